Context: an optimization exercise on an open-source flow, tuned for small area and a short achievable clock period. The choices shown serve that exercise and are no tape-out recipe. In this exercise RTL edits were held to simulation tests only and were not proved equivalent to the original. Order is by start time. A run may have started before the one above it ended, and the first run may already hold edits. Some runs may be left out. An edit can pass the tests and still lose a function that they never use. The clock port is modelled as an ideal driver; clocking choices that lean on that would not hold on a real chip.

## config.mk

```make
export PLATFORM = sky130hd
export DESIGN_NAME = sincos
export DESIGN_NICKNAME = sincos
export VERILOG_FILES = /design/flow/design.v
export SDC_FILE = /design/flow/constraint.sdc
export NUM_CORES = 4
export LEC_CHECK = 0
export CAP_MARGIN = 20
export CORE_MARGIN = 2
export CORE_UTILIZATION = 40
export SLEW_MARGIN = 20
```

## constraint.sdc

```tcl
create_clock -name core_clock -period 4.0 [get_ports {clk}]
set_input_delay 0.8000 -clock core_clock [delete_from_list [all_inputs] [get_ports {clk}]]
set_output_delay 0.8000 -clock core_clock [all_outputs]
set_load 0.01 [all_outputs]
```

## design.v

```verilog
module sincos (
    input wire clk,
    input wire rst,
    input wire [7:0] theta,          
    output reg [7:0] sine,           
    output reg [7:0] cosine,         
    output reg done                  
);
    localparam stage = 8;
    reg signed [7:0] x [0:stage];
    reg signed [7:0] y [0:stage];
    reg signed [7:0] z [0:stage];
    reg signed [7:0] theta_q;        
    reg signed [7:0] atan [0:stage-1];
    reg [3:0] count;  
    reg [stage-1:0] valid;  
    integer i;
    always @(posedge clk or posedge rst) begin
        if (rst) begin
            atan[0] <= 8'd50;   
            atan[1] <= 8'd29;   
            atan[2] <= 8'd15;
            atan[3] <= 8'd8;
            atan[4] <= 8'd4;
            atan[5] <= 8'd2;
            atan[6] <= 8'd1;
            atan[7] <= 8'd1;
            x[0] <= 8'd49;   
            y[0] <= 0;
            valid <= 0;
            done <= 0;
            count <= 0;
        end else begin
            if (theta_q >= 0) begin
                x[1] <= x[0] - y[0];
                y[1] <= y[0] + x[0];
                z[1] <= theta_q - atan[0];
            end else begin
                x[1] <= x[0] + y[0];
                y[1] <= y[0] - x[0];
                z[1] <= theta_q + atan[0];
            end
            for (i = 1; i < stage; i = i + 1) begin
                if (z[i] >= 0) begin
                    x[i+1] <= x[i] - (y[i] >>> i);
                    y[i+1] <= y[i] + (x[i] >>> i);
                    z[i+1] <= z[i] - atan[i];
                end else begin
                    x[i+1] <= x[i] + (y[i] >>> i);
                    y[i+1] <= y[i] - (x[i] >>> i);
                    z[i+1] <= z[i] + atan[i];
                end
            end
            x[0] <= 8'd49;    
            y[0] <= 0;
            valid <= {valid[stage-2:0], 1'b1};
            done <= valid[stage-1];
            sine   <= y[stage];
            cosine <= x[stage];
        end
    end
    always @(posedge clk) begin
        theta_q <= theta;
    end
endmodule
```

## run.sh

```bash
#!/bin/bash
# synth_recipe.tcl (not shown) runs the flow's synth.tcl, then flattens the netlist and writes it again
# the make line also repeats each setting of config.mk as NAME=value (left out here)
make -C /OpenROAD-flow-scripts/flow DESIGN_CONFIG=/design/flow/config.mk WORK_HOME=/design/flow/orfs CLKGATE_MAP_FILE= SYNTH_SCRIPT=/design/flow/synth_recipe.tcl finish
```

==> flow_summary_export.csv, run 1 <==
group,metric,value,unit
detailed_routing,drt-total-wl,17.3,mm
setup_path,rr_startpoint,"z[6][7]",
clocking,cts_tree,"yes",
floorplanning,ios,27,
detailed_routing,ant_nets,0,
floorplanning,die_x,172,um
setup_path,crit_type,"flop to flop",
final_layout,area_delta_synth_final,12.6,%
flow_run,maxCapViolCount,0,
detailed_routing,vias,6706,
setup_path,start_kind,"flop",
final_layout,post-route-util,0.458,
detailed_routing,viasPerCell,4.80,
setup_path,crit_top_cell,"ha_1",
floorplanning,start_util,0.407,
clocking,hold_buffers,0,
timing,worst_pin_slew,0.704,ns
detailed_routing,drc,0,
yosys,synth_flop_cell,"edfxtp_1",
clocking,insertion_delay,0.45,ns
placement,dpl.cell_count,1364,
setup_path,worstSetupStartpoint,"z[6][7]",
setup_path,r2r_cells,13,
yosys,syn_area_per_cell,11.9,um^2
clocking,cts_setup_buffers,0,
final_layout,drive_above_1_share,0.0560,
placement,dp_hpwl,13.3,mm
final_layout,nFillCells,2534,
timing,max_freq,272,MHz
clocking,clock_path_buffers,2,
clocking,clk_pin_slew_worst_paths,0.08,ns
global_route,antenna_found_initial,0,
clocking,ctsResizeCount,0,
clocking,cts_max_level,4,
yosys,synth_seq_cells,190,
yosys,ys_seq_area_frac,0.492,
outcome,status,"no timing/DRC/antenna violations",
clocking,numCtsBuffers,17,
setup_path,arrival,3.86,ns
yosys,yosys-top-cells-area,"edfxtp_1, ha_1, xnor2_1, inv_1, a21oi_1",
setup_path,critPathSlowestCell,"or4b_4",
yosys,syn_inst,956,
yosys,synth_edf_count,173,
placement,gp_congestion,0.759,
timing,hold_viol_final,0,
floorplanning,core_area,0.0279,mm^2
clocking,root_buffer,"clkbuf_16",
setup_path,reg2reg_slack,0.32,ns
timing,drv_slew,0,
final_layout,antennaDiodeCount,0,
setup_path,cpPeakStageDelay,0.48,ns
setup_path,cp-end-kind,"flop",
final_layout,fin_cells,1396,
yosys,async_flop_share,0.0474,
final_layout,multiInputGateArea,0.00533,mm^2
yosys,netlist.area_leader.share,0.458,
yosys,yosysWarningCount,5,
placement,port_buffers,26,
floorplanning,dieArea,0.0297,mm^2
final_layout,nNetsFinal,1168,
timing,skew,0.0155,ns
floorplanning,fp.dieH,172,um
final_layout,final-seq-area,0.00558,mm^2
global_route,grt_pass1_vias,6879,
setup_path,crit_end,"y[7][7]",
detailed_routing,detail_route.wl_per_cell,12.4,um
global_route,grt_max_degree,74,
timing,rsz0062_at_grt,"false",
global_route,grt_pass1_wl,30.2,mm
setup_path,worstPathCellList,"inv_1 > ha_1 > or4b_4 > o41ai_4 > nand2_1 > o21ai_0 > ha_1 > a21o_1 > a21oi_1 > nor2b_1 > o21a_1 > o41a_1 > xnor3_1",
timing,post-route-period-util,0.920,
yosys,syn_nets,1119,
min_path,hold_path.class,"flop to flop",
detailed_routing,first_iter_violations,270,
yosys,synth_area,0.0113,mm^2
setup_path,critPathMaxFanout,4,
detailed_routing,firstDrtPassIters,4,
setup_path,rr_endpoint,"y[7][7]",
timing,layout_min_cycle_time,3.68,ns
timing,setup_tns,0,ns
yosys,synth_cell_types,57,
timing,final-setup-viol-count,0,
global_route,overflow,0,
yosys,synth_top_area_cell,"edfxtp_1",
floorplanning,row_count,61,
setup_path,critPathRequiredTime,4.18,ns
clocking,clock-sinks,190,
timing,relSlewSlack,0.518,
global_route,grt_usage,0.127,
==> cell usage in the layout, fill, tap and decap left out, types with 25 or more instances in the layout <==
| cell type | n |
|---|---|
| xor2_1 | 33 |
| clkdlybuf4s50_1 | 26 |
| o21ai_0 | 28 |
| edfxtp_1 | 173 |
| a21oi_1 | 72 |
| nor2_1 | 62 |
| inv_1 | 105 |
| xnor2_1 | 88 |
| nand2_1 | 38 |
| ha_1 | 135 |
| a21o_1 | 25 |
==> layer usage <==
metal	vias up	routed length (um)	GRT usage
met1	3118	6880	0.127
met5	-	0	0
met3	25	369	0.0247
met4	0	347	0.0420
li1	3501	-	-
met2	62	9680	0.258
==> area by class of cell <==
type,count,area share
Clock buffer,18,0.0336
Sequential cell,190,0.437
Inverter,107,0.0318
Timing Repair Buffer,37,0.0298
Tap cell,378,0.0370
Multi-Input combinational cell,652,0.418
Clock inverter,14,0.0129
==> per-stage QoR <==
stage	area (um^2)	hold WS [ns]	setup slack, ns
finish	12800	0.342	0.319
global route	12800	0.361	0.0701
CTS	12800	0.346	0.249
detailed placement	12200	0.335	0.262
global placement	12200	0.332	0.397
floorplan	11300	0.331	0.145
==> cells by family after synthesis <==
logic type | after synthesis | synth area share
flops | 190 | 0.492
compound gates | 184 | 0.106
simple gates | 184 | 0.0793
fa+ha+maj | 154 | 0.182
xor+xnor | 123 | 0.0974
buf+inv | 114 | 0.0385
mux | 6 | 0.00540
other cells | 1 | 0.000331
==> flip-flops by register name, indices dropped and copies added, names as in the netlist <==
name	flops
sine	8
valid	8
cosine	8
y	54
done	1
x	54
z	49
theta_q	8
==> synthesized netlist by cell type (5+ instances only) <==
cell type,count
edfxtp_1,173
ha_1,135
inv_1,106
xnor2_1,88
a21oi_1,72
nor2_1,62
nand2_1,38
xor2_1,33
o21ai_0,28
a21o_1,25
nor2b_1,21
nor3_1,21
fa_1,18
o21bai_1,16
o21a_1,10
dfrtp_1,9
dfxtp_1,8
o41ai_1,8
nand3_1,7
nand2b_1,6
mux2i_1,5
nor4_1,5
==> critical path: cells and delay by family (launching register included) <==
kind                       cells  cell delay [ns]
adders and majority gates      2             0.46
DFF                            1             0.44
buffers and inverters          1             0.11
and+or+nand+nor                3             0.66
xor gates and xnor gates       1             0.34
AOI/OAI and AO/OA              6             1.41
==> how the worst min path moves through the flow <==
stage | from | end | slack [ns] | cells after the start
after floorplan | valid[7] | done | 0.33 | 0
after global placement | valid[0] | valid[1] | 0.33 | 0
after detailed placement | valid[2] | valid[3] | 0.33 | 0
after CTS | valid[5] | valid[6] | 0.35 | 0
after global routing | valid[5] | valid[6] | 0.36 | 0
final | valid[5] | valid[6] | 0.34 | 0
Power of run 1 is not shown: the default activity estimate is doubtful for this run.
==> run 2, diff against run 1 <==
==> design.v (replaced) <==
module sincos (
    input wire clk,
    input wire rst,
    input wire [7:0] theta,
    output reg [7:0] sine,
    output reg [7:0] cosine,
    output reg done
);
    reg [7:0] t [0:8];
    integer i;
    always @(posedge clk) begin
        t[0] <= theta;
        for (i = 1; i < 9; i = i + 1) t[i] <= t[i-1];
    end
    reg [7:0] s_n, c_n;
    always @* begin
        case (t[8])
            8'd0: begin s_n = 8'd1; c_n = 8'd80; end
            8'd1: begin s_n = 8'd1; c_n = 8'd80; end
            8'd2: begin s_n = 8'd3; c_n = 8'd80; end
            8'd3: begin s_n = 8'd3; c_n = 8'd80; end
            8'd4: begin s_n = 8'd5; c_n = 8'd80; end
            8'd5: begin s_n = 8'd5; c_n = 8'd80; end
            8'd6: begin s_n = 8'd9; c_n = 8'd80; end
            8'd7: begin s_n = 8'd9; c_n = 8'd80; end
            8'd8: begin s_n = 8'd11; c_n = 8'd80; end
            8'd9: begin s_n = 8'd11; c_n = 8'd80; end
            8'd10: begin s_n = 8'd13; c_n = 8'd80; end
            8'd11: begin s_n = 8'd13; c_n = 8'd80; end
            8'd12: begin s_n = 8'd15; c_n = 8'd80; end
            8'd13: begin s_n = 8'd15; c_n = 8'd80; end
            8'd14: begin s_n = 8'd17; c_n = 8'd78; end
            8'd15: begin s_n = 8'd17; c_n = 8'd78; end
            8'd16: begin s_n = 8'd19; c_n = 8'd78; end
            8'd17: begin s_n = 8'd19; c_n = 8'd78; end
            8'd18: begin s_n = 8'd21; c_n = 8'd78; end
            8'd19: begin s_n = 8'd21; c_n = 8'd78; end
            8'd20: begin s_n = 8'd23; c_n = 8'd78; end
            8'd21: begin s_n = 8'd28; c_n = 8'd74; end
            8'd22: begin s_n = 8'd30; c_n = 8'd74; end
            8'd23: begin s_n = 8'd30; c_n = 8'd74; end
            8'd24: begin s_n = 8'd32; c_n = 8'd74; end
            8'd25: begin s_n = 8'd32; c_n = 8'd74; end
            8'd26: begin s_n = 8'd34; c_n = 8'd74; end
            8'd27: begin s_n = 8'd34; c_n = 8'd74; end
            8'd28: begin s_n = 8'd36; c_n = 8'd71; end
            8'd29: begin s_n = 8'd36; c_n = 8'd71; end
            8'd30: begin s_n = 8'd38; c_n = 8'd71; end
            8'd31: begin s_n = 8'd38; c_n = 8'd71; end
            8'd32: begin s_n = 8'd40; c_n = 8'd69; end
            8'd33: begin s_n = 8'd40; c_n = 8'd69; end
            8'd34: begin s_n = 8'd42; c_n = 8'd69; end
            8'd35: begin s_n = 8'd42; c_n = 8'd69; end
            8'd36: begin s_n = 8'd45; c_n = 8'd66; end
            8'd37: begin s_n = 8'd45; c_n = 8'd66; end
            8'd38: begin s_n = 8'd47; c_n = 8'd66; end
            8'd39: begin s_n = 8'd47; c_n = 8'd66; end
            8'd40: begin s_n = 8'd49; c_n = 8'd64; end
            8'd41: begin s_n = 8'd49; c_n = 8'd64; end
            8'd42: begin s_n = 8'd51; c_n = 8'd64; end
            8'd43: begin s_n = 8'd51; c_n = 8'd64; end
            8'd44: begin s_n = 8'd53; c_n = 8'd60; end
            8'd45: begin s_n = 8'd53; c_n = 8'd60; end
            8'd46: begin s_n = 8'd53; c_n = 8'd60; end
            8'd47: begin s_n = 8'd53; c_n = 8'd60; end
            8'd48: begin s_n = 8'd55; c_n = 8'd58; end
            8'd49: begin s_n = 8'd55; c_n = 8'd58; end
            8'd50: begin s_n = 8'd58; c_n = 8'd55; end
            8'd51: begin s_n = 8'd58; c_n = 8'd55; end
            8'd52: begin s_n = 8'd60; c_n = 8'd53; end
            8'd53: begin s_n = 8'd60; c_n = 8'd53; end
            8'd54: begin s_n = 8'd60; c_n = 8'd53; end
            8'd55: begin s_n = 8'd60; c_n = 8'd53; end
            8'd56: begin s_n = 8'd64; c_n = 8'd51; end
            8'd57: begin s_n = 8'd64; c_n = 8'd51; end
            8'd58: begin s_n = 8'd64; c_n = 8'd49; end
            8'd59: begin s_n = 8'd64; c_n = 8'd49; end
            8'd60: begin s_n = 8'd66; c_n = 8'd47; end
            8'd61: begin s_n = 8'd66; c_n = 8'd47; end
            8'd62: begin s_n = 8'd66; c_n = 8'd45; end
            8'd63: begin s_n = 8'd66; c_n = 8'd45; end
            8'd64: begin s_n = 8'd69; c_n = 8'd42; end
            8'd65: begin s_n = 8'd69; c_n = 8'd42; end
            8'd66: begin s_n = 8'd69; c_n = 8'd40; end
            8'd67: begin s_n = 8'd69; c_n = 8'd40; end
            8'd68: begin s_n = 8'd71; c_n = 8'd38; end
            8'd69: begin s_n = 8'd71; c_n = 8'd38; end
            8'd70: begin s_n = 8'd71; c_n = 8'd36; end
            8'd71: begin s_n = 8'd71; c_n = 8'd36; end
            8'd72: begin s_n = 8'd74; c_n = 8'd34; end
            8'd73: begin s_n = 8'd74; c_n = 8'd34; end
            8'd74: begin s_n = 8'd74; c_n = 8'd32; end
            8'd75: begin s_n = 8'd74; c_n = 8'd32; end
            8'd76: begin s_n = 8'd74; c_n = 8'd30; end
            8'd77: begin s_n = 8'd74; c_n = 8'd30; end
            8'd78: begin s_n = 8'd74; c_n = 8'd28; end
            8'd79: begin s_n = 8'd78; c_n = 8'd23; end
            8'd80: begin s_n = 8'd78; c_n = 8'd21; end
            8'd81: begin s_n = 8'd78; c_n = 8'd21; end
            8'd82: begin s_n = 8'd78; c_n = 8'd19; end
            8'd83: begin s_n = 8'd78; c_n = 8'd19; end
            8'd84: begin s_n = 8'd78; c_n = 8'd17; end
            8'd85: begin s_n = 8'd78; c_n = 8'd17; end
            8'd86: begin s_n = 8'd80; c_n = 8'd15; end
            8'd87: begin s_n = 8'd80; c_n = 8'd15; end
            8'd88: begin s_n = 8'd80; c_n = 8'd13; end
            8'd89: begin s_n = 8'd80; c_n = 8'd13; end
            8'd90: begin s_n = 8'd80; c_n = 8'd11; end
            8'd91: begin s_n = 8'd80; c_n = 8'd11; end
            8'd92: begin s_n = 8'd80; c_n = 8'd9; end
            8'd93: begin s_n = 8'd80; c_n = 8'd9; end
            8'd94: begin s_n = 8'd80; c_n = 8'd5; end
            8'd95: begin s_n = 8'd80; c_n = 8'd5; end
            8'd96: begin s_n = 8'd80; c_n = 8'd3; end
            8'd97: begin s_n = 8'd80; c_n = 8'd3; end
            8'd98: begin s_n = 8'd80; c_n = 8'd1; end
            8'd99: begin s_n = 8'd80; c_n = 8'd1; end
            8'd100: begin s_n = 8'd81; c_n = 8'd255; end
            8'd101: begin s_n = 8'd79; c_n = 8'd255; end
            8'd102: begin s_n = 8'd81; c_n = 8'd253; end
            8'd103: begin s_n = 8'd79; c_n = 8'd253; end
            8'd104: begin s_n = 8'd79; c_n = 8'd251; end
            8'd105: begin s_n = 8'd77; c_n = 8'd251; end
            8'd106: begin s_n = 8'd79; c_n = 8'd249; end
            8'd107: begin s_n = 8'd77; c_n = 8'd249; end
            8'd108: begin s_n = 8'd77; c_n = 8'd247; end
            8'd109: begin s_n = 8'd75; c_n = 8'd247; end
            8'd110: begin s_n = 8'd75; c_n = 8'd247; end
            8'd111: begin s_n = 8'd75; c_n = 8'd247; end
            8'd112: begin s_n = 8'd75; c_n = 8'd247; end
            8'd113: begin s_n = 8'd75; c_n = 8'd247; end
            8'd114: begin s_n = 8'd75; c_n = 8'd247; end
            8'd115: begin s_n = 8'd75; c_n = 8'd247; end
            8'd116: begin s_n = 8'd75; c_n = 8'd247; end
            8'd117: begin s_n = 8'd75; c_n = 8'd247; end
            8'd118: begin s_n = 8'd75; c_n = 8'd247; end
            8'd119: begin s_n = 8'd75; c_n = 8'd247; end
            8'd120: begin s_n = 8'd75; c_n = 8'd247; end
            8'd121: begin s_n = 8'd75; c_n = 8'd247; end
            8'd122: begin s_n = 8'd75; c_n = 8'd247; end
            8'd123: begin s_n = 8'd75; c_n = 8'd247; end
            8'd124: begin s_n = 8'd75; c_n = 8'd247; end
            8'd125: begin s_n = 8'd75; c_n = 8'd247; end
            8'd126: begin s_n = 8'd75; c_n = 8'd247; end
            8'd127: begin s_n = 8'd75; c_n = 8'd247; end
            8'd128: begin s_n = 8'd181; c_n = 8'd240; end
            8'd129: begin s_n = 8'd181; c_n = 8'd240; end
            8'd130: begin s_n = 8'd181; c_n = 8'd240; end
            8'd131: begin s_n = 8'd181; c_n = 8'd240; end
            8'd132: begin s_n = 8'd181; c_n = 8'd240; end
            8'd133: begin s_n = 8'd181; c_n = 8'd240; end
            8'd134: begin s_n = 8'd181; c_n = 8'd240; end
            8'd135: begin s_n = 8'd181; c_n = 8'd240; end
            8'd136: begin s_n = 8'd181; c_n = 8'd240; end
            8'd137: begin s_n = 8'd181; c_n = 8'd240; end
            8'd138: begin s_n = 8'd181; c_n = 8'd240; end
            8'd139: begin s_n = 8'd181; c_n = 8'd240; end
            8'd140: begin s_n = 8'd181; c_n = 8'd240; end
            8'd141: begin s_n = 8'd181; c_n = 8'd240; end
            8'd142: begin s_n = 8'd181; c_n = 8'd240; end
            8'd143: begin s_n = 8'd181; c_n = 8'd240; end
            8'd144: begin s_n = 8'd181; c_n = 8'd240; end
            8'd145: begin s_n = 8'd181; c_n = 8'd240; end
            8'd146: begin s_n = 8'd181; c_n = 8'd240; end
            8'd147: begin s_n = 8'd179; c_n = 8'd242; end
            8'd148: begin s_n = 8'd179; c_n = 8'd244; end
            8'd149: begin s_n = 8'd177; c_n = 8'd246; end
            8'd150: begin s_n = 8'd179; c_n = 8'd246; end
            8'd151: begin s_n = 8'd177; c_n = 8'd248; end
            8'd152: begin s_n = 8'd177; c_n = 8'd250; end
            8'd153: begin s_n = 8'd175; c_n = 8'd252; end
            8'd154: begin s_n = 8'd178; c_n = 8'd250; end
            8'd155: begin s_n = 8'd176; c_n = 8'd252; end
            8'd156: begin s_n = 8'd176; c_n = 8'd254; end
            8'd157: begin s_n = 8'd174; c_n = 8'd0; end
            8'd158: begin s_n = 8'd176; c_n = 8'd0; end
            8'd159: begin s_n = 8'd176; c_n = 8'd2; end
            8'd160: begin s_n = 8'd176; c_n = 8'd4; end
            8'd161: begin s_n = 8'd176; c_n = 8'd6; end
            8'd162: begin s_n = 8'd177; c_n = 8'd4; end
            8'd163: begin s_n = 8'd177; c_n = 8'd6; end
            8'd164: begin s_n = 8'd177; c_n = 8'd8; end
            8'd165: begin s_n = 8'd177; c_n = 8'd10; end
            8'd166: begin s_n = 8'd177; c_n = 8'd10; end
            8'd167: begin s_n = 8'd177; c_n = 8'd12; end
            8'd168: begin s_n = 8'd177; c_n = 8'd14; end
            8'd169: begin s_n = 8'd177; c_n = 8'd16; end
            8'd170: begin s_n = 8'd177; c_n = 8'd14; end
            8'd171: begin s_n = 8'd177; c_n = 8'd16; end
            8'd172: begin s_n = 8'd177; c_n = 8'd18; end
            8'd173: begin s_n = 8'd177; c_n = 8'd20; end
            8'd174: begin s_n = 8'd177; c_n = 8'd20; end
            8'd175: begin s_n = 8'd177; c_n = 8'd22; end
            8'd176: begin s_n = 8'd177; c_n = 8'd24; end
            8'd177: begin s_n = 8'd182; c_n = 8'd25; end
            8'd178: begin s_n = 8'd182; c_n = 8'd27; end
            8'd179: begin s_n = 8'd182; c_n = 8'd29; end
            8'd180: begin s_n = 8'd182; c_n = 8'd29; end
            8'd181: begin s_n = 8'd182; c_n = 8'd31; end
            8'd182: begin s_n = 8'd182; c_n = 8'd33; end
            8'd183: begin s_n = 8'd182; c_n = 8'd35; end
            8'd184: begin s_n = 8'd185; c_n = 8'd33; end
            8'd185: begin s_n = 8'd185; c_n = 8'd35; end
            8'd186: begin s_n = 8'd185; c_n = 8'd37; end
            8'd187: begin s_n = 8'd185; c_n = 8'd39; end
            8'd188: begin s_n = 8'd187; c_n = 8'd39; end
            8'd189: begin s_n = 8'd187; c_n = 8'd41; end
            8'd190: begin s_n = 8'd187; c_n = 8'd43; end
            8'd191: begin s_n = 8'd187; c_n = 8'd45; end
            8'd192: begin s_n = 8'd190; c_n = 8'd42; end
            8'd193: begin s_n = 8'd190; c_n = 8'd44; end
            8'd194: begin s_n = 8'd190; c_n = 8'd46; end
            8'd195: begin s_n = 8'd190; c_n = 8'd48; end
            8'd196: begin s_n = 8'd192; c_n = 8'd49; end
            8'd197: begin s_n = 8'd192; c_n = 8'd51; end
            8'd198: begin s_n = 8'd192; c_n = 8'd51; end
            8'd199: begin s_n = 8'd192; c_n = 8'd53; end
            8'd200: begin s_n = 8'd196; c_n = 8'd52; end
            8'd201: begin s_n = 8'd196; c_n = 8'd54; end
            8'd202: begin s_n = 8'd196; c_n = 8'd54; end
            8'd203: begin s_n = 8'd196; c_n = 8'd56; end
            8'd204: begin s_n = 8'd198; c_n = 8'd56; end
            8'd205: begin s_n = 8'd198; c_n = 8'd58; end
            8'd206: begin s_n = 8'd201; c_n = 8'd55; end
            8'd207: begin s_n = 8'd201; c_n = 8'd57; end
            8'd208: begin s_n = 8'd203; c_n = 8'd57; end
            8'd209: begin s_n = 8'd203; c_n = 8'd59; end
            8'd210: begin s_n = 8'd203; c_n = 8'd59; end
            8'd211: begin s_n = 8'd203; c_n = 8'd61; end
            8'd212: begin s_n = 8'd206; c_n = 8'd61; end
            8'd213: begin s_n = 8'd206; c_n = 8'd63; end
            8'd214: begin s_n = 8'd206; c_n = 8'd63; end
            8'd215: begin s_n = 8'd206; c_n = 8'd65; end
            8'd216: begin s_n = 8'd209; c_n = 8'd65; end
            8'd217: begin s_n = 8'd209; c_n = 8'd67; end
            8'd218: begin s_n = 8'd211; c_n = 8'd67; end
            8'd219: begin s_n = 8'd211; c_n = 8'd69; end
            8'd220: begin s_n = 8'd214; c_n = 8'd66; end
            8'd221: begin s_n = 8'd214; c_n = 8'd68; end
            8'd222: begin s_n = 8'd216; c_n = 8'd68; end
            8'd223: begin s_n = 8'd216; c_n = 8'd70; end
            8'd224: begin s_n = 8'd218; c_n = 8'd70; end
            8'd225: begin s_n = 8'd218; c_n = 8'd72; end
            8'd226: begin s_n = 8'd220; c_n = 8'd72; end
            8'd227: begin s_n = 8'd220; c_n = 8'd74; end
            8'd228: begin s_n = 8'd222; c_n = 8'd73; end
            8'd229: begin s_n = 8'd222; c_n = 8'd75; end
            8'd230: begin s_n = 8'd224; c_n = 8'd75; end
            8'd231: begin s_n = 8'd224; c_n = 8'd77; end
            8'd232: begin s_n = 8'd226; c_n = 8'd75; end
            8'd233: begin s_n = 8'd226; c_n = 8'd77; end
            8'd234: begin s_n = 8'd228; c_n = 8'd77; end
            8'd235: begin s_n = 8'd231; c_n = 8'd77; end
            8'd236: begin s_n = 8'd233; c_n = 8'd77; end
            8'd237: begin s_n = 8'd233; c_n = 8'd79; end
            8'd238: begin s_n = 8'd235; c_n = 8'd77; end
            8'd239: begin s_n = 8'd235; c_n = 8'd79; end
            8'd240: begin s_n = 8'd237; c_n = 8'd79; end
            8'd241: begin s_n = 8'd237; c_n = 8'd81; end
            8'd242: begin s_n = 8'd241; c_n = 8'd79; end
            8'd243: begin s_n = 8'd241; c_n = 8'd81; end
            8'd244: begin s_n = 8'd243; c_n = 8'd81; end
            8'd245: begin s_n = 8'd243; c_n = 8'd83; end
            8'd246: begin s_n = 8'd245; c_n = 8'd81; end
            8'd247: begin s_n = 8'd245; c_n = 8'd83; end
            8'd248: begin s_n = 8'd247; c_n = 8'd83; end
            8'd249: begin s_n = 8'd247; c_n = 8'd85; end
            8'd250: begin s_n = 8'd251; c_n = 8'd79; end
            8'd251: begin s_n = 8'd251; c_n = 8'd81; end
            8'd252: begin s_n = 8'd253; c_n = 8'd81; end
            8'd253: begin s_n = 8'd253; c_n = 8'd83; end
            8'd254: begin s_n = 8'd255; c_n = 8'd82; end
            8'd255: begin s_n = 8'd255; c_n = 8'd84; end
        endcase
    end
    always @(posedge clk) begin
        sine <= s_n;
        cosine <= c_n;
    end
    reg [2:0] cnt;
    reg full;
    always @(posedge clk or posedge rst) begin
        if (rst) begin
            cnt <= 3'd0;
            full <= 1'b0;
            done <= 1'b0;
        end else begin
            cnt <= cnt + 3'd1;
            full <= full | (&cnt);
            done <= full;
        end
    end
endmodule
==> flow_summary_export.csv, run 2 <==
group,metric,value,unit
outcome,status,"no timing/DRC/antenna violations",
floorplanning,fp.dieH,109,um
yosys,synth_area,0.00445,mm^2
final_layout,top_regs,"t: 72 flops, cosine: 8 flops, sine: 8 flops",
yosys,syn_nets,506,
min_path,hold_path.class,"flop to flop",
floorplanning,core_area,0.0108,mm^2
detailed_routing,vias,3585,
clocking,clock-sinks,93,
final_layout,multiInputGateArea,0.00228,mm^2
clocking,cts_max_level,3,
clocking,clock_path_buffers,2,
global_route,grt_usage,0.186,
detailed_routing,viasPerCell,5.86,
yosys,synth_top_cells_by_count,"dfxtp_1, ha_1, a21oi_1, o21ai_0, nand2_1",
floorplanning,dieArea,0.0120,mm^2
setup_path,cpPeakStageDelay,0.77,ns
detailed_routing,ant_nets,0,
final_layout,antennaDiodeCount,0,
timing,final-setup-viol-count,0,
yosys,synth_seq_cells,93,
detailed_routing,drt-total-wl,10.7,mm
detailed_routing,first_iter_violations,412,
timing,rsz0062_at_grt,"false",
final_layout,nFillCells,1044,
clocking,cts_setup_buffers,0,
yosys,synth_cell_types,72,
global_route,grt_pass1_wl,17.0,mm
timing,layout_min_cycle_time,3.07,ns
timing,hold_viol_final,0,
global_route,grt_pass1_vias,3284,
detailed_routing,detail_route.wl_per_cell,17.5,um
yosys,syn_area_per_cell,9.64,um^2
setup_path,critPathRequiredTime,4.28,ns
yosys,yosysWarningCount,2,
yosys,netlist.area_leader.share,0.396,
final_layout,area_delta_synth_final,11.4,%
final_layout,fin_cells,612,
timing,setup_tns,0,ns
timing,post-route-period-util,0.768,
yosys,synth_most_common_cell,"dfxtp_1",
min_path,hold_start,"t[6][2]",
final_layout,largest_register_ff_count,72,
floorplanning,die_x,109,um
clocking,root_buffer,"clkbuf_8",
floorplanning,start_util,0.411,
placement,gp_congestion,0.917,
final_layout,final-seq-area,0.00189,mm^2
timing,worst_pin_slew,0.776,ns
timing,drv_slew,0,
yosys,syn_inst,462,
clocking,ctsResizeCount,0,
detailed_routing,firstDrtPassIters,5,
yosys,yosys-top-cells-area,"dfxtp_1, ha_1, a21oi_1, o21ai_0, dfrtp_1",
detailed_routing,drc,0,
timing,fin_ws,0.929,ns
yosys,synth_edf_count,0,
setup_path,critPathMaxFanout,20,
setup_path,start_kind,"flop",
timing,relSlewSlack,0.482,
placement,port_buffers,26,
flow_run,maxCapViolCount,0,
floorplanning,row_count,38,
placement,dp_hpwl,7.04,mm
global_route,grt_max_degree,80,
global_route,antenna_found_initial,0,
setup_path,arrival,3.35,ns
clocking,cts_tree,"yes",
timing,max_freq,326,MHz
floorplanning,ios,27,
setup_path,cp-end-kind,"flop",
final_layout,final_common_cell,"dfxtp_1",
clocking,numCtsBuffers,9,
setup_path,worstSetupStartpoint,"t[8][1]",
clocking,hold_buffers,0,
setup_path,critPathSlowestCell,"dfxtp_1",
setup_path,worstPathCellList,"inv_1 > ha_1 > or2b_1 > a21boi_1 > a2111oi_2 > nor3_1 > a221oi_2",
final_layout,post-route-util,0.458,
yosys,async_flop_share,0.0538,
setup_path,reg2reg_slack,0.93,ns
placement,dpl.cell_count,596,
final_layout,nNetsFinal,511,
placement,post-place-ws,0.963,ns
yosys,synth_top_area_cell,"dfxtp_1",
setup_path,crit_type,"flop to flop",
global_route,overflow,0,
final_layout,most-common-layout-cells,"dfxtp_1, ha_1, o21ai_0, a21oi_1",
clocking,clk_pin_slew_worst_paths,0.11,ns
clocking,insertion_delay,0.37,ns
timing,skew,0.0197,ns
final_layout,drive_above_1_share,0.0996,
yosys,synth_flop_cell,"dfxtp_1",
final_layout,top_register,"t",
yosys,ys_seq_area_frac,0.424,
setup_path,rr_startpoint,"t[8][1]",
[run 2: cell count changes after synthesis, sizes merged, moves of 41 or more]
| cell | before | now |
|---|---|---|
| a21oi | 72 | 31 |
| edfxtp | 173 | 0 |
| dfxtp | 8 | 88 |
| ha | 135 | 34 |
| inv | 107 | 11 |
| xnor2 | 88 | 1 |
[run 2: cell type report]
class                      instances  area share
clock buffer                      10      0.0257
clock inverter                     6      0.0240
sequential                        93       0.381
tap                              140      0.0353
inverter                          13      0.0101
multi-input combinational        316       0.459
timing repair buffer              34      0.0646
[run 2: metal layers]
| metal | up-vias | GRT usage | part of all wire |
|---|---|---|---|
| li1 | 1694 | - | - |
| met1 | 1673 | 0.250 | 0.43 |
| met2 | 190 | 0.285 | 0.46 |
| met3 | 28 | 0.0462 | 0.081 |
| met4 | 0 | 0.0750 | 0.028 |
| met5 | - | 0 | 0 |
[run 2: worst paths after layout]
kind,end,cells after the start
max in group asynchronous,full,2
min in group asynchronous,done,2
hold reg to reg,t[7][2],0
hold / removal,t[7][2],0
setup / recovery,cosine[1],7
setup reg to reg,cosine[1],7
[run 2: worst max-delay path, delay by kind of cell, from the launching register on]
| kind | cells | cell delay [ns] |
|---|---|---|
| and+or+nand+nor | 2 | 0.40 |
| AOI/OAI and AO/OA | 3 | 0.91 |
| adders and majority gates | 1 | 0.58 |
| buffers and inverters | 1 | 0.34 |
| DFF | 1 | 0.77 |
[run 2: through the flow]
step	cell area, um^2	hold WS (ns)
floorplan	4450	0.310
finish	4960	0.320
CTS	4960	0.327
global placement	4710	0.310
global route	4960	0.332
detailed placement	4710	0.312
[run 2: logic make-up after synthesis]
group,synth area share
compound gates,0.244
xor+xnor,0.00197
fa+ha+maj,0.0956
buf+inv,0.0644
flops,0.424
mux,0.0332
simple gates,0.137
Power of run 2 is not shown: the default activity estimate is doubtful for this run.
==> run 3, diff against run 2 <==
--- a/config.mk
+++ b/config.mk
@@ -7,2 +7,3 @@
 export LEC_CHECK = 0
+export ABC_CLOCK_PERIOD_IN_PS = 1500
 export CAP_MARGIN = 20
@@ -10,2 +11,3 @@
 export CORE_UTILIZATION = 40
+export SETUP_SLACK_MARGIN = 2.2
 export SLEW_MARGIN = 20
==> flow_summary_export.csv, run 3 <==
group,metric,value,unit
outcome,status,"no timing/DRC/antenna violations",
final_layout,largest_register_ff_count,72,
setup_path,reg2reg_slack,1.94,ns
yosys,synth_most_common_cell,"dfxtp_1",
min_path,hold_start,"t[7][2]",
timing,drv_slew,0,
clocking,clock_path_buffers,2,
setup_path,worstPathCellList,"clkinvlp_4 > buf_4 > buf_6 > ha_2 > a21o_1 > mux4_2 > a211oi_2 > a21oi_1",
setup_path,arrival,2.31,ns
clocking,cts_tree,"yes",
final_layout,top_regs,"t: 72 flops, cosine: 8 flops, sine: 8 flops",
timing,hold_slack,0.315,ns
yosys,synth_cell_types,72,
yosys,synth_top_area_cell,"dfxtp_1",
setup_path,cp-end-kind,"flop",
floorplanning,dieArea,0.0120,mm^2
yosys,syn_area_per_cell,9.64,um^2
min_path,hold_path.class,"flop to flop",
setup_path,crit_family,"multiplexers",
timing,relSlewSlack,0.687,
floorplanning,start_util,0.411,
detailed_routing,drc,0,
timing,post-route-period-util,0.515,
global_route,overflow,0,
final_layout,nNetsFinal,544,
placement,port_buffers,26,
setup_path,critPathBufInv,3,
setup_path,critPathRequiredTime,4.25,ns
floorplanning,row_count,38,
timing,layout_min_cycle_time,2.06,ns
setup_path,r2r_cells,8,
global_route,grt_max_degree,51,
floorplanning,ios,27,
detailed_routing,ant_nets,0,
detailed_routing,drt-total-wl,12.6,mm
setup_path,critPathSlowestCell,"mux4_2",
final_layout,post-route-util,0.509,
final_layout,antennaDiodeCount,0,
final_layout,final-seq-area,0.00191,mm^2
timing,hold_viol_final,0,
setup_path,critPathMaxFanout,4,
min_path,whs_endpoint,"t[8][2]",
timing,final-setup-viol-count,0,
floorplanning,core_area,0.0108,mm^2
clocking,numCtsBuffers,9,
yosys,syn_inst,462,
placement,dp_hpwl,7.16,mm
yosys,synth_flop_cell,"dfxtp_1",
placement,gp_congestion,0.915,
final_layout,drive_above_1_share,0.250,
yosys,yosysWarningCount,2,
yosys,synth_area,0.00445,mm^2
timing,max_freq,486,MHz
final_layout,final_common_cell,"dfxtp_1",
clocking,hold_buffers,0,
detailed_routing,firstDrtPassIters,5,
final_layout,top_register,"t",
setup_path,start_kind,"flop",
yosys,async_flop_share,0.0538,
detailed_routing,viasPerCell,6.01,
clocking,insertion_delay,0.38,ns
yosys,synth_edf_count,0,
setup_path,rr_endpoint,"sine[3]",
global_route,grt_pass1_wl,19.7,mm
setup_path,rr_startpoint,"t[8][1]",
timing,rsz0062_at_grt,"true",
clocking,clk_pin_slew_worst_paths,0.11,ns
final_layout,multiInputGateArea,0.00253,mm^2
yosys,netlist.area_leader.share,0.396,
detailed_routing,detail_route.wl_per_cell,19.5,um
floorplanning,fp.dieH,109,um
floorplanning,die_x,109,um
detailed_routing,first_iter_violations,436,
timing,skew,0.0214,ns
clocking,root_buffer,"clkbuf_8",
clocking,cts_max_level,3,
yosys,synth_top_cells_by_count,"dfxtp_1, ha_1, a21oi_1, o21ai_0, nand2_1",
timing,setup_tns,0,ns
min_path,whs_path_depth,0,
yosys,synth_seq_cells,93,
yosys,syn_nets,506,
setup_path,crit_type,"flop to flop",
global_route,grt_pass1_vias,3640,
yosys,ys_seq_area_frac,0.424,
timing,worst_pin_slew,0.467,ns
clocking,clock-sinks,93,
final_layout,nFillCells,1018,
detailed_routing,vias,3879,
setup_path,cpPeakStageDelay,0.49,ns
flow_run,maxCapViolCount,0,
final_layout,most-common-layout-cells,"dfxtp_1, a21oi_1, o21ai_0, buf_4, nand2_1",
yosys,yosys-top-cells-area,"dfxtp_1, ha_1, a21oi_1, o21ai_0, dfrtp_1",
global_route,antenna_found_initial,0,
global_route,grt_usage,0.217,
final_layout,area_delta_synth_final,23.9,%
run 3: logic make-up after synthesis:
logic type | count (synthesis) | share of synthesized area
xor gates and xnor gates | 1 | 0.00197
muxes | 12 | 0.0332
DFF | 93 | 0.424
buffers and inverters | 53 | 0.0644
and+or+nand+nor | 116 | 0.137
adders and majority gates | 34 | 0.0956
AOI/OAI and AO/OA | 153 | 0.244
run 3: through the flow:
| stage | instances | setup WS (ns) | instance area (um^2) |
|---|---|---|---|
| 6_report | 645 | 1.94 | 5520 |
| 5_1_grt | 645 | 1.84 | 5520 |
| 4_1_cts | 635 | 1.95 | 5370 |
| 3_5_place_dp | 595 | 1.27 | 4760 |
| 3_3_place_gp | 595 | 1.28 | 4760 |
| 2_1_floorplan | 462 | 1.90 | 4510 |
run 3: repair_timing:
action,CTS,global route
setup buffers,24,9
gates cloned,0,1
resized for setup,76,27
endpoints found under the hold margin,0,0
setup endpoints to repair,32,17
pin swaps,9,10
run 3: per-layer routing:
| metal | global-route usage | share of wire | vias up |
|---|---|---|---|
| li1 | - | - | 1775 |
| met1 | 0.283 | 0.42 | 1843 |
| met2 | 0.324 | 0.46 | 220 |
| met3 | 0.0569 | 0.084 | 41 |
| met4 | 0.125 | 0.037 | 0 |
| met5 | 0 | 0 | - |
run 3: worst reg2reg max path, cell delays in order (launching register included):
cell and delay [ns]:
dfxtp_4 0.39, clkinvlp_4 0.13, buf_4 0.15, buf_6 0.12, ha_2 0.20, a21o_1 0.17, mux4_2 0.49, a211oi_2 0.22
a21oi_1 0.07
run 3: how the worst max path moves through the flow:
stage               startpoint   endpoint  slack [ns]  depth (start not counted)
detailed placement     t[8][2]    sine[3]        1.27                          6
global route           t[8][0]  cosine[1]        1.84                          7
CTS                    t[8][1]  cosine[1]        1.95                          7
finish                 t[8][1]    sine[3]        1.94                          8
floorplan              t[8][1]  cosine[1]        1.90                          8
global placement       t[8][2]    sine[3]        1.28                          6
run 3: cell type report:
type	instances	area share
Inverter	13	0.0143
Clock buffer	9	0.0225
Timing Repair Buffer	66	0.112
Sequential cell	93	0.346
Tap cell	140	0.0318
Timing Repair inverter	1	0.00136
Multi-Input combinational cell	316	0.459
Clock inverter	7	0.0127
Power of run 3 is not shown: the default activity estimate is doubtful for this run.
==> run 4, diff against run 3 <==
--- a/config.mk
+++ b/config.mk
@@ -7,3 +7,2 @@
 export LEC_CHECK = 0
-export ABC_CLOCK_PERIOD_IN_PS = 1500
 export CAP_MARGIN = 20
==> flow_summary_export.csv, run 4 <==
group,metric,value,unit
yosys,synth_top_cells_by_count,"dfxtp_1, ha_1, a21oi_1, o21ai_0, nand2_1",
yosys,syn_inst,462,
timing,final-setup-viol-count,0,
setup_path,crit_type,"flop to flop",
yosys,synth_cell_types,72,
yosys,async_flop_share,0.0538,
timing,max_freq,486,MHz
global_route,grt_max_degree,51,
timing,rsz0062_at_grt,"true",
detailed_routing,met3WireLength,1.06,mm
min_path,whs_endpoint,"t[8][2]",
detailed_routing,drt-met1-wl,5.30,mm
timing,drv_slew,0,
clocking,clock_path_buffers,2,
setup_path,critPathRequiredTime,4.25,ns
clocking,clk_pin_slew_worst_paths,0.11,ns
final_layout,area_delta_synth_final,23.9,%
final_layout,nFillCells,1018,
setup_path,critPathMaxFanout,4,
global_route,grt_pass1_vias,3640,
setup_path,rr_endpoint,"sine[3]",
yosys,synth_flop_cell,"dfxtp_1",
setup_path,cpPeakStageDelay,0.49,ns
detailed_routing,drt-total-wl,12.6,mm
floorplanning,core_area,0.0108,mm^2
clocking,cts_tree,"yes",
floorplanning,fp.dieH,109,um
final_layout,top_register,"t",
final_layout,drive_above_1_share,0.250,
final_layout,most-common-layout-cells,"dfxtp_1, a21oi_1, o21ai_0, buf_4, nand2_1",
final_layout,top_regs,"t: 72 flops, cosine: 8 flops, sine: 8 flops",
global_route,grt_usage,0.217,
final_layout,fin_area,0.00552,mm^2
setup_path,r2r_cells,8,
final_layout,largest_register_ff_count,72,
yosys,syn_area_per_cell,9.64,um^2
placement,gp_congestion,0.915,
detailed_routing,first_iter_violations,436,
clocking,insertion_delay,0.38,ns
global_route,antenna_found_initial,0,
setup_path,worstPathCellList,"clkinvlp_4 > buf_4 > buf_6 > ha_2 > a21o_1 > mux4_2 > a211oi_2 > a21oi_1",
placement,dp_hpwl,7.16,mm
yosys,synth_top_area_cell,"dfxtp_1",
final_layout,final_common_cell,"dfxtp_1",
timing,hold_viol_final,0,
yosys,yosysWarningCount,2,
floorplanning,row_count,38,
timing,relSlewSlack,0.687,
yosys,synthAdderAreaFrac,0.0956,
floorplanning,die_x,109,um
floorplanning,start_util,0.411,
final_layout,nNetsFinal,544,
setup_path,rr_startpoint,"t[8][1]",
detailed_routing,vias,3879,
min_path,hold_start,"t[7][2]",
yosys,synth_most_common_cell,"dfxtp_1",
setup_path,critPathSlowestCell,"mux4_2",
yosys,synthMuxAreaShare,0.0332,
floorplanning,dieArea,0.0120,mm^2
timing,post-route-period-util,0.515,
min_path,whs_path_depth,0,
min_path,hold_path.class,"flop to flop",
clocking,cts_max_level,3,
yosys,yosys-top-cells-area,"dfxtp_1, ha_1, a21oi_1, o21ai_0, dfrtp_1",
global_route,overflow,0,
yosys,netlist.area_leader.share,0.396,
clocking,root_buffer,"clkbuf_8",
setup_path,start_kind,"flop",
timing,skew,0.0214,ns
clocking,clock-sinks,93,
placement,placed_area,0.00476,mm^2
yosys,yosys.area_share.simple,0.137,
detailed_routing,drc,0,
timing,worst_pin_slew,0.467,ns
setup_path,critPathBufInv,3,
yosys,syn_nets,506,
detailed_routing,viasPerCell,6.01,
clocking,numCtsBuffers,9,
timing,setup_tns,0,ns
detailed_routing,detail_route.wl_per_cell,19.5,um
setup_path,arrival,2.31,ns
yosys,synth_compound_area_frac,0.244,
setup_path,cp-end-kind,"flop",
detailed_routing,routed.top_layer,"met4",
setup_path,crit_family,"multiplexers",
setup_path,cp.depth,8,
outcome,status,"no timing/DRC/antenna violations",
final_layout,antennaDiodeCount,0,
placement,port_buffers,26,
setup_path,reg2reg_slack,1.94,ns
yosys,synth_xor_area_frac,0.00197,
flow_run,maxCapViolCount,0,
detailed_routing,met2_length,5.73,mm
detailed_routing,ant_nets,0,
yosys,ys_seq_area_frac,0.424,
yosys,synth_top_family_by_area,"compound AO/OA/AOI/OAI gates",
floorplanning,ios,27,
yosys,synth_seq_cells,93,
timing,layout_min_cycle_time,2.06,ns
detailed_routing,firstDrtPassIters,5,
yosys,synth_edf_count,0,
global_route,grt_pass1_wl,19.7,mm
yosys,synth_area,0.00445,mm^2
==> run 4: repair_timing <==
item                                    CTS  global route
hold buffers                              0             0
endpoints found under the setup margin   32            17
buffers inserted                         24             9
cloned                                    0             1
pin swaps                                 9            10
resized for setup                        76            27
==> run 4: worst max-delay path by stage <==
stage,slack [ns],endpoint,start
2_1_floorplan,1.90,cosine[1],t[8][1]
6_report,1.94,sine[3],t[8][1]
4_1_cts,1.95,cosine[1],t[8][1]
3_5_place_dp,1.27,sine[3],t[8][2]
5_1_grt,1.84,cosine[1],t[8][0]
3_3_place_gp,1.28,sine[3],t[8][2]
==> run 4: worst register-to-register path: cells and delay by family, from the launching register on <==
kind,cells,cell delay [ns]
flip-flops,1,0.39
AO/OA/AOI/OAI,3,0.46
buffers and inverters,3,0.40
multiplexers,1,0.49
adder cells (fa/ha/maj),1,0.20
==> run 4: metrics by stage <==
| stage | hold slack, ns | setup WS (ns) | instances | util |
|---|---|---|---|---|
| 2_1_floorplan | 0.309 | 1.90 | 462 | - |
| 3_3_place_gp | 0.309 | 1.28 | 595 | 0.439 |
| 3_5_place_dp | 0.312 | 1.27 | 595 | 0.439 |
| 4_1_cts | 0.316 | 1.95 | 635 | 0.495 |
| 5_1_grt | 0.337 | 1.84 | 645 | 0.509 |
| 6_report | 0.315 | 1.94 | 645 | 0.509 |
==> run 4: area by class of cell <==
type                       count  area, um^2  area share
timing repair buffer          66         619       0.112
sequential                    93        1910       0.346
tap                          140         175      0.0318
clock inverter                 7        70.1      0.0127
multi-input combinational    316        2530       0.459
timing repair inverter         1        7.51     0.00136
inverter                      13        78.8      0.0143
clock buffer                   9         124      0.0225
==> run 4: kinds of logic after synthesis <==
group,after synthesis
and+or+nand+nor,116
DFF,93
buffers and inverters,53
xor gates and xnor gates,1
adders and majority gates,34
AOI/OAI and AO/OA,153
muxes,12
==> run 4: per-layer routing <==
| layer | vias up | track usage |
|---|---|---|
| met5 | - | 0 |
| met4 | 0 | 0.125 |
| met3 | 41 | 0.0569 |
| met2 | 220 | 0.324 |
| met1 | 1843 | 0.283 |
| li1 | 1775 | - |
Power of run 4 is not shown: the default activity estimate is doubtful for this run.
==> run 5, diff against run 4 <==
==> design.v (replaced) <==
module sincos (
    input wire clk,
    input wire rst,
    input wire [7:0] theta,
    output reg [7:0] sine,
    output reg [7:0] cosine,
    output reg done
);
    reg [7:0] t [0:6];
    reg [7:0] t8;
    integer i;
    always @(posedge clk) begin
        t[0] <= theta;
        for (i = 1; i < 7; i = i + 1) t[i] <= t[i-1];
        t8 <= t[6];
    end
    wire a_n25, a_n26, a_n27, a_n28, a_n29, a_n30, a_n31, a_n32, a_s6, a_n34;
    wire a_n35, a_n36, a_n37, a_n38, a_n39, a_n40, a_n41, a_n42, a_s5, a_n44;
    wire a_n45, a_n46, a_n47, a_n48, a_n49, a_n50, a_n51, a_n52, a_n53, a_n54;
    wire a_n55, a_n56, a_n57, a_n58, a_n59, a_n60, a_n61, a_n62, a_n63, a_n64;
    wire a_n65, a_n66, a_n67, a_n68, a_n69, a_n70, a_n71, a_n72, a_n73, a_n74;
    wire a_n75, a_n76, a_n77, a_n78, a_n79, a_n80, a_n81, a_n82, a_n83, a_n84;
    wire a_n85, a_n86, a_n87, a_n88, a_n89, a_n90, a_n91, a_n92, a_n93, a_n94;
    wire a_n95, a_n96, a_n97, a_n98, a_n99, a_n100, a_n101, a_n102, a_n103, a_n104;
    wire a_n105, a_n106, a_n107, a_n108, a_n109, a_n110, a_n111, a_n112, a_n113, a_n114;
    wire a_n115, a_n116, a_n117, a_n118, a_n119, a_n120, a_n121, a_n122, a_n123, a_n124;
    wire a_n125, a_n126, a_n127, a_n128, a_n129, a_n130, a_n131, a_n132, a_n133, a_n134;
    wire a_n135, a_n136, a_n137, a_n138, a_n139, a_n140, a_n141, a_n142, a_n143, a_n144;
    wire a_n145, a_n146, a_n147, a_n148, a_n149, a_s1, a_n151, a_n152, a_n153, a_n154;
    wire a_n156, a_n157, a_n158, a_n159, a_n160, a_n161, a_n162, a_n163, a_n164, a_n165;
    wire a_n166, a_n167, a_n168, a_n169, a_n170, a_n171, a_n172, a_n173, a_n177, a_n181;
    wire a_n182, a_n183, a_n184, a_n185, a_n187, a_n189, a_n191, a_n192, a_n193, a_n194;
    wire a_n195, a_n196, a_n197, a_n198, a_n199, a_n200, a_n201, a_n202, a_n203, a_n204;
    wire a_n205, a_n206, a_n207, a_n208, a_n209, a_n210, a_n211, a_n212, a_n213, a_n214;
    wire a_n215, a_n218, a_n219, a_n220, a_n221, a_n222, a_n223, a_n224, a_n225, a_n226;
    wire a_n227, a_n228, a_n229, a_n230, a_n231, a_n232, a_n233, a_n234, a_n235, a_n236;
    wire a_n237, a_n238, a_n239, a_s0, a_n241, a_n242, a_n243, a_n244, a_n245, a_c7;
    wire a_n247, a_n248, a_n249, a_n250, a_n251, a_c6, a_n253, a_n254, a_n255, a_n256;
    wire a_n260, a_n261, a_n262, a_n263, a_n264, a_n265, a_n266, a_n267, a_n269, a_n270;
    wire a_n272, a_n273, a_n274, a_n275, a_n276, a_n277, a_n278, a_n279, a_n280, a_n282;
    wire a_n283, a_n284, a_n285, a_n286, a_n287, a_n288, a_n289, a_n290, a_n291, a_n292;
    wire a_n293, a_n294, a_n295, a_n296, a_n297, a_n298, a_n299, a_n300, a_n301, a_n302;
    wire a_n303, a_n304, a_n305, a_n306, a_n307, a_n308, a_n309, a_n310, a_n311, a_n312;
    wire a_n313, a_n314, a_n315, a_n316, a_n317, a_n318, a_n319, a_n320, a_n321, a_n322;
    wire a_n323, a_c3, a_n325, a_n326, a_n327, a_n328, a_n329, a_n330, a_n331, a_n332;
    wire a_n333, a_n334, a_n335, a_n336, a_n337, a_n338, a_n339, a_n340, a_n341, a_n342;
    wire a_n343, a_n344, a_n345, a_n346, a_n347, a_n348, a_n349, a_n350, a_n351, a_n352;
    wire a_n353, a_n354, a_n355, a_n356, a_n357, a_n358, a_n359, a_n360, a_n361, a_n362;
    wire a_n363, a_n364, a_n365, a_n366, a_n367, a_n368, a_n369, a_n370, a_n371, a_n372;
    wire a_c2, a_n374, a_n375, a_n376, a_n377, a_n378, a_n379, a_n380, a_n381, a_n382;
    wire a_n383, a_n384, a_n385, a_n386, a_n387, a_n388, a_n389, a_n390, a_n391, a_n392;
    wire a_n393, a_n394, a_n395, a_n396, a_n397, a_n398, a_n399, a_n400, a_n401, a_n402;
    wire a_n403, a_n404, a_n405, a_n406, a_n407, a_n408, a_n409, a_n410, a_n411, a_n412;
    wire a_n413, a_c1, a_n417, a_n419;
    assign a_n25 = t8[4] & t8[3];
    assign a_n26 = ~t8[7] & t8[5];
    assign a_n27 = a_n25 & a_n26;
    assign a_n28 = t8[7] & ~t8[5];
    assign a_n29 = ~t8[3] & ~t8[2];
    assign a_n30 = ~t8[4] & a_n29;
    assign a_n31 = a_n28 & a_n30;
    assign a_n32 = t8[6] & ~a_n31;
    assign a_s6 = a_n27 | a_n32;
    assign a_n34 = t8[7] & t8[5];
    assign a_n35 = ~t8[4] & ~t8[3];
    assign a_n36 = t8[2] & t8[1];
    assign a_n37 = a_n35 & ~a_n36;
    assign a_n38 = a_n34 & ~a_n37;
    assign a_n39 = a_n32 & ~a_n38;
    assign a_n40 = ~t8[7] & ~t8[5];
    assign a_n41 = ~a_n25 & a_n40;
    assign a_n42 = ~a_n27 & ~a_n41;
    assign a_s5 = ~a_n39 & a_n42;
    assign a_n44 = t8[5] & t8[4];
    assign a_n45 = ~t8[3] & t8[2];
    assign a_n46 = ~t8[7] & a_n45;
    assign a_n47 = t8[3] & ~t8[2];
    assign a_n48 = ~a_n46 & ~a_n47;
    assign a_n49 = a_n44 & ~a_n48;
    assign a_n50 = ~t8[6] & t8[4];
    assign a_n51 = ~t8[7] & ~t8[6];
    assign a_n52 = ~t8[2] & a_n51;
    assign a_n53 = t8[5] & ~a_n29;
    assign a_n54 = ~a_n52 & a_n53;
    assign a_n55 = ~a_n44 & ~a_n54;
    assign a_n56 = ~t8[6] & a_n35;
    assign a_n57 = ~a_n55 & ~a_n56;
    assign a_n58 = a_n51 & ~a_n57;
    assign a_n59 = ~a_n50 & ~a_n58;
    assign a_n60 = ~a_n49 & ~a_n59;
    assign a_n61 = ~t8[3] & ~a_n36;
    assign a_n62 = t8[4] & ~a_n61;
    assign a_n63 = a_n40 & a_n62;
    assign a_n64 = t8[4] & ~t8[1];
    assign a_n65 = a_n47 & a_n64;
    assign a_n66 = ~t8[5] & a_n65;
    assign a_n67 = t8[6] & ~a_n66;
    assign a_n68 = ~a_n63 & a_n67;
    assign a_n69 = ~a_n60 & ~a_n68;
    assign a_n70 = ~t8[1] & ~a_n50;
    assign a_n71 = ~t8[1] & t8[0];
    assign a_n72 = ~a_n44 & ~a_n71;
    assign a_n73 = ~a_n70 & ~a_n72;
    assign a_n74 = t8[7] & t8[3];
    assign a_n75 = ~a_n46 & ~a_n74;
    assign a_n76 = t8[1] & a_n29;
    assign a_n77 = ~t8[7] & a_n76;
    assign a_n78 = a_n75 & ~a_n77;
    assign a_n79 = a_n73 & ~a_n78;
    assign a_n80 = ~t8[7] & ~t8[4];
    assign a_n81 = t8[5] & ~t8[4];
    assign a_n82 = ~a_n36 & ~a_n81;
    assign a_n83 = a_n80 & a_n82;
    assign a_n84 = t8[6] & t8[5];
    assign a_n85 = ~a_n36 & a_n84;
    assign a_n86 = ~a_n83 & ~a_n85;
    assign a_n87 = t8[7] & ~t8[2];
    assign a_n88 = t8[3] & ~a_n87;
    assign a_n89 = ~a_n86 & a_n88;
    assign a_n90 = ~a_n79 & ~a_n89;
    assign a_n91 = t8[3] & ~t8[1];
    assign a_n92 = ~a_n76 & ~a_n91;
    assign a_n93 = t8[7] & t8[0];
    assign a_n94 = t8[4] & a_n93;
    assign a_n95 = ~a_n80 & ~a_n94;
    assign a_n96 = a_n92 & a_n95;
    assign a_n97 = a_n90 & a_n96;
    assign a_n98 = ~t8[6] & ~t8[5];
    assign a_n99 = ~a_n92 & ~a_n95;
    assign a_n100 = a_n98 & ~a_n99;
    assign a_n101 = ~a_n97 & a_n100;
    assign a_n102 = ~t8[7] & t8[3];
    assign a_n103 = t8[5] & a_n45;
    assign a_n104 = ~a_n102 & ~a_n103;
    assign a_n105 = ~a_n36 & ~a_n104;
    assign a_n106 = ~a_n26 & ~a_n105;
    assign a_n107 = t8[3] & t8[2];
    assign a_n108 = t8[0] & a_n107;
    assign a_n109 = a_n81 & ~a_n108;
    assign a_n110 = ~a_n106 & ~a_n109;
    assign a_n111 = t8[6] & ~t8[2];
    assign a_n112 = t8[6] & ~a_n80;
    assign a_n113 = t8[6] & ~t8[4];
    assign a_n114 = t8[3] & a_n113;
    assign a_n115 = ~t8[0] & a_n114;
    assign a_n116 = ~a_n112 & ~a_n115;
    assign a_n117 = a_n111 & a_n116;
    assign a_n118 = ~a_n86 & a_n107;
    assign a_n119 = ~a_n117 & ~a_n118;
    assign a_n120 = ~a_n110 & ~a_n119;
    assign a_n121 = a_n28 & a_n107;
    assign a_n122 = ~t8[3] & a_n84;
    assign a_n123 = ~a_n121 & ~a_n122;
    assign a_n124 = ~a_n25 & ~a_n35;
    assign a_n125 = ~t8[5] & t8[1];
    assign a_n126 = a_n124 & a_n125;
    assign a_n127 = a_n52 & ~a_n126;
    assign a_n128 = t8[4] & a_n111;
    assign a_n129 = t8[7] & a_n128;
    assign a_n130 = ~a_n127 & ~a_n129;
    assign a_n131 = ~t8[0] & a_n80;
    assign a_n132 = t8[7] & t8[1];
    assign a_n133 = ~a_n131 & ~a_n132;
    assign a_n134 = a_n130 & a_n133;
    assign a_n135 = ~a_n123 & ~a_n134;
    assign a_n136 = ~t8[6] & ~t8[1];
    assign a_n137 = ~t8[0] & a_n87;
    assign a_n138 = ~a_n81 & ~a_n137;
    assign a_n139 = a_n136 & ~a_n138;
    assign a_n140 = t8[1] & ~a_n93;
    assign a_n141 = t8[5] & ~a_n140;
    assign a_n142 = ~t8[4] & ~a_n29;
    assign a_n143 = t8[7] & ~a_n107;
    assign a_n144 = a_n142 & a_n143;
    assign a_n145 = ~a_n141 & a_n144;
    assign a_n146 = ~a_n139 & ~a_n145;
    assign a_n147 = ~a_n135 & a_n146;
    assign a_n148 = ~a_n120 & a_n147;
    assign a_n149 = ~a_n101 & a_n148;
    assign a_s1 = ~a_n69 & a_n149;
    assign a_n151 = t8[7] & t8[4];
    assign a_n152 = ~t8[5] & ~t8[4];
    assign a_n153 = ~a_n87 & ~a_n152;
    assign a_n154 = ~a_n151 & a_n153;
    assign a_n156 = ~t8[6] & ~t8[3];
    assign a_n157 = ~t8[7] & a_n156;
    assign a_n158 = ~a_n82 & a_n157;
    assign a_n159 = a_n90 & ~a_n158;
    assign a_n160 = t8[4] & a_n107;
    assign a_n161 = t8[6] & t8[1];
    assign a_n162 = a_n160 & a_n161;
    assign a_n163 = ~a_n30 & ~a_n162;
    assign a_n164 = t8[7] & ~a_n163;
    assign a_n165 = ~t8[4] & t8[1];
    assign a_n166 = a_n107 & a_n165;
    assign a_n167 = a_n29 & a_n64;
    assign a_n168 = ~t8[5] & ~t8[3];
    assign a_n169 = a_n151 & a_n168;
    assign a_n170 = ~a_n167 & ~a_n169;
    assign a_n171 = ~a_n166 & a_n170;
    assign a_n172 = ~a_n164 & a_n171;
    assign a_n173 = a_n159 & a_n172;
    assign a_n177 = ~t8[4] & ~a_n26;
    assign a_n181 = ~t8[5] & t8[3];
    assign a_n182 = a_n73 & a_n181;
    assign a_n183 = a_n51 & ~a_n124;
    assign a_n184 = ~a_n83 & ~a_n183;
    assign a_n185 = ~a_n182 & a_n184;
    assign a_n187 = ~t8[6] & a_n159;
    assign a_n189 = t8[5] & a_n35;
    assign a_n191 = ~t8[6] & t8[5];
    assign a_n192 = a_n25 & a_n191;
    assign a_n193 = ~a_n101 & a_n116;
    assign a_n194 = t8[7] & ~a_n181;
    assign a_n195 = a_n36 & ~a_n194;
    assign a_n196 = ~a_n193 & a_n195;
    assign a_n197 = t8[6] & a_n110;
    assign a_n198 = ~t8[1] & a_n44;
    assign a_n199 = ~a_n130 & ~a_n198;
    assign a_n200 = ~t8[0] & a_n168;
    assign a_n201 = ~a_n161 & ~a_n200;
    assign a_n202 = ~t8[2] & ~a_n201;
    assign a_n203 = ~t8[0] & a_n64;
    assign a_n204 = ~a_n81 & ~a_n203;
    assign a_n205 = ~a_n45 & ~a_n125;
    assign a_n206 = a_n204 & a_n205;
    assign a_n207 = ~t8[4] & ~a_n98;
    assign a_n208 = ~a_n50 & ~a_n207;
    assign a_n209 = t8[7] & ~a_n103;
    assign a_n210 = ~a_n208 & a_n209;
    assign a_n211 = ~a_n206 & a_n210;
    assign a_n212 = ~a_n202 & a_n211;
    assign a_n213 = ~a_n199 & ~a_n212;
    assign a_n214 = ~a_n197 & a_n213;
    assign a_n215 = ~a_n196 & a_n214;
    assign a_n218 = ~a_n165 & ~a_n168;
    assign a_n219 = a_n187 & ~a_n218;
    assign a_n220 = a_n95 & a_n167;
    assign a_n221 = ~a_n142 & ~a_n220;
    assign a_n222 = ~t8[6] & ~a_n221;
    assign a_n223 = ~a_n65 & ~a_n128;
    assign a_n224 = t8[5] & t8[3];
    assign a_n225 = t8[1] & t8[0];
    assign a_n226 = a_n224 & a_n225;
    assign a_n227 = ~a_n166 & ~a_n226;
    assign a_n228 = a_n223 & a_n227;
    assign a_n229 = t8[7] & ~a_n228;
    assign a_n230 = ~a_n35 & a_n84;
    assign a_n231 = ~a_n87 & a_n230;
    assign a_n232 = t8[5] & ~t8[2];
    assign a_n233 = ~t8[3] & a_n80;
    assign a_n234 = ~a_n232 & a_n233;
    assign a_n235 = a_n25 & a_n34;
    assign a_n236 = ~a_n234 & ~a_n235;
    assign a_n237 = ~a_n231 & a_n236;
    assign a_n238 = ~a_n229 & a_n237;
    assign a_n239 = ~a_n222 & a_n238;
    assign a_s0 = a_n219 | ~a_n239;
    assign a_n241 = ~t8[7] & t8[6];
    assign a_n242 = ~a_n55 & a_n241;
    assign a_n243 = a_n160 & ~a_n203;
    assign a_n244 = t8[7] & a_n98;
    assign a_n245 = ~a_n243 & a_n244;
    assign a_c7 = a_n242 | a_n245;
    assign a_n247 = ~t8[5] & ~a_n62;
    assign a_n248 = ~a_n200 & ~a_n247;
    assign a_n249 = t8[7] & t8[6];
    assign a_n250 = a_n248 & a_n249;
    assign a_n251 = ~a_n58 & ~a_c7;
    assign a_c6 = a_n250 | ~a_n251;
    assign a_n253 = ~t8[6] & a_n62;
    assign a_n254 = t8[7] & ~a_n253;
    assign a_n255 = a_n57 & ~a_n254;
    assign a_n256 = ~a_n69 & ~a_n248;
    assign a_n260 = ~t8[7] & a_n113;
    assign a_n261 = t8[4] & a_n51;
    assign a_n262 = ~a_n260 & ~a_n261;
    assign a_n263 = ~a_n107 & ~a_n262;
    assign a_n264 = a_n35 & a_n111;
    assign a_n265 = ~a_n225 & a_n264;
    assign a_n266 = ~a_n263 & ~a_n265;
    assign a_n267 = a_n40 & a_n266;
    assign a_n269 = a_n51 & a_n166;
    assign a_n270 = a_n266 & ~a_n269;
    assign a_n272 = ~t8[0] & a_n47;
    assign a_n273 = ~a_n64 & a_n272;
    assign a_n274 = t8[6] & ~t8[0];
    assign a_n275 = a_n29 & a_n274;
    assign a_n276 = ~a_n113 & ~a_n275;
    assign a_n277 = ~a_n273 & a_n276;
    assign a_n278 = ~a_n253 & a_n277;
    assign a_n279 = a_n270 & ~a_n278;
    assign a_n280 = a_n57 & ~a_n279;
    assign a_n282 = ~a_n51 & a_n103;
    assign a_n283 = ~a_n137 & a_n249;
    assign a_n284 = ~a_n282 & ~a_n283;
    assign a_n285 = ~a_n81 & ~a_n136;
    assign a_n286 = a_n266 & a_n285;
    assign a_n287 = ~a_n284 & ~a_n286;
    assign a_n288 = a_n44 & ~a_n203;
    assign a_n289 = ~t8[5] & ~t8[1];
    assign a_n290 = a_n80 & ~a_n289;
    assign a_n291 = ~t8[6] & ~a_n290;
    assign a_n292 = ~a_n288 & a_n291;
    assign a_n293 = ~a_n84 & a_n107;
    assign a_n294 = ~a_n161 & a_n293;
    assign a_n295 = ~a_n292 & a_n294;
    assign a_n296 = ~a_n51 & ~a_n249;
    assign a_n297 = a_n61 & a_n296;
    assign a_n298 = t8[7] & ~t8[0];
    assign a_n299 = ~t8[6] & a_n36;
    assign a_n300 = a_n298 & a_n299;
    assign a_n301 = a_n107 & ~a_n298;
    assign a_n302 = ~t8[5] & t8[4];
    assign a_n303 = ~a_n301 & a_n302;
    assign a_n304 = ~a_n300 & a_n303;
    assign a_n305 = ~a_n297 & a_n304;
    assign a_n306 = ~a_n295 & ~a_n305;
    assign a_n307 = ~a_n250 & ~a_n306;
    assign a_n308 = a_n50 & a_n141;
    assign a_n309 = t8[6] & ~a_n93;
    assign a_n310 = a_n152 & a_n309;
    assign a_n311 = ~a_n308 & ~a_n310;
    assign a_n312 = t8[2] & ~t8[0];
    assign a_n313 = a_n102 & a_n312;
    assign a_n314 = ~a_n29 & ~a_n313;
    assign a_n315 = ~a_n311 & ~a_n314;
    assign a_n316 = ~a_n124 & ~a_n161;
    assign a_n317 = a_n298 & ~a_n316;
    assign a_n318 = ~a_n114 & ~a_n317;
    assign a_n319 = t8[1] & a_n93;
    assign a_n320 = ~a_n232 & ~a_n319;
    assign a_n321 = ~a_n318 & ~a_n320;
    assign a_n322 = ~a_n315 & ~a_n321;
    assign a_n323 = ~a_n307 & a_n322;
    assign a_c3 = a_n287 | ~a_n323;
    assign a_n325 = t8[3] & t8[0];
    assign a_n326 = ~a_n289 & ~a_n325;
    assign a_n327 = a_n95 & ~a_n326;
    assign a_n328 = t8[6] & ~a_n327;
    assign a_n329 = ~a_n102 & a_n204;
    assign a_n330 = ~a_n70 & ~a_n329;
    assign a_n331 = t8[5] & ~a_n298;
    assign a_n332 = ~a_n169 & ~a_n331;
    assign a_n333 = ~a_n330 & a_n332;
    assign a_n334 = ~a_n328 & a_n333;
    assign a_n335 = a_n35 & ~a_n241;
    assign a_n336 = a_n44 & ~a_n156;
    assign a_n337 = ~a_n93 & ~a_n249;
    assign a_n338 = a_n336 & ~a_n337;
    assign a_n339 = ~a_n335 & ~a_n338;
    assign a_n340 = ~a_n319 & ~a_n339;
    assign a_n341 = t8[1] & a_n94;
    assign a_n342 = t8[2] & ~a_n341;
    assign a_n343 = ~a_n107 & ~a_n342;
    assign a_n344 = ~a_n340 & ~a_n343;
    assign a_n345 = ~a_n334 & a_n344;
    assign a_n346 = ~t8[6] & ~a_n102;
    assign a_n347 = ~a_n198 & a_n346;
    assign a_n348 = ~t8[4] & a_n325;
    assign a_n349 = t8[7] & a_n168;
    assign a_n350 = ~a_n348 & ~a_n349;
    assign a_n351 = a_n347 & a_n350;
    assign a_n352 = ~a_n40 & ~a_n189;
    assign a_n353 = t8[1] & ~a_n352;
    assign a_n354 = a_n44 & a_n319;
    assign a_n355 = ~t8[5] & ~a_n64;
    assign a_n356 = a_n93 & ~a_n224;
    assign a_n357 = ~a_n355 & a_n356;
    assign a_n358 = a_n112 & ~a_n357;
    assign a_n359 = ~a_n354 & a_n358;
    assign a_n360 = ~a_n353 & a_n359;
    assign a_n361 = ~a_n351 & ~a_n360;
    assign a_n362 = t8[4] & ~a_n336;
    assign a_n363 = a_n84 & a_n91;
    assign a_n364 = ~t8[3] & a_n289;
    assign a_n365 = ~a_n363 & ~a_n364;
    assign a_n366 = ~a_n362 & a_n365;
    assign a_n367 = a_n298 & ~a_n366;
    assign a_n368 = t8[6] & ~a_n319;
    assign a_n369 = a_n152 & ~a_n368;
    assign a_n370 = ~t8[2] & ~a_n369;
    assign a_n371 = ~a_n367 & a_n370;
    assign a_n372 = ~a_n361 & a_n371;
    assign a_c2 = a_n345 | a_n372;
    assign a_n374 = t8[4] & a_n168;
    assign a_n375 = a_n34 & ~a_n124;
    assign a_n376 = ~a_n374 & ~a_n375;
    assign a_n377 = t8[2] & ~a_n376;
    assign a_n378 = ~a_n108 & a_n337;
    assign a_n379 = a_n152 & ~a_n378;
    assign a_n380 = a_n29 & a_n44;
    assign a_n381 = ~a_n128 & ~a_n380;
    assign a_n382 = ~a_n379 & a_n381;
    assign a_n383 = ~a_n377 & a_n382;
    assign a_n384 = ~a_n93 & ~a_n383;
    assign a_n385 = ~a_n47 & a_n93;
    assign a_n386 = a_n383 & a_n385;
    assign a_n387 = t8[1] & ~a_n386;
    assign a_n388 = ~a_n384 & a_n387;
    assign a_n389 = ~a_n160 & ~a_n224;
    assign a_n390 = ~a_n84 & ~a_n389;
    assign a_n391 = ~a_n30 & ~a_n232;
    assign a_n392 = ~a_n390 & a_n391;
    assign a_n393 = ~a_n260 & a_n392;
    assign a_n394 = a_n262 & ~a_n298;
    assign a_n395 = ~a_n393 & ~a_n394;
    assign a_n396 = a_n93 & a_n392;
    assign a_n397 = ~t8[1] & ~a_n396;
    assign a_n398 = ~a_n395 & a_n397;
    assign a_n399 = a_n136 & ~a_n153;
    assign a_n400 = ~a_n398 & ~a_n399;
    assign a_n401 = ~a_n388 & a_n400;
    assign a_n402 = ~t8[4] & ~a_n166;
    assign a_n403 = t8[7] & ~a_n272;
    assign a_n404 = ~a_n84 & ~a_n98;
    assign a_n405 = ~a_n403 & ~a_n404;
    assign a_n406 = ~a_n402 & a_n405;
    assign a_n407 = ~t8[4] & ~a_n75;
    assign a_n408 = ~a_n403 & a_n407;
    assign a_n409 = t8[0] & a_n87;
    assign a_n410 = ~a_n124 & a_n409;
    assign a_n411 = ~a_n408 & ~a_n410;
    assign a_n412 = a_n191 & ~a_n411;
    assign a_n413 = ~a_n406 & ~a_n412;
    assign a_c1 = a_n401 | ~a_n413;
    assign a_n417 = ~t8[5] & ~a_n112;
    assign a_n419 = ~a_n164 & ~a_n222;
    reg k_t7, k_t6, k_t3, k_n28, k_s6, k_s5, k_n51, k_n124, k_s1, k_n154, k_n173, k_n177, k_n185, k_n187, k_n189, k_n192, k_n215, k_s0, k_c7, k_c6, k_n255, k_n256, k_n267, k_n270, k_n280, k_c3, k_c2, k_c1, k_n417, k_n419;
    always @(posedge clk) begin
        k_t7 <= t8[7];
        k_t6 <= t8[6];
        k_t3 <= t8[3];
        k_n28 <= a_n28;
        k_s6 <= a_s6;
        k_s5 <= a_s5;
        k_n51 <= a_n51;
        k_n124 <= a_n124;
        k_s1 <= a_s1;
        k_n154 <= a_n154;
        k_n173 <= a_n173;
        k_n177 <= a_n177;
        k_n185 <= a_n185;
        k_n187 <= a_n187;
        k_n189 <= a_n189;
        k_n192 <= a_n192;
        k_n215 <= a_n215;
        k_s0 <= a_s0;
        k_c7 <= a_c7;
        k_c6 <= a_c6;
        k_n255 <= a_n255;
        k_n256 <= a_n256;
        k_n267 <= a_n267;
        k_n270 <= a_n270;
        k_n280 <= a_n280;
        k_c3 <= a_c3;
        k_c2 <= a_c2;
        k_c1 <= a_c1;
        k_n417 <= a_n417;
        k_n419 <= a_n419;
    end
    wire [7:0] s_n, c_n;
    wire b_n155, b_n174, b_n175, b_n176, b_n178, b_n179, b_n180, b_n190, b_n216, b_n257;
    wire b_n258, b_n259, b_n271, b_n415, b_n416, b_n418, b_n420;
    assign b_n155 = k_s1 & k_n154;
    assign b_n174 = ~b_n155 & k_n173;
    assign b_n175 = k_t7 & ~k_n124;
    assign b_n176 = ~b_n174 & b_n175;
    assign b_n178 = b_n174 & ~k_n177;
    assign b_n179 = k_t6 & ~b_n178;
    assign b_n180 = ~b_n176 & b_n179;
    assign s_n[4] = ~b_n180 & k_n185;
    assign s_n[3] = ~b_n174 & ~k_n187;
    assign b_n190 = b_n174 & k_n189;
    assign b_n216 = ~k_n192 & k_n215;
    assign s_n[2] = ~b_n190 & b_n216;
    assign b_n257 = ~k_c7 & ~k_n256;
    assign b_n258 = ~k_n51 & ~b_n257;
    assign b_n259 = ~k_n255 & ~b_n258;
    assign c_n[5] = ~b_n259 & ~k_n267;
    assign b_n271 = ~b_n257 & k_n270;
    assign c_n[4] = b_n271 | k_n280;
    assign b_n415 = k_t3 & k_n215;
    assign b_n416 = k_n28 & b_n415;
    assign b_n418 = ~b_n415 & k_n417;
    assign b_n420 = ~b_n418 & k_n419;
    assign c_n[0] = ~b_n416 & b_n420;
    assign s_n[7] = k_t7;
    assign s_n[6] = k_s6;
    assign s_n[5] = k_s5;
    assign s_n[1] = k_s1;
    assign s_n[0] = k_s0;
    assign c_n[7] = k_c7;
    assign c_n[6] = k_c6;
    assign c_n[3] = k_c3;
    assign c_n[2] = k_c2;
    assign c_n[1] = k_c1;
    always @(posedge clk) begin
        sine <= s_n;
        cosine <= c_n;
    end
    reg [2:0] cnt;
    reg full;
    always @(posedge clk or posedge rst) begin
        if (rst) begin
            cnt <= 3'd0;
            full <= 1'b0;
            done <= 1'b0;
        end else begin
            cnt <= cnt + 3'd1;
            full <= full | (&cnt);
            done <= full;
        end
    end
endmodule
==> flow/run.sh (new file) <==
#!/bin/bash
# Own layout flow: the standard ORFS flow (standard.sh, unchanged synthesis), with the
# port buffers made from sky130_fd_sc_hd__buf_2 instead of the delay-buffer cell that
# buffer_ports picks by default, and repair allowed to change a cell's footprint.
set -euo pipefail
cd "$(dirname "$0")/.."
bash standard.sh \
  BUFFER_PORTS_ARGS="-buffer_cell sky130_fd_sc_hd__buf_2" \
  MATCH_CELL_FOOTPRINT=0 \
  finish > flow_make.log 2>&1
==> standard.sh (new file) <==
#!/bin/bash
# synth_recipe.tcl (not shown) runs the flow's synth.tcl, then flattens the netlist and writes it again
# the make line also repeats each setting of config.mk as NAME=value (left out here)
make -C /OpenROAD-flow-scripts/flow DESIGN_CONFIG=/design/flow/config.mk WORK_HOME=/design/flow/orfs CLKGATE_MAP_FILE= SYNTH_SCRIPT=/design/flow/synth_recipe.tcl "${@:-finish}"
removed: run.sh
==> flow_summary_export.csv, run 5 <==
group,metric,value,unit
outcome,status,"no timing/DRC/antenna violations",
floorplanning,core_area,0.00982,mm^2
yosys,synth_flop_cell,"dfxtp_1",
final_layout,nNetsFinal,489,
placement,port_buffers,26,
setup_path,worstSetupStartpoint,"done",
detailed_routing,drc,0,
timing,rsz0062_at_grt,"true",
timing,drv_slew,0,
setup_path,cp.depth,1,
clocking,numCtsBuffers,17,
setup_path,rr_endpoint,"k_s1",
global_route,grt_pass1_wl,17.4,mm
final_layout,most-common-layout-cells,"dfxtp_1, nor2_1, nand2_1, o21ai_0",
setup_path,rr_startpoint,"t8[4]",
timing,final-setup-viol-count,0,
floorplanning,start_util,0.415,
final_layout,area_delta_synth_final,30.7,%
global_route,overflow,0,
detailed_routing,ant_nets,0,
timing,max_freq,556,MHz
setup_path,cpPeakStageDelay,0.36,ns
clocking,hold_buffers,0,
setup_path,arrival,1.00,ns
yosys,yosysWarningCount,2,
final_layout,final-seq-area,0.00235,mm^2
detailed_routing,viasPerCell,5.63,
yosys,yosys-top-cells-area,"dfxtp_1, nor2_1, o21ai_0, a21oi_1, dfrtp_1",
final_layout,top_register,"t",
yosys,synth_most_common_cell,"dfxtp_1",
timing,hold_viol_final,0,
setup_path,critPathMaxFanout,1,
setup_path,start_kind,"flop",
clocking,cts_tree,"yes",
clocking,root_buffer,"clkbuf_8",
final_layout,final_common_cell,"dfxtp_1",
setup_path,critPathBufInv,1,
yosys,synth_top_cells_by_count,"dfxtp_1, nor2_1, o21ai_0, nand2_1, a21oi_1",
setup_path,crit_type,"flop to output pin",
placement,gp_congestion,0.954,
setup_path,r2r_cells,8,
yosys,synth_seq_cells,115,
yosys,syn_nets,437,
setup_path,crit_family,"flip-flops",
final_layout,antennaDiodeCount,0,
placement,dp_hpwl,6.66,mm
floorplanning,dieArea,0.0110,mm^2
floorplanning,die_x,105,um
detailed_routing,detail_route.wl_per_cell,17.9,um
floorplanning,ios,27,
setup_path,critPathSlowestCell,"dfrtp_1",
final_layout,nFillCells,913,
clocking,clk_pin_slew_worst_paths,0.06,ns
floorplanning,row_count,36,
clocking,cts_max_level,4,
yosys,synth_area,0.00408,mm^2
setup_path,reg2reg_slack,2.21,ns
detailed_routing,vias,3461,
setup_path,critPathRequiredTime,3.20,ns
final_layout,largest_register_ff_count,56,
clocking,clock_path_buffers,2,
timing,layout_min_cycle_time,1.80,ns
global_route,grt_max_degree,37,
yosys,synth_cell_types,58,
flow_run,maxCapViolCount,0,
yosys,syn_area_per_cell,9.78,um^2
min_path,hold_path.class,"primary input to async pin",
yosys,netlist.area_leader.share,0.540,
timing,relSlewSlack,0.688,
yosys,synth_top_area_cell,"dfxtp_1",
timing,setup_tns,0,ns
detailed_routing,drt-total-wl,11.0,mm
setup_path,worstPathCellList,"buf_2",
detailed_routing,firstDrtPassIters,6,
detailed_routing,first_iter_violations,498,
setup_path,cp-end-kind,"output pin",
yosys,syn_inst,417,
yosys,ys_seq_area_frac,0.571,
clocking,clock-sinks,115,
timing,worst_pin_slew,0.464,ns
global_route,antenna_found_initial,0,
yosys,synth_edf_count,0,
timing,post-route-period-util,0.450,
clocking,insertion_delay,0.51,ns
final_layout,multiInputGateArea,0.00167,mm^2
timing,skew,0.00745,ns
global_route,grt_usage,0.206,
floorplanning,fp.dieH,105,um
final_layout,drive_above_1_share,0.268,
yosys,async_flop_share,0.0435,
global_route,grt_pass1_vias,3299,
[run 5: layout make-up]
| cell class | count | area share |
|---|---|---|
| repair buffers | 61 | 0.0909 |
| well taps | 133 | 0.0312 |
| multi-input cells | 262 | 0.313 |
| inverters | 12 | 0.0115 |
| clock inverters | 14 | 0.0331 |
| flip-flops and latches | 115 | 0.442 |
| clock buffers | 18 | 0.0784 |
[run 5: cell families after synthesis]
group           after synthesis  synth area share
fa+ha+maj                    10            0.0307
buf+inv                      40            0.0448
xor+xnor                      1           0.00215
compound gates              117             0.187
mux                           2           0.00491
simple gates                132             0.160
flops                       115             0.571
[run 5: through the flow]
step | area, um^2 | hold WS (ns) | std cells | setup WS (ns) | util
after floorplan | 4100 | 0.310 | 417 | 2.20 | -
after global placement | 4320 | 0.310 | 558 | 1.65 | 0.440
after detailed placement | 4320 | 0.312 | 558 | 1.68 | 0.440
after CTS | 5150 | 0.161 | 601 | 2.17 | 0.524
after global routing | 5330 | 0.182 | 615 | 2.10 | 0.543
final | 5330 | 0.172 | 615 | 2.20 | 0.543
[run 5: worst max path at each step]
stage,endpoint,slack [ns]
2_1_floorplan,k_s1,2.20
5_1_grt,k_s1,2.10
3_3_place_gp,k_c1,1.65
6_report,done,2.20
4_1_cts,done,2.17
3_5_place_dp,k_c1,1.68
[run 5: metal layers]
metal  GRT usage  wire [um]  vias up
met5           0          0        -
met4       0.100        540        0
met3      0.0512        983       55
met2       0.332       5110      206
met1       0.258       4400     1616
li1            -          -     1584
[run 5: what timing repair did]
item / CTS / global route
resized for setup: 38 / 16
buffers inserted: 10 / 13
cloned: 1 / 1
setup endpoints to repair: 17 / 12
pin swaps: 9 / 11
Power of run 5 is not shown: the default activity estimate is doubtful for this run.
==> run 6, diff against run 5 <==
==> flow/run.sh (replaced) <==
#!/bin/bash
# Own layout flow: the standard ORFS flow (standard.sh, with its unchanged synthesis) and
# three changes to how the layout is made:
#  - port buffers are sky130_fd_sc_hd__buf_2 instead of the delay cell buffer_ports picks;
#  - repair may change a cell's footprint (MATCH_CELL_FOOTPRINT=0);
#  - the clock is distributed by flow/clock_tree.tcl (run as the CTS step's pre-hook): the
#    clock port drives 4 clkbuf_16, one per cluster of nearby flip-flops, so every register
#    sees one buffer level; TritonCTS then finds the clock already buffered and leaves it.
# Each tool's full output stays in orfs/logs/ (ORFS writes one log per step); make's own
# output goes to flow_make.log.
set -euo pipefail
cd "$(dirname "$0")/.."
bash standard.sh \
  BUFFER_PORTS_ARGS="-buffer_cell sky130_fd_sc_hd__buf_2" \
  MATCH_CELL_FOOTPRINT=0 \
  PRE_CTS_TCL="$PWD/flow/clock_tree.tcl" \
  finish > flow_make.log 2>&1
==> flow/clock_tree.tcl (new file) <==
# Clock distribution made here instead of TritonCTS's H-tree: the clock port drives
# CLK_TREE_K clock buffers, each placed at the centre of a cluster of nearby flip-flops and
# driving that cluster's clock pins. One level of buffering gives every register the same
# kind of clock path (a balanced tree with a single buffer level).
set k_want [expr {[info exists ::env(CLK_TREE_K)] ? $::env(CLK_TREE_K) : 4}]
set bufname [expr {[info exists ::env(CLK_TREE_BUF)] ? $::env(CLK_TREE_BUF) : "sky130_fd_sc_hd__clkbuf_16"}]
set block [ord::get_db_block]
set db [ord::get_db]
set clk_port [lindex [sta::find_clocks_matching * 0 0] 0]
set clknet ""
foreach bt [$block getBTerms] {
  if {[$bt getName] eq "clk"} { set clknet [$bt getNet] }
}
set master [$db findMaster $bufname]
set sinks {}
foreach it [$clknet getITerms] { lappend sinks $it }
set n [llength $sinks]
puts "clock_tree: $n sinks, $k_want buffers of $bufname"
# coordinates
set xs {}; set ys {}
foreach it $sinks {
  set b [[$it getInst] getBBox]
  lappend xs [expr {([$b xMin] + [$b xMax]) / 2.0}]
  lappend ys [expr {([$b yMin] + [$b yMax]) / 2.0}]
}
# k-means, seeded by sorting along x then y (deterministic)
set order [lsort -integer -indices [lmap x $xs {expr {int($x)}}]]
set cx {}; set cy {}
for {set k 0} {$k < $k_want} {incr k} {
  set i [lindex $order [expr {int(($k + 0.5) * $n / $k_want)}]]
  lappend cx [lindex $xs $i]; lappend cy [lindex $ys $i]
}
set cap [expr {int(ceil(double($n) / $k_want)) + 2}]
for {set iter 0} {$iter < 30} {incr iter} {
  # balanced assignment: greedy by distance with a cap per cluster
  set pairs {}
  for {set i 0} {$i < $n} {incr i} {
    for {set k 0} {$k < $k_want} {incr k} {
      set d [expr {abs([lindex $xs $i] - [lindex $cx $k]) + abs([lindex $ys $i] - [lindex $cy $k])}]
      lappend pairs [list $d $i $k]
    }
  }
  set pairs [lsort -real -index 0 $pairs]
  set asg [lrepeat $n -1]; set cnt [lrepeat $k_want 0]
  foreach p $pairs {
    lassign $p d i k
    if {[lindex $asg $i] >= 0} continue
    if {[lindex $cnt $k] >= $cap} continue
    lset asg $i $k; lset cnt $k [expr {[lindex $cnt $k] + 1}]
  }
  set sx [lrepeat $k_want 0.0]; set sy [lrepeat $k_want 0.0]
  for {set i 0} {$i < $n} {incr i} {
    set k [lindex $asg $i]
    lset sx $k [expr {[lindex $sx $k] + [lindex $xs $i]}]
    lset sy $k [expr {[lindex $sy $k] + [lindex $ys $i]}]
  }
  for {set k 0} {$k < $k_want} {incr k} {
    if {[lindex $cnt $k] > 0} {
      lset cx $k [expr {[lindex $sx $k] / [lindex $cnt $k]}]
      lset cy $k [expr {[lindex $sy $k] / [lindex $cnt $k]}]
    }
  }
}
for {set k 0} {$k < $k_want} {incr k} {
  set inst [odb::dbInst_create $block $master "clkbuf_root_$k"]
  set net [odb::dbNet_create $block "clknet_root_$k"]
  $net setSigType CLOCK
  [$inst findITerm A] connect $clknet
  [$inst findITerm X] connect $net
  set w [[$inst getMaster] getWidth]; set h [[$inst getMaster] getHeight]
  $inst setLocation [expr {int([lindex $cx $k] - $w / 2)}] [expr {int([lindex $cy $k] - $h / 2)}]
  $inst setPlacementStatus PLACED
  $inst setSourceType TIMING
  puts "clock_tree: buffer $k at ([expr {int([lindex $cx $k])}], [expr {int([lindex $cy $k])}]) drives [lindex $cnt $k] sinks"
}
for {set i 0} {$i < $n} {incr i} {
  set it [lindex $sinks $i]
  set k [lindex $asg $i]
  $it disconnect
  $it connect [$block findNet "clknet_root_$k"]
}
$clknet setSigType CLOCK
global_connect
set_propagated_clock [all_clocks]
--- a/config.mk
+++ b/config.mk
@@ -10,3 +10,3 @@
 export CORE_UTILIZATION = 40
-export SETUP_SLACK_MARGIN = 2.2
+export SETUP_SLACK_MARGIN = 2.3
 export SLEW_MARGIN = 20
==> flow_summary_export.csv, run 6 <==
group,metric,value,unit
timing,final-setup-viol-count,0,
min_path,hold_start,"t[4][7]",
clocking,insertion_delay,0.17,ns
placement,post-place-ws,1.74,ns
setup_path,reg2reg_slack,2.25,ns
final_layout,multiInputGateArea,0.00169,mm^2
yosys,async_flop_share,0.0435,
final_layout,final-seq-area,0.00236,mm^2
detailed_routing,drt-total-wl,10.4,mm
setup_path,crit_type,"flop to flop",
timing,layout_min_cycle_time,1.75,ns
detailed_routing,drc,0,
timing,relSlewSlack,0.666,
yosys,yosysWarningCount,2,
floorplanning,dieArea,0.0110,mm^2
global_route,grt_usage,0.184,
timing,worst_pin_slew,0.497,ns
final_layout,nFillCells,941,
detailed_routing,ant_nets,0,
floorplanning,core_area,0.00982,mm^2
min_path,hold_path.class,"flop to flop",
timing,rsz0062_at_grt,"true",
detailed_routing,firstDrtPassIters,5,
placement,placed_area,0.00432,mm^2
final_layout,fin_area,0.00481,mm^2
final_layout,final_common_cell,"dfxtp_1",
timing,fin_ws,2.25,ns
yosys,synth_top_area_cell,"dfxtp_1",
detailed_routing,first_iter_violations,445,
floorplanning,die_x,105,um
yosys,synth_most_common_cell,"dfxtp_1",
detailed_routing,vias,3310,
yosys,netlist.area_leader.share,0.540,
global_route,antenna_found_initial,0,
setup_path,worstPathCellList,"inv_6 > ha_4 > nor2b_1 > o311ai_2 > nand2_1 > a32oi_1 > nor2_1 > nor4_2",
setup_path,critPathSlowestCell,"dfxtp_4",
placement,port_buffers,26,
floorplanning,ios,27,
setup_path,critPathBufInv,1,
placement,gp_congestion,1.03,
floorplanning,row_count,36,
setup_path,cp-end-kind,"flop",
detailed_routing,viasPerCell,5.68,
yosys,syn_inst,417,
clocking,clk_pin_slew_worst_paths,0.11,ns
timing,post-route-period-util,0.437,
floorplanning,fp.dieH,105,um
global_route,grt_pass1_vias,3151,
setup_path,critPathRequiredTime,4.08,ns
final_layout,most-common-layout-cells,"dfxtp_1, nor2_1, o21ai_0, nand2_1, buf_2",
timing,skew,0.0145,ns
placement,dp_hpwl,6.24,mm
global_route,grt_pass1_wl,16.5,mm
setup_path,rr_startpoint,"t8[6]",
setup_path,critPathMaxFanout,9,
final_layout,largest_register_ff_count,56,
final_layout,drive_above_1_share,0.227,
yosys,synth_flop_cell,"dfxtp_1",
timing,drv_slew,0,
setup_path,cpPeakStageDelay,0.40,ns
yosys,synth_seq_cells,115,
setup_path,worstSetupStartpoint,"t8[6]",
yosys,synth_cell_types,58,
global_route,grt_max_degree,37,
detailed_routing,detail_route.wl_per_cell,17.8,um
final_layout,area_delta_synth_final,17.9,%
final_layout,top_register,"t",
yosys,synth_area,0.00408,mm^2
setup_path,arrival,1.83,ns
yosys,synth_top_cells_by_count,"dfxtp_1, nor2_1, o21ai_0, nand2_1, a21oi_1",
yosys,yosys-top-cells-area,"dfxtp_1, nor2_1, o21ai_0, a21oi_1, dfrtp_1",
floorplanning,start_util,0.415,
timing,hold_viol_final,0,
outcome,status,"no timing/DRC/antenna violations",
timing,max_freq,572,MHz
yosys,ys_seq_area_frac,0.571,
setup_path,start_kind,"flop",
setup_path,crit_family,"simple AND/OR/NAND/NOR gates",
flow_run,maxCapViolCount,0,
final_layout,nNetsFinal,472,
yosys,syn_nets,437,
yosys,syn_area_per_cell,9.78,um^2
global_route,overflow,0,
timing,setup_tns,0,ns
yosys,synth_edf_count,0,
final_layout,antennaDiodeCount,0,
## run 6: cell counts after synthesis
No cell type changed its count.
## run 6: cell families after synthesis
kind of cell | Yosys count | synth area share
adders and majority gates | 10 | 0.0307
xor gates and xnor gates | 1 | 0.00215
DFF | 115 | 0.571
muxes | 2 | 0.00491
and+or+nand+nor | 132 | 0.160
buffers and inverters | 40 | 0.0448
AOI/OAI and AO/OA | 117 | 0.187
## run 6: path summary, 6_finish.rpt
check | endpoint | cells after the start
setup / recovery | k_s1 | 8
hold / removal | t[5][7] | 0
setup reg to reg | k_s1 | 8
hold reg to reg | t[5][7] | 0
max in group asynchronous | cnt[0] | 2
min in group asynchronous | cnt[2] | 2
## run 6: per-stage QoR
stage	hold WS [ns]	cells	util
after global placement	0.310	554	0.440
after detailed placement	0.312	554	0.440
after CTS	0.329	576	0.476
after global routing	0.337	583	0.489
after floorplan	0.310	417	-
final	0.324	583	0.489
## run 6: cell type report, without the clock buffers
type,count,share of cell area
Multi-Input combinational cell,262,0.352
Inverter,12,0.0141
Tap cell,133,0.0346
Sequential cell,115,0.490
Timing Repair Buffer,57,0.0880
## run 6: repair_timing
| item | in CTS | in global routing |
|---|---|---|
| setup buffers | 18 | 7 |
| pin swaps | 4 | 9 |
| endpoints found under the setup margin | 19 | 9 |
| resized for setup | 33 | 15 |
| hold buffers | 0 | 0 |
## run 6: per-layer routing
layer	routed length, um	GRT usage
met3	1240	0.0343
met5	0	0
met4	561	0.0905
met2	4480	0.289
met1	4100	0.242
Power of run 6 is not shown: the default activity estimate is doubtful for this run.
==> run 7, diff against run 6 <==
==> flow/run.sh (replaced) <==
#!/bin/bash
# Own layout flow: the standard ORFS flow (standard.sh, with its unchanged synthesis) and
# these changes to how the layout is made:
#  - port buffers are sky130_fd_sc_hd__buf_2 instead of the delay cell buffer_ports picks;
#  - repair may change a cell's footprint (MATCH_CELL_FOOTPRINT=0);
#  - the clock is distributed by flow/clock_tree.tcl (run as the CTS step's pre-hook): the
#    clock port drives 3 clkbuf_16, one per cluster of nearby flip-flops, so those registers
#    see one buffer level; the 4th branch feeds the registers in the middle of the result
#    table (k_*, register-to-register paths only, no port paths) through one delay cell and a
#    clkbuf_16, which moves time from the short stage after them to the long stage before
#    them. TritonCTS then finds the clock already buffered and leaves it.
# Each tool's full output stays in orfs/logs/ (ORFS writes one log per step); make's own
# output goes to flow_make.log.
set -euo pipefail
cd "$(dirname "$0")/.."
bash standard.sh \
  BUFFER_PORTS_ARGS="-buffer_cell sky130_fd_sc_hd__buf_2" \
  MATCH_CELL_FOOTPRINT=0 \
  PRE_CTS_TCL="$PWD/flow/clock_tree.tcl" \
  CLK_SKEW_PATTERN='k_*' \
  CLK_SKEW_CELL=sky130_fd_sc_hd__clkdlybuf4s25_1 \
  finish > flow_make.log 2>&1
--- a/flow/clock_tree.tcl
+++ b/flow/clock_tree.tcl
@@ -14,4 +14,9 @@
 set master [$db findMaster $bufname]
-set sinks {}
-foreach it [$clknet getITerms] { lappend sinks $it }
+set skew_pat [expr {[info exists ::env(CLK_SKEW_PATTERN)] ? $::env(CLK_SKEW_PATTERN) : ""}]
+set skew_cell [expr {[info exists ::env(CLK_SKEW_CELL)] ? $::env(CLK_SKEW_CELL) : ""}]
+set sinks {}; set late {}
+foreach it [$clknet getITerms] {
+  if {$skew_pat ne "" && [string match $skew_pat [[$it getInst] getName]]} { lappend late $it } else { lappend sinks $it }
+}
+if {[llength $late] > 0} { incr k_want -1 }
 set n [llength $sinks]
@@ -81,2 +86,26 @@
 }
+if {[llength $late] > 0} {
+  # the pipeline's middle register: its clock passes one delay cell more, which moves time
+  # from the stage after it to the stage before it (both are register-to-register paths)
+  set lx 0.0; set ly 0.0
+  foreach it $late {
+    set b [[$it getInst] getBBox]
+    set lx [expr {$lx + ([$b xMin] + [$b xMax]) / 2.0}]; set ly [expr {$ly + ([$b yMin] + [$b yMax]) / 2.0}]
+  }
+  set lx [expr {int($lx / [llength $late])}]; set ly [expr {int($ly / [llength $late])}]
+  set dly [odb::dbInst_create $block [$db findMaster $skew_cell] "clkdly_late"]
+  set dnet [odb::dbNet_create $block "clknet_late_d"]
+  $dnet setSigType CLOCK
+  [$dly findITerm A] connect $clknet
+  [$dly findITerm X] connect $dnet
+  $dly setLocation [expr {$lx - 2000}] $ly; $dly setPlacementStatus PLACED; $dly setSourceType TIMING
+  set lb [odb::dbInst_create $block $master "clkbuf_late"]
+  set lnet [odb::dbNet_create $block "clknet_late"]
+  $lnet setSigType CLOCK
+  [$lb findITerm A] connect $dnet
+  [$lb findITerm X] connect $lnet
+  $lb setLocation $lx $ly; $lb setPlacementStatus PLACED; $lb setSourceType TIMING
+  foreach it $late { $it disconnect; $it connect $lnet }
+  puts "clock_tree: [llength $late] sinks matching $skew_pat behind $skew_cell"
+}
 $clknet setSigType CLOCK
--- a/config.mk
+++ b/config.mk
@@ -10,3 +10,3 @@
 export CORE_UTILIZATION = 40
-export SETUP_SLACK_MARGIN = 2.3
+export SETUP_SLACK_MARGIN = 2.45
 export SLEW_MARGIN = 20
==> flow_summary_export.csv, run 7 <==
group,metric,value,unit
detailed_routing,detail_route.wl_per_cell,18.1,um
detailed_routing,firstDrtPassIters,5,
setup_path,worstPathCellList,"inv_2 > ha_1 > a21oi_1 > a31o_1 > a32oi_1 > o2bb2a_1 > o311ai_1",
yosys,synth_most_common_cell,"dfxtp_1",
setup_path,reg2reg_slack,2.51,ns
setup_path,critPathMaxFanout,17,
min_path,hold_start,"t8[6]",
setup_path,crit_type,"flop to flop",
timing,hold_viol_final,0,
min_path,whs_path_depth,1,
detailed_routing,vias,3334,
floorplanning,row_count,36,
yosys,netlist.area_leader.share,0.540,
clocking,clk_pin_slew_worst_paths,0.12,ns
detailed_routing,viasPerCell,5.77,
final_layout,most-common-layout-cells,"dfxtp_1, nor2_1, o21ai_0, nand2_1",
placement,port_buffers,26,
yosys,syn_inst,417,
yosys,yosys-top-cells-area,"dfxtp_1, nor2_1, o21ai_0, a21oi_1, dfrtp_1",
yosys,synth_cell_types,58,
setup_path,cpPeakStageDelay,0.48,ns
final_layout,antennaDiodeCount,0,
setup_path,start_kind,"flop",
setup_path,r2r_cells,7,
timing,final-setup-viol-count,0,
setup_path,rr_endpoint,"k_c1",
yosys,async_flop_share,0.0435,
yosys,yosysWarningCount,2,
timing,relSlewSlack,0.609,
global_route,antenna_found_initial,0,
setup_path,cp-end-kind,"flop",
detailed_routing,drc,0,
yosys,synth_edf_count,0,
final_layout,top_register,"t",
setup_path,rr_startpoint,"t8[5]",
timing,fin_ws,2.51,ns
setup_path,critPathBufInv,1,
outcome,status,"no timing/DRC/antenna violations",
yosys,synth_top_cells_by_count,"dfxtp_1, nor2_1, o21ai_0, nand2_1, a21oi_1",
setup_path,arrival,1.88,ns
floorplanning,start_util,0.415,
yosys,synth_area,0.00408,mm^2
global_route,grt_usage,0.183,
yosys,syn_nets,437,
clocking,hold_buffers,0,
setup_path,critPathRequiredTime,4.40,ns
yosys,syn_area_per_cell,9.78,um^2
final_layout,largest_register_ff_count,56,
global_route,grt_pass1_wl,16.6,mm
placement,post-place-ws,1.69,ns
timing,worst_pin_slew,0.584,ns
final_layout,final_common_cell,"dfxtp_1",
final_layout,post-route-util,0.478,
setup_path,crit_family,"compound AO/OA/AOI/OAI gates",
timing,drv_slew,0,
final_layout,area_delta_synth_final,15.1,%
global_route,grt_max_degree,36,
timing,layout_min_cycle_time,1.49,ns
timing,rsz0062_at_grt,"true",
global_route,grt_pass1_vias,3256,
clocking,insertion_delay,0.48,ns
floorplanning,ios,27,
yosys,ys_seq_area_frac,0.571,
floorplanning,fp.dieH,105,um
yosys,synth_top_area_cell,"dfxtp_1",
timing,post-route-period-util,0.371,
yosys,synth_flop_cell,"dfxtp_1",
yosys,synth_seq_cells,115,
final_layout,drive_above_1_share,0.187,
timing,skew,0.326,ns
min_path,hold_path.class,"flop to flop",
setup_path,critPathSlowestCell,"dfxtp_4",
timing,max_freq,673,MHz
detailed_routing,drt-total-wl,10.4,mm
final_layout,nNetsFinal,467,
placement,dp_hpwl,6.36,mm
placement,gp_congestion,0.959,
floorplanning,die_x,105,um
floorplanning,core_area,0.00982,mm^2
flow_run,maxCapViolCount,0,
timing,setup_tns,0,ns
min_path,whs_endpoint,"k_t6",
detailed_routing,first_iter_violations,395,
global_route,overflow,0,
floorplanning,dieArea,0.0110,mm^2
detailed_routing,ant_nets,0,
-- run 7: cell counts after synthesis --
Identical to the previous run, type by type.
-- run 7: per-layer routing --
| metal | up-vias | GRT usage | routed length [um] |
|---|---|---|---|
| met5 | - | 0 | 0 |
| met4 | 0 | 0.103 | 669 |
| met3 | 61 | 0.0218 | 968 |
| met2 | 231 | 0.296 | 4610 |
| met1 | 1529 | 0.238 | 4200 |
| li1 | 1513 | - | - |
-- run 7: cell type report, without the clock buffers --
class | count | area (um^2)
well taps | 133 | 166
fillers | 971 | 5130
multi-input cells | 262 | 1630
repair buffers | 51 | 370
inverters | 12 | 60.1
flip-flops and latches | 115 | 2350
-- run 7: worst max path at each step --
stage | start | end | cells after the start
after floorplan | t8[6] | k_s1 | 9
after global placement | t8[7] | k_c2 | 6
after detailed placement | t8[7] | k_s1 | 5
after CTS | t8[1] | k_s1 | 6
after global routing | t8[4] | k_s1 | 8
final | t8[5] | k_c1 | 7
-- run 7: what timing repair did --
| action | 4_1_cts | 5_1_grt |
|---|---|---|
| pin swaps | 0 | 4 |
| setup endpoints to repair | 17 | 8 |
| setup buffers | 8 | 10 |
| gates resized for setup | 6 | 11 |
| gates cloned | 0 | 1 |
-- run 7: worst reg2reg max path, cell delays in order, from the launching register on --
cell and delay, ns:
dfxtp_4 0.48, inv_2 0.18, ha_1 0.33, a21oi_1 0.14
a31o_1 0.14, a32oi_1 0.05, o2bb2a_1 0.31, o311ai_1 0.08
-- run 7: stage by stage --
| stage | instances | instance area [um^2] | hold slack (ns) |
|---|---|---|---|
| after global placement | 554 | 4350 | 0.310 |
| after global routing | 578 | 4690 | 0.297 |
| after floorplan | 417 | 4190 | 0.309 |
| after CTS | 567 | 4550 | 0.299 |
| after detailed placement | 554 | 4350 | 0.312 |
| final | 578 | 4690 | 0.293 |
-- run 7: logic make-up after synthesis --
family	after synthesis	synth area share
AOI/OAI and AO/OA	117	0.187
DFF	115	0.571
and+or+nand+nor	132	0.160
xor gates and xnor gates	1	0.00215
adders and majority gates	10	0.0307
muxes	2	0.00491
buffers and inverters	40	0.0448
Power of run 7 is not shown: the default activity estimate is doubtful for this run.
==> run 8, diff against run 7 <==
==> design.v (replaced) <==
module sincos (
    input wire clk,
    input wire rst,
    input wire [7:0] theta,
    output reg [7:0] sine,
    output reg [7:0] cosine,
    output reg done
);
    reg [7:0] t [0:6];
    reg [7:0] t8;
    integer i;
    always @(posedge clk) begin
        t[0] <= theta;
        for (i = 1; i < 7; i = i + 1) t[i] <= t[i-1];
        t8 <= t[6];
    end
    wire a_n25, a_n26, a_n27, a_n28, a_n29, a_n30, a_n31, a_n32, a_s6, a_n34;
    wire a_n35, a_n36, a_n37, a_n38, a_n39, a_n40, a_n41, a_n42, a_s5, a_n44;
    wire a_n45, a_n46, a_n47, a_n48, a_n49, a_n50, a_n51, a_n52, a_n53, a_n54;
    wire a_n55, a_n56, a_n57, a_n58, a_n59, a_n60, a_n61, a_n62, a_n63, a_n64;
    wire a_n65, a_n66, a_n67, a_n68, a_n69, a_n70, a_n71, a_n72, a_n73, a_n74;
    wire a_n75, a_n76, a_n77, a_n78, a_n79, a_n80, a_n81, a_n82, a_n83, a_n84;
    wire a_n85, a_n86, a_n87, a_n88, a_n89, a_n90, a_n91, a_n92, a_n93, a_n94;
    wire a_n95, a_n96, a_n97, a_n98, a_n99, a_n100, a_n101, a_n102, a_n103, a_n104;
    wire a_n105, a_n106, a_n107, a_n108, a_n109, a_n110, a_n111, a_n112, a_n113, a_n114;
    wire a_n115, a_n116, a_n117, a_n118, a_n119, a_n120, a_n121, a_n122, a_n123, a_n124;
    wire a_n125, a_n126, a_n127, a_n128, a_n129, a_n130, a_n131, a_n132, a_n133, a_n134;
    wire a_n135, a_n136, a_n137, a_n138, a_n139, a_n140, a_n141, a_n142, a_n143, a_n144;
    wire a_n145, a_n146, a_n147, a_n148, a_n149, a_n150, a_n151, a_n152, a_n153, a_n154;
    wire a_n155, a_n156, a_n157, a_n158, a_n159, a_n160, a_n161, a_n162, a_n163, a_n164;
    wire a_n165, a_n166, a_n167, a_n168, a_n169, a_n170, a_n171, a_n172, a_n173, a_n174;
    wire a_n175, a_n176, a_n177, a_n178, a_n179, a_n180, a_n181, a_n182, a_n183, a_n184;
    wire a_n186, a_n187, a_n188, a_n189, a_n190, a_n191, a_n192, a_n193, a_n195, a_n196;
    wire a_n198, a_n200, a_n201, a_n202, a_n203, a_n204, a_n205, a_n206, a_n207, a_n208;
    wire a_n209, a_n210, a_n211, a_n212, a_n213, a_n214, a_n215, a_n216, a_n217, a_n218;
    wire a_n219, a_n220, a_n221, a_n222, a_n223, a_n224, a_n225, a_n226, a_n227, a_n228;
    wire a_n229, a_n231, a_s1, a_n233, a_n234, a_n235, a_n236, a_n237, a_n238, a_n239;
    wire a_n240, a_n241, a_n242, a_n243, a_n244, a_n245, a_n246, a_n247, a_n248, a_n249;
    wire a_n250, a_n251, a_n252, a_n253, a_n254, a_s0, a_n256, a_n257, a_n258, a_n259;
    wire a_n260, a_n261, a_n262, a_n263, a_c7, a_n265, a_n266, a_n267, a_n268, a_n269;
    wire a_n270, a_n271, a_n272, a_c6, a_n274, a_n275, a_n276, a_n277, a_n278, a_n279;
    wire a_n280, a_n281, a_n282, a_n283, a_n284, a_n285, a_n286, a_n287, a_n288, a_n290;
    wire a_n291, a_n292, a_n293, a_n294, a_n295, a_n296, a_n297, a_n298, a_n299, a_n300;
    wire a_n301, a_c4, a_n303, a_n304, a_n305, a_n306, a_n307, a_n308, a_n309, a_n310;
    wire a_n311, a_n312, a_n313, a_n314, a_n315, a_n316, a_n317, a_n318, a_n319, a_n320;
    wire a_n321, a_n322, a_n323, a_n324, a_n325, a_n326, a_n327, a_n328, a_n329, a_n330;
    wire a_n331, a_n332, a_n333, a_n334, a_n335, a_n336, a_n337, a_n338, a_n339, a_n340;
    wire a_n341, a_n342, a_n343, a_n344, a_c3, a_n346, a_n347, a_n348, a_n349, a_n350;
    wire a_n351, a_n352, a_n353, a_n354, a_n355, a_n356, a_n357, a_n358, a_n359, a_n360;
    wire a_n361, a_n362, a_n363, a_n364, a_n365, a_n366, a_n367, a_n368, a_n369, a_n370;
    wire a_n371, a_n372, a_n373, a_n374, a_n375, a_n376, a_n377, a_n378, a_n379, a_n380;
    wire a_n381, a_n382, a_n383, a_n384, a_n385, a_n386, a_n387, a_n388, a_n389, a_n390;
    wire a_n391, a_n392, a_n393, a_c2, a_n395, a_n396, a_n397, a_n398, a_n399, a_n400;
    wire a_n401, a_n402, a_n403, a_n404, a_n405, a_n406, a_n407, a_n408, a_n409, a_n410;
    wire a_n411, a_n412, a_n413, a_n414, a_n415, a_n416, a_n417, a_n418, a_n419, a_n420;
    wire a_n421, a_n422, a_n423, a_n424, a_n425, a_n426, a_n427, a_n428, a_n429, a_n430;
    wire a_n431, a_n432, a_n433, a_n434, a_n435, a_n436, a_n438, a_n439, a_n440, a_n441;
    wire a_n443;
    assign a_n25 = t8[4] & t8[3];
    assign a_n26 = ~t8[7] & t8[5];
    assign a_n27 = a_n25 & a_n26;
    assign a_n28 = t8[7] & ~t8[5];
    assign a_n29 = ~t8[3] & ~t8[2];
    assign a_n30 = ~t8[4] & a_n29;
    assign a_n31 = a_n28 & a_n30;
    assign a_n32 = t8[6] & ~a_n31;
    assign a_s6 = a_n27 | a_n32;
    assign a_n34 = t8[7] & t8[5];
    assign a_n35 = ~t8[4] & ~t8[3];
    assign a_n36 = t8[2] & t8[1];
    assign a_n37 = a_n35 & ~a_n36;
    assign a_n38 = a_n34 & ~a_n37;
    assign a_n39 = a_n32 & ~a_n38;
    assign a_n40 = ~t8[7] & ~t8[5];
    assign a_n41 = ~a_n25 & a_n40;
    assign a_n42 = ~a_n27 & ~a_n41;
    assign a_s5 = ~a_n39 & a_n42;
    assign a_n44 = t8[3] & t8[2];
    assign a_n45 = a_n28 & a_n44;
    assign a_n46 = t8[6] & t8[5];
    assign a_n47 = ~t8[3] & a_n46;
    assign a_n48 = ~a_n45 & ~a_n47;
    assign a_n49 = ~t8[7] & ~t8[6];
    assign a_n50 = ~t8[2] & a_n49;
    assign a_n51 = ~a_n25 & ~a_n35;
    assign a_n52 = ~t8[5] & t8[1];
    assign a_n53 = a_n51 & a_n52;
    assign a_n54 = a_n50 & ~a_n53;
    assign a_n55 = t8[6] & ~t8[2];
    assign a_n56 = t8[4] & a_n55;
    assign a_n57 = t8[7] & a_n56;
    assign a_n58 = ~a_n54 & ~a_n57;
    assign a_n59 = ~t8[7] & ~t8[4];
    assign a_n60 = ~t8[0] & a_n59;
    assign a_n61 = t8[7] & t8[1];
    assign a_n62 = ~a_n60 & ~a_n61;
    assign a_n63 = a_n58 & a_n62;
    assign a_n64 = ~a_n48 & ~a_n63;
    assign a_n65 = ~t8[6] & ~t8[1];
    assign a_n66 = t8[5] & ~t8[4];
    assign a_n67 = t8[7] & ~t8[2];
    assign a_n68 = ~t8[0] & a_n67;
    assign a_n69 = ~a_n66 & ~a_n68;
    assign a_n70 = a_n65 & ~a_n69;
    assign a_n71 = t8[7] & t8[0];
    assign a_n72 = t8[1] & ~a_n71;
    assign a_n73 = t8[5] & ~a_n72;
    assign a_n74 = ~t8[4] & ~a_n29;
    assign a_n75 = t8[7] & ~a_n44;
    assign a_n76 = a_n74 & a_n75;
    assign a_n77 = ~a_n73 & a_n76;
    assign a_n78 = ~a_n70 & ~a_n77;
    assign a_n79 = t8[0] & a_n44;
    assign a_n80 = a_n66 & ~a_n79;
    assign a_n81 = ~t8[3] & t8[2];
    assign a_n82 = t8[5] & a_n81;
    assign a_n83 = ~t8[7] & t8[3];
    assign a_n84 = ~a_n26 & ~a_n83;
    assign a_n85 = ~a_n82 & a_n84;
    assign a_n86 = ~a_n80 & ~a_n85;
    assign a_n87 = ~a_n26 & a_n36;
    assign a_n88 = a_n86 & ~a_n87;
    assign a_n89 = t8[6] & ~a_n59;
    assign a_n90 = t8[6] & ~t8[4];
    assign a_n91 = t8[3] & ~t8[0];
    assign a_n92 = a_n90 & a_n91;
    assign a_n93 = ~a_n89 & ~a_n92;
    assign a_n94 = a_n55 & a_n93;
    assign a_n95 = ~t8[5] & t8[4];
    assign a_n96 = ~a_n36 & ~a_n95;
    assign a_n97 = ~t8[6] & t8[5];
    assign a_n98 = ~a_n28 & ~a_n97;
    assign a_n99 = a_n96 & a_n98;
    assign a_n100 = a_n44 & a_n99;
    assign a_n101 = ~a_n94 & ~a_n100;
    assign a_n102 = ~a_n88 & ~a_n101;
    assign a_n103 = a_n78 & ~a_n102;
    assign a_n104 = ~a_n64 & a_n103;
    assign a_n105 = t8[3] & ~a_n67;
    assign a_n106 = a_n99 & a_n105;
    assign a_n107 = ~t8[6] & t8[4];
    assign a_n108 = ~t8[1] & ~a_n107;
    assign a_n109 = t8[5] & t8[4];
    assign a_n110 = ~t8[1] & t8[0];
    assign a_n111 = ~a_n109 & ~a_n110;
    assign a_n112 = ~a_n108 & ~a_n111;
    assign a_n113 = ~t8[7] & ~t8[2];
    assign a_n114 = ~t8[1] & a_n113;
    assign a_n115 = t8[7] & ~t8[3];
    assign a_n116 = ~a_n83 & ~a_n115;
    assign a_n117 = ~a_n114 & a_n116;
    assign a_n118 = a_n112 & a_n117;
    assign a_n119 = ~a_n106 & ~a_n118;
    assign a_n120 = t8[3] & ~t8[1];
    assign a_n121 = t8[1] & a_n29;
    assign a_n122 = ~a_n120 & ~a_n121;
    assign a_n123 = t8[4] & a_n71;
    assign a_n124 = ~a_n59 & ~a_n123;
    assign a_n125 = a_n122 & a_n124;
    assign a_n126 = a_n119 & a_n125;
    assign a_n127 = ~t8[6] & ~t8[5];
    assign a_n128 = ~a_n122 & ~a_n124;
    assign a_n129 = a_n127 & ~a_n128;
    assign a_n130 = ~a_n126 & a_n129;
    assign a_n131 = ~t8[3] & ~a_n36;
    assign a_n132 = t8[4] & ~a_n131;
    assign a_n133 = a_n40 & a_n132;
    assign a_n134 = t8[3] & ~t8[2];
    assign a_n135 = t8[4] & ~t8[1];
    assign a_n136 = a_n134 & a_n135;
    assign a_n137 = ~t8[5] & a_n136;
    assign a_n138 = t8[6] & ~a_n137;
    assign a_n139 = ~a_n133 & a_n138;
    assign a_n140 = ~t8[7] & a_n81;
    assign a_n141 = ~a_n134 & ~a_n140;
    assign a_n142 = a_n109 & ~a_n141;
    assign a_n143 = ~t8[4] & ~t8[2];
    assign a_n144 = a_n49 & a_n143;
    assign a_n145 = ~t8[6] & ~t8[3];
    assign a_n146 = a_n49 & a_n145;
    assign a_n147 = ~a_n144 & ~a_n146;
    assign a_n148 = ~t8[5] & a_n49;
    assign a_n149 = ~a_n107 & ~a_n148;
    assign a_n150 = a_n147 & a_n149;
    assign a_n151 = ~a_n142 & ~a_n150;
    assign a_n152 = ~a_n139 & ~a_n151;
    assign a_n153 = t8[7] & t8[4];
    assign a_n154 = ~t8[5] & ~t8[4];
    assign a_n155 = ~a_n67 & ~a_n154;
    assign a_n156 = ~a_n153 & a_n155;
    assign a_n157 = ~a_n152 & a_n156;
    assign a_n158 = ~a_n130 & a_n157;
    assign a_n159 = a_n104 & a_n158;
    assign a_n160 = ~a_n36 & ~a_n66;
    assign a_n161 = ~t8[7] & a_n145;
    assign a_n162 = ~a_n160 & a_n161;
    assign a_n163 = a_n119 & ~a_n162;
    assign a_n164 = t8[4] & a_n44;
    assign a_n165 = t8[6] & t8[1];
    assign a_n166 = a_n164 & a_n165;
    assign a_n167 = ~a_n30 & ~a_n166;
    assign a_n168 = t8[7] & ~a_n167;
    assign a_n169 = ~t8[5] & ~t8[3];
    assign a_n170 = a_n153 & a_n169;
    assign a_n171 = ~t8[4] & t8[1];
    assign a_n172 = a_n44 & a_n171;
    assign a_n173 = a_n29 & a_n135;
    assign a_n174 = ~a_n172 & ~a_n173;
    assign a_n175 = ~a_n170 & a_n174;
    assign a_n176 = ~a_n168 & a_n175;
    assign a_n177 = a_n163 & a_n176;
    assign a_n178 = ~t8[4] & ~a_n26;
    assign a_n179 = t8[6] & a_n178;
    assign a_n180 = a_n177 & a_n179;
    assign a_n181 = ~a_n159 & a_n180;
    assign a_n182 = t8[7] & ~a_n51;
    assign a_n183 = t8[6] & ~a_n182;
    assign a_n184 = a_n159 & a_n183;
    assign a_n186 = ~t8[5] & t8[3];
    assign a_n187 = a_n112 & a_n186;
    assign a_n188 = a_n49 & ~a_n51;
    assign a_n189 = a_n59 & a_n160;
    assign a_n190 = ~a_n188 & ~a_n189;
    assign a_n191 = ~a_n187 & a_n190;
    assign a_n192 = ~a_n177 & a_n183;
    assign a_n193 = a_n191 & ~a_n192;
    assign a_n195 = ~a_n159 & a_n177;
    assign a_n196 = ~t8[6] & a_n163;
    assign a_n198 = t8[5] & a_n35;
    assign a_n200 = a_n93 & a_n125;
    assign a_n201 = a_n119 & a_n200;
    assign a_n202 = a_n93 & a_n128;
    assign a_n203 = t8[7] & ~a_n186;
    assign a_n204 = a_n36 & ~a_n203;
    assign a_n205 = a_n93 & ~a_n127;
    assign a_n206 = a_n204 & ~a_n205;
    assign a_n207 = ~a_n202 & a_n206;
    assign a_n208 = ~a_n201 & a_n207;
    assign a_n209 = ~t8[0] & a_n169;
    assign a_n210 = ~a_n165 & ~a_n209;
    assign a_n211 = ~t8[2] & ~a_n210;
    assign a_n212 = ~t8[4] & ~a_n127;
    assign a_n213 = ~a_n107 & ~a_n212;
    assign a_n214 = t8[7] & ~a_n82;
    assign a_n215 = ~a_n213 & a_n214;
    assign a_n216 = ~t8[0] & a_n135;
    assign a_n217 = ~a_n66 & ~a_n216;
    assign a_n218 = ~a_n52 & ~a_n81;
    assign a_n219 = a_n217 & a_n218;
    assign a_n220 = a_n215 & ~a_n219;
    assign a_n221 = ~a_n211 & a_n220;
    assign a_n222 = ~t8[1] & a_n109;
    assign a_n223 = ~a_n58 & ~a_n222;
    assign a_n224 = ~a_n221 & ~a_n223;
    assign a_n225 = ~a_n208 & a_n224;
    assign a_n226 = t8[6] & a_n88;
    assign a_n227 = a_n225 & ~a_n226;
    assign a_n228 = a_n25 & a_n97;
    assign a_n229 = a_n227 & ~a_n228;
    assign a_n231 = ~a_n130 & ~a_n152;
    assign a_s1 = a_n104 & a_n231;
    assign a_n233 = ~a_n169 & ~a_n171;
    assign a_n234 = a_n196 & ~a_n233;
    assign a_n235 = a_n124 & a_n173;
    assign a_n236 = ~a_n74 & ~a_n235;
    assign a_n237 = ~t8[6] & ~a_n236;
    assign a_n238 = t8[5] & t8[3];
    assign a_n239 = t8[1] & t8[0];
    assign a_n240 = a_n238 & a_n239;
    assign a_n241 = ~a_n172 & ~a_n240;
    assign a_n242 = ~a_n56 & ~a_n136;
    assign a_n243 = a_n241 & a_n242;
    assign a_n244 = t8[7] & ~a_n243;
    assign a_n245 = t8[5] & ~t8[2];
    assign a_n246 = a_n59 & ~a_n245;
    assign a_n247 = ~t8[3] & a_n246;
    assign a_n248 = a_n25 & a_n34;
    assign a_n249 = ~a_n247 & ~a_n248;
    assign a_n250 = ~a_n35 & a_n46;
    assign a_n251 = ~a_n67 & a_n250;
    assign a_n252 = a_n249 & ~a_n251;
    assign a_n253 = ~a_n244 & a_n252;
    assign a_n254 = ~a_n237 & a_n253;
    assign a_s0 = a_n234 | ~a_n254;
    assign a_n256 = a_n164 & ~a_n216;
    assign a_n257 = t8[7] & a_n127;
    assign a_n258 = ~a_n256 & a_n257;
    assign a_n259 = t8[5] & ~a_n29;
    assign a_n260 = ~a_n50 & a_n259;
    assign a_n261 = ~a_n109 & ~a_n260;
    assign a_n262 = ~t8[7] & t8[6];
    assign a_n263 = ~a_n261 & a_n262;
    assign a_c7 = a_n258 | a_n263;
    assign a_n265 = ~t8[5] & ~a_n132;
    assign a_n266 = ~a_n209 & ~a_n265;
    assign a_n267 = t8[7] & t8[6];
    assign a_n268 = a_n266 & a_n267;
    assign a_n269 = ~t8[6] & a_n35;
    assign a_n270 = ~a_n261 & ~a_n269;
    assign a_n271 = a_n49 & ~a_n270;
    assign a_n272 = ~a_c7 & ~a_n271;
    assign a_c6 = a_n268 | ~a_n272;
    assign a_n274 = ~t8[6] & a_n132;
    assign a_n275 = t8[7] & ~a_n274;
    assign a_n276 = a_n270 & ~a_n275;
    assign a_n277 = ~a_n152 & ~a_n266;
    assign a_n278 = ~a_c7 & ~a_n277;
    assign a_n279 = ~a_n49 & ~a_n278;
    assign a_n280 = ~a_n276 & ~a_n279;
    assign a_n281 = ~t8[7] & a_n90;
    assign a_n282 = t8[4] & a_n49;
    assign a_n283 = ~a_n281 & ~a_n282;
    assign a_n284 = ~a_n44 & ~a_n283;
    assign a_n285 = a_n35 & a_n55;
    assign a_n286 = ~a_n239 & a_n285;
    assign a_n287 = ~a_n284 & ~a_n286;
    assign a_n288 = a_n40 & a_n287;
    assign a_n290 = a_n49 & a_n172;
    assign a_n291 = a_n287 & ~a_n290;
    assign a_n292 = ~t8[0] & a_n134;
    assign a_n293 = ~a_n135 & a_n292;
    assign a_n294 = t8[6] & ~t8[0];
    assign a_n295 = a_n29 & a_n294;
    assign a_n296 = ~a_n90 & ~a_n295;
    assign a_n297 = ~a_n293 & a_n296;
    assign a_n298 = ~a_n274 & a_n297;
    assign a_n299 = a_n291 & ~a_n298;
    assign a_n300 = a_n270 & ~a_n299;
    assign a_n301 = ~a_n278 & a_n291;
    assign a_c4 = a_n300 | a_n301;
    assign a_n303 = ~a_n68 & a_n267;
    assign a_n304 = ~a_n49 & a_n82;
    assign a_n305 = ~a_n303 & ~a_n304;
    assign a_n306 = ~a_n65 & ~a_n66;
    assign a_n307 = a_n287 & a_n306;
    assign a_n308 = ~a_n305 & ~a_n307;
    assign a_n309 = t8[7] & ~t8[0];
    assign a_n310 = ~a_n51 & ~a_n165;
    assign a_n311 = a_n309 & ~a_n310;
    assign a_n312 = t8[3] & a_n90;
    assign a_n313 = ~a_n311 & ~a_n312;
    assign a_n314 = t8[1] & a_n71;
    assign a_n315 = ~a_n245 & ~a_n314;
    assign a_n316 = ~a_n313 & ~a_n315;
    assign a_n317 = ~a_n71 & a_n154;
    assign a_n318 = t8[6] & a_n317;
    assign a_n319 = a_n73 & a_n107;
    assign a_n320 = ~a_n318 & ~a_n319;
    assign a_n321 = t8[2] & ~t8[0];
    assign a_n322 = a_n83 & a_n321;
    assign a_n323 = ~a_n29 & ~a_n322;
    assign a_n324 = ~a_n320 & ~a_n323;
    assign a_n325 = ~a_n316 & ~a_n324;
    assign a_n326 = a_n36 & a_n309;
    assign a_n327 = ~t8[6] & a_n326;
    assign a_n328 = a_n44 & ~a_n309;
    assign a_n329 = a_n95 & ~a_n328;
    assign a_n330 = ~a_n327 & a_n329;
    assign a_n331 = ~a_n49 & ~a_n267;
    assign a_n332 = a_n131 & a_n331;
    assign a_n333 = a_n330 & ~a_n332;
    assign a_n334 = a_n109 & ~a_n216;
    assign a_n335 = ~t8[5] & ~t8[1];
    assign a_n336 = a_n59 & ~a_n335;
    assign a_n337 = ~t8[6] & ~a_n336;
    assign a_n338 = ~a_n334 & a_n337;
    assign a_n339 = a_n44 & ~a_n46;
    assign a_n340 = ~a_n165 & a_n339;
    assign a_n341 = ~a_n338 & a_n340;
    assign a_n342 = ~a_n333 & ~a_n341;
    assign a_n343 = ~a_n268 & ~a_n342;
    assign a_n344 = a_n325 & ~a_n343;
    assign a_c3 = a_n308 | ~a_n344;
    assign a_n346 = ~a_n40 & ~a_n198;
    assign a_n347 = t8[1] & ~a_n346;
    assign a_n348 = ~t8[5] & ~a_n135;
    assign a_n349 = a_n71 & ~a_n238;
    assign a_n350 = ~a_n348 & a_n349;
    assign a_n351 = a_n109 & a_n314;
    assign a_n352 = ~a_n350 & ~a_n351;
    assign a_n353 = a_n89 & a_n352;
    assign a_n354 = ~a_n347 & a_n353;
    assign a_n355 = t8[3] & t8[0];
    assign a_n356 = ~t8[4] & a_n355;
    assign a_n357 = t8[7] & a_n169;
    assign a_n358 = ~a_n356 & ~a_n357;
    assign a_n359 = ~t8[6] & ~a_n83;
    assign a_n360 = ~a_n222 & a_n359;
    assign a_n361 = a_n358 & a_n360;
    assign a_n362 = ~a_n354 & ~a_n361;
    assign a_n363 = a_n109 & ~a_n145;
    assign a_n364 = t8[4] & ~a_n363;
    assign a_n365 = ~t8[3] & a_n335;
    assign a_n366 = a_n46 & a_n120;
    assign a_n367 = ~a_n365 & ~a_n366;
    assign a_n368 = ~a_n364 & a_n367;
    assign a_n369 = a_n309 & ~a_n368;
    assign a_n370 = t8[6] & ~a_n314;
    assign a_n371 = a_n154 & ~a_n370;
    assign a_n372 = ~t8[2] & ~a_n371;
    assign a_n373 = ~a_n369 & a_n372;
    assign a_n374 = ~a_n362 & a_n373;
    assign a_n375 = ~a_n83 & a_n217;
    assign a_n376 = ~a_n108 & ~a_n375;
    assign a_n377 = t8[5] & ~a_n309;
    assign a_n378 = ~a_n170 & ~a_n377;
    assign a_n379 = ~a_n376 & a_n378;
    assign a_n380 = ~a_n335 & ~a_n355;
    assign a_n381 = a_n124 & ~a_n380;
    assign a_n382 = t8[6] & ~a_n381;
    assign a_n383 = a_n379 & ~a_n382;
    assign a_n384 = ~a_n71 & ~a_n267;
    assign a_n385 = a_n363 & ~a_n384;
    assign a_n386 = a_n35 & ~a_n262;
    assign a_n387 = ~a_n385 & ~a_n386;
    assign a_n388 = ~a_n314 & ~a_n387;
    assign a_n389 = ~t8[3] & t8[1];
    assign a_n390 = a_n123 & a_n389;
    assign a_n391 = t8[2] & ~a_n390;
    assign a_n392 = ~a_n388 & a_n391;
    assign a_n393 = ~a_n383 & a_n392;
    assign a_c2 = a_n374 | a_n393;
    assign a_n395 = ~a_n79 & a_n384;
    assign a_n396 = a_n154 & ~a_n395;
    assign a_n397 = a_n29 & a_n109;
    assign a_n398 = ~a_n56 & ~a_n397;
    assign a_n399 = ~a_n396 & a_n398;
    assign a_n400 = t8[4] & a_n169;
    assign a_n401 = a_n34 & ~a_n51;
    assign a_n402 = ~a_n400 & ~a_n401;
    assign a_n403 = t8[2] & ~a_n402;
    assign a_n404 = a_n399 & ~a_n403;
    assign a_n405 = ~a_n71 & ~a_n404;
    assign a_n406 = a_n71 & ~a_n134;
    assign a_n407 = a_n404 & a_n406;
    assign a_n408 = ~a_n405 & ~a_n407;
    assign a_n409 = t8[1] & a_n408;
    assign a_n410 = ~a_n164 & ~a_n238;
    assign a_n411 = ~a_n46 & ~a_n410;
    assign a_n412 = ~a_n30 & ~a_n245;
    assign a_n413 = ~a_n411 & a_n412;
    assign a_n414 = ~a_n281 & a_n413;
    assign a_n415 = a_n283 & ~a_n309;
    assign a_n416 = ~a_n414 & ~a_n415;
    assign a_n417 = a_n71 & a_n413;
    assign a_n418 = ~t8[1] & ~a_n417;
    assign a_n419 = ~a_n416 & a_n418;
    assign a_n420 = a_n65 & ~a_n155;
    assign a_n421 = ~a_n419 & ~a_n420;
    assign a_n422 = ~a_n409 & a_n421;
    assign a_n423 = t8[7] & ~a_n292;
    assign a_n424 = ~t8[4] & ~a_n172;
    assign a_n425 = ~a_n423 & ~a_n424;
    assign a_n426 = ~a_n46 & ~a_n127;
    assign a_n427 = a_n425 & ~a_n426;
    assign a_n428 = t8[7] & t8[3];
    assign a_n429 = ~a_n140 & ~a_n428;
    assign a_n430 = ~a_n423 & ~a_n429;
    assign a_n431 = ~t8[4] & a_n430;
    assign a_n432 = t8[0] & a_n67;
    assign a_n433 = ~a_n51 & a_n432;
    assign a_n434 = ~a_n431 & ~a_n433;
    assign a_n435 = a_n97 & ~a_n434;
    assign a_n436 = ~a_n427 & ~a_n435;
    assign a_n438 = t8[3] & a_n227;
    assign a_n439 = ~t8[5] & ~a_n89;
    assign a_n440 = ~a_n168 & ~a_n237;
    assign a_n441 = ~a_n439 & a_n440;
    assign a_n443 = ~a_n28 & a_n440;
    reg k_t7, k_s6, k_s5, k_n181, k_n184, k_n193, k_n195, k_n196, k_n198, k_n229, k_s1, k_s0, k_c7, k_c6, k_n280, k_n288, k_c4, k_c3, k_c2, k_n422, k_n436, k_n438, k_n441, k_n443;
    always @(posedge clk) begin
        k_t7 <= t8[7];
        k_s6 <= a_s6;
        k_s5 <= a_s5;
        k_n181 <= a_n181;
        k_n184 <= a_n184;
        k_n193 <= a_n193;
        k_n195 <= a_n195;
        k_n196 <= a_n196;
        k_n198 <= a_n198;
        k_n229 <= a_n229;
        k_s1 <= a_s1;
        k_s0 <= a_s0;
        k_c7 <= a_c7;
        k_c6 <= a_c6;
        k_n280 <= a_n280;
        k_n288 <= a_n288;
        k_c4 <= a_c4;
        k_c3 <= a_c3;
        k_c2 <= a_c2;
        k_n422 <= a_n422;
        k_n436 <= a_n436;
        k_n438 <= a_n438;
        k_n441 <= a_n441;
        k_n443 <= a_n443;
    end
    wire [7:0] s_n, c_n;
    wire b_n185, b_n199, b_n442, b_n444;
    assign b_n185 = ~k_n181 & ~k_n184;
    assign s_n[4] = b_n185 & k_n193;
    assign s_n[3] = ~k_n195 & ~k_n196;
    assign b_n199 = k_n195 & k_n198;
    assign s_n[2] = ~b_n199 & k_n229;
    assign c_n[5] = ~k_n280 & ~k_n288;
    assign c_n[1] = k_n422 | ~k_n436;
    assign b_n442 = ~k_n438 & k_n441;
    assign b_n444 = k_n438 & k_n443;
    assign c_n[0] = b_n442 | b_n444;
    assign s_n[7] = k_t7;
    assign s_n[6] = k_s6;
    assign s_n[5] = k_s5;
    assign s_n[1] = k_s1;
    assign s_n[0] = k_s0;
    assign c_n[7] = k_c7;
    assign c_n[6] = k_c6;
    assign c_n[4] = k_c4;
    assign c_n[3] = k_c3;
    assign c_n[2] = k_c2;
    always @(posedge clk) begin
        sine <= s_n;
        cosine <= c_n;
    end
    reg [2:0] cnt;
    reg full;
    always @(posedge clk or posedge rst) begin
        if (rst) begin
            cnt <= 3'd0;
            full <= 1'b0;
            done <= 1'b0;
        end else begin
            cnt <= cnt + 3'd1;
            full <= full | (&cnt);
            done <= full;
        end
    end
endmodule
--- a/flow/run.sh
+++ b/flow/run.sh
@@ -20,3 +20,3 @@
   CLK_SKEW_PATTERN='k_*' \
-  CLK_SKEW_CELL=sky130_fd_sc_hd__clkdlybuf4s25_1 \
+  CLK_SKEW_CELL=sky130_fd_sc_hd__clkdlybuf4s50_1 \
   finish > flow_make.log 2>&1
--- a/config.mk
+++ b/config.mk
@@ -7,2 +7,3 @@
 export LEC_CHECK = 0
+export ABC_AREA = 1
 export CAP_MARGIN = 20
==> flow_summary_export.csv, run 8 <==
group,metric,value,unit
global_route,grt_max_degree,32,
setup_path,start_kind,"flop",
global_route,grt_pass1_vias,3202,
setup_path,critPathMaxFanout,1,
timing,worst_pin_slew,0.500,ns
timing,max_freq,680,MHz
clocking,clk_pin_slew_worst_paths,0.11,ns
yosys,ys_seq_area_frac,0.559,
timing,final-setup-viol-count,0,
timing,relSlewSlack,0.666,
clocking,insertion_delay,0.69,ns
flow_run,maxCapViolCount,0,
setup_path,critPathSlowestCell,"dfrtp_1",
global_route,overflow,0,
floorplanning,fp.dieH,103,um
setup_path,critPathRequiredTime,3.20,ns
yosys,synth_flop_cell,"dfxtp_1",
final_layout,nNetsFinal,525,
final_layout,area_delta_synth_final,12.3,%
final_layout,antennaDiodeCount,0,
yosys,synth_top_area_cell,"dfxtp_1",
yosys,synth_top_cells_by_count,"nand2_1, dfxtp_1, nor2_1, inv_1, nand3_1",
detailed_routing,firstDrtPassIters,5,
yosys,syn_area_per_cell,8.35,um^2
floorplanning,dieArea,0.0107,mm^2
timing,setup_tns,0,ns
placement,dp_hpwl,7.97,mm
yosys,syn_nets,495,
setup_path,crit_family,"flip-flops",
global_route,grt_usage,0.213,
yosys,synth_cell_types,34,
setup_path,rr_startpoint,"t8[2]",
timing,rsz0062_at_grt,"false",
yosys,synth_most_common_cell,"nand2_1",
timing,skew,0.531,ns
setup_path,crit_type,"flop to output pin",
outcome,status,"no timing/DRC/antenna violations",
floorplanning,ios,27,
setup_path,critPathBufInv,1,
min_path,whs_path_depth,3,
setup_path,arrival,0.67,ns
setup_path,r2r_cells,10,
yosys,yosys-top-cells-area,"dfxtp_1, nand2_1, nor2_1, nand3_1, inv_1",
timing,drv_slew,0,
min_path,hold_start,"t8[5]",
placement,placed_area,0.00421,mm^2
detailed_routing,first_iter_violations,314,
floorplanning,die_x,103,um
setup_path,rr_endpoint,"k_n193",
yosys,synth_seq_cells,109,
final_layout,top_register,"t",
setup_path,worstPathCellList,"buf_2",
timing,layout_min_cycle_time,1.47,ns
global_route,grt_pass1_wl,17.1,mm
detailed_routing,detail_route.wl_per_cell,17.5,um
detailed_routing,drt-total-wl,11.1,mm
detailed_routing,drc,0,
timing,hold_viol_final,0,
final_layout,fin_area,0.00444,mm^2
min_path,whs_endpoint,"k_n198",
final_layout,final_common_cell,"nand2_1",
yosys,syn_inst,473,
floorplanning,start_util,0.408,
final_layout,largest_register_ff_count,56,
setup_path,cp-end-kind,"output pin",
setup_path,cpPeakStageDelay,0.37,ns
yosys,synth_edf_count,0,
floorplanning,row_count,36,
floorplanning,core_area,0.00968,mm^2
yosys,synth_area,0.00395,mm^2
min_path,hold_path.class,"flop to flop",
final_layout,drive_above_1_share,0.124,
detailed_routing,ant_nets,0,
detailed_routing,vias,3389,
final_layout,most-common-layout-cells,"nand2_1, dfxtp_1, nor2_1, inv_1, nand3_1",
timing,post-route-period-util,0.368,
yosys,async_flop_share,0.0459,
setup_path,reg2reg_slack,2.62,ns
yosys,netlist.area_leader.share,0.527,
placement,port_buffers,26,
yosys,yosysWarningCount,2,
global_route,antenna_found_initial,0,
placement,gp_congestion,0.996,
detailed_routing,viasPerCell,5.35,
run 8: changes by cell type after synthesis, sizes merged, moves of 9 or more:
cell / delta
a21oi: -12
buf: -9
inv: +37
nand2: +84
nand2b: -11
nand3: +26
nand4: +10
nor2: +15
nor2b: -12
nor3: -9
run 8: worst max path at each step:
stage,startpoint,to,slack [ns],cells after the start
after floorplan,t8[4],k_n181,2.45,11
after global placement,t8[2],k_n193,1.67,9
after detailed placement,t8[2],k_n193,1.79,9
after CTS,done,done,2.52,1
after global routing,t8[6],k_n195,2.47,12
final,done,done,2.53,1
run 8: cell type report, without the clock buffers:
cell class	instances	area, um^2
fillers	955	5250
multi-input cells	300	1510
repair buffers	38	230
flip-flops and latches	109	2220
inverters	49	206
well taps	133	166
run 8: worst register-to-register path: stages (launching register included):
cell and delay (ns):
dfxtp_4 0.42, inv_1 0.26, nand2_1 0.12, nor2_1 0.29
inv_1 0.18, nand2_1 0.10, nand2_1 0.11, nand2_1 0.12
nor2_1 0.07, nor2_1 0.09, nor2_1 0.04
run 8: repair_timing:
item	in CTS	in global routing
setup buffers	7	1
hold buffers	0	1
endpoints found under the hold margin	0	1
endpoints found under the setup margin	8	11
resized for setup	8	15
run 8: layer usage:
layer	track usage	up-vias	wire length, um
li1	-	1587	-
met1	0.272	1548	4420
met2	0.340	205	4980
met3	0.0255	49	901
met4	0.134	0	786
met5	0	-	0
run 8: kinds of logic after synthesis:
| logic type | Yosys count | share of synthesized area |
|---|---|---|
| flip-flops | 109 | 0.559 |
| adder cells (fa/ha/maj) | 12 | 0.0380 |
| AO/OA/AOI/OAI | 67 | 0.0982 |
| buffers and inverters | 64 | 0.0700 |
| multiplexers | 1 | 0.00285 |
| AND/OR/NAND/NOR | 220 | 0.232 |
run 8: stage by stage:
stage | utilization | hold WS (ns) | instances | setup WS (ns)
floorplan | - | 0.310 | 473 | 2.45
global placement | 0.434 | 0.310 | 620 | 1.67
detailed placement | 0.434 | 0.312 | 620 | 1.79
CTS | 0.453 | 0.0183 | 632 | 2.52
global route | 0.458 | 0.165 | 634 | 2.47
finish | 0.458 | 0.152 | 634 | 2.53
Power of run 8 is not shown: the default activity estimate is doubtful for this run.
==> run 9, diff against run 8 <==
==> design.v (replaced) <==
module sincos (
    input wire clk,
    input wire rst,
    input wire [7:0] theta,
    output reg [7:0] sine,
    output reg [7:0] cosine,
    output reg done
);
    reg [7:0] t [0:6];
    reg [7:0] t8;
    integer i;
    always @(posedge clk) begin
        t[0] <= theta;
        for (i = 1; i < 7; i = i + 1) t[i] <= t[i-1];
        t8 <= t[6] ^ {1'b0, t[6][7:1]};
    end
    wire a_n25, a_n26, a_n27, a_n28, a_n29, a_n30, a_n31, a_n32, a_n33, a_n34;
    wire a_n35, a_s6, a_n37, a_n38, a_n39, a_n40, a_n41, a_n42, a_n43, a_n44;
    wire a_n45, a_s5, a_n47, a_n48, a_n49, a_n50, a_n51, a_n52, a_n53, a_n54;
    wire a_n55, a_n56, a_n57, a_n58, a_n59, a_n60, a_n61, a_n62, a_n63, a_n64;
    wire a_n65, a_n66, a_n67, a_n68, a_n69, a_n70, a_n71, a_n72, a_n73, a_n74;
    wire a_n75, a_n76, a_n77, a_n78, a_n79, a_n80, a_n81, a_n82, a_n83, a_n84;
    wire a_n85, a_n86, a_n87, a_n88, a_n89, a_n90, a_n91, a_n92, a_n93, a_n94;
    wire a_n95, a_n96, a_n97, a_n98, a_n99, a_n100, a_n101, a_n102, a_n103, a_n104;
    wire a_n105, a_n106, a_n107, a_n108, a_n109, a_n110, a_n111, a_n112, a_n113, a_n114;
    wire a_n115, a_n116, a_n117, a_n118, a_n119, a_n120, a_n121, a_n122, a_n123, a_n124;
    wire a_n125, a_n126, a_n127, a_n128, a_n129, a_n130, a_n131, a_n132, a_n133, a_n134;
    wire a_n135, a_n136, a_n137, a_n138, a_n139, a_n140, a_n141, a_n142, a_n143, a_n144;
    wire a_n145, a_n146, a_n147, a_n148, a_n149, a_n150, a_n151, a_n152, a_n153, a_n154;
    wire a_n155, a_n156, a_n157, a_n158, a_n159, a_n160, a_n161, a_n162, a_n163, a_n164;
    wire a_n165, a_n166, a_s4, a_n168, a_n171, a_n172, a_n173, a_n174, a_n175, a_n179;
    wire a_n180, a_n181, a_n182, a_n183, a_n184, a_n185, a_n186, a_n187, a_n189, a_n190;
    wire a_n191, a_n192, a_n193, a_n194, a_n195, a_n196, a_n197, a_n199, a_n200, a_n201;
    wire a_n202, a_n203, a_n204, a_n205, a_n206, a_n207, a_n208, a_n210, a_n211, a_n212;
    wire a_n213, a_n214, a_n215, a_n216, a_n217, a_n218, a_n219, a_n220, a_n221, a_n222;
    wire a_n223, a_c7, a_n225, a_n226, a_n227, a_n228, a_n229, a_n230, a_n231, a_n232;
    wire a_n233, a_n234, a_n235, a_n236, a_n237, a_n238, a_n239, a_n240, a_n241, a_n242;
    wire a_n243, a_n244, a_n245, a_n248, a_n249, a_n250, a_s0, a_n252, a_n253, a_n254;
    wire a_n255, a_c5, a_n259, a_n260, a_n261, a_n262, a_n263, a_n264, a_n265, a_n266;
    wire a_c4, a_n268, a_n269, a_n270, a_n271, a_n272, a_n273, a_n274, a_n275, a_n276;
    wire a_n277, a_n278, a_c3, a_n280, a_n281, a_n282, a_n283, a_n284, a_n285, a_n286;
    wire a_n287, a_n288, a_n289, a_n290, a_n291, a_n293, a_n294, a_n295, a_n296, a_n297;
    wire a_n298, a_n299, a_n300, a_n301, a_n302, a_n303, a_n304, a_n305, a_n306, a_n307;
    wire a_n308, a_n309, a_n310, a_n311, a_n312, a_n313, a_n314, a_n315, a_n316, a_n317;
    wire a_n320, a_n321, a_n322, a_n323, a_n324, a_n325, a_n326, a_n327, a_n328, a_n329;
    wire a_n330, a_n331, a_n332, a_n333, a_n334, a_n335, a_n336, a_n337, a_n338, a_n339;
    wire a_n340, a_n341, a_n342, a_n343, a_n344, a_n345, a_n346, a_n347, a_c1, a_n349;
    wire a_n350, a_n351, a_n352, a_n353, a_n354, a_n355, a_n356;
    assign a_n25 = t8[7] & t8[6];
    assign a_n26 = ~t8[4] & ~t8[3];
    assign a_n27 = t8[5] & a_n26;
    assign a_n28 = ~t8[7] & ~t8[6];
    assign a_n29 = ~a_n27 & a_n28;
    assign a_n30 = ~a_n25 & ~a_n29;
    assign a_n31 = t8[7] & ~t8[3];
    assign a_n32 = ~t8[7] & t8[3];
    assign a_n33 = ~a_n31 & ~a_n32;
    assign a_n34 = ~t8[2] & ~a_n33;
    assign a_n35 = a_n27 & a_n34;
    assign a_s6 = a_n30 & ~a_n35;
    assign a_n37 = ~t8[6] & ~t8[5];
    assign a_n38 = t8[4] & ~t8[3];
    assign a_n39 = a_n37 & ~a_n38;
    assign a_n40 = ~a_s6 & ~a_n39;
    assign a_n41 = ~t8[6] & ~t8[2];
    assign a_n42 = ~t8[1] & ~a_n41;
    assign a_n43 = a_n38 & ~a_n42;
    assign a_n44 = a_n37 & ~a_n43;
    assign a_n45 = a_s6 & a_n44;
    assign a_s5 = a_n40 | a_n45;
    assign a_n47 = ~t8[4] & t8[1];
    assign a_n48 = ~t8[2] & ~a_n47;
    assign a_n49 = t8[5] & t8[3];
    assign a_n50 = ~a_n48 & a_n49;
    assign a_n51 = t8[6] & ~t8[5];
    assign a_n52 = t8[2] & t8[1];
    assign a_n53 = t8[4] & t8[3];
    assign a_n54 = a_n52 & a_n53;
    assign a_n55 = ~a_n51 & ~a_n54;
    assign a_n56 = ~a_n50 & a_n55;
    assign a_n57 = t8[6] & t8[4];
    assign a_n58 = t8[1] & ~t8[0];
    assign a_n59 = t8[3] & ~t8[2];
    assign a_n60 = ~a_n58 & a_n59;
    assign a_n61 = a_n57 & ~a_n60;
    assign a_n62 = a_n37 & a_n38;
    assign a_n63 = ~a_n61 & ~a_n62;
    assign a_n64 = ~a_n56 & a_n63;
    assign a_n65 = ~t8[1] & a_n57;
    assign a_n66 = ~t8[5] & ~t8[1];
    assign a_n67 = ~a_n38 & ~a_n66;
    assign a_n68 = ~a_n65 & a_n67;
    assign a_n69 = ~a_n62 & ~a_n68;
    assign a_n70 = ~t8[6] & t8[3];
    assign a_n71 = t8[3] & t8[0];
    assign a_n72 = ~a_n41 & ~a_n71;
    assign a_n73 = ~a_n70 & ~a_n72;
    assign a_n74 = ~t8[4] & ~a_n62;
    assign a_n75 = a_n73 & a_n74;
    assign a_n76 = ~a_n69 & ~a_n75;
    assign a_n77 = ~a_n64 & a_n76;
    assign a_n78 = t8[5] & ~t8[0];
    assign a_n79 = t8[7] & a_n78;
    assign a_n80 = t8[7] & t8[0];
    assign a_n81 = ~t8[2] & a_n80;
    assign a_n82 = ~a_n79 & ~a_n81;
    assign a_n83 = a_n47 & a_n82;
    assign a_n84 = t8[2] & ~a_n78;
    assign a_n85 = ~a_n70 & ~a_n84;
    assign a_n86 = ~t8[4] & ~t8[1];
    assign a_n87 = a_n80 & a_n86;
    assign a_n88 = ~a_n85 & ~a_n87;
    assign a_n89 = ~a_n83 & a_n88;
    assign a_n90 = t8[7] & ~t8[5];
    assign a_n91 = t8[0] & ~a_n70;
    assign a_n92 = a_n90 & a_n91;
    assign a_n93 = t8[7] & a_n58;
    assign a_n94 = ~t8[2] & ~a_n93;
    assign a_n95 = t8[4] & ~t8[1];
    assign a_n96 = ~a_n80 & a_n95;
    assign a_n97 = t8[7] & t8[3];
    assign a_n98 = ~a_n86 & a_n97;
    assign a_n99 = ~a_n96 & a_n98;
    assign a_n100 = ~a_n94 & ~a_n99;
    assign a_n101 = a_n92 & ~a_n100;
    assign a_n102 = a_n89 & a_n101;
    assign a_n103 = a_n77 & a_n102;
    assign a_n104 = t8[6] & t8[2];
    assign a_n105 = ~t8[1] & t8[0];
    assign a_n106 = ~a_n58 & ~a_n105;
    assign a_n107 = ~t8[5] & a_n106;
    assign a_n108 = a_n61 & ~a_n107;
    assign a_n109 = t8[6] & t8[3];
    assign a_n110 = t8[5] & a_n109;
    assign a_n111 = a_n66 & ~a_n109;
    assign a_n112 = ~a_n110 & ~a_n111;
    assign a_n113 = ~t8[1] & ~a_n70;
    assign a_n114 = ~a_n112 & ~a_n113;
    assign a_n115 = a_n108 & ~a_n114;
    assign a_n116 = a_n104 & a_n115;
    assign a_n117 = a_n89 & ~a_n100;
    assign a_n118 = a_n116 & a_n117;
    assign a_n119 = ~a_n103 & ~a_n118;
    assign a_n120 = a_n77 & a_n92;
    assign a_n121 = ~a_n116 & ~a_n117;
    assign a_n122 = ~a_n120 & a_n121;
    assign a_n123 = a_n119 & ~a_n122;
    assign a_n124 = ~t8[3] & a_n77;
    assign a_n125 = ~t8[2] & ~t8[1];
    assign a_n126 = ~a_n52 & ~a_n125;
    assign a_n127 = t8[2] & a_n71;
    assign a_n128 = ~a_n126 & ~a_n127;
    assign a_n129 = ~t8[6] & a_n128;
    assign a_n130 = t8[6] & t8[0];
    assign a_n131 = a_n31 & a_n130;
    assign a_n132 = ~a_n125 & a_n131;
    assign a_n133 = ~a_n129 & ~a_n132;
    assign a_n134 = a_n104 & a_n106;
    assign a_n135 = ~a_n38 & ~a_n41;
    assign a_n136 = ~a_n134 & ~a_n135;
    assign a_n137 = ~t8[7] & ~t8[5];
    assign a_n138 = ~a_n136 & a_n137;
    assign a_n139 = a_n133 & a_n138;
    assign a_n140 = a_n90 & a_n136;
    assign a_n141 = ~a_n133 & a_n140;
    assign a_n142 = ~a_n139 & ~a_n141;
    assign a_n143 = ~t8[3] & ~a_n57;
    assign a_n144 = ~t8[3] & t8[1];
    assign a_n145 = ~t8[5] & a_n144;
    assign a_n146 = a_n143 & a_n145;
    assign a_n147 = a_s6 & a_n146;
    assign a_n148 = t8[5] & a_n143;
    assign a_n149 = ~a_s6 & a_n148;
    assign a_n150 = ~a_n147 & ~a_n149;
    assign a_n151 = a_n142 & a_n150;
    assign a_n152 = a_n124 & a_n151;
    assign a_n153 = a_n123 & a_n152;
    assign a_n154 = ~t8[5] & ~t8[4];
    assign a_n155 = ~t8[6] & ~a_n154;
    assign a_n156 = ~a_n26 & ~a_n155;
    assign a_n157 = ~a_n33 & ~a_n156;
    assign a_n158 = ~t8[6] & t8[4];
    assign a_n159 = a_n32 & ~a_n158;
    assign a_n160 = a_n124 & ~a_n159;
    assign a_n161 = a_n151 & a_n160;
    assign a_n162 = a_n157 & ~a_n161;
    assign a_n163 = ~a_n153 & a_n162;
    assign a_n164 = ~a_n123 & a_n159;
    assign a_n165 = a_n151 & a_n156;
    assign a_n166 = ~a_n164 & a_n165;
    assign a_s4 = a_n163 | a_n166;
    assign a_n168 = t8[5] & t8[4];
    assign a_n171 = a_n142 & ~a_n164;
    assign a_n172 = a_n150 & a_n171;
    assign a_n173 = ~t8[5] & t8[4];
    assign a_n174 = t8[1] & ~a_n173;
    assign a_n175 = a_n41 & ~a_n174;
    assign a_n179 = ~a_n56 & ~a_n61;
    assign a_n180 = t8[4] & ~a_n41;
    assign a_n181 = ~a_n179 & a_n180;
    assign a_n182 = ~t8[6] & ~a_n95;
    assign a_n183 = t8[3] & t8[2];
    assign a_n184 = ~t8[7] & ~a_n183;
    assign a_n185 = a_n182 & ~a_n184;
    assign a_n186 = a_n175 & a_n185;
    assign a_n187 = ~a_n181 & ~a_n186;
    assign a_n189 = t8[7] & ~a_n175;
    assign a_n190 = t8[2] & ~a_n168;
    assign a_n191 = a_n155 & a_n190;
    assign a_n192 = ~a_n189 & ~a_n191;
    assign a_n193 = ~a_n181 & ~a_n192;
    assign a_n194 = ~a_n77 & a_n193;
    assign a_n195 = ~t8[7] & ~a_n191;
    assign a_n196 = a_n77 & a_n195;
    assign a_n197 = ~a_n194 & ~a_n196;
    assign a_n199 = ~t8[3] & ~t8[2];
    assign a_n200 = ~t8[6] & t8[5];
    assign a_n201 = ~a_n199 & a_n200;
    assign a_n202 = a_n95 & ~a_n201;
    assign a_n203 = ~a_n95 & a_n201;
    assign a_n204 = ~a_n202 & ~a_n203;
    assign a_n205 = ~t8[5] & a_n133;
    assign a_n206 = ~t8[4] & ~a_n34;
    assign a_n207 = ~a_n205 & ~a_n206;
    assign a_n208 = a_n204 & a_n207;
    assign a_n210 = t8[6] & ~a_n108;
    assign a_n211 = ~a_n114 & ~a_n210;
    assign a_n212 = ~a_n154 & a_n199;
    assign a_n213 = ~a_n211 & ~a_n212;
    assign a_n214 = ~t8[4] & ~t8[2];
    assign a_n215 = a_n211 & a_n214;
    assign a_n216 = ~a_n213 & ~a_n215;
    assign a_n217 = ~t8[5] & a_n179;
    assign a_n218 = ~t8[0] & a_n217;
    assign a_n219 = ~t8[4] & a_n73;
    assign a_n220 = ~a_n179 & ~a_n219;
    assign a_n221 = a_n59 & a_n220;
    assign a_n222 = ~a_n218 & ~a_n221;
    assign a_n223 = a_n38 & a_n94;
    assign a_c7 = a_n51 & ~a_n223;
    assign a_n225 = t8[7] & t8[1];
    assign a_n226 = a_c7 & ~a_n225;
    assign a_n227 = t8[4] & t8[2];
    assign a_n228 = t8[6] & ~a_n95;
    assign a_n229 = ~a_n227 & ~a_n228;
    assign a_n230 = t8[5] & ~a_n97;
    assign a_n231 = ~a_n229 & a_n230;
    assign a_n232 = t8[3] & a_n57;
    assign a_n233 = ~a_n154 & ~a_n232;
    assign a_n234 = ~a_n231 & a_n233;
    assign a_n235 = ~a_n226 & a_n234;
    assign a_n236 = a_n222 & a_n235;
    assign a_n237 = a_n90 & ~a_n236;
    assign a_n238 = a_n216 & ~a_n237;
    assign a_n239 = t8[7] & ~a_n216;
    assign a_n240 = ~a_n175 & ~a_n239;
    assign a_n241 = ~a_n236 & ~a_n240;
    assign a_n242 = ~a_n238 & ~a_n241;
    assign a_n243 = ~a_n154 & ~a_n168;
    assign a_n244 = ~a_n185 & ~a_n243;
    assign a_n245 = a_n207 & ~a_n244;
    assign a_n248 = t8[6] & a_n168;
    assign a_n249 = ~a_n110 & ~a_n248;
    assign a_n250 = ~t8[7] & ~a_n249;
    assign a_s0 = ~a_n236 & ~a_n250;
    assign a_n252 = a_n100 & ~a_n168;
    assign a_n253 = ~a_n38 & ~a_n110;
    assign a_n254 = ~a_n100 & a_n253;
    assign a_n255 = ~a_n252 & ~a_n254;
    assign a_c5 = ~a_n37 & ~a_n255;
    assign a_n259 = ~a_n51 & ~a_n200;
    assign a_n260 = a_n123 & a_n259;
    assign a_n261 = t8[6] & ~t8[4];
    assign a_n262 = t8[5] & a_n261;
    assign a_n263 = ~a_n158 & ~a_n262;
    assign a_n264 = a_n100 & ~a_n263;
    assign a_n265 = a_n212 & ~a_n252;
    assign a_n266 = ~a_n264 & ~a_n265;
    assign a_c4 = ~a_n260 & a_n266;
    assign a_n268 = ~t8[0] & ~a_n47;
    assign a_n269 = ~t8[7] & a_n268;
    assign a_n270 = a_n261 & ~a_n269;
    assign a_n271 = ~t8[7] & t8[6];
    assign a_n272 = a_n144 & a_n271;
    assign a_n273 = ~a_n26 & ~a_n272;
    assign a_n274 = ~a_n270 & a_n273;
    assign a_n275 = t8[5] & ~a_n100;
    assign a_n276 = ~a_n274 & a_n275;
    assign a_n277 = a_n100 & a_n173;
    assign a_n278 = ~a_n276 & ~a_n277;
    assign a_c3 = a_n123 | ~a_n278;
    assign a_n280 = ~a_n116 & ~a_n120;
    assign a_n281 = ~a_n154 & ~a_n227;
    assign a_n282 = a_n222 & a_n281;
    assign a_n283 = a_n280 & ~a_n282;
    assign a_n284 = a_n171 & a_n283;
    assign a_n285 = ~a_n81 & ~a_n96;
    assign a_n286 = t8[5] & t8[2];
    assign a_n287 = ~a_n47 & a_n286;
    assign a_n288 = a_n25 & ~a_n287;
    assign a_n289 = ~a_n28 & a_n154;
    assign a_n290 = ~a_n288 & ~a_n289;
    assign a_n291 = a_n285 & ~a_n290;
    assign a_n293 = ~a_n86 & ~a_n199;
    assign a_n294 = a_n200 & ~a_n293;
    assign a_n295 = ~a_n248 & ~a_n294;
    assign a_n296 = ~a_n285 & ~a_n295;
    assign a_n297 = ~a_n77 & a_n234;
    assign a_n298 = ~t8[7] & ~a_n205;
    assign a_n299 = a_n297 & a_n298;
    assign a_n300 = ~a_n296 & ~a_n299;
    assign a_n301 = ~t8[7] & t8[2];
    assign a_n302 = a_n216 & ~a_n301;
    assign a_n303 = ~a_n271 & ~a_n302;
    assign a_n304 = t8[2] & t8[0];
    assign a_n305 = a_n297 & a_n304;
    assign a_n306 = ~a_n183 & ~a_n199;
    assign a_n307 = t8[6] & ~a_n306;
    assign a_n308 = ~a_n204 & a_n268;
    assign a_n309 = ~t8[7] & ~a_n248;
    assign a_n310 = a_n91 & a_n154;
    assign a_n311 = ~a_n309 & ~a_n310;
    assign a_n312 = ~a_n308 & a_n311;
    assign a_n313 = ~a_n307 & ~a_n312;
    assign a_n314 = ~a_n305 & ~a_n313;
    assign a_n315 = ~a_n303 & ~a_n314;
    assign a_n316 = t8[3] & a_n260;
    assign a_n317 = ~a_n315 & ~a_n316;
    assign a_n320 = ~a_n77 & ~a_n112;
    assign a_n321 = ~t8[3] & ~a_n47;
    assign a_n322 = a_n41 & a_n321;
    assign a_n323 = t8[6] & t8[1];
    assign a_n324 = ~a_n227 & a_n323;
    assign a_n325 = ~a_n322 & ~a_n324;
    assign a_n326 = t8[0] & ~a_n325;
    assign a_n327 = ~t8[0] & a_n325;
    assign a_n328 = ~a_n326 & ~a_n327;
    assign a_n329 = ~a_n320 & ~a_n328;
    assign a_n330 = a_n320 & a_n328;
    assign a_n331 = ~a_n329 & ~a_n330;
    assign a_n332 = t8[7] & ~a_n217;
    assign a_n333 = a_n331 & a_n332;
    assign a_n334 = a_n104 & a_n144;
    assign a_n335 = a_n109 & a_n126;
    assign a_n336 = ~a_n334 & ~a_n335;
    assign a_n337 = ~t8[2] & a_n47;
    assign a_n338 = t8[5] & ~a_n337;
    assign a_n339 = a_n155 & ~a_n338;
    assign a_n340 = a_n336 & ~a_n339;
    assign a_n341 = a_n200 & a_n321;
    assign a_n342 = a_n125 & ~a_n168;
    assign a_n343 = ~a_n341 & ~a_n342;
    assign a_n344 = ~a_n73 & ~a_n343;
    assign a_n345 = a_n340 & ~a_n344;
    assign a_n346 = ~a_n217 & a_n345;
    assign a_n347 = ~t8[7] & ~a_n346;
    assign a_c1 = a_n333 | a_n347;
    assign a_n349 = ~t8[6] & ~a_n282;
    assign a_n350 = a_n222 & a_n262;
    assign a_n351 = ~a_n349 & ~a_n350;
    assign a_n352 = ~t8[3] & a_n191;
    assign a_n353 = t8[7] & ~a_n352;
    assign a_n354 = a_n351 & a_n353;
    assign a_n355 = ~a_n97 & ~a_n189;
    assign a_n356 = ~a_n351 & a_n355;
    reg k_t7, k_t6, k_s6, k_s5, k_s4, k_n168, k_n172, k_n175, k_n187, k_n197, k_n208, k_c7, k_n242, k_n245, k_s0, k_c5, k_c4, k_c3, k_n284, k_n291, k_n300, k_n317, k_c1, k_n354, k_n356;
    always @(posedge clk) begin
        k_t7 <= t8[7];
        k_t6 <= t8[6];
        k_s6 <= a_s6;
        k_s5 <= a_s5;
        k_s4 <= a_s4;
        k_n168 <= a_n168;
        k_n172 <= a_n172;
        k_n175 <= a_n175;
        k_n187 <= a_n187;
        k_n197 <= a_n197;
        k_n208 <= a_n208;
        k_c7 <= a_c7;
        k_n242 <= a_n242;
        k_n245 <= a_n245;
        k_s0 <= a_s0;
        k_c5 <= a_c5;
        k_c4 <= a_c4;
        k_c3 <= a_c3;
        k_n284 <= a_n284;
        k_n291 <= a_n291;
        k_n300 <= a_n300;
        k_n317 <= a_n317;
        k_c1 <= a_c1;
        k_n354 <= a_n354;
        k_n356 <= a_n356;
    end
    wire [7:0] s_n, c_n;
    wire b_n169, b_n170, b_n176, b_n177, b_n188, b_n209, b_n246, b_n257, b_n292, b_n318;
    assign b_n169 = k_t7 & k_n168;
    assign b_n170 = ~k_s4 & b_n169;
    assign b_n176 = k_t7 & k_n175;
    assign b_n177 = k_n172 & ~b_n176;
    assign s_n[3] = b_n170 | ~b_n177;
    assign b_n188 = ~k_n172 & ~k_n187;
    assign s_n[2] = b_n188 | ~k_n197;
    assign b_n209 = ~k_s4 & k_n208;
    assign b_n246 = ~k_n242 & ~k_n245;
    assign s_n[1] = b_n209 | ~b_n246;
    assign b_n257 = ~k_t6 & ~k_c5;
    assign c_n[6] = k_c7 | b_n257;
    assign b_n292 = ~k_n284 & k_n291;
    assign b_n318 = k_n300 & k_n317;
    assign c_n[2] = b_n292 | ~b_n318;
    assign c_n[0] = ~k_n354 & ~k_n356;
    assign s_n[7] = k_t7;
    assign s_n[6] = k_s6;
    assign s_n[5] = k_s5;
    assign s_n[4] = k_s4;
    assign s_n[0] = k_s0;
    assign c_n[7] = k_c7;
    assign c_n[5] = k_c5;
    assign c_n[4] = k_c4;
    assign c_n[3] = k_c3;
    assign c_n[1] = k_c1;
    always @(posedge clk) begin
        sine <= s_n;
        cosine <= c_n;
    end
    reg [2:0] cnt;
    reg full;
    always @(posedge clk or posedge rst) begin
        if (rst) begin
            cnt <= 3'd0;
            full <= 1'b0;
            done <= 1'b0;
        end else begin
            cnt <= cnt + 3'd1;
            full <= full | (&cnt);
            done <= full;
        end
    end
endmodule
==> flow_summary_export.csv, run 9 <==
group,metric,value,unit
global_route,antenna_found_initial,0,
yosys,synth_area,0.00392,mm^2
yosys,netlist.area_leader.share,0.536,
placement,post-place-ws,1.63,ns
final_layout,antennaDiodeCount,0,
placement,dpl.cell_count,580,
timing,relSlewSlack,0.733,
final_layout,final_common_cell,"dfxtp_1",
final_layout,nFillCells,978,
floorplanning,start_util,0.407,
setup_path,arrival,0.67,ns
yosys,synth_most_common_cell,"dfxtp_1",
yosys,syn_nets,455,
final_layout,drive_above_1_share,0.193,
yosys,ys_seq_area_frac,0.568,
detailed_routing,vias,2894,
detailed_routing,first_iter_violations,177,
yosys,async_flop_share,0.0455,
setup_path,critPathMaxFanout,1,
final_layout,largest_register_ff_count,56,
outcome,status,"no timing/DRC/antenna violations",
setup_path,critPathRequiredTime,3.20,ns
final_layout,fin_cells,593,
timing,skew,0.550,ns
floorplanning,dieArea,0.0106,mm^2
yosys,synth_flop_cell,"dfxtp_1",
floorplanning,core_area,0.00964,mm^2
final_layout,top_register,"t",
yosys,yosysWarningCount,2,
final_layout,area_delta_synth_final,12.5,%
timing,setup_tns,0,ns
detailed_routing,detail_route.wl_per_cell,15.0,um
clocking,insertion_delay,0.70,ns
global_route,grt_pass1_vias,2692,
clocking,clk_pin_slew_worst_paths,0.11,ns
setup_path,critPathBufInv,1,
detailed_routing,firstDrtPassIters,7,
yosys,synth_seq_cells,110,
placement,gp_congestion,0.971,
yosys,synth_top_area_cell,"dfxtp_1",
final_layout,most-common-layout-cells,"dfxtp_1, nand2_1, inv_1, nor2_1, buf_2",
flow_run,maxCapViolCount,0,
global_route,grt_usage,0.171,
setup_path,start_kind,"flop",
detailed_routing,drt-total-wl,8.92,mm
placement,dp_hpwl,6.46,mm
timing,final-setup-viol-count,0,
timing,max_freq,679,MHz
timing,drv_slew,0,
timing,post-route-period-util,0.368,
setup_path,cp-end-kind,"output pin",
yosys,synth_edf_count,0,
timing,rsz0062_at_grt,"false",
detailed_routing,ant_nets,0,
timing,worst_pin_slew,0.401,ns
timing,layout_min_cycle_time,1.47,ns
floorplanning,ios,27,
yosys,syn_area_per_cell,9.16,um^2
yosys,yosys-top-cells-area,"dfxtp_1, nand2_1, ha_1, inv_1, nand3_1",
setup_path,critPathSlowestCell,"dfrtp_1",
final_layout,nNetsFinal,489,
floorplanning,row_count,36,
detailed_routing,viasPerCell,4.88,
yosys,synth_cell_types,36,
min_path,hold_path.class,"flop to flop",
floorplanning,die_x,103,um
detailed_routing,drc,0,
setup_path,crit_family,"flip-flops",
yosys,synth_top_cells_by_count,"dfxtp_1, nand2_1, inv_1, nor2_1, nand3_1",
setup_path,worstPathCellList,"buf_2",
placement,port_buffers,26,
timing,fin_ws,2.53,ns
setup_path,crit_type,"flop to output pin",
global_route,overflow,0,
setup_path,cpPeakStageDelay,0.37,ns
yosys,syn_inst,428,
timing,hold_viol_final,0,
floorplanning,fp.dieH,103,um
global_route,grt_pass1_wl,14.1,mm
global_route,grt_max_degree,32,
-- run 9: final cells by class, without the clock buffers --
cell class	instances	area [um^2]	area share
inverter	52	210	0.0476
multi-input combinational	258	1470	0.333
sequential	110	2250	0.511
tap	133	166	0.0377
timing repair buffer	35	203	0.0459
-- run 9: per-layer routing --
| layer | GRT usage | share of wire |
|---|---|---|
| met5 | 0 | 0 |
| met4 | 0.0678 | 0.046 |
| met3 | 0.0129 | 0.051 |
| met2 | 0.298 | 0.47 |
| met1 | 0.220 | 0.44 |
-- run 9: worst reg2reg max path, stage by stage, from the launching register on --
cell	delay [ns]
dfxtp_4	0.51
ha_1	0.19
inv_1	0.06
nor2_1	0.22
nand2_2	0.13
nand2_2	0.15
nand3_2	0.12
nor2_2	0.16
nor2_4	0.06
nand2_2	0.09
nand2_1	0.05
nand2_1	0.05
nand2_1	0.04
-- run 9: repair_timing --
| item | 4_1_cts | 5_1_grt |
|---|---|---|
| setup endpoints to repair | 12 | 12 |
| gates resized for setup | 7 | 10 |
| hold buffers | 0 | 2 |
| buffers inserted | 0 | 6 |
| gates cloned | 0 | 0 |
| hold endpoints to repair | 0 | 2 |
| pin swaps | 0 | 2 |
-- run 9: path summary, 6_finish.rpt --
path                        from  endpoint  slack (ns)  cells past startpoint
setup / recovery            done      done        2.53                      1
hold reg to reg            t8[7]      k_c1        0.08                      2
max in group asynchronous    rst    cnt[1]        3.34                      2
setup reg to reg           t8[7]      k_s4        2.62                     12
hold / removal             t8[7]      k_c1        0.08                      2
min in group asynchronous    rst      done        0.50                      2
-- run 9: cells by family (layout without fill, tap and decap cells) --
group           after synthesis  count (layout)  share of synthesized area
buf+inv                      60              92                     0.0654
fa+ha+maj                    17              17                     0.0542
xor+xnor                     10              10                     0.0223
compound gates               54              54                     0.0801
flops                       110             110                      0.568
simple gates                177             177                      0.210
-- run 9: through the flow --
step	area (um^2)	utilization	hold slack, ns
2_1_floorplan	3960	-	0.310
3_3_place_gp	4200	0.436	0.311
3_5_place_dp	4200	0.436	0.312
4_1_cts	4320	0.449	0.0229
5_1_grt	4410	0.458	0.118
6_report	4410	0.458	0.0848
Power of run 9 is not shown: the default activity estimate is doubtful for this run.
==> run 10, diff against run 9 <==
==> design.v (replaced) <==
module sincos (
    input wire clk,
    input wire rst,
    input wire [7:0] theta,
    output reg [7:0] sine,
    output reg [7:0] cosine,
    output reg done
);
    reg [7:0] t [0:6];
    reg [7:0] t8;
    integer i;
    always @(posedge clk) begin
        t[0] <= theta;
        for (i = 1; i < 7; i = i + 1) t[i] <= t[i-1];
        t8 <= t[6] ^ {1'b0, t[6][7:1]};
    end
    wire a_n25, a_n26, a_n27, a_n28, a_n29, a_n30, a_n31, a_n32, a_n33, a_n34;
    wire a_n35, a_s6, a_n37, a_n38, a_n39, a_n40, a_n41, a_n42, a_n43, a_n44;
    wire a_n45, a_s5, a_n47, a_n48, a_n49, a_n50, a_n51, a_n52, a_n53, a_n54;
    wire a_n55, a_n56, a_n57, a_n58, a_n59, a_n60, a_n61, a_n62, a_n63, a_n64;
    wire a_n65, a_n66, a_n67, a_n68, a_n69, a_n70, a_n71, a_n72, a_n73, a_n74;
    wire a_n75, a_n76, a_n77, a_n78, a_n79, a_n80, a_n81, a_n82, a_n83, a_n84;
    wire a_n85, a_n86, a_n87, a_n88, a_n89, a_n90, a_n91, a_n92, a_n93, a_n94;
    wire a_n95, a_n96, a_n97, a_n98, a_n99, a_n100, a_n101, a_n102, a_n103, a_n104;
    wire a_n105, a_n106, a_n107, a_n108, a_n109, a_n110, a_n111, a_n112, a_n113, a_n114;
    wire a_n115, a_n116, a_n117, a_n118, a_n119, a_n120, a_n121, a_n122, a_n123, a_n124;
    wire a_n125, a_n126, a_n127, a_n128, a_n129, a_n130, a_n131, a_n132, a_n133, a_n134;
    wire a_n135, a_n136, a_n137, a_n138, a_n139, a_n140, a_n141, a_n142, a_n143, a_n144;
    wire a_n145, a_n146, a_n147, a_n148, a_n149, a_n150, a_n151, a_n152, a_n153, a_n154;
    wire a_n155, a_n156, a_n157, a_n158, a_n159, a_n160, a_n161, a_n162, a_s4, a_n164;
    wire a_n165, a_n166, a_n167, a_n168, a_n169, a_n170, a_n171, a_n172, a_n173, a_n174;
    wire a_s3, a_n176, a_n177, a_n178, a_n179, a_n180, a_n181, a_n182, a_n183, a_n184;
    wire a_n185, a_n186, a_n187, a_n188, a_n189, a_n190, a_n191, a_n192, a_n193, a_n194;
    wire a_n195, a_s2, a_n197, a_n198, a_n199, a_n200, a_n201, a_n202, a_n203, a_n204;
    wire a_n205, a_n206, a_n207, a_c7, a_n209, a_n210, a_n211, a_n212, a_n213, a_n214;
    wire a_n215, a_n216, a_n217, a_n218, a_n219, a_n220, a_n221, a_n222, a_n223, a_n224;
    wire a_n225, a_n226, a_n227, a_n228, a_n229, a_n230, a_n231, a_n232, a_n233, a_n234;
    wire a_n235, a_n236, a_n237, a_n238, a_n239, a_n240, a_s1, a_n242, a_n243, a_n244;
    wire a_s0, a_n246, a_n247, a_n248, a_n249, a_c5, a_n251, a_n253, a_n254, a_n255;
    wire a_n256, a_n257, a_n258, a_n259, a_n260, a_n261, a_n262, a_n263, a_c4, a_n265;
    wire a_n266, a_n267, a_n268, a_n269, a_n270, a_n271, a_n272, a_n273, a_n274, a_n275;
    wire a_c3, a_n277, a_n278, a_n279, a_n280, a_n281, a_n282, a_n283, a_n284, a_n285;
    wire a_n286, a_n287, a_n288, a_n289, a_n290, a_n291, a_n292, a_n293, a_n294, a_n295;
    wire a_n296, a_n297, a_n298, a_n299, a_n300, a_n301, a_n302, a_n303, a_n304, a_n305;
    wire a_n306, a_n307, a_n308, a_n309, a_n310, a_n311, a_n312, a_n313, a_n314, a_c2;
    wire a_n316, a_n317, a_n318, a_n319, a_n320, a_n321, a_n322, a_n323, a_n324, a_n325;
    wire a_n326, a_n327, a_n328, a_n329, a_n330, a_n331, a_n332, a_n333, a_n334, a_n335;
    wire a_n336, a_n337, a_n338, a_n339, a_n340, a_n341, a_n342, a_n343, a_n344, a_c1;
    wire a_n346, a_n347, a_n348, a_n349, a_n350, a_n351, a_n352, a_n353, a_c0;
    assign a_n25 = t8[7] & t8[6];
    assign a_n26 = ~t8[4] & ~t8[3];
    assign a_n27 = t8[5] & a_n26;
    assign a_n28 = ~t8[7] & ~t8[6];
    assign a_n29 = ~a_n27 & a_n28;
    assign a_n30 = ~a_n25 & ~a_n29;
    assign a_n31 = t8[7] & ~t8[3];
    assign a_n32 = ~t8[7] & t8[3];
    assign a_n33 = ~a_n31 & ~a_n32;
    assign a_n34 = ~t8[2] & ~a_n33;
    assign a_n35 = a_n27 & a_n34;
    assign a_s6 = a_n30 & ~a_n35;
    assign a_n37 = ~t8[6] & ~t8[5];
    assign a_n38 = t8[4] & ~t8[3];
    assign a_n39 = a_n37 & ~a_n38;
    assign a_n40 = ~a_s6 & ~a_n39;
    assign a_n41 = ~t8[6] & ~t8[2];
    assign a_n42 = ~t8[1] & ~a_n41;
    assign a_n43 = a_n38 & ~a_n42;
    assign a_n44 = a_n37 & ~a_n43;
    assign a_n45 = a_s6 & a_n44;
    assign a_s5 = a_n40 | a_n45;
    assign a_n47 = t8[2] & t8[1];
    assign a_n48 = t8[4] & a_n47;
    assign a_n49 = t8[3] & a_n48;
    assign a_n50 = ~t8[4] & t8[1];
    assign a_n51 = ~t8[2] & ~a_n50;
    assign a_n52 = t8[5] & t8[3];
    assign a_n53 = ~a_n51 & a_n52;
    assign a_n54 = ~a_n49 & ~a_n53;
    assign a_n55 = t8[3] & t8[0];
    assign a_n56 = ~a_n41 & ~a_n55;
    assign a_n57 = ~t8[6] & t8[3];
    assign a_n58 = ~t8[4] & ~a_n57;
    assign a_n59 = ~a_n56 & a_n58;
    assign a_n60 = t8[6] & ~t8[5];
    assign a_n61 = ~a_n59 & ~a_n60;
    assign a_n62 = a_n54 & a_n61;
    assign a_n63 = t8[6] & t8[4];
    assign a_n64 = t8[1] & ~t8[0];
    assign a_n65 = t8[3] & ~t8[2];
    assign a_n66 = ~a_n64 & a_n65;
    assign a_n67 = a_n63 & ~a_n66;
    assign a_n68 = ~a_n59 & a_n67;
    assign a_n69 = ~a_n62 & ~a_n68;
    assign a_n70 = t8[5] & ~a_n63;
    assign a_n71 = ~t8[1] & ~a_n70;
    assign a_n72 = ~a_n38 & ~a_n71;
    assign a_n73 = t8[7] & ~t8[5];
    assign a_n74 = t8[0] & ~a_n57;
    assign a_n75 = a_n73 & a_n74;
    assign a_n76 = a_n72 & a_n75;
    assign a_n77 = ~a_n69 & a_n76;
    assign a_n78 = a_n37 & a_n38;
    assign a_n79 = a_n75 & a_n78;
    assign a_n80 = ~a_n77 & ~a_n79;
    assign a_n81 = t8[6] & t8[2];
    assign a_n82 = t8[6] & t8[3];
    assign a_n83 = t8[5] & a_n82;
    assign a_n84 = ~t8[5] & ~t8[1];
    assign a_n85 = ~a_n82 & a_n84;
    assign a_n86 = ~a_n83 & ~a_n85;
    assign a_n87 = ~t8[1] & ~a_n57;
    assign a_n88 = ~a_n86 & ~a_n87;
    assign a_n89 = ~t8[1] & t8[0];
    assign a_n90 = ~a_n64 & ~a_n89;
    assign a_n91 = ~t8[5] & a_n90;
    assign a_n92 = a_n67 & ~a_n91;
    assign a_n93 = t8[6] & ~a_n92;
    assign a_n94 = ~a_n88 & ~a_n93;
    assign a_n95 = a_n81 & a_n94;
    assign a_n96 = a_n80 & ~a_n95;
    assign a_n97 = t8[7] & a_n64;
    assign a_n98 = ~t8[2] & ~a_n97;
    assign a_n99 = t8[7] & t8[0];
    assign a_n100 = t8[4] & ~t8[1];
    assign a_n101 = ~a_n99 & a_n100;
    assign a_n102 = ~t8[4] & ~t8[1];
    assign a_n103 = t8[7] & t8[3];
    assign a_n104 = ~a_n102 & a_n103;
    assign a_n105 = ~a_n101 & a_n104;
    assign a_n106 = ~a_n98 & ~a_n105;
    assign a_n107 = t8[5] & ~t8[0];
    assign a_n108 = t8[2] & ~a_n107;
    assign a_n109 = ~a_n57 & ~a_n108;
    assign a_n110 = a_n99 & a_n102;
    assign a_n111 = ~a_n109 & ~a_n110;
    assign a_n112 = t8[7] & a_n107;
    assign a_n113 = ~t8[2] & a_n99;
    assign a_n114 = ~a_n112 & ~a_n113;
    assign a_n115 = a_n50 & a_n114;
    assign a_n116 = a_n111 & ~a_n115;
    assign a_n117 = ~a_n106 & a_n116;
    assign a_n118 = ~t8[6] & t8[4];
    assign a_n119 = a_n32 & ~a_n118;
    assign a_n120 = ~a_n117 & a_n119;
    assign a_n121 = a_n96 & a_n120;
    assign a_n122 = a_n117 & a_n119;
    assign a_n123 = ~a_n96 & a_n122;
    assign a_n124 = ~a_n121 & ~a_n123;
    assign a_n125 = ~t8[5] & ~t8[4];
    assign a_n126 = ~t8[6] & ~a_n125;
    assign a_n127 = ~a_n26 & ~a_n126;
    assign a_n128 = ~t8[2] & ~t8[1];
    assign a_n129 = t8[6] & t8[0];
    assign a_n130 = a_n31 & a_n129;
    assign a_n131 = ~a_n128 & a_n130;
    assign a_n132 = ~a_n47 & ~a_n128;
    assign a_n133 = t8[2] & a_n55;
    assign a_n134 = ~t8[6] & ~a_n133;
    assign a_n135 = ~a_n132 & a_n134;
    assign a_n136 = ~a_n131 & ~a_n135;
    assign a_n137 = ~t8[5] & a_n136;
    assign a_n138 = a_n81 & a_n90;
    assign a_n139 = ~a_n38 & ~a_n41;
    assign a_n140 = ~a_n138 & ~a_n139;
    assign a_n141 = ~t8[7] & ~a_n140;
    assign a_n142 = a_n137 & a_n141;
    assign a_n143 = a_n73 & a_n140;
    assign a_n144 = ~a_n136 & a_n143;
    assign a_n145 = ~a_n142 & ~a_n144;
    assign a_n146 = ~t8[3] & t8[1];
    assign a_n147 = ~t8[5] & a_n146;
    assign a_n148 = a_s6 & ~a_n147;
    assign a_n149 = ~t8[5] & ~a_s6;
    assign a_n150 = ~a_n148 & ~a_n149;
    assign a_n151 = ~t8[3] & ~a_n63;
    assign a_n152 = a_n150 & a_n151;
    assign a_n153 = a_n145 & ~a_n152;
    assign a_n154 = a_n127 & a_n153;
    assign a_n155 = a_n124 & a_n154;
    assign a_n156 = ~a_n69 & a_n72;
    assign a_n157 = ~a_n78 & ~a_n156;
    assign a_n158 = ~t8[3] & ~a_n157;
    assign a_n159 = a_n153 & a_n158;
    assign a_n160 = a_n124 & a_n159;
    assign a_n161 = ~a_n33 & ~a_n127;
    assign a_n162 = ~a_n160 & a_n161;
    assign a_s4 = a_n155 | a_n162;
    assign a_n164 = t8[5] & t8[4];
    assign a_n165 = ~a_n155 & a_n164;
    assign a_n166 = ~a_n162 & a_n165;
    assign a_n167 = a_n124 & a_n145;
    assign a_n168 = ~a_n152 & a_n167;
    assign a_n169 = ~t8[5] & t8[4];
    assign a_n170 = t8[1] & ~a_n169;
    assign a_n171 = a_n41 & ~a_n170;
    assign a_n172 = a_n168 & ~a_n171;
    assign a_n173 = ~a_n166 & a_n172;
    assign a_n174 = ~t8[7] & a_n168;
    assign a_s3 = ~a_n173 & ~a_n174;
    assign a_n176 = a_n54 & ~a_n60;
    assign a_n177 = ~a_n67 & ~a_n176;
    assign a_n178 = t8[4] & ~a_n41;
    assign a_n179 = ~a_n177 & a_n178;
    assign a_n180 = t8[7] & ~a_n171;
    assign a_n181 = t8[2] & ~a_n164;
    assign a_n182 = a_n126 & a_n181;
    assign a_n183 = ~a_n180 & ~a_n182;
    assign a_n184 = ~a_n179 & ~a_n183;
    assign a_n185 = a_n157 & a_n184;
    assign a_n186 = ~t8[7] & ~a_n182;
    assign a_n187 = ~a_n157 & a_n186;
    assign a_n188 = ~a_n185 & ~a_n187;
    assign a_n189 = ~t8[6] & ~a_n100;
    assign a_n190 = t8[3] & t8[2];
    assign a_n191 = ~t8[7] & ~a_n190;
    assign a_n192 = a_n189 & ~a_n191;
    assign a_n193 = a_n171 & a_n192;
    assign a_n194 = ~a_n179 & ~a_n193;
    assign a_n195 = ~a_n168 & ~a_n194;
    assign a_s2 = ~a_n188 | a_n195;
    assign a_n197 = ~t8[3] & ~t8[2];
    assign a_n198 = ~a_n125 & a_n197;
    assign a_n199 = ~a_n94 & ~a_n198;
    assign a_n200 = ~t8[4] & ~t8[2];
    assign a_n201 = a_n94 & a_n200;
    assign a_n202 = ~a_n199 & ~a_n201;
    assign a_n203 = ~t8[5] & a_n177;
    assign a_n204 = ~t8[0] & a_n203;
    assign a_n205 = a_n65 & ~a_n69;
    assign a_n206 = ~a_n204 & ~a_n205;
    assign a_n207 = a_n38 & a_n98;
    assign a_c7 = a_n60 & ~a_n207;
    assign a_n209 = t8[7] & t8[1];
    assign a_n210 = a_c7 & ~a_n209;
    assign a_n211 = t8[3] & a_n63;
    assign a_n212 = ~a_n125 & ~a_n211;
    assign a_n213 = t8[4] & t8[2];
    assign a_n214 = t8[6] & ~a_n100;
    assign a_n215 = ~a_n213 & ~a_n214;
    assign a_n216 = t8[5] & ~a_n103;
    assign a_n217 = ~a_n215 & a_n216;
    assign a_n218 = a_n212 & ~a_n217;
    assign a_n219 = ~a_n210 & a_n218;
    assign a_n220 = a_n206 & a_n219;
    assign a_n221 = a_n73 & ~a_n220;
    assign a_n222 = a_n202 & ~a_n221;
    assign a_n223 = t8[7] & ~a_n202;
    assign a_n224 = ~a_n171 & ~a_n223;
    assign a_n225 = ~a_n220 & ~a_n224;
    assign a_n226 = ~a_n222 & ~a_n225;
    assign a_n227 = ~t8[4] & ~a_n34;
    assign a_n228 = ~a_n137 & ~a_n227;
    assign a_n229 = ~a_n226 & ~a_n228;
    assign a_n230 = ~t8[6] & t8[5];
    assign a_n231 = ~a_n197 & a_n230;
    assign a_n232 = a_n100 & ~a_n231;
    assign a_n233 = ~a_n100 & a_n231;
    assign a_n234 = ~a_n232 & ~a_n233;
    assign a_n235 = ~a_n155 & a_n234;
    assign a_n236 = ~a_n162 & a_n235;
    assign a_n237 = ~a_n125 & ~a_n164;
    assign a_n238 = ~a_n192 & ~a_n237;
    assign a_n239 = ~a_n226 & a_n238;
    assign a_n240 = ~a_n236 & a_n239;
    assign a_s1 = ~a_n229 & ~a_n240;
    assign a_n242 = t8[6] & a_n164;
    assign a_n243 = ~a_n83 & ~a_n242;
    assign a_n244 = ~t8[7] & ~a_n243;
    assign a_s0 = ~a_n220 & ~a_n244;
    assign a_n246 = a_n106 & ~a_n164;
    assign a_n247 = ~a_n38 & ~a_n83;
    assign a_n248 = ~a_n106 & a_n247;
    assign a_n249 = ~a_n246 & ~a_n248;
    assign a_c5 = ~a_n37 & ~a_n249;
    assign a_n251 = ~t8[6] & ~a_c5;
    assign a_n253 = a_n96 & ~a_n117;
    assign a_n254 = ~a_n96 & a_n117;
    assign a_n255 = ~a_n253 & ~a_n254;
    assign a_n256 = ~a_n60 & ~a_n230;
    assign a_n257 = a_n255 & a_n256;
    assign a_n258 = t8[6] & ~t8[4];
    assign a_n259 = t8[5] & a_n258;
    assign a_n260 = ~a_n118 & ~a_n259;
    assign a_n261 = a_n106 & ~a_n260;
    assign a_n262 = a_n198 & ~a_n246;
    assign a_n263 = ~a_n261 & ~a_n262;
    assign a_c4 = ~a_n257 & a_n263;
    assign a_n265 = ~t8[0] & ~a_n50;
    assign a_n266 = ~t8[7] & a_n265;
    assign a_n267 = a_n258 & ~a_n266;
    assign a_n268 = ~t8[7] & t8[6];
    assign a_n269 = a_n146 & a_n268;
    assign a_n270 = ~a_n26 & ~a_n269;
    assign a_n271 = ~a_n267 & a_n270;
    assign a_n272 = t8[5] & ~a_n106;
    assign a_n273 = ~a_n271 & a_n272;
    assign a_n274 = a_n106 & a_n169;
    assign a_n275 = ~a_n273 & ~a_n274;
    assign a_c3 = a_n255 | ~a_n275;
    assign a_n277 = ~a_n125 & ~a_n213;
    assign a_n278 = a_n206 & a_n277;
    assign a_n279 = a_n96 & ~a_n278;
    assign a_n280 = a_n167 & a_n279;
    assign a_n281 = ~a_n101 & ~a_n113;
    assign a_n282 = t8[5] & t8[2];
    assign a_n283 = ~a_n50 & a_n282;
    assign a_n284 = a_n25 & ~a_n283;
    assign a_n285 = ~a_n28 & a_n125;
    assign a_n286 = ~a_n284 & ~a_n285;
    assign a_n287 = a_n281 & ~a_n286;
    assign a_n288 = ~a_n280 & a_n287;
    assign a_n289 = t8[3] & a_n257;
    assign a_n290 = a_n157 & a_n218;
    assign a_n291 = t8[2] & t8[0];
    assign a_n292 = a_n290 & a_n291;
    assign a_n293 = ~a_n190 & ~a_n197;
    assign a_n294 = t8[6] & ~a_n293;
    assign a_n295 = ~t8[7] & ~a_n242;
    assign a_n296 = a_n74 & a_n125;
    assign a_n297 = ~a_n295 & ~a_n296;
    assign a_n298 = ~a_n234 & a_n265;
    assign a_n299 = a_n297 & ~a_n298;
    assign a_n300 = ~a_n294 & ~a_n299;
    assign a_n301 = ~a_n292 & ~a_n300;
    assign a_n302 = ~t8[7] & t8[2];
    assign a_n303 = a_n202 & ~a_n302;
    assign a_n304 = ~a_n268 & ~a_n303;
    assign a_n305 = ~a_n301 & ~a_n304;
    assign a_n306 = ~a_n102 & ~a_n197;
    assign a_n307 = a_n230 & ~a_n306;
    assign a_n308 = ~a_n242 & ~a_n307;
    assign a_n309 = ~a_n281 & ~a_n308;
    assign a_n310 = ~t8[7] & ~a_n137;
    assign a_n311 = a_n290 & a_n310;
    assign a_n312 = ~a_n309 & ~a_n311;
    assign a_n313 = ~a_n305 & a_n312;
    assign a_n314 = ~a_n289 & a_n313;
    assign a_c2 = a_n288 | ~a_n314;
    assign a_n316 = ~t8[3] & ~a_n50;
    assign a_n317 = a_n230 & a_n316;
    assign a_n318 = a_n128 & ~a_n164;
    assign a_n319 = ~a_n317 & ~a_n318;
    assign a_n320 = ~a_n56 & ~a_n57;
    assign a_n321 = ~a_n319 & ~a_n320;
    assign a_n322 = a_n81 & a_n146;
    assign a_n323 = a_n82 & a_n132;
    assign a_n324 = ~a_n322 & ~a_n323;
    assign a_n325 = ~t8[2] & a_n50;
    assign a_n326 = t8[5] & ~a_n325;
    assign a_n327 = a_n126 & ~a_n326;
    assign a_n328 = a_n324 & ~a_n327;
    assign a_n329 = ~a_n321 & a_n328;
    assign a_n330 = ~a_n203 & a_n329;
    assign a_n331 = ~t8[7] & ~a_n330;
    assign a_n332 = t8[7] & ~a_n203;
    assign a_n333 = ~a_n86 & a_n157;
    assign a_n334 = t8[6] & t8[1];
    assign a_n335 = ~a_n213 & a_n334;
    assign a_n336 = a_n41 & a_n316;
    assign a_n337 = ~a_n335 & ~a_n336;
    assign a_n338 = t8[0] & ~a_n337;
    assign a_n339 = ~t8[0] & a_n337;
    assign a_n340 = ~a_n338 & ~a_n339;
    assign a_n341 = a_n333 & a_n340;
    assign a_n342 = a_n332 & ~a_n341;
    assign a_n343 = ~a_n333 & ~a_n340;
    assign a_n344 = a_n342 & ~a_n343;
    assign a_c1 = a_n331 | a_n344;
    assign a_n346 = ~t8[6] & ~a_n278;
    assign a_n347 = a_n206 & a_n259;
    assign a_n348 = ~a_n346 & ~a_n347;
    assign a_n349 = ~t8[3] & a_n182;
    assign a_n350 = t8[7] & ~a_n349;
    assign a_n351 = a_n348 & a_n350;
    assign a_n352 = ~a_n103 & ~a_n180;
    assign a_n353 = ~a_n348 & a_n352;
    assign a_c0 = ~a_n351 & ~a_n353;
    reg k_t7, k_s6, k_s5, k_s4, k_s3, k_s2, k_c7, k_s1, k_s0, k_c5, k_n251, k_c4, k_c3, k_c2, k_c1, k_c0;
    always @(posedge clk) begin
        k_t7 <= t8[7];
        k_s6 <= a_s6;
        k_s5 <= a_s5;
        k_s4 <= a_s4;
        k_s3 <= a_s3;
        k_s2 <= a_s2;
        k_c7 <= a_c7;
        k_s1 <= a_s1;
        k_s0 <= a_s0;
        k_c5 <= a_c5;
        k_n251 <= a_n251;
        k_c4 <= a_c4;
        k_c3 <= a_c3;
        k_c2 <= a_c2;
        k_c1 <= a_c1;
        k_c0 <= a_c0;
    end
    wire [7:0] s_n, c_n;
    assign c_n[6] = k_c7 | k_n251;
    assign s_n[7] = k_t7;
    assign s_n[6] = k_s6;
    assign s_n[5] = k_s5;
    assign s_n[4] = k_s4;
    assign s_n[3] = k_s3;
    assign s_n[2] = k_s2;
    assign s_n[1] = k_s1;
    assign s_n[0] = k_s0;
    assign c_n[7] = k_c7;
    assign c_n[5] = k_c5;
    assign c_n[4] = k_c4;
    assign c_n[3] = k_c3;
    assign c_n[2] = k_c2;
    assign c_n[1] = k_c1;
    assign c_n[0] = k_c0;
    always @(posedge clk) begin
        sine <= s_n;
        cosine <= c_n;
    end
    reg [2:0] cnt;
    reg full;
    always @(posedge clk or posedge rst) begin
        if (rst) begin
            cnt <= 3'd0;
            full <= 1'b0;
            done <= 1'b0;
        end else begin
            cnt <= cnt + 3'd1;
            full <= full | (&cnt);
            done <= full;
        end
    end
endmodule
==> flow/run.sh (replaced) <==
#!/bin/bash
# Own layout flow: the standard ORFS flow (standard.sh, with its unchanged synthesis) and
# these changes to how the layout is made:
#  - port buffers are sky130_fd_sc_hd__buf_2 instead of the delay cell buffer_ports picks;
#  - repair may change a cell's footprint (MATCH_CELL_FOOTPRINT=0);
set -euo pipefail
cd "$(dirname "$0")/.."
bash standard.sh \
  BUFFER_PORTS_ARGS="-buffer_cell sky130_fd_sc_hd__buf_2" \
  MATCH_CELL_FOOTPRINT=0 \
  PRE_CTS_TCL="$PWD/flow/clock_tree.tcl" \
  CLK_SKEW_PATTERN='k_*' \
  CLK_SKEW_CELL='sky130_fd_sc_hd__clkdlybuf4s50_1 sky130_fd_sc_hd__clkdlybuf4s25_1' \
  finish > flow_make.log 2>&1
--- a/flow/clock_tree.tcl
+++ b/flow/clock_tree.tcl
@@ -87,3 +87,3 @@
 if {[llength $late] > 0} {
-  # the pipeline's middle register: its clock passes one delay cell more, which moves time
+  # the pipeline's middle register: its clock passes through extra delay cells, which moves time
   # from the stage after it to the stage before it (both are register-to-register paths)
@@ -95,8 +95,14 @@
   set lx [expr {int($lx / [llength $late])}]; set ly [expr {int($ly / [llength $late])}]
-  set dly [odb::dbInst_create $block [$db findMaster $skew_cell] "clkdly_late"]
-  set dnet [odb::dbNet_create $block "clknet_late_d"]
-  $dnet setSigType CLOCK
-  [$dly findITerm A] connect $clknet
-  [$dly findITerm X] connect $dnet
-  $dly setLocation [expr {$lx - 2000}] $ly; $dly setPlacementStatus PLACED; $dly setSourceType TIMING
+  set prev $clknet
+  set di 0
+  foreach cell $skew_cell {
+    set dly [odb::dbInst_create $block [$db findMaster $cell] "clkdly_late_$di"]
+    set dnet [odb::dbNet_create $block "clknet_late_d$di"]
+    $dnet setSigType CLOCK
+    [$dly findITerm A] connect $prev
+    [$dly findITerm X] connect $dnet
+    $dly setLocation [expr {$lx - 2000 - 4000 * $di}] $ly; $dly setPlacementStatus PLACED; $dly setSourceType TIMING
+    set prev $dnet
+    incr di
+  }
   set lb [odb::dbInst_create $block $master "clkbuf_late"]
@@ -104,3 +110,3 @@
   $lnet setSigType CLOCK
-  [$lb findITerm A] connect $dnet
+  [$lb findITerm A] connect $prev
   [$lb findITerm X] connect $lnet
--- a/config.mk
+++ b/config.mk
@@ -11,3 +11,3 @@
 export CORE_UTILIZATION = 40
-export SETUP_SLACK_MARGIN = 2.45
+export SETUP_SLACK_MARGIN = 2.5
 export SLEW_MARGIN = 20
==> flow_summary_export.csv, run 10 <==
group,metric,value,unit
setup_path,rr_endpoint,"cosine[6]",
min_path,whs_path_depth,3,
detailed_routing,first_iter_violations,212,
final_layout,nNetsFinal,458,
yosys,syn_inst,403,
setup_path,critPathRequiredTime,3.20,ns
yosys,synth_cell_types,36,
placement,gp_congestion,0.957,
final_layout,final-seq-area,0.00206,mm^2
timing,final-setup-viol-count,0,
setup_path,reg2reg_slack,2.55,ns
detailed_routing,drt-total-wl,8.21,mm
setup_path,cp-end-kind,"output pin",
setup_path,worstPathCellList,"buf_2",
floorplanning,die_x,100,um
yosys,syn_area_per_cell,9.14,um^2
clocking,clk_pin_slew_worst_paths,0.10,ns
setup_path,start_kind,"flop",
final_layout,top_register,"t",
final_layout,drive_above_1_share,0.191,
yosys,synth_top_cells_by_count,"dfxtp_1, nand2_1, inv_1, nand3_1, nor2_1",
yosys,synth_seq_cells,101,
global_route,grt_max_degree,32,
timing,max_freq,677,MHz
final_layout,area_delta_synth_final,12.0,%
timing,hold_viol_final,0,
setup_path,cpPeakStageDelay,0.38,ns
yosys,async_flop_share,0.0495,
timing,layout_min_cycle_time,1.48,ns
setup_path,rr_startpoint,"k_n251",
floorplanning,fp.dieH,100,um
min_path,hold_start,"t8[3]",
timing,worst_pin_slew,0.659,ns
detailed_routing,vias,2707,
min_path,hold_path.class,"flop to flop",
timing,drv_slew,0,
timing,relSlewSlack,0.556,
min_path,whs_endpoint,"k_c5",
global_route,antenna_found_initial,0,
clocking,insertion_delay,0.93,ns
detailed_routing,drc,0,
yosys,ys_seq_area_frac,0.556,
placement,port_buffers,26,
floorplanning,ios,27,
floorplanning,dieArea,0.0100,mm^2
yosys,yosysWarningCount,2,
detailed_routing,detail_route.wl_per_cell,15.2,um
yosys,synth_top_area_cell,"dfxtp_1",
final_layout,nFillCells,909,
setup_path,crit_type,"flop to output pin",
yosys,syn_nets,430,
outcome,status,"no timing/DRC/antenna violations",
setup_path,critPathBufInv,1,
clocking,cts_setup_buffers,0,
global_route,grt_pass1_wl,13.3,mm
yosys,netlist.area_leader.share,0.522,
final_layout,antennaDiodeCount,0,
global_route,grt_pass1_vias,2626,
timing,setup_tns,0,ns
timing,skew,0.775,ns
yosys,yosys-top-cells-area,"dfxtp_1, nand2_1, ha_1, nand3_1, dfrtp_1",
timing,rsz0062_at_grt,"true",
final_layout,final_common_cell,"dfxtp_1",
detailed_routing,ant_nets,0,
final_layout,most-common-layout-cells,"dfxtp_1, nand2_1, inv_1, nor2_1, nand3_1",
setup_path,crit_family,"flip-flops",
timing,post-route-period-util,0.369,
setup_path,arrival,0.68,ns
final_layout,multiInputGateArea,0.00146,mm^2
floorplanning,core_area,0.00911,mm^2
final_layout,largest_register_ff_count,56,
setup_path,critPathSlowestCell,"dfrtp_1",
yosys,synth_edf_count,0,
setup_path,r2r_cells,1,
setup_path,critPathMaxFanout,1,
floorplanning,row_count,35,
yosys,synth_most_common_cell,"dfxtp_1",
yosys,synth_area,0.00368,mm^2
global_route,grt_usage,0.165,
yosys,synth_flop_cell,"dfxtp_1",
floorplanning,start_util,0.405,
global_route,overflow,0,
placement,dp_hpwl,5.81,mm
detailed_routing,viasPerCell,5.01,
flow_run,maxCapViolCount,0,
detailed_routing,firstDrtPassIters,5,
-- run 10: cell types whose count changed in the layout (fill, tap and decap cells not counted), sizes merged, moves of 3 or more --
| cell | delta |
|---|---|
| nand3 | +3 |
| buf | -7 |
| a21oi | +3 |
| nand4 | -3 |
| nor2 | -9 |
| inv | -10 |
| dfxtp | -9 |
-- run 10: per-layer routing --
layer / share of wire / vias up / track usage
met5: 0 / - / 0
met4: 0.050 / 0 / 0.0885
met3: 0.056 / 28 / 0.0202
met2: 0.46 / 123 / 0.277
met1: 0.44 / 1214 / 0.209
li1: - / 1342 / -
-- run 10: cell type report, without the clock buffers --
| cell class | instances | share of cell area |
|---|---|---|
| well taps | 111 | 0.0337 |
| inverters | 42 | 0.0418 |
| flip-flops and latches | 101 | 0.500 |
| repair buffers | 30 | 0.0412 |
| multi-input cells | 250 | 0.354 |
-- run 10: worst max path at each step --
stage / end / cells after the start / startpoint / slack [ns]
detailed placement: k_s3 / 12 / t8[7] / 1.61
finish: done / 1 / done / 2.52
global placement: k_s3 / 12 / t8[7] / 1.56
global route: done / 1 / done / 2.49
CTS: done / 1 / done / 2.51
floorplan: k_s3 / 14 / t8[6] / 2.35
-- run 10: logic make-up after synthesis --
family / Yosys count / synth area share
DFF: 101 / 0.556
and+or+nand+nor: 169 / 0.214
adders and majority gates: 17 / 0.0577
buffers and inverters: 52 / 0.0672
xor gates and xnor gates: 11 / 0.0261
AOI/OAI and AO/OA: 53 / 0.0798
-- run 10: metrics by stage --
stage | worst slack (ns) | cell area (um^2) | std cells | hold slack [ns] | utilization
2_1_floorplan | 2.35 | 3780 | 403 | 0.310 | -
3_3_place_gp | 1.56 | 3960 | 530 | 0.310 | 0.435
3_5_place_dp | 1.61 | 3960 | 530 | 0.312 | 0.435
4_1_cts | 2.51 | 4120 | 540 | 0.0342 | 0.453
5_1_grt | 2.49 | 4130 | 540 | 0.0416 | 0.453
6_report | 2.52 | 4130 | 540 | 0.0450 | 0.453
-- run 10: repair_timing --
action / CTS / global route
endpoints found under the setup margin: 7 / 9
resized for setup: 1 / 2
hold buffers: 4 / 0
hold endpoints to repair: 4 / 0
Power of run 10 is not shown: the default activity estimate is doubtful for this run.
==> run 11, diff against run 10 <==
--- a/flow/run.sh
+++ b/flow/run.sh
@@ -12,3 +12,4 @@
   CLK_SKEW_PATTERN='k_*' \
-  CLK_SKEW_CELL='sky130_fd_sc_hd__clkdlybuf4s50_1 sky130_fd_sc_hd__clkdlybuf4s25_1' \
+  CLK_SKEW_CELL=sky130_fd_sc_hd__clkdlybuf4s50_1 \
+  CLK_LATE_FROM_GROUP=1 \
   finish > flow_make.log 2>&1
--- a/flow/clock_tree.tcl
+++ b/flow/clock_tree.tcl
@@ -20,3 +20,4 @@
 }
-if {[llength $late] > 0} { incr k_want -1 }
+set late_from_group [expr {[info exists ::env(CLK_LATE_FROM_GROUP)] && $::env(CLK_LATE_FROM_GROUP)}]
+if {[llength $late] > 0 && !$late_from_group} { incr k_want -1 }
 set n [llength $sinks]
@@ -96,2 +97,10 @@
   set prev $clknet
+  if {$late_from_group} {
+    # start the delay chain from the clock buffer nearest to the late registers
+    set bestd 1e18
+    for {set k 0} {$k < $k_want} {incr k} {
+      set d [expr {abs([lindex $cx $k] - $lx) + abs([lindex $cy $k] - $ly)}]
+      if {$d < $bestd} { set bestd $d; set prev [$block findNet "clknet_root_$k"] }
+    }
+  }
   set di 0
--- a/config.mk
+++ b/config.mk
@@ -11,3 +11,3 @@
 export CORE_UTILIZATION = 40
-export SETUP_SLACK_MARGIN = 2.5
+export SETUP_SLACK_MARGIN = 2.55
 export SLEW_MARGIN = 20
==> flow_summary_export.csv, run 11 <==
group,metric,value,unit
yosys,synth_seq_cells,101,
setup_path,critPathMaxFanout,1,
placement,dp_hpwl,5.81,mm
yosys,synth_flop_cell,"dfxtp_1",
timing,max_freq,692,MHz
final_layout,area_delta_synth_final,13.7,%
setup_path,reg2reg_slack,2.62,ns
detailed_routing,met2_length,3.82,mm
timing,final-setup-viol-count,0,
global_route,antenna_found_initial,0,
placement,dpl.cell_count,530,
yosys,synth_top_area_cell,"dfxtp_1",
timing,worst_pin_slew,0.610,ns
detailed_routing,firstDrtPassIters,5,
yosys,async_flop_share,0.0495,
yosys,yosys-top-cells-area,"dfxtp_1, nand2_1, ha_1, nand3_1, dfrtp_1",
detailed_routing,drc,0,
setup_path,worstSetupStartpoint,"done",
timing,drv_slew,0,
yosys,synth_most_common_cell,"dfxtp_1",
setup_path,cpPeakStageDelay,0.37,ns
outcome,status,"no timing/DRC/antenna violations",
yosys,yosysWarningCount,2,
min_path,hold_path.class,"flop to flop",
clocking,insertion_delay,0.85,ns
final_layout,fin_cells,545,
timing,hold_viol_final,0,
setup_path,critPathRequiredTime,3.20,ns
timing,rsz0062_at_grt,"true",
floorplanning,die_x,100,um
final_layout,largest_register_ff_count,56,
final_layout,multiInputGateArea,0.00146,mm^2
global_route,grt_usage,0.165,
detailed_routing,detail_route.wl_per_cell,15.0,um
timing,post-route-period-util,0.361,
yosys,syn_area_per_cell,9.14,um^2
setup_path,rr_endpoint,"cosine[6]",
setup_path,worstPathCellList,"buf_2",
floorplanning,dieArea,0.0100,mm^2
global_route,overflow,0,
timing,relSlewSlack,0.589,
final_layout,final_common_cell,"dfxtp_1",
detailed_routing,drt-met1-wl,3.46,mm
yosys,netlist.area_leader.share,0.522,
detailed_routing,vias,2710,
final_layout,nFillCells,909,
final_layout,nNetsFinal,463,
floorplanning,ios,27,
yosys,syn_inst,403,
yosys,ys_seq_area_frac,0.556,
global_route,grt_max_degree,25,
placement,gp_congestion,0.957,
detailed_routing,met3WireLength,512,um
final_layout,antennaDiodeCount,0,
setup_path,critPathSlowestCell,"dfrtp_1",
setup_path,rr_startpoint,"k_n251",
floorplanning,fp.dieH,100,um
setup_path,critPathBufInv,1,
detailed_routing,ant_nets,0,
setup_path,cp.depth,1,
floorplanning,core_area,0.00911,mm^2
detailed_routing,first_iter_violations,252,
final_layout,most-common-layout-cells,"dfxtp_1, nand2_1, inv_1, nor2_1, nand3_1",
clocking,clk_pin_slew_worst_paths,0.08,ns
global_route,grt_pass1_vias,2585,
setup_path,arrival,0.65,ns
detailed_routing,viasPerCell,4.97,
yosys,synth_cell_types,36,
setup_path,start_kind,"flop",
yosys,synth_area,0.00368,mm^2
final_layout,top_register,"t",
timing,setup_tns,0,ns
flow_run,maxCapViolCount,0,
yosys,syn_nets,430,
detailed_routing,routed.top_layer,"met4",
yosys,synth_top_cells_by_count,"dfxtp_1, nand2_1, inv_1, nand3_1, nor2_1",
floorplanning,row_count,35,
timing,layout_min_cycle_time,1.45,ns
yosys,synth_edf_count,0,
placement,port_buffers,26,
final_layout,drive_above_1_share,0.203,
setup_path,r2r_cells,1,
final_layout,final-seq-area,0.00207,mm^2
setup_path,cp-end-kind,"output pin",
floorplanning,start_util,0.405,
detailed_routing,drt-total-wl,8.17,mm
setup_path,crit_type,"flop to output pin",
global_route,grt_pass1_wl,13.2,mm
setup_path,crit_end,"done",
timing,skew,0.705,ns
setup_path,crit_family,"flip-flops",
-- run 11: cell counts after synthesis --
Identical to the previous run, type by type.
-- run 11: worst min-delay path by stage --
| stage | startpoint | end | slack [ns] | cells past startpoint |
|---|---|---|---|---|
| after floorplan | k_c0 | cosine[0] | 0.31 | 0 |
| after global placement | k_s0 | sine[0] | 0.31 | 0 |
| after detailed placement | k_t7 | sine[7] | 0.31 | 0 |
| after CTS | t8[7] | k_c0 | 0.02 | 2 |
| after global routing | t8[5] | k_c1 | 0.01 | 2 |
| final | t8[5] | k_c1 | 0.004 | 2 |
-- run 11: through the flow --
step | cell area [um^2] | setup WS, ns | hold WS [ns] | util
after floorplan | 3780 | 2.35 | 0.310 | -
final | 4190 | 2.55 | 0.00395 | 0.460
after CTS | 4130 | 2.54 | 0.0248 | 0.453
after global routing | 4190 | 2.52 | 0.0128 | 0.460
after global placement | 3960 | 1.56 | 0.310 | 0.435
after detailed placement | 3960 | 1.61 | 0.312 | 0.435
-- run 11: area by class of cell, without the clock buffers --
class	count	area share
Tap cell	111	0.0332
Timing Repair Buffer	35	0.0496
Sequential cell	101	0.495
Multi-Input combinational cell	250	0.349
Inverter	42	0.0412
-- run 11: cell families after synthesis --
logic type / share of synthesized area
AOI/OAI and AO/OA: 0.0798
xor gates and xnor gates: 0.0261
adders and majority gates: 0.0577
and+or+nand+nor: 0.214
DFF: 0.556
buffers and inverters: 0.0672
-- run 11: what timing repair did --
| action | 4_1_cts | 5_1_grt |
|---|---|---|
| hold buffers | 3 | 1 |
| endpoints found under the setup margin | 8 | 8 |
| hold endpoints to repair | 3 | 1 |
| gates resized for setup | 2 | 5 |
| setup buffers | 0 | 5 |
-- run 11: per-layer routing --
layer | GRT usage | vias to the layer above
met2 | 0.282 | 111
li1 | - | 1357
met4 | 0.0780 | 0
met3 | 0.0181 | 24
met5 | 0 | -
met1 | 0.211 | 1218
Power of run 11 is not shown: the default activity estimate is doubtful for this run.
==> run 12, diff against run 11 <==
==> design.v (replaced) <==
module sincos (
    input wire clk,
    input wire rst,
    input wire [7:0] theta,
    output reg [7:0] sine,
    output reg [7:0] cosine,
    output reg done
);
    reg [7:0] t [0:6];
    reg [7:0] t8;
    integer i;
    always @(posedge clk) begin
        t[0] <= theta;
        for (i = 1; i < 7; i = i + 1) t[i] <= t[i-1];
        t8 <= t[6] ^ {1'b0, t[6][7:1]};
    end
    wire a_n25, a_n26, a_n27, a_n28, a_n29, a_n30, a_n31, a_n32, a_n33, a_s6;
    wire a_n35, a_n36, a_n37, a_n38, a_n39, a_n40, a_n41, a_n42, a_s5, a_n44;
    wire a_n45, a_n46, a_n47, a_n48, a_n49, a_n50, a_n51, a_n52, a_n53, a_n54;
    wire a_n55, a_n56, a_n57, a_n58, a_n59, a_n60, a_n61, a_n62, a_n63, a_n64;
    wire a_n65, a_n66, a_n67, a_n68, a_n69, a_n70, a_n71, a_n72, a_n73, a_n74;
    wire a_n75, a_n76, a_n77, a_n78, a_n79, a_n80, a_n81, a_n82, a_n83, a_n84;
    wire a_n85, a_n86, a_n87, a_n88, a_n89, a_n90, a_n91, a_n92, a_n93, a_n94;
    wire a_n95, a_n96, a_n97, a_n98, a_n99, a_n100, a_n101, a_n102, a_n103, a_n104;
    wire a_n105, a_n106, a_n107, a_n108, a_n109, a_n110, a_n111, a_n112, a_n113, a_n114;
    wire a_n115, a_n116, a_n117, a_n118, a_n119, a_n120, a_n121, a_n122, a_n123, a_n124;
    wire a_n125, a_n126, a_n127, a_n128, a_n129, a_n130, a_n131, a_n132, a_n133, a_n134;
    wire a_n135, a_n136, a_n137, a_n138, a_n139, a_n140, a_n141, a_n142, a_n143, a_n144;
    wire a_n145, a_n146, a_n147, a_n148, a_n149, a_n150, a_n151, a_n152, a_n153, a_n154;
    wire a_n155, a_n156, a_n157, a_n158, a_n159, a_n160, a_n161, a_n162, a_n163, a_n164;
    wire a_n165, a_n166, a_n167, a_n168, a_n169, a_n170, a_n171, a_n172, a_n173, a_n174;
    wire a_n175, a_n176, a_n177, a_n178, a_n179, a_n180, a_n181, a_s3, a_n183, a_n184;
    wire a_n185, a_n186, a_n187, a_n188, a_s4, a_n190, a_n191, a_n192, a_n193, a_n194;
    wire a_n195, a_n196, a_n197, a_n198, a_n199, a_n200, a_n201, a_n202, a_n203, a_n204;
    wire a_n205, a_n206, a_n207, a_n208, a_n209, a_n210, a_n211, a_s2, a_n213, a_n214;
    wire a_n215, a_n216, a_n217, a_n218, a_n219, a_n220, a_n221, a_n222, a_n223, a_n224;
    wire a_n225, a_s1, a_n227, a_s0, a_c7, a_n230, a_n231, a_n233, a_n234, a_n235;
    wire a_n236, a_n237, a_n238, a_n239, a_n240, a_n241, a_c5, a_n243, a_n244, a_n245;
    wire a_c4, a_n247, a_n248, a_n249, a_c3, a_n251, a_n252, a_n253, a_n254, a_n255;
    wire a_n256, a_n257, a_n258, a_n259, a_n260, a_n261, a_n262, a_n263, a_n264, a_n265;
    wire a_n266, a_n267, a_n268, a_n269, a_n270, a_n271, a_n272, a_n273, a_n274, a_n275;
    wire a_n276, a_n277, a_n278, a_n279, a_n280, a_n281, a_n282, a_c2, a_n284, a_n285;
    wire a_n286, a_n287, a_n288, a_n289, a_c0, a_n291, a_n292, a_n293, a_n294, a_n295;
    wire a_n296, a_n297, a_n298, a_n299, a_n300, a_n301, a_n302, a_n303, a_n304, a_n305;
    wire a_n306, a_n307, a_n308, a_n309, a_n310, a_n311, a_n312, a_n313, a_n314, a_n315;
    wire a_n316, a_n317, a_n318, a_n319, a_n320, a_n321, a_n322, a_n323, a_c1;
    assign a_n25 = t8[7] & ~t8[6];
    assign a_n26 = t8[5] & ~t8[3];
    assign a_n27 = ~t8[4] & ~t8[2];
    assign a_n28 = a_n26 & a_n27;
    assign a_n29 = a_n25 & ~a_n28;
    assign a_n30 = ~t8[6] & ~a_n26;
    assign a_n31 = ~t8[6] & t8[4];
    assign a_n32 = ~t8[7] & ~a_n31;
    assign a_n33 = ~a_n30 & a_n32;
    assign a_s6 = a_n29 | a_n33;
    assign a_n35 = t8[4] & ~t8[3];
    assign a_n36 = ~t8[5] & ~a_n35;
    assign a_n37 = ~t8[6] & ~t8[5];
    assign a_n38 = t8[2] & ~t8[1];
    assign a_n39 = a_n37 & a_n38;
    assign a_n40 = ~a_n36 & ~a_n39;
    assign a_n41 = a_s6 & a_n40;
    assign a_n42 = ~t8[7] & a_n36;
    assign a_s5 = ~a_n41 & ~a_n42;
    assign a_n44 = ~t8[7] & t8[6];
    assign a_n45 = ~t8[2] & a_n26;
    assign a_n46 = t8[5] & t8[3];
    assign a_n47 = t8[2] & a_n46;
    assign a_n48 = ~a_n45 & ~a_n47;
    assign a_n49 = a_n44 & a_n48;
    assign a_n50 = ~t8[4] & ~a_n49;
    assign a_n51 = ~t8[6] & ~t8[3];
    assign a_n52 = t8[0] & a_n51;
    assign a_n53 = t8[5] & t8[1];
    assign a_n54 = ~t8[6] & t8[5];
    assign a_n55 = ~a_n53 & ~a_n54;
    assign a_n56 = ~a_n52 & a_n55;
    assign a_n57 = t8[2] & ~a_n56;
    assign a_n58 = a_n50 & ~a_n57;
    assign a_n59 = t8[6] & t8[2];
    assign a_n60 = t8[7] & ~t8[0];
    assign a_n61 = ~a_n59 & ~a_n60;
    assign a_n62 = a_n53 & ~a_n61;
    assign a_n63 = ~t8[3] & ~a_n60;
    assign a_n64 = ~a_n62 & ~a_n63;
    assign a_n65 = a_n50 & ~a_n64;
    assign a_n66 = ~a_s5 & a_n65;
    assign a_n67 = ~a_n58 & ~a_n66;
    assign a_n68 = t8[6] & t8[0];
    assign a_n69 = t8[1] & ~a_n68;
    assign a_n70 = ~t8[5] & ~a_n69;
    assign a_n71 = ~a_n31 & a_n70;
    assign a_n72 = ~t8[5] & ~t8[3];
    assign a_n73 = t8[7] & t8[1];
    assign a_n74 = t8[7] & t8[0];
    assign a_n75 = ~a_n73 & ~a_n74;
    assign a_n76 = a_n72 & ~a_n75;
    assign a_n77 = ~a_n71 & a_n76;
    assign a_n78 = a_n67 & a_n77;
    assign a_n79 = t8[4] & ~a_n36;
    assign a_n80 = t8[2] & a_n75;
    assign a_n81 = t8[3] & ~a_n80;
    assign a_n82 = t8[1] & ~a_n74;
    assign a_n83 = ~t8[1] & a_n74;
    assign a_n84 = ~a_n82 & ~a_n83;
    assign a_n85 = ~t8[6] & ~t8[2];
    assign a_n86 = ~a_n62 & ~a_n85;
    assign a_n87 = a_n84 & ~a_n86;
    assign a_n88 = ~t8[4] & a_n62;
    assign a_n89 = ~a_n31 & ~a_n88;
    assign a_n90 = ~a_n87 & a_n89;
    assign a_n91 = a_n81 & ~a_n90;
    assign a_n92 = ~t8[3] & ~t8[1];
    assign a_n93 = ~t8[2] & a_n92;
    assign a_n94 = t8[3] & ~t8[2];
    assign a_n95 = ~a_n68 & a_n94;
    assign a_n96 = ~t8[1] & a_n95;
    assign a_n97 = ~t8[4] & ~a_n96;
    assign a_n98 = ~a_n93 & ~a_n97;
    assign a_n99 = ~t8[7] & t8[5];
    assign a_n100 = ~t8[2] & ~a_n99;
    assign a_n101 = t8[3] & t8[1];
    assign a_n102 = t8[6] & ~a_n101;
    assign a_n103 = t8[5] & ~a_n102;
    assign a_n104 = ~a_n100 & ~a_n103;
    assign a_n105 = a_n98 & a_n104;
    assign a_n106 = ~a_n81 & a_n105;
    assign a_n107 = ~a_n91 & ~a_n106;
    assign a_n108 = a_n79 & a_n107;
    assign a_n109 = ~a_n78 & a_n108;
    assign a_n110 = t8[6] & ~t8[5];
    assign a_n111 = ~a_n73 & a_n110;
    assign a_n112 = ~a_n109 & a_n111;
    assign a_n113 = ~t8[3] & a_n85;
    assign a_n114 = ~a_n44 & ~a_n72;
    assign a_n115 = ~a_n113 & a_n114;
    assign a_n116 = a_n98 & a_n115;
    assign a_n117 = t8[3] & t8[2];
    assign a_n118 = ~t8[6] & ~t8[4];
    assign a_n119 = ~a_n38 & ~a_n101;
    assign a_n120 = a_n118 & ~a_n119;
    assign a_n121 = a_n37 & a_n117;
    assign a_n122 = ~a_n26 & ~a_n121;
    assign a_n123 = ~a_n120 & a_n122;
    assign a_n124 = a_s6 & ~a_n39;
    assign a_n125 = a_n123 & ~a_n124;
    assign a_n126 = ~t8[5] & ~t8[1];
    assign a_n127 = ~a_n68 & a_n126;
    assign a_n128 = ~t8[5] & t8[1];
    assign a_n129 = a_n68 & a_n128;
    assign a_n130 = ~a_n127 & ~a_n129;
    assign a_n131 = ~a_n27 & a_n130;
    assign a_n132 = t8[6] & ~t8[3];
    assign a_n133 = ~t8[2] & a_n132;
    assign a_n134 = ~a_n131 & ~a_n133;
    assign a_n135 = t8[6] & a_n79;
    assign a_n136 = ~a_n134 & a_n135;
    assign a_n137 = ~a_n125 & ~a_n136;
    assign a_n138 = t8[6] & t8[5];
    assign a_n139 = t8[7] & ~a_n138;
    assign a_n140 = ~t8[1] & ~a_n59;
    assign a_n141 = a_n139 & ~a_n140;
    assign a_n142 = t8[2] & t8[1];
    assign a_n143 = a_n30 & a_n142;
    assign a_n144 = ~a_n141 & ~a_n143;
    assign a_n145 = ~t8[0] & a_n102;
    assign a_n146 = ~t8[5] & a_n85;
    assign a_n147 = ~t8[5] & t8[0];
    assign a_n148 = a_n101 & a_n147;
    assign a_n149 = ~a_n146 & ~a_n148;
    assign a_n150 = ~a_n145 & a_n149;
    assign a_n151 = ~a_n144 & a_n150;
    assign a_n152 = t8[4] & ~a_n151;
    assign a_n153 = ~a_n92 & ~a_n142;
    assign a_n154 = t8[7] & a_n37;
    assign a_n155 = ~a_n153 & a_n154;
    assign a_n156 = ~t8[4] & ~a_n155;
    assign a_n157 = ~a_n49 & a_n156;
    assign a_n158 = ~a_n123 & ~a_n157;
    assign a_n159 = ~a_n152 & a_n158;
    assign a_n160 = a_n137 & ~a_n159;
    assign a_n161 = a_n117 & a_n160;
    assign a_n162 = a_n116 & ~a_n161;
    assign a_n163 = t8[5] & ~a_n132;
    assign a_n164 = ~t8[4] & ~a_n163;
    assign a_n165 = t8[4] & ~t8[1];
    assign a_n166 = a_n59 & a_n165;
    assign a_n167 = t8[3] & ~a_n166;
    assign a_n168 = ~t8[6] & t8[2];
    assign a_n169 = ~a_n165 & a_n168;
    assign a_n170 = a_n167 & ~a_n169;
    assign a_n171 = ~a_n164 & a_n170;
    assign a_n172 = ~a_n162 & a_n171;
    assign a_n173 = ~a_n112 & a_n172;
    assign a_n174 = ~a_n152 & ~a_n157;
    assign a_n175 = t8[7] & a_n93;
    assign a_n176 = a_s6 & ~a_n175;
    assign a_n177 = ~a_n123 & a_n176;
    assign a_n178 = a_n160 & ~a_n177;
    assign a_n179 = ~a_n174 & ~a_n178;
    assign a_n180 = ~a_n173 & a_n179;
    assign a_n181 = ~a_n136 & ~a_n178;
    assign a_s3 = ~a_n180 & ~a_n181;
    assign a_n183 = ~a_n37 & ~a_s3;
    assign a_n184 = ~a_n26 & ~a_n37;
    assign a_n185 = ~a_s5 & ~a_n184;
    assign a_n186 = ~a_n97 & ~a_n185;
    assign a_n187 = ~a_n183 & a_n186;
    assign a_n188 = ~a_s5 & a_n97;
    assign a_s4 = ~a_n187 & ~a_n188;
    assign a_n190 = ~a_n27 & a_n54;
    assign a_n191 = ~t8[7] & ~a_n190;
    assign a_n192 = ~t8[4] & ~a_n191;
    assign a_n193 = t8[7] & ~t8[2];
    assign a_n194 = ~a_n92 & a_n193;
    assign a_n195 = ~a_n192 & ~a_n194;
    assign a_n196 = ~t8[7] & ~t8[5];
    assign a_n197 = a_s5 & a_n196;
    assign a_n198 = a_n195 & ~a_n197;
    assign a_n199 = a_n97 & a_n184;
    assign a_n200 = ~a_n113 & ~a_n199;
    assign a_n201 = ~a_n71 & a_n200;
    assign a_n202 = ~a_n198 & ~a_n201;
    assign a_n203 = ~a_n105 & ~a_n201;
    assign a_n204 = a_n198 & ~a_n203;
    assign a_n205 = ~a_n202 & ~a_n204;
    assign a_n206 = ~a_n78 & a_n107;
    assign a_n207 = ~t8[6] & ~a_n126;
    assign a_n208 = ~a_n206 & a_n207;
    assign a_n209 = t8[4] & ~a_n208;
    assign a_n210 = ~a_n202 & a_n209;
    assign a_n211 = ~a_s3 & a_n210;
    assign a_s2 = ~a_n205 & ~a_n211;
    assign a_n213 = a_n27 & a_n126;
    assign a_n214 = t8[2] & a_n51;
    assign a_n215 = ~a_n213 & ~a_n214;
    assign a_n216 = ~t8[7] & a_n215;
    assign a_n217 = a_n134 & a_n216;
    assign a_n218 = a_n45 & ~a_n165;
    assign a_n219 = t8[2] & ~a_n26;
    assign a_n220 = ~a_n45 & ~a_n219;
    assign a_n221 = a_n165 & a_n220;
    assign a_n222 = ~a_n218 & ~a_n221;
    assign a_n223 = a_n178 & ~a_n222;
    assign a_n224 = ~a_n217 & ~a_n223;
    assign a_n225 = ~a_n174 & a_n224;
    assign a_s1 = a_n173 | ~a_n225;
    assign a_n227 = ~a_n162 & ~a_n164;
    assign a_s0 = a_n112 | ~a_n227;
    assign a_c7 = ~a_n109 & a_n110;
    assign a_n230 = ~a_n37 & ~a_n109;
    assign a_n231 = ~t8[6] & ~a_n230;
    assign a_n233 = a_n27 & ~a_n62;
    assign a_n234 = ~t8[4] & a_n138;
    assign a_n235 = ~a_n233 & a_n234;
    assign a_n236 = ~a_n31 & ~a_n35;
    assign a_n237 = ~a_n235 & a_n236;
    assign a_n238 = a_n26 & a_n233;
    assign a_n239 = a_n237 & ~a_n238;
    assign a_n240 = a_n206 & ~a_n239;
    assign a_n241 = a_n138 & ~a_n240;
    assign a_c5 = a_n230 & ~a_n241;
    assign a_n243 = t8[4] & a_n138;
    assign a_n244 = ~a_n37 & ~a_n243;
    assign a_n245 = ~a_n206 & ~a_n244;
    assign a_c4 = ~a_n240 & ~a_n245;
    assign a_n247 = ~a_n45 & ~a_n138;
    assign a_n248 = a_n233 & ~a_n247;
    assign a_n249 = ~a_n105 & a_n248;
    assign a_c3 = ~a_n206 | a_n249;
    assign a_n251 = a_n59 & a_n72;
    assign a_n252 = ~t8[7] & a_n251;
    assign a_n253 = ~t8[6] & a_n84;
    assign a_n254 = ~a_n26 & ~a_n253;
    assign a_n255 = a_n60 & ~a_n254;
    assign a_n256 = ~a_n91 & ~a_n255;
    assign a_n257 = ~a_n54 & ~a_n256;
    assign a_n258 = a_n54 & a_n256;
    assign a_n259 = ~a_n257 & ~a_n258;
    assign a_n260 = a_n110 & a_n160;
    assign a_n261 = a_n259 & ~a_n260;
    assign a_n262 = ~t8[2] & ~a_n261;
    assign a_n263 = ~a_n252 & ~a_n262;
    assign a_n264 = a_n104 & ~a_n144;
    assign a_n265 = ~a_n145 & a_n264;
    assign a_n266 = a_s0 & a_n265;
    assign a_n267 = t8[5] & ~t8[2];
    assign a_n268 = a_n74 & ~a_n267;
    assign a_n269 = ~a_n82 & ~a_n268;
    assign a_n270 = a_n25 & a_n72;
    assign a_n271 = a_n247 & ~a_n270;
    assign a_n272 = ~t8[3] & a_n60;
    assign a_n273 = a_n271 & a_n272;
    assign a_n274 = ~a_n91 & ~a_n273;
    assign a_n275 = ~a_n269 & ~a_n274;
    assign a_n276 = ~t8[7] & a_n85;
    assign a_n277 = t8[4] & ~a_n276;
    assign a_n278 = a_n269 & ~a_n271;
    assign a_n279 = a_n277 & ~a_n278;
    assign a_n280 = ~a_n275 & a_n279;
    assign a_n281 = ~a_n266 & a_n280;
    assign a_n282 = a_n67 & ~a_n281;
    assign a_c2 = ~a_n263 | a_n282;
    assign a_n284 = t8[5] & ~a_n51;
    assign a_n285 = a_n97 & a_n284;
    assign a_n286 = ~a_n97 & a_n113;
    assign a_n287 = ~a_n285 & ~a_n286;
    assign a_n288 = a_n176 & a_n287;
    assign a_n289 = ~a_s6 & ~a_n287;
    assign a_c0 = a_n288 | a_n289;
    assign a_n291 = ~a_n35 & a_n126;
    assign a_n292 = ~t8[1] & ~a_n284;
    assign a_n293 = t8[4] & a_n153;
    assign a_n294 = ~a_n292 & ~a_n293;
    assign a_n295 = ~a_n291 & ~a_n294;
    assign a_n296 = ~a_c0 & a_n295;
    assign a_n297 = ~a_n92 & a_n102;
    assign a_n298 = ~a_n291 & ~a_n297;
    assign a_n299 = a_c0 & ~a_n298;
    assign a_n300 = ~a_n296 & ~a_n299;
    assign a_n301 = a_n74 & a_n300;
    assign a_n302 = t8[5] & ~a_n93;
    assign a_n303 = t8[6] & ~a_n302;
    assign a_n304 = ~a_n96 & ~a_n303;
    assign a_n305 = ~t8[4] & ~a_n304;
    assign a_n306 = t8[5] & ~a_n142;
    assign a_n307 = a_n118 & ~a_n306;
    assign a_n308 = a_n190 & ~a_n214;
    assign a_n309 = ~a_n307 & ~a_n308;
    assign a_n310 = a_n59 & ~a_n297;
    assign a_n311 = a_n309 & ~a_n310;
    assign a_n312 = ~a_n92 & ~a_n102;
    assign a_n313 = ~t8[2] & ~a_n126;
    assign a_n314 = ~a_n312 & a_n313;
    assign a_n315 = a_n311 & ~a_n314;
    assign a_n316 = ~a_n305 & ~a_n315;
    assign a_n317 = ~t8[7] & ~a_n316;
    assign a_n318 = a_n60 & ~a_n300;
    assign a_n319 = ~a_n317 & ~a_n318;
    assign a_n320 = ~a_n301 & a_n319;
    assign a_n321 = ~t8[5] & ~a_n51;
    assign a_n322 = a_n319 & a_n321;
    assign a_n323 = a_s2 & a_n322;
    assign a_c1 = ~a_n320 & ~a_n323;
    reg k_t7, k_s6, k_s5, k_s3, k_s4, k_s2, k_s1, k_s0, k_c7, k_n231, k_c5, k_c4, k_c3, k_c2, k_c0, k_c1;
    always @(posedge clk) begin
        k_t7 <= t8[7];
        k_s6 <= a_s6;
        k_s5 <= a_s5;
        k_s3 <= a_s3;
        k_s4 <= a_s4;
        k_s2 <= a_s2;
        k_s1 <= a_s1;
        k_s0 <= a_s0;
        k_c7 <= a_c7;
        k_n231 <= a_n231;
        k_c5 <= a_c5;
        k_c4 <= a_c4;
        k_c3 <= a_c3;
        k_c2 <= a_c2;
        k_c0 <= a_c0;
        k_c1 <= a_c1;
    end
    wire [7:0] s_n, c_n;
    assign c_n[6] = k_c7 | k_n231;
    assign s_n[7] = k_t7;
    assign s_n[6] = k_s6;
    assign s_n[5] = k_s5;
    assign s_n[4] = k_s4;
    assign s_n[3] = k_s3;
    assign s_n[2] = k_s2;
    assign s_n[1] = k_s1;
    assign s_n[0] = k_s0;
    assign c_n[7] = k_c7;
    assign c_n[5] = k_c5;
    assign c_n[4] = k_c4;
    assign c_n[3] = k_c3;
    assign c_n[2] = k_c2;
    assign c_n[1] = k_c1;
    assign c_n[0] = k_c0;
    always @(posedge clk) begin
        sine <= s_n;
        cosine <= c_n;
    end
    reg [2:0] cnt;
    reg full;
    always @(posedge clk or posedge rst) begin
        if (rst) begin
            cnt <= 3'd0;
            full <= 1'b0;
            done <= 1'b0;
        end else begin
            cnt <= cnt + 3'd1;
            full <= full | (&cnt);
            done <= full;
        end
    end
endmodule
--- a/flow/clock_tree.tcl
+++ b/flow/clock_tree.tcl
@@ -116,3 +116,5 @@
   }
-  set lb [odb::dbInst_create $block $master "clkbuf_late"]
+  set lmaster $master
+  if {[info exists ::env(CLK_LATE_BUF)]} { set lmaster [$db findMaster $::env(CLK_LATE_BUF)] }
+  set lb [odb::dbInst_create $block $lmaster "clkbuf_late"]
   set lnet [odb::dbNet_create $block "clknet_late"]
--- a/config.mk
+++ b/config.mk
@@ -11,3 +11,4 @@
 export CORE_UTILIZATION = 40
-export SETUP_SLACK_MARGIN = 2.55
+export HOLD_SLACK_MARGIN = 0.05
+export SETUP_SLACK_MARGIN = 2.45
 export SLEW_MARGIN = 20
==> flow_summary_export.csv, run 12 <==
group,metric,value,unit
outcome,status,"no timing/DRC/antenna violations",
final_layout,final-seq-area,0.00207,mm^2
flow_run,maxCapViolCount,0,
timing,hold_viol_final,0,
detailed_routing,met3WireLength,514,um
global_route,grt_max_degree,25,
floorplanning,row_count,33,
yosys,synth_seq_cells,101,
floorplanning,fp.dieH,96.7,um
floorplanning,dieArea,0.00935,mm^2
yosys,synth_edf_count,0,
final_layout,nNetsFinal,439,
setup_path,crit_type,"flop to output pin",
placement,dp_hpwl,5.12,mm
yosys,syn_nets,397,
timing,final-setup-viol-count,0,
placement,gp_congestion,0.991,
global_route,grt_pass1_wl,12.0,mm
yosys,synth_area,0.00344,mm^2
yosys,synth_top_cells_by_count,"dfxtp_1, nand2_1, inv_1, nor2_1, nand3_1",
yosys,syn_area_per_cell,8.95,um^2
final_layout,post-route-util,0.483,
timing,rsz0062_at_grt,"false",
detailed_routing,drt-met1-wl,3.05,mm
detailed_routing,detail_route.wl_per_cell,13.7,um
final_layout,drive_above_1_share,0.203,
global_route,antenna_found_initial,0,
setup_path,critPathSlowestCell,"dfrtp_1",
final_layout,largest_register_ff_count,56,
setup_path,critPathRequiredTime,3.20,ns
detailed_routing,met2_length,3.33,mm
floorplanning,die_x,96.7,um
timing,post-route-period-util,0.362,
final_layout,final_common_cell,"nand2_1",
floorplanning,start_util,0.416,
final_layout,multiInputGateArea,0.00118,mm^2
yosys,synth_top_area_cell,"dfxtp_1",
yosys,async_flop_share,0.0495,
global_route,grt_usage,0.151,
final_layout,nFillCells,824,
placement,post-place-ws,1.38,ns
detailed_routing,routed.top_layer,"met4",
detailed_routing,firstDrtPassIters,5,
global_route,grt_pass1_vias,2518,
floorplanning,core_area,0.00826,mm^2
final_layout,top_register,"t",
timing,fin_ws,2.55,ns
yosys,yosysWarningCount,2,
global_route,overflow,0,
min_path,hold_path.class,"flop to flop",
timing,layout_min_cycle_time,1.45,ns
setup_path,critPathMaxFanout,1,
floorplanning,ios,27,
detailed_routing,vias,2704,
final_layout,antennaDiodeCount,0,
final_layout,area_delta_synth_final,16.1,%
setup_path,cp-end-kind,"output pin",
setup_path,cpPeakStageDelay,0.37,ns
setup_path,worstPathCellList,"buf_2",
placement,port_buffers,26,
timing,worst_pin_slew,0.352,ns
setup_path,crit_family,"flip-flops",
detailed_routing,drt-total-wl,7.25,mm
timing,setup_tns,0,ns
timing,drv_slew,0,
detailed_routing,ant_nets,0,
yosys,ys_seq_area_frac,0.596,
setup_path,critPathBufInv,1,
yosys,synth_cell_types,38,
detailed_routing,first_iter_violations,225,
yosys,netlist.area_leader.share,0.559,
detailed_routing,drc,0,
timing,skew,0.701,ns
clocking,clk_pin_slew_worst_paths,0.09,ns
yosys,syn_inst,384,
setup_path,start_kind,"flop",
yosys,synth_flop_cell,"dfxtp_1",
final_layout,most-common-layout-cells,"nand2_1, dfxtp_1, inv_1, nor2_1",
setup_path,arrival,0.65,ns
clocking,insertion_delay,0.84,ns
timing,max_freq,690,MHz
timing,relSlewSlack,0.763,
yosys,yosys-top-cells-area,"dfxtp_1, nand2_1, nand3_1, inv_1, dfrtp_1",
detailed_routing,viasPerCell,5.11,
-- run 12: changes by cell type after synthesis, sizes merged, moves of 5 or more --
cell | before | now
nand2 | 93 | 102
ha | 17 | 3
o21ai | 26 | 21
nand3 | 33 | 28
a21oi | 15 | 10
-- run 12: timing repair --
item / 4_1_cts / 5_1_grt
setup buffers: 2 / 15
setup endpoints to repair: 11 / 8
hold buffers: 3 / 1
cloned: 0 / 0
endpoints found under the hold margin: 3 / 1
gates resized for setup: 8 / 10
-- run 12: through the flow --
stage	cell area [um^2]	std cells	hold slack, ns
global placement	3630	502	0.311
CTS	3820	513	0.0751
finish	3990	529	0.0887
detailed placement	3630	502	0.312
floorplan	3470	384	0.310
global route	3990	529	0.121
-- run 12: cell families (layout without fill, tap and decap cells) --
logic type / count (synthesis) / count (layout) / synth area share
AND/OR/NAND/NOR: 172 / 172 / 0.213
adder cells (fa/ha/maj): 3 / 3 / 0.0109
XOR/XNOR: 8 / 8 / 0.0204
flip-flops: 101 / 101 / 0.596
multiplexers: 1 / 1 / 0.00291
buffers and inverters: 51 / 91 / 0.0699
AO/OA/AOI/OAI: 48 / 48 / 0.0877
-- run 12: final cells by class, without the clock buffers --
| type | instances | area share |
|---|---|---|
| Sequential cell | 101 | 0.520 |
| Multi-Input combinational cell | 232 | 0.296 |
| Timing Repair Buffer | 47 | 0.0778 |
| Inverter | 38 | 0.0398 |
| Tap cell | 105 | 0.0329 |
-- run 12: per-layer routing --
metal	GRT usage	vias to the layer above
met5	0	-
met4	0.0585	0
met3	0.0130	30
met2	0.257	134
met1	0.199	1241
li1	-	1299
-- run 12: final timing paths --
path | cells past startpoint | start | end | slack, ns
max | 1 | done | done | 2.55
min | 3 | t8[4] | k_s1 | 0.09
max reg2reg | 14 | t8[3] | k_c1 | 2.60
min reg2reg | 3 | t8[4] | k_s1 | 0.09
max in group asynchronous | 2 | rst | cnt[0] | 3.31
min in group asynchronous | 2 | rst | cnt[2] | 0.52
Power of run 12 is not shown: the default activity estimate is doubtful for this run.
==> run 13, diff against run 12 <==
--- a/flow/run.sh
+++ b/flow/run.sh
@@ -7,2 +7,3 @@
 cd "$(dirname "$0")/.."
+# Up to CTS with config.mk's setup margin; the routing steps' repair aims lower (see below).
 bash standard.sh \
@@ -14,2 +15,11 @@
   CLK_LATE_FROM_GROUP=1 \
+  cts > flow_make_cts.log 2>&1
+bash standard.sh \
+  BUFFER_PORTS_ARGS="-buffer_cell sky130_fd_sc_hd__buf_2" \
+  MATCH_CELL_FOOTPRINT=0 \
+  PRE_CTS_TCL="$PWD/flow/clock_tree.tcl" \
+  CLK_SKEW_PATTERN='k_*' \
+  CLK_SKEW_CELL=sky130_fd_sc_hd__clkdlybuf4s50_1 \
+  CLK_LATE_FROM_GROUP=1 \
+  SETUP_SLACK_MARGIN=2.3 \
   finish > flow_make.log 2>&1
==> flow_summary_export.csv, run 13 <==
group,metric,value,unit
yosys,syn_inst,384,
timing,skew,0.699,ns
final_layout,area_delta_synth_final,12.3,%
timing,final-setup-viol-count,0,
global_route,grt_pass1_wl,12.0,mm
yosys,synth_edf_count,0,
detailed_routing,detail_route.wl_per_cell,13.9,um
setup_path,crit_type,"flop to flop",
setup_path,worstPathCellList,"inv_1 > nand2_1 > nand2_1 > nand2_1 > nand3_1 > nand2_1 > inv_1 > a21oi_2 > o21ai_2 > nand2_1 > inv_1 > nand2_1 > nand2_2 > nand2_1 > nand3_1 > nand2_1 > inv_1",
setup_path,r2r_cells,17,
detailed_routing,drc,0,
final_layout,antennaDiodeCount,0,
min_path,whs_path_depth,3,
flow_run,maxCapViolCount,0,
global_route,antenna_found_initial,0,
floorplanning,row_count,33,
yosys,ys_seq_area_frac,0.596,
placement,port_buffers,26,
min_path,hold_path.class,"flop to flop",
final_layout,largest_register_ff_count,56,
setup_path,crit_top_cell,"nand2_1",
detailed_routing,vias,2610,
setup_path,critPathSlowestCell,"dfxtp_2",
yosys,syn_nets,397,
yosys,async_flop_share,0.0495,
timing,max_freq,666,MHz
min_path,whs_endpoint,"k_s6",
floorplanning,die_x,96.7,um
setup_path,arrival,2.25,ns
setup_path,cp-end-kind,"flop",
final_layout,nNetsFinal,426,
floorplanning,core_area,0.00826,mm^2
timing,relSlewSlack,0.761,
yosys,synth_area,0.00344,mm^2
placement,dp_hpwl,5.12,mm
setup_path,critPathRequiredTime,4.75,ns
final_layout,fin_area,0.00386,mm^2
setup_path,critPathMaxFanout,13,
floorplanning,ios,27,
timing,setup_tns,0,ns
timing,worst_pin_slew,0.354,ns
global_route,grt_usage,0.151,
setup_path,cpPeakStageDelay,0.51,ns
final_layout,most-common-layout-cells,"nand2_1, dfxtp_1, inv_1, nor2_1",
placement,placed_area,0.00363,mm^2
floorplanning,dieArea,0.00935,mm^2
outcome,status,"no timing/DRC/antenna violations",
yosys,synth_cell_types,38,
setup_path,rr_startpoint,"t8[1]",
yosys,synth_top_area_cell,"dfxtp_1",
timing,hold_viol_final,0,
final_layout,nFillCells,834,
setup_path,start_kind,"flop",
detailed_routing,viasPerCell,5.06,
global_route,grt_max_degree,25,
final_layout,drive_above_1_share,0.175,
yosys,netlist.area_leader.share,0.559,
yosys,yosysWarningCount,2,
min_path,hold_start,"t8[7]",
timing,post-route-period-util,0.375,
yosys,syn_area_per_cell,8.95,um^2
setup_path,rr_endpoint,"k_c1",
global_route,overflow,0,
timing,layout_min_cycle_time,1.50,ns
placement,gp_congestion,0.991,
yosys,synth_seq_cells,101,
detailed_routing,drt-total-wl,7.17,mm
yosys,synth_flop_cell,"dfxtp_1",
timing,rsz0062_at_grt,"false",
clocking,clk_pin_slew_worst_paths,0.08,ns
global_route,grt_pass1_vias,2518,
floorplanning,start_util,0.416,
clocking,insertion_delay,0.84,ns
floorplanning,fp.dieH,96.7,um
final_layout,final_common_cell,"nand2_1",
yosys,yosys-top-cells-area,"dfxtp_1, nand2_1, nand3_1, inv_1, dfrtp_1",
setup_path,reg2reg_slack,2.50,ns
timing,drv_slew,0,
detailed_routing,firstDrtPassIters,5,
detailed_routing,first_iter_violations,265,
yosys,synth_top_cells_by_count,"dfxtp_1, nand2_1, inv_1, nor2_1, nand3_1",
final_layout,top_register,"t",
detailed_routing,ant_nets,0,
[run 13: cell counts after synthesis]
No cell type changed its count.
[run 13: worst max path at each step]
stage / start / end / cells after the start / slack [ns]
floorplan: t8[6] / k_c1 / 16 / 2.33
global placement: t8[4] / k_c1 / 17 / 1.31
detailed placement: t8[4] / k_c1 / 17 / 1.38
CTS: t8[3] / k_c1 / 17 / 2.54
global route: t8[1] / k_c1 / 17 / 2.30
finish: t8[1] / k_c1 / 17 / 2.50
[run 13: layout make-up, without the clock buffers]
cell class                      count  area (um^2)  share of cell area
Inverter                           38          155              0.0402
Multi-Input combinational cell    232         1180               0.305
Sequential cell                   101         2070               0.535
Tap cell                          105          131              0.0340
Timing Repair Buffer               34          198              0.0512
[run 13: metrics by stage]
step / util / hold WS, ns / std cells / setup slack [ns]
3_3_place_gp: 0.440 / 0.311 / 502 / 1.31
5_1_grt: 0.468 / 0.0856 / 516 / 2.30
2_1_floorplan: - / 0.310 / 384 / 2.33
3_5_place_dp: 0.440 / 0.312 / 502 / 1.38
6_report: 0.468 / 0.0540 / 516 / 2.50
4_1_cts: 0.463 / 0.0751 / 513 / 2.54
[run 13: cell families (layout without fill, tap and decap cells)]
logic type,Yosys count,count (layout),share of synthesized area
fa+ha+maj,3,3,0.0109
simple gates,172,172,0.213
compound gates,48,48,0.0877
flops,101,101,0.596
buf+inv,51,78,0.0699
mux,1,1,0.00291
xor+xnor,8,8,0.0204
[run 13: timing repair]
item,in CTS,in global routing
hold buffers,3,0
pin swaps,0,0
hold endpoints to repair,3,0
endpoints found under the setup margin,11,3
setup buffers,2,3
gates resized for setup,8,5
[run 13: critical path, delay by kind of cell, from the launching register on]
family / cells / cell delay, ns
and+or+nand+nor: 11 / 0.98
DFF: 1 / 0.51
buffers and inverters: 4 / 0.31
AOI/OAI and AO/OA: 2 / 0.32
[run 13: metal layers]
layer,GRT usage,up-vias,wire [um]
met5,0,-,0
met4,0.0585,0,310
li1,-,1268,-
met1,0.199,1192,3110
met2,0.257,121,3270
met3,0.0130,29,481
Power of run 13 is not shown: the default activity estimate is doubtful for this run.
==> run 14, diff against run 13 <==
--- a/flow/run.sh
+++ b/flow/run.sh
@@ -23,3 +23,3 @@
   CLK_LATE_FROM_GROUP=1 \
-  SETUP_SLACK_MARGIN=2.3 \
+  SETUP_SLACK_MARGIN=2.0 \
   finish > flow_make.log 2>&1
==> flow_summary_export.csv, run 14 <==
group,metric,value,unit
floorplanning,fp.dieH,96.7,um
clocking,insertion_delay,0.84,ns
floorplanning,start_util,0.416,
global_route,met3_usage,0.0130,
yosys,synth_edf_count,0,
yosys,syn_area_per_cell,8.95,um^2
yosys,syn_inst,384,
setup_path,critPathRequiredTime,4.79,ns
global_route,grt_pass1_vias,2518,
final_layout,largest_register_ff_count,56,
timing,layout_min_cycle_time,1.52,ns
timing,worst_pin_slew,0.402,ns
yosys,ys_seq_area_frac,0.596,
setup_path,critPathMaxFanout,13,
final_layout,nNetsFinal,423,
global_route,antenna_found_initial,0,
floorplanning,row_count,33,
timing,rsz0062_at_grt,"false",
setup_path,arrival,2.30,ns
yosys,synth_flop_cell,"dfxtp_1",
timing,skew,0.700,ns
global_route,grt_pass1_wl,12.0,mm
global_route,overflow,0,
placement,gp_congestion,0.991,
yosys,synth_seq_cells,101,
final_layout,area_delta_synth_final,11.3,%
detailed_routing,first_iter_violations,264,
final_layout,final_common_cell,"nand2_1",
final_layout,drive_above_1_share,0.167,
detailed_routing,detail_route.wl_per_cell,13.9,um
yosys,synth_top_cells_by_count,"dfxtp_1, nand2_1, inv_1, nor2_1, nand3_1",
setup_path,cp-end-kind,"flop",
global_route,grt_usage,0.151,
detailed_routing,drt-total-wl,7.15,mm
yosys,synth_cell_types,38,
timing,drv_slew,0,
final_layout,post-route-util,0.463,
yosys,synth_area,0.00344,mm^2
final_layout,most-common-layout-cells,"nand2_1, dfxtp_1, inv_1, nor2_1",
global_route,use_met2,0.257,
yosys,synth_top_area_cell,"dfxtp_1",
timing,setup_tns,0,ns
outcome,status,"no timing/DRC/antenna violations",
yosys,async_flop_share,0.0495,
floorplanning,die_x,96.7,um
placement,dp_hpwl,5.12,mm
yosys,yosys-top-cells-area,"dfxtp_1, nand2_1, nand3_1, inv_1, dfrtp_1",
global_route,grt.busiest_layer,"met2",
timing,post-route-period-util,0.379,
final_layout,nFillCells,838,
timing,relSlewSlack,0.732,
placement,port_buffers,26,
yosys,netlist.area_leader.share,0.559,
detailed_routing,viasPerCell,5.09,
yosys,yosysWarningCount,2,
timing,hold_viol_final,0,
timing,final-setup-viol-count,0,
final_layout,antennaDiodeCount,0,
timing,max_freq,659,MHz
clocking,clk_pin_slew_worst_paths,0.08,ns
setup_path,crit_type,"flop to flop",
min_path,hold_path.class,"flop to flop",
global_route,grt_max_degree,25,
detailed_routing,firstDrtPassIters,5,
detailed_routing,drc,0,
final_layout,top_register,"t",
flow_run,maxCapViolCount,0,
floorplanning,ios,27,
floorplanning,core_area,0.00826,mm^2
yosys,syn_nets,397,
setup_path,start_kind,"flop",
detailed_routing,ant_nets,0,
detailed_routing,vias,2613,
floorplanning,dieArea,0.00935,mm^2
global_route,met1_usage,0.199,
-- run 14: cell types whose count changed in the layout (fill, tap and decap cells not counted) --
cell        previous run  this run
dfxtp_2                3         7
dfxtp_4                4         0
buf_4                  5         2
clkinvlp_4             2         1
inv_1                 33        34
-- run 14: per-stage QoR --
stage	setup WS, ns	instances	hold slack [ns]	instance area [um^2]
after global routing	2.23	513	0.144	3820
after detailed placement	1.38	502	0.312	3630
after global placement	1.31	502	0.311	3630
final	2.48	513	0.0970	3820
after floorplan	2.33	384	0.310	3470
after CTS	2.54	513	0.0751	3820
-- run 14: repair_timing --
item,in CTS,in global routing
resized for setup,8,0
hold endpoints to repair,3,0
hold buffers,3,0
buffers inserted,2,0
endpoints found under the setup margin,11,0
-- run 14: layout make-up, without the clock buffers --
class / count / area (um^2) / share of cell area
repair buffers: 31 / 175 / 0.0458
multi-input cells: 232 / 1180 / 0.307
flip-flops and latches: 101 / 2060 / 0.537
inverters: 38 / 151 / 0.0396
well taps: 105 / 131 / 0.0343
-- run 14: metal layers --
metal  share of wire  wire length, um  vias up
li1                -                -     1268
met1            0.44             3150     1210
met2            0.46             3300      114
met3           0.061              433       21
met4           0.037              267        0
met5               0                0        -
-- run 14: cell families (layout without fill, tap and decap cells) --
logic type | count (synthesis) | in the layout | synth area share
DFF | 101 | 101 | 0.596
xor gates and xnor gates | 8 | 8 | 0.0204
and+or+nand+nor | 172 | 172 | 0.213
adders and majority gates | 3 | 3 | 0.0109
AOI/OAI and AO/OA | 48 | 48 | 0.0877
muxes | 1 | 1 | 0.00291
buffers and inverters | 51 | 75 | 0.0699
-- run 14: worst max-delay path: stages, from the launching register on --
cell	delay, ns
dfxtp_2	0.51
inv_1	0.28
nor2_1	0.20
nand2_1	0.11
nand2_1	0.08
inv_1	0.04
nand2_1	0.06
nand2_2	0.09
nand2_1	0.09
nand3_1	0.10
nand2_1	0.10
nand2_1	0.07
nand3_1	0.11
nand3_1	0.09
nand3_1	0.09
nand3_1	0.07
nand2_1	0.07
-- run 14: final timing paths --
check	startpoint	endpoint	slack, ns	cells past startpoint
setup / recovery	t8[2]	k_c2	2.48	16
hold / removal	t8[7]	k_s6	0.1	3
setup reg to reg	t8[2]	k_c2	2.48	16
hold reg to reg	t8[7]	k_s6	0.1	3
max in group asynchronous	rst	cnt[0]	3.31	2
min in group asynchronous	rst	cnt[2]	0.52	2
Power of run 14 is not shown: the default activity estimate is doubtful for this run.
==> run 15, diff against run 14 <==
--- a/flow/run.sh
+++ b/flow/run.sh
@@ -23,3 +23,3 @@
   CLK_LATE_FROM_GROUP=1 \
-  SETUP_SLACK_MARGIN=2.0 \
+  SETUP_SLACK_MARGIN=2.5 \
   finish > flow_make.log 2>&1
==> flow_summary_export.csv, run 15 <==
group,metric,value,unit
timing,layout_min_cycle_time,1.45,ns
timing,skew,0.700,ns
yosys,syn_area_per_cell,8.95,um^2
final_layout,most-common-layout-cells,"nand2_1, dfxtp_1, inv_1, nor2_1",
yosys,synth_flop_cell,"dfxtp_1",
final_layout,nFillCells,813,
setup_path,cpPeakStageDelay,0.37,ns
detailed_routing,ant_nets,0,
floorplanning,start_util,0.416,
detailed_routing,detail_route.wl_per_cell,13.7,um
detailed_routing,vias,2719,
setup_path,cp-end-kind,"output pin",
timing,setup_tns,0,ns
yosys,synth_top_cells_by_count,"dfxtp_1, nand2_1, inv_1, nor2_1, nand3_1",
setup_path,worstPathCellList,"buf_2",
final_layout,multiInputGateArea,0.00119,mm^2
floorplanning,row_count,33,
flow_run,maxCapViolCount,0,
yosys,synth_seq_cells,101,
final_layout,largest_register_ff_count,56,
detailed_routing,drc,0,
min_path,hold_path.class,"flop to flop",
yosys,async_flop_share,0.0495,
timing,drv_slew,0,
yosys,synth_area,0.00344,mm^2
yosys,netlist.area_leader.share,0.559,
placement,port_buffers,26,
setup_path,r2r_cells,1,
timing,worst_pin_slew,0.352,ns
detailed_routing,firstDrtPassIters,5,
timing,post-route-period-util,0.362,
floorplanning,fp.dieH,96.7,um
setup_path,critPathRequiredTime,3.20,ns
setup_path,crit_type,"flop to output pin",
floorplanning,die_x,96.7,um
final_layout,final-seq-area,0.00207,mm^2
min_path,whs_path_depth,4,
yosys,syn_nets,397,
yosys,yosys-top-cells-area,"dfxtp_1, nand2_1, nand3_1, inv_1, dfrtp_1",
detailed_routing,viasPerCell,5.10,
setup_path,critPathSlowestCell,"dfrtp_1",
setup_path,reg2reg_slack,2.64,ns
global_route,antenna_found_initial,0,
floorplanning,dieArea,0.00935,mm^2
global_route,grt_pass1_wl,12.0,mm
min_path,whs_endpoint,"k_c5",
timing,hold_viol_final,0,
setup_path,rr_startpoint,"k_n231",
timing,relSlewSlack,0.763,
global_route,grt_pass1_vias,2518,
floorplanning,ios,27,
yosys,synth_edf_count,0,
setup_path,critPathMaxFanout,1,
setup_path,crit_family,"flip-flops",
setup_path,start_kind,"flop",
yosys,synth_cell_types,38,
timing,hold_slack,0.0598,ns
yosys,yosysWarningCount,2,
setup_path,arrival,0.65,ns
global_route,grt_max_degree,25,
final_layout,final_common_cell,"nand2_1",
clocking,clk_pin_slew_worst_paths,0.09,ns
yosys,syn_inst,384,
timing,rsz0062_at_grt,"false",
clocking,insertion_delay,0.84,ns
yosys,synth_top_area_cell,"dfxtp_1",
final_layout,area_delta_synth_final,18.0,%
global_route,overflow,0,
timing,max_freq,690,MHz
placement,dp_hpwl,5.12,mm
placement,gp_congestion,0.991,
final_layout,post-route-util,0.491,
final_layout,antennaDiodeCount,0,
min_path,hold_start,"t8[4]",
setup_path,rr_endpoint,"cosine[6]",
floorplanning,core_area,0.00826,mm^2
timing,final-setup-viol-count,0,
detailed_routing,first_iter_violations,261,
final_layout,drive_above_1_share,0.217,
final_layout,nNetsFinal,443,
final_layout,top_register,"t",
yosys,ys_seq_area_frac,0.596,
detailed_routing,drt-total-wl,7.32,mm
global_route,grt_usage,0.151,
setup_path,critPathBufInv,1,
outcome,status,"no timing/DRC/antenna violations",
-- run 15: cell counts after synthesis --
No cell type changed its count.
-- run 15: layout make-up, without the clock buffers --
cell class	count	area share
well taps	105	0.0324
flip-flops and latches	101	0.512
repair buffers	51	0.0901
inverters	38	0.0398
multi-input cells	232	0.293
-- run 15: repair_timing --
action                     4_1_cts  5_1_grt
hold buffers                     3        1
gates cloned                     0        0
resized for setup                8       15
pin swaps                        0        0
buffers inserted                 2       19
setup endpoints to repair       11        9
hold endpoints to repair         3        1
-- run 15: stage by stage --
stage | instances | instance area, um^2 | worst slack, ns
after global placement | 502 | 3630 | 1.31
after global routing | 533 | 4060 | 2.50
after detailed placement | 502 | 3630 | 1.38
after floorplan | 384 | 3470 | 2.33
final | 533 | 4060 | 2.55
after CTS | 513 | 3820 | 2.54
-- run 15: logic make-up after synthesis --
logic type	count (synthesis)	share of synthesized area
and+or+nand+nor	172	0.213
DFF	101	0.596
buffers and inverters	51	0.0699
AOI/OAI and AO/OA	48	0.0877
xor gates and xnor gates	8	0.0204
adders and majority gates	3	0.0109
muxes	1	0.00291
-- run 15: layer usage --
| layer | track usage | part of all wire |
|---|---|---|
| met3 | 0.0130 | 0.070 |
| met4 | 0.0585 | 0.046 |
| met2 | 0.257 | 0.46 |
| met1 | 0.199 | 0.42 |
| met5 | 0 | 0 |
-- run 15: how the worst max path moves through the flow --
stage	startpoint	end	slack [ns]	depth (start not counted)
final	done	done	2.55	1
after global placement	t8[4]	k_c1	1.31	17
after global routing	t8[2]	k_c1	2.50	17
after floorplan	t8[6]	k_c1	2.33	16
after CTS	t8[3]	k_c1	2.54	17
after detailed placement	t8[4]	k_c1	1.38	17
Power of run 15 is not shown: the default activity estimate is doubtful for this run.
==> run 16, diff against run 15 <==
--- a/flow/run.sh
+++ b/flow/run.sh
@@ -23,3 +23,3 @@
   CLK_LATE_FROM_GROUP=1 \
-  SETUP_SLACK_MARGIN=2.5 \
+  SETUP_SLACK_MARGIN=2.6 \
   finish > flow_make.log 2>&1
==> flow_summary_export.csv, run 16 <==
group,metric,value,unit
global_route,grt_max_degree,25,
floorplanning,row_count,33,
floorplanning,start_util,0.416,
timing,final-setup-viol-count,0,
yosys,synth_area,0.00344,mm^2
final_layout,nFillCells,809,
placement,gp_congestion,0.991,
detailed_routing,drt-total-wl,7.58,mm
yosys,synth_top_area_cell,"dfxtp_1",
setup_path,critPathSlowestCell,"dfrtp_1",
setup_path,start_kind,"flop",
setup_path,worstPathCellList,"buf_2",
timing,rsz0062_at_grt,"true",
detailed_routing,viasPerCell,5.12,
global_route,grt_usage,0.151,
yosys,ys_seq_area_frac,0.596,
setup_path,critPathRequiredTime,3.20,ns
final_layout,most-common-layout-cells,"nand2_1, dfxtp_1, inv_1, nor2_1, nand3_1",
floorplanning,fp.dieH,96.7,um
setup_path,critPathBufInv,1,
clocking,clk_pin_slew_worst_paths,0.08,ns
setup_path,reg2reg_slack,2.67,ns
placement,port_buffers,26,
detailed_routing,detail_route.wl_per_cell,14.0,um
flow_run,maxCapViolCount,0,
global_route,grt_pass1_wl,12.0,mm
timing,worst_pin_slew,0.358,ns
final_layout,nNetsFinal,452,
min_path,hold_path.class,"flop to flop",
outcome,status,"no timing/DRC/antenna violations",
floorplanning,core_area,0.00826,mm^2
final_layout,antennaDiodeCount,0,
global_route,antenna_found_initial,0,
setup_path,crit_type,"flop to output pin",
global_route,overflow,0,
yosys,syn_inst,384,
floorplanning,dieArea,0.00935,mm^2
timing,post-route-period-util,0.362,
setup_path,critPathMaxFanout,1,
setup_path,cpPeakStageDelay,0.37,ns
detailed_routing,drc,0,
placement,dp_hpwl,5.12,mm
global_route,grt_pass1_vias,2518,
min_path,whs_path_depth,4,
final_layout,final_common_cell,"nand2_1",
detailed_routing,ant_nets,0,
yosys,synth_cell_types,38,
clocking,insertion_delay,0.84,ns
detailed_routing,first_iter_violations,297,
timing,hold_viol_final,0,
yosys,synth_top_cells_by_count,"dfxtp_1, nand2_1, inv_1, nor2_1, nand3_1",
yosys,netlist.area_leader.share,0.559,
timing,layout_min_cycle_time,1.45,ns
yosys,synth_flop_cell,"dfxtp_1",
setup_path,cp-end-kind,"output pin",
timing,max_freq,690,MHz
timing,skew,0.702,ns
setup_path,crit_family,"flip-flops",
final_layout,drive_above_1_share,0.245,
detailed_routing,firstDrtPassIters,5,
yosys,yosysWarningCount,2,
yosys,synth_seq_cells,101,
yosys,synth_edf_count,0,
yosys,syn_nets,397,
timing,relSlewSlack,0.759,
floorplanning,die_x,96.7,um
floorplanning,ios,27,
setup_path,r2r_cells,14,
detailed_routing,vias,2773,
yosys,syn_area_per_cell,8.95,um^2
timing,setup_tns,0,ns
final_layout,area_delta_synth_final,20.6,%
timing,drv_slew,0,
setup_path,cp.depth,1,
setup_path,arrival,0.65,ns
final_layout,top_register,"t",
yosys,yosys-top-cells-area,"dfxtp_1, nand2_1, nand3_1, inv_1, dfrtp_1",
final_layout,largest_register_ff_count,56,
yosys,async_flop_share,0.0495,
[run 16: what timing repair did]
action	in CTS	in global routing
endpoints found under the hold margin	3	0
hold buffers	3	0
buffers inserted	2	29
gates resized for setup	8	25
pin swaps	0	2
endpoints found under the setup margin	11	25
[run 16: worst paths after layout]
kind                            start     end
worst max-delay path             done    done
worst min-delay path            t8[4]    k_c5
worst max register to register  t8[5]    k_c1
worst min register to register  t8[4]    k_c5
max in group asynchronous         rst  cnt[0]
min in group asynchronous         rst  cnt[2]
[run 16: worst min-delay path: cells and delay by family, from the launching register on]
| kind | cells | cell delay [ns] |
|---|---|---|
| compound gates | 3 | 0.26 |
| flops | 1 | 0.39 |
| simple gates | 1 | 0.08 |
[run 16: cell families after synthesis]
logic type	after synthesis	share of synthesized area
and+or+nand+nor	172	0.213
DFF	101	0.596
buffers and inverters	51	0.0699
adders and majority gates	3	0.0109
muxes	1	0.00291
AOI/OAI and AO/OA	48	0.0877
xor gates and xnor gates	8	0.0204
[run 16: layout make-up, without the clock buffers]
type                            count  area, um^2  area share
Sequential cell                   101        2080       0.502
Multi-Input combinational cell    232        1200       0.290
Timing Repair Buffer               60         435       0.105
Inverter                           38         161      0.0389
Tap cell                          105         131      0.0317
[run 16: layer usage]
layer	GRT usage	wire length [um]	up-vias
li1	-	-	1328
met1	0.199	3150	1255
met2	0.257	3500	154
met3	0.0130	534	36
met4	0.0585	394	0
met5	0	0	-
[run 16: metrics by stage]
stage	cells	util	hold WS, ns	setup slack [ns]	cell area, um^2
floorplan	384	-	0.310	2.33	3470
global placement	502	0.440	0.311	1.31	3630
detailed placement	502	0.440	0.312	1.38	3630
CTS	513	0.463	0.0751	2.54	3820
global route	542	0.502	0.0965	2.51	4140
finish	542	0.502	0.0643	2.55	4140
Power of run 16 is not shown: the default activity estimate is doubtful for this run.

[re-timing with driven ports]
No port has a modelled driver above. Below, the same layouts with a new extraction and two added sets of constraints. Step 1 (the two cells are an assumption about what drives the block):
set clk [get_ports {clk}]
set_driving_cell -lib_cell sky130_fd_sc_hd__clkbuf_16 $clk
set_driving_cell -lib_cell sky130_fd_sc_hd__buf_2 [delete_from_list [all_inputs] $clk]
Step 2, shift: input delay + t, output delay - t, t = (earliest + latest rising clock arrival at the registers) / 2. This alone moves slack from input paths to output paths. Three values: ideal, step 1, step 2; two values: the first two.
| run | t (ns) | setup WS [ns] | clock arrival spread, ns | slew at the worst register clock pin (ns) | cell pins on the clock port's net |
|---|---|---|---|---|---|
| run 1 | 0.479 | 0.319 / 0.319 / 0.319 | 0.024 / 0.024 | 0.09 / 0.09 | 1 |
| run 2 | 0.397 | 0.929 / 0.929 / 0.929 | 0.021 / 0.020 | 0.11 / 0.11 | 1 |
| run 3 | 0.402 | 1.941 / 1.941 / 1.941 | 0.022 / 0.021 | 0.11 / 0.11 | 1 |
| run 4 | 0.402 | 1.941 / 1.941 / 1.941 | 0.022 / 0.021 | 0.11 / 0.11 | 1 |
| run 5 | 0.535 | 2.200 / 2.168 / 2.210 | 0.008 / 0.008 | 0.06 / 0.06 | 1 |
| run 6 | 0.243 | 2.251 / 2.251 / 2.251 | 0.015 / 0.014 | 0.11 / 0.11 | 4 |
| run 7 | 0.381 | 2.515 / 2.484 / 2.514 | 0.327 / 0.326 | 0.12 / 0.12 | 4 |
| run 8 | 0.490 | 2.529 / 2.460 / 2.617 | 0.531 / 0.530 | 0.11 / 0.11 | 4 |
| run 9 | 0.494 | 2.528 / 2.460 / 2.618 | 0.551 / 0.550 | 0.11 / 0.11 | 4 |
| run 10 | 0.614 | 2.522 / 2.452 / 2.556 | 0.779 / 0.777 | 0.10 / 0.10 | 4 |
| run 11 | 0.568 | 2.555 / 2.480 / 2.620 | 0.707 / 0.706 | 0.08 / 0.08 | 4 |
| run 12 | 0.560 | 2.551 / 2.481 / 2.604 | 0.701 / 0.701 | 0.09 / 0.09 | 4 |
| run 13 | 0.560 | 2.498 / 2.482 / 2.498 | 0.700 / 0.700 | 0.08 / 0.08 | 4 |
| run 14 | 0.560 | 2.482 / 2.480 / 2.482 | 0.701 / 0.701 | 0.09 / 0.09 | 4 |
| run 15 | 0.561 | 2.551 / 2.480 / 2.639 | 0.701 / 0.700 | 0.09 / 0.09 | 4 |
| run 16 | 0.561 | 2.551 / 2.480 / 2.644 | 0.702 / 0.702 | 0.09 / 0.09 | 4 |
In 10 of these runs the clock reaches the registers at very different times; t lies between them, and the last value is a rough guide only. The setup slack of run 7, which loses most, moves by -0.031 ns with the drivers and by -0.001 ns with both steps.
